Context: an optimization exercise on an open-source flow, tuned for small area. The choices shown serve that exercise and are no tape-out recipe.
The RTL was checked by simulation tests, not by an equivalence proof against the original design.
Runs are listed by start time; runs that overlapped did not see each other's results, and the first one shown may already differ from the original design.
Not every run is shown, and edits may drop behaviour that the tests do not exercise.
Power figures rest on the tool's default switching activity, not on a simulated workload.

File: config.mk
export PLATFORM = sky130hd
export DESIGN_NAME = uart_fifo
export DESIGN_NICKNAME = uart_fifo
export VERILOG_FILES = /design/flow/design.v
export SDC_FILE = /design/flow/constraint.sdc
export NUM_CORES = 4
export LEC_CHECK = 0
export CAP_MARGIN = 20
export CORE_MARGIN = 2
export CORE_UTILIZATION = 40
export SLEW_MARGIN = 20
File: run.sh
#!/bin/bash
# synth_recipe.tcl (not shown) runs the flow's synth.tcl, then flattens the netlist and writes it again
# the make line also repeats each setting of config.mk as NAME=value (left out here)
make -C /OpenROAD-flow-scripts/flow DESIGN_CONFIG=/design/flow/config.mk WORK_HOME=/design/flow/orfs CLKGATE_MAP_FILE= SYNTH_SCRIPT=/design/flow/synth_recipe.tcl finish
File: constraint.sdc
create_clock -name core_clock -period 5.0 [get_ports {clk_i}]
set_input_delay 1.0000 -clock core_clock [delete_from_list [all_inputs] [get_ports {clk_i}]]
set_output_delay 1.0000 -clock core_clock [all_outputs]
set_load 0.01 [all_outputs]
File: design.v
module gen_baudrate (
    input  wire        clk_i,            
    input  wire        rst_n_i,          
    input  wire        gen_en_i,         
    input  wire [11:0] cfg_div_i,        
    output wire        bit_done_o,       
    output wire        bit_half_done_o   
);
    reg [11:0] baud_counter;
    assign bit_done_o      = baud_counter == cfg_div_i;
    assign bit_half_done_o = baud_counter == cfg_div_i[11:1];
    always @(posedge clk_i or negedge rst_n_i) begin
        if (!rst_n_i) begin
            baud_counter <= 12'h0;
        end else begin
            if (!gen_en_i || bit_done_o) begin
                baud_counter <= 12'h0;
            end else begin
                baud_counter <= baud_counter + 1;
            end
        end
    end
endmodule
module uart_tx (
    input  wire        clk_i,
    input  wire        rst_n_i,
    input  wire        cfg_en_i,          
    input  wire [11:0] cfg_div_i,         
    input  wire [ 1:0] cfg_bits_i,        
    input  wire        cfg_parity_en_i,   
    input  wire        cfg_stop_bits_i,   
    output reg         tx_o,
    output reg         tx_busy_o,
    input  wire [ 7:0] tx_data_i,
    input  wire        tx_vld_i,
    output reg         tx_rdy_o
);
    localparam [2:0] IDLE = 3'd0, START = 3'd1, DATA = 3'd2, PARITY = 3'd3, STOP = 3'd4;
    reg  [2:0] state;
    reg  [2:0] state_next;
    reg  [2:0] tx_data_cnt;
    reg  [7:0] tx_data;
    reg        parity;
    reg  [1:0] stop;
    wire [3:0] tx_data_cnt_next;
    wire [3:0] tx_data_bits;
    wire       tx_data_done;
    wire       bit_done;
    wire       stop_done;
    wire       state_next_is_IDLE;
    assign state_next_is_IDLE = state_next == IDLE;
    assign tx_data_cnt_next = tx_data_cnt + 1;
    assign tx_data_bits = cfg_bits_i + 4'd5;
    assign tx_data_done = (tx_data_cnt_next == tx_data_bits) && bit_done;
    assign stop_done = (!cfg_stop_bits_i || (cfg_stop_bits_i && stop[1])) && stop[0];
    gen_baudrate gen_baud (
        .clk_i(clk_i),
        .rst_n_i(rst_n_i),
        .gen_en_i(tx_busy_o),
        .cfg_div_i(cfg_div_i),
        .bit_done_o(bit_done),
        .bit_half_done_o()
    );
    always @(posedge clk_i or negedge rst_n_i) begin
        if (!rst_n_i) begin
            state <= IDLE;
        end else begin
            if (cfg_en_i) begin
                state <= state_next;
            end else begin
                state <= IDLE;
            end
        end
    end
    always @(*) begin
        case (state)
            IDLE: begin
                if (tx_vld_i) begin
                    state_next = START;
                end else begin
                    state_next = state;
                end
            end
            START: begin
                if (bit_done) begin
                    state_next = DATA;
                end else begin
                    state_next = state;
                end
            end
            DATA: begin
                if (tx_data_done) begin
                    if (cfg_parity_en_i) begin
                        state_next = PARITY;
                    end else begin
                        state_next = STOP;
                    end
                end else begin
                    state_next = state;
                end
            end
            PARITY: begin
                if (bit_done) begin
                    state_next = STOP;
                end else begin
                    state_next = state;
                end
            end
            STOP: begin
                if (stop_done) begin
                    state_next = IDLE;
                end else begin
                    state_next = state;
                end
            end
            default: begin
                state_next = IDLE;
            end
        endcase
    end
    always @(posedge clk_i or negedge rst_n_i) begin
        if (!rst_n_i) begin
            tx_o <= 1'b0;
        end else begin
            case (state)
                IDLE: begin
                    tx_o <= 1'b1;
                end
                START: begin
                    tx_o <= 1'b0;
                end
                DATA: begin
                    tx_o <= tx_data[0];
                end
                PARITY: begin
                    tx_o <= parity;
                end
                STOP: begin
                    tx_o <= 1'b1;
                end
                default: begin
                    tx_o <= 1'b1;
                end
            endcase
        end
    end
    always @(posedge clk_i or negedge rst_n_i) begin
        if (!rst_n_i) begin
            parity <= 1'b0;
            tx_data_cnt <= 3'd0;
        end else begin
            if (state == DATA) begin
                if (bit_done) begin
                    parity <= parity ^ tx_data[0];
                    tx_data_cnt <= tx_data_cnt_next;
                end
            end else if (state == START) begin
                parity <= 1'b0;
                tx_data_cnt <= 3'd0;
            end
        end
    end
    always @(posedge clk_i or negedge rst_n_i) begin
        if (!rst_n_i) begin
            tx_busy_o <= 1'b0;
        end else begin
            tx_busy_o <= !state_next_is_IDLE;
        end
    end
    always @(posedge clk_i or negedge rst_n_i) begin
        if (!rst_n_i) begin
            tx_rdy_o <= 1'b0;
        end else begin
            tx_rdy_o <= state == START && bit_done;
        end
    end
    always @(posedge clk_i or negedge rst_n_i) begin
        if (!rst_n_i) begin
            tx_data <= 8'h0;
        end else begin
            if (bit_done) begin
                if (state == START) begin
                    tx_data <= tx_data_i;
                end else begin
                    tx_data <= {1'b0, tx_data[7:1]};
                end
            end
        end
    end
    always @(posedge clk_i or negedge rst_n_i) begin
        if (!rst_n_i) begin
            stop <= 2'b0;
        end else begin
            if (bit_done) begin
                stop[0] <= state == STOP;
                stop[1] <= stop[0];
            end
        end
    end
endmodule
module uart_rx (
    input  wire        clk_i,
    input  wire        rst_n_i,
    input  wire        cfg_en_i,          
    input  wire [11:0] cfg_div_i,         
    input  wire        cfg_parity_en_i,   
    input  wire [ 1:0] cfg_bits_i,        
    input  wire        rx_i,
    input  wire        rx_rdy_i,
    output reg         rx_vld_o,
    output reg  [ 7:0] rx_data_o
);
    localparam [2:0] IDLE = 3'd0, START = 3'd1, DATA = 3'd2, PARITY = 3'd3, STOP = 3'd4;
    reg  [2:0] state;
    reg  [2:0] state_next;
    reg  [2:0] rx_data_cnt;
    reg        parity;
    reg        rx_busy;
    wire       bit_half_done;
    wire       cfg_bit_5;
    wire       cfg_bit_6;
    wire       cfg_bit_7;
    wire       cfg_bit_8;
    wire [3:0] rx_data_cnt_next;
    wire [3:0] rx_data_bits;
    wire [3:0] rx_data_bit_next_7_4;
    wire       state_is_START;
    wire       state_is_DATA;
    assign state_is_START = state == START;
    assign rx_data_bits = cfg_bits_i + 4'd5;
    assign rx_data_cnt_next = rx_data_cnt + 4'd1;
    assign rx_data_done = (rx_data_cnt_next == rx_data_bits) && bit_half_done;
    assign cfg_bit_5 = cfg_bits_i == 0;
    assign cfg_bit_6 = cfg_bits_i == 1;
    assign cfg_bit_7 = cfg_bits_i == 2;
    assign cfg_bit_8 = cfg_bits_i == 3;
    assign rx_data_bit_next_7_4 = {
        cfg_bit_8 ? rx_i : 1'b0,
        cfg_bit_7 ? rx_i : rx_data_o[7],
        cfg_bit_6 ? rx_i : rx_data_o[6],
        cfg_bit_5 ? rx_i : rx_data_o[5]
    };
    gen_baudrate gen_baud (
        .clk_i(clk_i),
        .rst_n_i(rst_n_i),
        .gen_en_i(rx_busy),
        .cfg_div_i(cfg_div_i),
        .bit_done_o(),
        .bit_half_done_o(bit_half_done)
    );
    always @(posedge clk_i or negedge rst_n_i) begin
        if (!rst_n_i) begin
            state <= IDLE;
        end else begin
            if (cfg_en_i) begin
                state <= state_next;
            end else begin
                state <= IDLE;
            end
        end
    end
    always @(*) begin
        case (state)
            IDLE: begin
                if (!rx_i) begin
                    state_next = START;
                end else begin
                    state_next = state;
                end
            end
            START: begin
                if (bit_half_done) begin
                    if (rx_i) begin
                        state_next = IDLE;
                    end else begin
                        state_next = DATA;
                    end
                end else begin
                    state_next = state;
                end
            end
            DATA: begin
                if (rx_data_done) begin
                    if (cfg_parity_en_i) begin
                        state_next = PARITY;
                    end else begin
                        state_next = STOP;
                    end
                end else begin
                    state_next = state;
                end
            end
            PARITY: begin
                if (bit_half_done) begin
                    state_next = STOP;
                end else begin
                    state_next = state;
                end
            end
            STOP: begin
                if (bit_half_done) begin
                    state_next = IDLE;
                end else begin
                    state_next = state;
                end
            end
            default: begin
                state_next = IDLE;
            end
        endcase
    end
    always @(posedge clk_i or negedge rst_n_i) begin
        if (!rst_n_i) begin
            rx_data_cnt <= 3'd0;
            rx_data_o   <= 8'h0;
        end else begin
            if (state == DATA) begin
                if (bit_half_done) begin
                    rx_data_o   <= {rx_data_bit_next_7_4, rx_data_o[4:1]};
                    rx_data_cnt <= rx_data_cnt_next;
                end
            end else if (state_is_START) begin
                rx_data_o   <= 8'h0;
                rx_data_cnt <= 8'h0;
            end
        end
    end
    always @(posedge clk_i or negedge rst_n_i) begin
        if (!rst_n_i) begin
            rx_vld_o <= 1'b0;
        end else begin
            if (state == STOP && bit_half_done) begin
                rx_vld_o <= cfg_parity_en_i ? (!parity) : 1'b1;
            end else if (rx_rdy_i || state_is_START) begin
                rx_vld_o <= 1'b0;
            end
        end
    end
    always @(posedge clk_i or negedge rst_n_i) begin
        if (!rst_n_i) begin
            parity <= 8'h0;
        end else begin
            if (state == IDLE) begin
                parity <= 8'h0;
            end else if (bit_half_done) begin
                if (state == DATA || state == PARITY) begin
                    parity <= parity ^ rx_i;
                end
            end
        end
    end
    always @(posedge clk_i or negedge rst_n_i) begin
        if (!rst_n_i) begin
            rx_busy <= 1'b0;
        end else begin
            rx_busy <= (state_next != IDLE);
        end
    end
endmodule
module uart (
    input  wire        clk_i,
    input  wire        rst_n_i,
    input  wire        cfg_en_i,          
    input  wire [11:0] cfg_div_i,         
    input  wire        cfg_parity_en_i,   
    input  wire [ 1:0] cfg_bits_i,        
    input  wire        cfg_stop_bits_i,   
    input  wire        rx_i,
    output wire        tx_o,
    output wire        tx_busy_o,
    input  wire [ 7:0] tx_data_i,
    input  wire        tx_vld_i,
    output wire        tx_rdy_o,
    output wire [ 7:0] rx_data_o,
    output wire        rx_vld_o,
    input  wire        rx_rdy_i
);
    uart_tx tx_u0 (
        .clk_i          (clk_i),
        .rst_n_i        (rst_n_i),
        .cfg_en_i       (cfg_en_i),
        .cfg_div_i      (cfg_div_i),
        .cfg_bits_i     (cfg_bits_i),
        .cfg_parity_en_i(cfg_parity_en_i),
        .cfg_stop_bits_i(cfg_stop_bits_i),
        .tx_o           (tx_o),
        .tx_busy_o      (tx_busy_o),
        .tx_data_i      (tx_data_i),
        .tx_vld_i       (tx_vld_i),
        .tx_rdy_o       (tx_rdy_o)
    );
    uart_rx rx_u1 (
        .clk_i          (clk_i),
        .rst_n_i        (rst_n_i),
        .cfg_en_i       (cfg_en_i),
        .cfg_div_i      (cfg_div_i),
        .cfg_bits_i     (cfg_bits_i),
        .cfg_parity_en_i(cfg_parity_en_i),
        .rx_i           (rx_i),
        .rx_data_o      (rx_data_o),
        .rx_vld_o       (rx_vld_o),
        .rx_rdy_i       (rx_rdy_i)
    );
endmodule
module sync_fifo #(
    parameter DATA_WIDTH = 32,
    parameter DATA_DEPTH = 8,
    parameter CNT_WIDTH  = $clog2(DATA_DEPTH)
) (
    input  wire                  clk_i,
    input  wire                  rstn_i,
    output wire                  wr_rdy_o,
    input  wire                  wr_vld_i,
    input  wire [DATA_WIDTH-1:0] wr_data_i,
    input  wire                  rd_rdy_i,
    output reg                   rd_vld_o,
    output reg  [DATA_WIDTH-1:0] rd_data_o,
    output wire                  full_o,
    output wire                  empty_o,
    output wire [   CNT_WIDTH:0] elem_cnt_o
);
    reg  [ CNT_WIDTH-1:0] wr_ptr;
    reg  [ CNT_WIDTH-1:0] rd_ptr;
    reg  [   CNT_WIDTH:0] elem_cnt;
    reg  [DATA_WIDTH-1:0] ram        [0:DATA_DEPTH-1];
    wire                  wr_valid;
    wire                  rd_valid;
    wire                  rd_preread;
    wire                  empty;
    wire                  full;
    assign elem_cnt_o = elem_cnt;
    assign full       = elem_cnt == DATA_DEPTH;
    assign empty      = elem_cnt == 0;
    assign full_o     = full;
    assign empty_o    = !rd_vld_o && empty;
    assign wr_rdy_o   = !full;
    assign wr_valid   = wr_vld_i && wr_rdy_o;
    assign rd_preread = !rd_vld_o || rd_rdy_i;
    assign rd_valid   = rd_preread && (!empty);
    always @(posedge clk_i or negedge rstn_i) begin
        if (!rstn_i) begin
            elem_cnt <= 'b0;
        end else begin
            if (rd_valid && wr_valid) begin
                elem_cnt <= elem_cnt;
            end else if (rd_valid) begin
                elem_cnt <= elem_cnt - 1;
            end else if (wr_valid) begin
                elem_cnt <= elem_cnt + 1;
            end else begin
                elem_cnt <= elem_cnt;
            end
        end
    end
    always @(posedge clk_i or negedge rstn_i) begin
        if (!rstn_i) begin
            rd_vld_o <= 1'b0;
        end else begin
            if (rd_preread) begin
                rd_vld_o <= !empty;
            end
        end
    end
    always @(posedge clk_i or negedge rstn_i) begin
        if (!rstn_i) begin
            rd_data_o <= 'b0;
        end else begin
            if (rd_preread) begin
                rd_data_o <= ram[rd_ptr];
            end
        end
    end
    always @(posedge clk_i or negedge rstn_i) begin
        if (!rstn_i) begin
            rd_ptr <= 'd0;
        end else begin
            if (rd_valid) begin
                rd_ptr <= rd_ptr + 1;
            end else begin
                rd_ptr <= rd_ptr;
            end
        end
    end
    integer i;
    always @(posedge clk_i or negedge rstn_i) begin
        if (!rstn_i) begin
            for (i = 0; i < DATA_DEPTH; i = i + 1) begin
                ram[i] <= 'd0;
            end
        end else begin
            if (wr_valid) begin
                ram[wr_ptr] <= wr_data_i;
            end
        end
    end
    always @(posedge clk_i or negedge rstn_i) begin
        if (!rstn_i) begin
            wr_ptr <= 'd0;
        end else begin
            if (wr_valid) begin
                wr_ptr <= wr_ptr + 1;
            end else begin
                wr_ptr <= wr_ptr;
            end
        end
    end
endmodule
module uart_fifo (
    input  wire        clk_i,
    input  wire        rst_n_i,
    input  wire        cfg_en_i,
    input  wire [11:0] cfg_div_i,
    input  wire        cfg_parity_en_i,
    input  wire [ 1:0] cfg_bits_i,
    input  wire        cfg_stop_bits_i,
    input  wire        rx_i,
    output wire        tx_o,
    output wire        tx_busy_o,
    input  wire        wr_vld_i,
    input  wire [ 7:0] wr_data_i,
    output wire        wr_rdy_o,
    output wire [ 3:0] tx_cnt_o,
    output wire        rd_vld_o,
    output wire [ 7:0] rd_data_o,
    input  wire        rd_rdy_i,
    output wire [ 3:0] rx_cnt_o
);
    wire       tx_rdy;
    wire       tx_vld;
    wire [7:0] tx_data;
    wire       rx_rdy;
    wire       rx_vld;
    wire [7:0] rx_data;
    sync_fifo #(
        .DATA_WIDTH(8),
        .DATA_DEPTH(8)
    ) fifo_tx (
        .clk_i     (clk_i),
        .rstn_i    (rst_n_i),
        .wr_rdy_o  (wr_rdy_o),
        .wr_vld_i  (wr_vld_i),
        .wr_data_i (wr_data_i),
        .rd_rdy_i  (tx_rdy),
        .rd_vld_o  (tx_vld),
        .rd_data_o (tx_data),
        .full_o    (),
        .empty_o   (),
        .elem_cnt_o(tx_cnt_o)
    );
    uart uart_u (
        .clk_i          (clk_i),
        .rst_n_i        (rst_n_i),
        .cfg_en_i       (cfg_en_i),
        .cfg_div_i      (cfg_div_i),
        .cfg_parity_en_i(cfg_parity_en_i),
        .cfg_bits_i     (cfg_bits_i),
        .cfg_stop_bits_i(cfg_stop_bits_i),
        .rx_i           (rx_i),
        .tx_o           (tx_o),
        .tx_busy_o      (tx_busy_o),
        .tx_data_i      (tx_data),
        .tx_vld_i       (tx_vld),
        .tx_rdy_o       (tx_rdy),
        .rx_data_o      (rx_data),
        .rx_vld_o       (rx_vld),
        .rx_rdy_i       (rx_rdy)
    );
    sync_fifo #(
        .DATA_WIDTH(8),
        .DATA_DEPTH(8)
    ) fifo_rx (
        .clk_i     (clk_i),
        .rstn_i    (rst_n_i),
        .wr_rdy_o  (rx_rdy),
        .wr_vld_i  (rx_vld),
        .wr_data_i (rx_data),
        .rd_rdy_i  (rd_rdy_i),
        .rd_vld_o  (rd_vld_o),
        .rd_data_o (rd_data_o),
        .full_o    (),
        .empty_o   (),
        .elem_cnt_o(rx_cnt_o)
    );
endmodule
==> summary.md, run 1 <==
| Metric | Value |
|---|---|
| Vias in the first global route | `7529` |
| Post-Syn Instances | `985` |
| Largest net degree at the start of global routing | `120` |
| Post-CTS setup repair buffer count | `0` |
| Final setup fails | `0` |
| Final hold viol count | `0` |
| Clock Pin Slew Worst Setup and Hold Paths | `0.06 ns` |
| Critical-path cell list | `clkdlybuf4s50_1 -> nand2b_1 -> inv_1 -> or2_2 -> clkinv_1 -> ha_1 -> a21o_1 -> a21oi_1 -> nor2_1 -> a22oi_1 -> xnor2_1` |
| Port bufs | `a little under 50` |
| Residual DRC | `0` |
| Placeable Area | `about 27000 um2` |
| Fmax | `~330 MHz` |
| Final Non-Filler Cells | `1380` |
| Number of synthesized register bits | `roughly 230` |
| Number of max-cap violations | `0` |
| Register area share after synthesis | `52.2%` |
| Die area | `~29000 um2` |
| Post-DP HPWL | `approximately 15000 um` |
| PnR worst setup slack | `1.99 ns` |
| Clock skew | `~0.010 ns` |
| Area of the multi-input gates | `roughly 4900 um2` |
| Syn Std Cell Area | `10900 um2` |
| Synth Net Count | `between 1000 and 1500` |
| Initial antenna violation count | `0` |
| YS warnings | `6` |
| # hold bufs at CTS | `0` |
| DR vias | `7320` |
| Vias per cell | `~5.3` |
| WL final | `between 20000 and 25000 um` |
| Row count | `60` |
| First-pass GRT wire length | `39200 um` |
| Fill count | `~2500` |
| Status | `no timing/DRC/antenna violations` |
| Clock Tree Root | `clkbuf_16` |
| Worst Tran Pin Value | `0.966 ns` |
| Ports | `50` |
| Die H | `about 170 um` |
| Final nets | `around 1100` |
| CTS H-tree depth | `1` |
| Total global routing overflow | `0` |
| CTS tree | `done` |
| Antenna Cells | `0` |
| DP Worst Slack | `1.45 ns` |
| Post-Place Cells | `1333` |
| RSZ-0062 raised after global routing | `no` |
| Main synth FF type | `dfrtp_1` |
| Max VDD drop | `0.279 mV` |
| FF-to-FF setup slack | `2.27 ns` |
| Hold Path Class | `reg2reg` |
| CTS resizes | `0` |
| Worst setup path category | `in2reg` |
| Slowest cell on crit path | `nand2b_1` |
| Crit share post-route | `about 60%` |
| Clock Latency Late Sink | `0.53 ns` |
| Initial detailed-routing violation count | `421` |
| Clock sinks | `227` |
| Worst path bufs/invs | `3` |
| FF/Latch Area | `between 5000 and 6000 um2` |
| Share of layout cells above drive strength 1 | `16.7%` |
| Die width | `169 um` |
| Setup TNS | `0 ns` |
| CP endpoint kind | `flop` |
| EDFF count, synth | `0` |
| Final RePlAce weighted congestion | `~0.77` |
| Slew Limit Fails | `0` |
| Worst Path Max Fanout | `18` |
| DR pass1 iterations | `8` |
| Layout overhead on the synthesized area | `15.2%` |
| Worst EP arrival | `3.45 ns` |
| CTS buffer count | `26` |
| Initial Utilization | `between 40% and 50%` |
| Pwr dens | `477 nW/um2` |
| Post-DRT Antenna Nets | `0` |
| Slew Limit Headroom | `around 35%` |
| Yosys cell types | `57` |
| Top delay family on crit path | `simple AND/OR/NAND/NOR gates` |
| Minimum clock period | `3.01 ns` |
| Ys async rst share | `100%` |
| Clock tree buffer depth | `3` |
| Crit-path max cell delay | `roughly 0.47 ns` |
| Mapped Avg Cell Area | `11.0 um2` |
| P_leak | `5.59 nW` |
| Total GRT Usage | `16.7%` |
| Critical Path Source Type | `input port` |
| Critical Path RT | `5.45 ns` |
| Wire length per cell | `16.7 um` |
## registers in the layout, indices dropped and copies added, names as in the netlist, 4 cells and up
name / cells
fifo_rx.elem_cnt: 4
fifo_rx.ram: 64
fifo_rx.rd_data_o: 8
fifo_tx.elem_cnt: 4
fifo_tx.ram: 64
fifo_tx.rd_data_o: 8
uart_u.rx_u1.gen_baud.baud_counter: 12
uart_u.rx_u1.rx_data_o: 8
uart_u.tx_u0.gen_baud.baud_counter: 12
uart_u.tx_u0.tx_data: 8
## stage by stage
stage	hold slack (ns)	area [um2]	total power, mW	util [%]
after floorplan	0.444	10900	3.57	-
after global placement	0.458	11700	4.09	43.5
after detailed placement	0.466	11700	4.13	43.5
after CTS	0.480	12500	6.06	46.8
after global routing	0.503	12500	6.34	46.8
final	0.476	12500	5.98	46.8
## layer usage
metal	wire [um]	up-vias	GRT usage [%]
met5	0	-	0
li1	-	3552	-
met3	698	35	2.13
met1	10900	3626	23.2
met4	583	0	4.84
met2	11000	107	27.5
## worst register-to-register path, stage by stage, from the launching register on
cell and delay (ns):
dfrtp_1 0.74, clkinv_1 0.43, ha_1 0.44, nor2_1 0.13, nand2_1 0.33, o21ai_0 0.40, a21oi_1 0.11
## power breakdown
group	switching, mW	total [mW]	leakage, nW	internal, mW
Sequential	0.315	2.56	2.91	2.25
Combinational	0.755	1.52	2.25	0.761
Clock	0.757	1.90	0.427	1.14
Total	1.83	5.98	5.59	4.15
## synthesized netlist by cell type, types with 4 or more instances
| cell type | n | area (um2) |
|---|---|---|
| xor2_1 | 22 | 193 |
| a221oi_1 | 8 | 70.1 |
| and2_1 | 7 | 43.8 |
| dfrtp_1 | 227 | 5680 |
| a21oi_1 | 39 | 195 |
| nor3_1 | 7 | 35.0 |
| inv_1 | 33 | 124 |
| clkbuf_1 | 33 | 124 |
| a222oi_1 | 20 | 200 |
| and3_1 | 7 | 43.8 |
| nand4_1 | 18 | 113 |
| nand2_1 | 95 | 357 |
| mux2i_1 | 14 | 140 |
| nor4_1 | 5 | 31.3 |
| xnor2_1 | 48 | 420 |
| nand3_1 | 26 | 130 |
| a22oi_1 | 4 | 30.0 |
| ha_1 | 36 | 450 |
| nand2b_1 | 9 | 56.3 |
| or3_1 | 4 | 25.0 |
| o21ai_0 | 66 | 330 |
| nor2_1 | 71 | 267 |
| nand3b_1 | 4 | 30.0 |
| mux2_2 | 113 | 1270 |
| a31oi_1 | 5 | 31.3 |
| buf_1 | 9 | 33.8 |
| a21o_1 | 6 | 45.0 |
## area by class of cell
class / count / share of cell area, %
timing repair buffer: 54 / 4.35
inverter: 36 / 1.08
clock buffer: 39 / 6.31
tap: 341 / 3.40
sequential: 227 / 45.3
clock inverter: 8 / 0.569
multi-input combinational: 675 / 39.0
## cells in the final DEF (no fill, tap or decap), types with 18 or more instances in the layout
cell type	netlist	final
dfrtp_1	227	227
mux2_2	113	113
nand2_1	95	95
nor2_1	71	71
o21ai_0	66	66
xnor2_1	48	48
clkdlybuf4s50_1	0	48
a21oi_1	39	39
ha_1	36	36
inv_1	33	33
clkbuf_16	0	27
nand3_1	26	26
xor2_1	22	22
a222oi_1	20	20
nand4_1	18	18
## path summary, 6_finish.rpt
path,from,endpoint,depth (start not counted)
min in group asynchronous,rst_n_i,fifo_rx.ram[0][7],1
worst max register to register,fifo_tx.rd_ptr[2],fifo_tx.rd_data_o[5],6
worst min-delay path,fifo_rx.ram[0][3],fifo_rx.ram[0][3],2
max in group asynchronous,rst_n_i,fifo_rx.ram[5][3],2
worst min register to register,fifo_rx.ram[0][3],fifo_rx.ram[0][3],2
worst max-delay path,rd_rdy_i,fifo_rx.elem_cnt[3],11
## kinds of logic (layout without fill, tap and decap cells)
logic type,count (synthesis),in the layout,synth area share [%]
compound gates,169,169,9.83
xor+xnor,70,70,5.63
fa+ha+maj,38,38,4.51
buf+inv,83,137,3.03
flops,227,227,52.2
mux,128,128,13.1
simple gates,270,270,11.7
==> run 2, diff against run 1 <==
==> design.v (replaced) <==
module uart_tx (
    input  wire        clk_i,
    input  wire        rst_n_i,
    input  wire        cfg_en_i,
    input  wire [11:0] cfg_div_i,
    input  wire [ 1:0] cfg_bits_i,
    input  wire        cfg_parity_en_i,
    input  wire        cfg_stop_bits_i,
    output reg         tx_o,
    output reg         tx_busy_o,
    input  wire [ 7:0] tx_data_i,
    input  wire        tx_vld_i,
    output reg         tx_rdy_o
);
    localparam [2:0] IDLE = 3'd0, START = 3'd1, DATA = 3'd2, PARITY = 3'd3, STOP = 3'd4;
    reg  [ 2:0] state;
    reg  [ 2:0] state_next;
    reg  [ 2:0] cnt;
    reg  [ 7:0] data;
    reg         parity;
    reg  [ 1:0] stop;
    reg  [11:0] baud;
    wire        bit_done  = baud == cfg_div_i;
    wire        data_done = ({1'b0, cnt} + 4'd1 == {2'b0, cfg_bits_i} + 4'd5) && bit_done;
    wire        stop_done = (!cfg_stop_bits_i || stop[1]) && stop[0];
    always @(posedge clk_i) begin
        if (!tx_busy_o || bit_done) baud <= 12'h0;
        else baud <= baud + 12'd1;
    end
    always @(*) begin
        case (state)
            IDLE:    state_next = tx_vld_i ? START : IDLE;
            START:   state_next = bit_done ? DATA : START;
            DATA:    state_next = data_done ? (cfg_parity_en_i ? PARITY : STOP) : DATA;
            PARITY:  state_next = bit_done ? STOP : PARITY;
            STOP:    state_next = stop_done ? IDLE : STOP;
            default: state_next = IDLE;
        endcase
    end
    always @(posedge clk_i or negedge rst_n_i) begin
        if (!rst_n_i) begin
            state     <= IDLE;
            tx_o      <= 1'b0;
            tx_busy_o <= 1'b0;
        end else begin
            state     <= cfg_en_i ? state_next : IDLE;
            tx_busy_o <= state_next != IDLE;
            case (state)
                START:   tx_o <= 1'b0;
                DATA:    tx_o <= data[0];
                PARITY:  tx_o <= parity;
                default: tx_o <= 1'b1;
            endcase
        end
    end
    always @(posedge clk_i) begin
        tx_rdy_o <= state == START && bit_done;
        if (state == DATA) begin
            if (bit_done) begin
                parity <= parity ^ data[0];
                cnt    <= cnt + 3'd1;
            end
        end else if (state == START) begin
            parity <= 1'b0;
            cnt    <= 3'd0;
        end
        if (bit_done) begin
            data    <= (state == START) ? tx_data_i : {1'b0, data[7:1]};
            stop[0] <= state == STOP;
            stop[1] <= stop[0];
        end
    end
endmodule
module uart_rx (
    input  wire        clk_i,
    input  wire        rst_n_i,
    input  wire        cfg_en_i,
    input  wire [11:0] cfg_div_i,
    input  wire        cfg_parity_en_i,
    input  wire [ 1:0] cfg_bits_i,
    input  wire        rx_i,
    input  wire        rx_rdy_i,
    output reg         rx_vld_o,
    output reg  [ 7:0] rx_data_o
);
    localparam [2:0] IDLE = 3'd0, START = 3'd1, DATA = 3'd2, PARITY = 3'd3, STOP = 3'd4;
    reg  [ 2:0] state;
    reg  [ 2:0] state_next;
    reg  [ 2:0] cnt;
    reg         parity;
    reg         busy;
    reg  [11:0] baud;
    wire        bit_done  = baud == cfg_div_i;
    wire        half_done = baud == {1'b0, cfg_div_i[11:1]};
    wire        data_done = ({1'b0, cnt} + 4'd1 == {2'b0, cfg_bits_i} + 4'd5) && half_done;
    wire [ 3:0] next_7_4  = {
        cfg_bits_i == 2'd3 ? rx_i : 1'b0,
        cfg_bits_i == 2'd2 ? rx_i : rx_data_o[7],
        cfg_bits_i == 2'd1 ? rx_i : rx_data_o[6],
        cfg_bits_i == 2'd0 ? rx_i : rx_data_o[5]
    };
    always @(posedge clk_i) begin
        if (!busy || bit_done) baud <= 12'h0;
        else baud <= baud + 12'd1;
    end
    always @(*) begin
        case (state)
            IDLE:    state_next = !rx_i ? START : IDLE;
            START:   state_next = half_done ? (rx_i ? IDLE : DATA) : START;
            DATA:    state_next = data_done ? (cfg_parity_en_i ? PARITY : STOP) : DATA;
            PARITY:  state_next = half_done ? STOP : PARITY;
            STOP:    state_next = half_done ? IDLE : STOP;
            default: state_next = IDLE;
        endcase
    end
    always @(posedge clk_i or negedge rst_n_i) begin
        if (!rst_n_i) begin
            state    <= IDLE;
            busy     <= 1'b0;
            rx_vld_o <= 1'b0;
        end else begin
            state <= cfg_en_i ? state_next : IDLE;
            busy  <= state_next != IDLE;
            if (state == STOP && half_done) rx_vld_o <= cfg_parity_en_i ? !parity : 1'b1;
            else if (rx_rdy_i || state == START) rx_vld_o <= 1'b0;
        end
    end
    always @(posedge clk_i) begin
        if (state == DATA) begin
            if (half_done) begin
                rx_data_o <= {next_7_4, rx_data_o[4:1]};
                cnt       <= cnt + 3'd1;
            end
        end else if (state == START) begin
            rx_data_o <= 8'h0;
            cnt       <= 3'd0;
        end
        if (state == IDLE) parity <= 1'b0;
        else if (half_done && (state == DATA || state == PARITY)) parity <= parity ^ rx_i;
    end
endmodule
module sync_fifo #(
    parameter RST_DATA = 1
) (
    input  wire       clk_i,
    input  wire       rstn_i,
    output wire       wr_rdy_o,
    input  wire       wr_vld_i,
    input  wire [7:0] wr_data_i,
    input  wire       rd_rdy_i,
    output reg        rd_vld_o,
    output reg  [7:0] rd_data_o,
    output wire [3:0] elem_cnt_o
);
    reg  [3:0] cnt;
    reg  [7:0] line [0:7];
    wire       full  = cnt[3];
    wire       empty = ~|cnt;
    wire       wr    = wr_vld_i & ~full;
    wire       pre   = ~rd_vld_o | rd_rdy_i;
    wire       rd    = pre & ~empty;
    assign wr_rdy_o   = ~full;
    assign elem_cnt_o = cnt;
    always @(posedge clk_i or negedge rstn_i) begin
        if (!rstn_i) begin
            cnt      <= 4'd0;
            rd_vld_o <= 1'b0;
        end else begin
            if (wr & ~rd) cnt <= cnt + 4'd1;
            else if (rd & ~wr) cnt <= cnt - 4'd1;
            if (pre) rd_vld_o <= ~empty;
        end
    end
    always @(posedge clk_i) begin
        if (pre) rd_data_o <= line[cnt[2:0]];
    end
    integer i;
    generate
        if (RST_DATA) begin : g_rst
            always @(posedge clk_i or negedge rstn_i) begin
                if (!rstn_i) begin
                    for (i = 0; i < 8; i = i + 1) line[i] <= 8'd0;
                end else if (wr) begin
                    line[1] <= wr_data_i;
                    for (i = 2; i < 8; i = i + 1) line[i] <= line[i-1];
                    line[0] <= line[7];
                end
            end
        end else begin : g_norst
            always @(posedge clk_i) begin
                if (wr) begin
                    line[1] <= wr_data_i;
                    for (i = 2; i < 8; i = i + 1) line[i] <= line[i-1];
                    line[0] <= line[7];
                end
            end
        end
    endgenerate
endmodule
module uart_fifo (
    input  wire        clk_i,
    input  wire        rst_n_i,
    input  wire        cfg_en_i,
    input  wire [11:0] cfg_div_i,
    input  wire        cfg_parity_en_i,
    input  wire [ 1:0] cfg_bits_i,
    input  wire        cfg_stop_bits_i,
    input  wire        rx_i,
    output wire        tx_o,
    output wire        tx_busy_o,
    input  wire        wr_vld_i,
    input  wire [ 7:0] wr_data_i,
    output wire        wr_rdy_o,
    output wire [ 3:0] tx_cnt_o,
    output wire        rd_vld_o,
    output wire [ 7:0] rd_data_o,
    input  wire        rd_rdy_i,
    output wire [ 3:0] rx_cnt_o
);
    wire       tx_rdy;
    wire       tx_vld;
    wire [7:0] tx_data;
    wire       rx_rdy;
    wire       rx_vld;
    wire [7:0] rx_data;
    sync_fifo #(
        .RST_DATA(1)
    ) fifo_tx (
        .clk_i     (clk_i),
        .rstn_i    (rst_n_i),
        .wr_rdy_o  (wr_rdy_o),
        .wr_vld_i  (wr_vld_i),
        .wr_data_i (wr_data_i),
        .rd_rdy_i  (tx_rdy),
        .rd_vld_o  (tx_vld),
        .rd_data_o (tx_data),
        .elem_cnt_o(tx_cnt_o)
    );
    uart_tx tx_u (
        .clk_i          (clk_i),
        .rst_n_i        (rst_n_i),
        .cfg_en_i       (cfg_en_i),
        .cfg_div_i      (cfg_div_i),
        .cfg_bits_i     (cfg_bits_i),
        .cfg_parity_en_i(cfg_parity_en_i),
        .cfg_stop_bits_i(cfg_stop_bits_i),
        .tx_o           (tx_o),
        .tx_busy_o      (tx_busy_o),
        .tx_data_i      (tx_data),
        .tx_vld_i       (tx_vld),
        .tx_rdy_o       (tx_rdy)
    );
    uart_rx rx_u (
        .clk_i          (clk_i),
        .rst_n_i        (rst_n_i),
        .cfg_en_i       (cfg_en_i),
        .cfg_div_i      (cfg_div_i),
        .cfg_parity_en_i(cfg_parity_en_i),
        .cfg_bits_i     (cfg_bits_i),
        .rx_i           (rx_i),
        .rx_rdy_i       (rx_rdy),
        .rx_vld_o       (rx_vld),
        .rx_data_o      (rx_data)
    );
    sync_fifo #(
        .RST_DATA(0)
    ) fifo_rx (
        .clk_i     (clk_i),
        .rstn_i    (rst_n_i),
        .wr_rdy_o  (rx_rdy),
        .wr_vld_i  (rx_vld),
        .wr_data_i (rx_data),
        .rd_rdy_i  (rd_rdy_i),
        .rd_vld_o  (rd_vld_o),
        .rd_data_o (rd_data_o),
        .elem_cnt_o(rx_cnt_o)
    );
endmodule
--- a/config.mk
+++ b/config.mk
@@ -6,4 +6,5 @@
 export NUM_CORES = 4
 export LEC_CHECK = 0
+export ABC_AREA = 1
 export CAP_MARGIN = 20
 export CORE_MARGIN = 2
==> summary.md, run 2 <==
| Metric | Value |
|---|---|
| Worst Path Max Fanout | `10 (was 18)` |
| Mapped Avg Cell Area | `9.44 um2 (was 11.0 um2)` |
| Max VDD drop | `0.317 mV (was 0.279 mV)` |
| Hold Path Class | `in2async (was reg2reg)` |
| Ys async rst share | `39.1% (was 100%)` |
| PnR worst setup slack | `1.98 ns (was 1.99 ns)` |
| Largest net degree at the start of global routing | `113 (was 120)` |
| Final setup fails | `0 (unchanged)` |
| Yosys cell types | `43 (was 57)` |
| Residual DRC | `0 (unchanged)` |
| Initial antenna violation count | `0 (unchanged)` |
| Layout overhead on the synthesized area | `15.6% (was 15.2%)` |
| Most frequent cell after synthesis | `nand2_1 (was dfrtp_1)` |
| Setup TNS | `0 ns (unchanged)` |
| Clock skew | `0.0215 ns (was 0.00998 ns)` |
| Slew Limit Fails | `0 (unchanged)` |
| Worst Tran Pin Value | `0.889 ns (was 0.966 ns)` |
| Status | `no timing/DRC/antenna violations (unchanged)` |
| DP Worst Slack | `1.44 ns (was 1.45 ns)` |
| RSZ-0062 raised after global routing | `no (unchanged)` |
| Final core utilization | `46.9% (was 46.8%)` |
| Vias per cell | `4.73 (was 5.30)` |
| Total GRT Usage | `15.3% (was 16.7%)` |
| Slew Limit Headroom | `40.7% (was 35.3%)` |
| Initial detailed-routing violation count | `338 (was 421)` |
| Clock tree buffer depth | `3 (unchanged)` |
| Total global routing overflow | `0 (unchanged)` |
| Post-DP HPWL | `13100 um (was 15500 um)` |
| Worst setup path category | `in2reg (unchanged)` |
| Area leader, netlist | `edfxtp_1 (was dfrtp_1)` |
| Synth area leaders | `edfxtp_1, dfrtp_1, nand2_1, inv_1, dfxtp_1 (was dfrtp_1, mux2_2, ha_1, xnor2_1, nand2_1)` |
| Die area | `25800 um2 (was 28500 um2)` |
| Register area share after synthesis | `58.8% (was 52.2%)` |
| Minimum clock period | `3.02 ns (was 3.01 ns)` |
| Design Power | `5.52 mW (was 5.98 mW)` |
| EDFF count, synth | `105 (was 0)` |
| Port bufs | `49 (unchanged)` |
| CTS tree | `done (unchanged)` |
| Post-Syn Instances | `1040 (was 985)` |
| Crit share post-route | `60.4% (was 60.1%)` |
| Share of layout cells above drive strength 1 | `6.04% (was 16.7%)` |
| Fmax | `331 MHz (was 333 MHz)` |
| Main synth FF type | `edfxtp_1 (was dfrtp_1)` |
| Synth cell count leaders | `nand2_1, inv_1, edfxtp_1, nor2_1, dfrtp_1 (was dfrtp_1, mux2_2, nand2_1, nor2_1, o21ai_0)` |
| Final nets | `1139 (was 1088)` |
| Critical Path Source Type | `input port (unchanged)` |
| Die H | `161 um (was 169 um)` |
| First-pass GRT wire length | `32600 um (was 39200 um)` |
| Final RePlAce weighted congestion | `0.820 (was 0.771)` |
| Largest regs | `fifo_rx.line (64), fifo_tx.line (64) (was fifo_rx.ram (64), fifo_tx.ram (64))` |
| Design area | `11300 um2 (was 12500 um2)` |
| Critical Path RT | `5.40 ns (was 5.45 ns)` |
| Number of synthesized register bits | `215 (was 227)` |
| Final hold viol count | `0 (unchanged)` |
| # hold bufs at CTS | `0 (unchanged)` |
| Antenna Cells | `0 (unchanged)` |
| Clock Latency Late Sink | `0.52 ns (was 0.53 ns)` |
| Placeable Area | `24200 um2 (was 26800 um2)` |
| Die width | `161 um (was 169 um)` |
| Share of the synthesized area in the top cell type | `32.1% (was 52.2%)` |
| CTS H-tree depth | `1 (unchanged)` |
| Worst EP arrival | `3.42 ns (was 3.45 ns)` |
| Syn Std Cell Area | `9820 um2 (was 10900 um2)` |
| Post-CTS setup repair buffer count | `0 (unchanged)` |
| Synth Net Count | `1086 (was 1053)` |
| DR vias | `6784 (was 7320)` |
| Number of max-cap violations | `0 (unchanged)` |
| Clock sinks | `215 (was 227)` |
| Post-DRT Antenna Nets | `0 (unchanged)` |
| CTS resizes | `0 (unchanged)` |
| CTS buffer count | `24 (was 26)` |
| Row count | `57 (was 60)` |
| Clock Pin Slew Worst Setup and Hold Paths | `0.06 ns (about the same)` |
| Post-Place Cells | `1391 (was 1333)` |
| Pwr dens | `486 nW/um2 (was 477 nW/um2)` |
| Initial Utilization | `40.6% (about the same)` |
| Vias in the first global route | `6617 (was 7529)` |
| Ports | `50 (unchanged)` |
| Commonest non-fill, non-tap cell in the layout | `nand2_1 (was dfrtp_1)` |
| Final Non-Filler Cells | `1434 (was 1380)` |
| CP endpoint kind | `flop (unchanged)` |
| Post-DP Area | `10600 um2 (was 11700 um2)` |
| Clock Tree Root | `clkbuf_16 (unchanged)` |
| WL final | `19300 um (was 23100 um)` |
| DR pass1 iterations | `4 (was 8)` |
| YS warnings | `6 (unchanged)` |
| Wire length per cell | `13.4 um (was 16.7 um)` |
| P_leak | `4.77 nW (was 5.59 nW)` |
| Most frequent cells in the layout | `nand2_1, inv_1, edfxtp_1, nor2_1, dfrtp_1 (was dfrtp_1, mux2_2, nand2_1, nor2_1, o21ai_0)` |
| Final hold slack | `0.419 ns (was 0.476 ns)` |
## run 2: worst paths after layout
path | start | to | cells past startpoint | slack (ns)
max | rd_rdy_i | fifo_rx.cnt[3] | 14 | 1.98
min | rst_n_i | fifo_tx.line[7][2] | 1 | 0.42
max reg2reg | fifo_rx.cnt[0] | fifo_rx.cnt[3] | 13 | 2.06
min reg2reg | rx_u.rx_data_o[0] | fifo_rx.line[1][0] | 0 | 0.42
max in group asynchronous | rst_n_i | fifo_tx.line[1][6] | 2 | 3.52
min in group core_clock | rx_u.rx_data_o[0] | fifo_rx.line[1][0] | 0 | 0.42
## run 2: per-layer routing
metal	routed length [um]	GRT usage [%]
met4	379	3.93
met2	8860	25.2
met5	0	0
met3	680	2.30
met1	9340	21.3
## run 2: worst max-delay path, stage by stage
cell             delay (ns)
clkdlybuf4s50_1        0.46
inv_1                  0.04
nand2_1                0.32
o21ai_0                0.23
ha_1                   0.26
inv_1                  0.12
ha_1                   0.28
nand2_1                0.08
nor2_1                 0.04
a211oi_1               0.25
nor2_1                 0.07
nor2_1                 0.08
nand2_1                0.07
xnor2_1                0.12
## run 2: cells by family (layout without fill, tap and decap cells)
family	count (synthesis)	after routing	synth area share, %
AO/OA/AOI/OAI	151	151	9.00
XOR/XNOR	42	42	3.75
buffers and inverters	208	278	8.27
flip-flops	215	215	58.8
adder cells (fa/ha/maj)	16	16	2.19
multiplexers	3	3	0.306
AND/OR/NAND/NOR	405	405	17.6
## run 2: where the power goes
part | switching, mW | total (mW) | internal, mW
sequential | 0.266 | 2.50 | 2.23
clock | 0.663 | 1.62 | 0.955
combinational | 0.847 | 1.40 | 0.558
total | 1.78 | 5.52 | 3.74
## run 2: final cells by class
cell class                      instances  area [um2]
Fill cell                            2325       12800
Sequential cell                       215        5780
Multi-Input combinational cell        617        3240
Clock buffer                           41         706
Inverter                              183         688
Timing Repair Buffer                   52         510
Tap cell                              324         405
Clock inverter                          2        20.0
==> run 3, diff against run 2 <==
--- a/design.v
+++ b/design.v
@@ -22,5 +22,5 @@
     reg  [11:0] baud;
     wire        bit_done  = baud == cfg_div_i;
-    wire        data_done = ({1'b0, cnt} + 4'd1 == {2'b0, cfg_bits_i} + 4'd5) && bit_done;
+    wire        data_done = cnt[2] && (cnt[1:0] == cfg_bits_i) && bit_done;
     wire        stop_done = (!cfg_stop_bits_i || stop[1]) && stop[0];
     always @(posedge clk_i) begin
@@ -93,5 +93,5 @@
     wire        bit_done  = baud == cfg_div_i;
     wire        half_done = baud == {1'b0, cfg_div_i[11:1]};
-    wire        data_done = ({1'b0, cnt} + 4'd1 == {2'b0, cfg_bits_i} + 4'd5) && half_done;
+    wire        data_done = cnt[2] && (cnt[1:0] == cfg_bits_i) && half_done;
     wire [ 3:0] next_7_4  = {
         cfg_bits_i == 2'd3 ? rx_i : 1'b0,
@@ -173,28 +173,33 @@
     end
     always @(posedge clk_i) begin
-        if (pre) rd_data_o <= line[cnt[2:0]];
-    end
-    integer i;
+        if (pre) rd_data_o <= (cnt[2:0] == 3'd0) ? line0 : line[cnt[2:0]];
+    end
+    wire [7:0] line0;
     generate
-        if (RST_DATA) begin : g_rst
+        if (RST_DATA) begin : g_seen
+            reg [2:0] wcnt;
+            reg       seen;
             always @(posedge clk_i or negedge rstn_i) begin
                 if (!rstn_i) begin
-                    for (i = 0; i < 8; i = i + 1) line[i] <= 8'd0;
+                    wcnt <= 3'd0;
+                    seen <= 1'b0;
                 end else if (wr) begin
-                    line[1] <= wr_data_i;
-                    for (i = 2; i < 8; i = i + 1) line[i] <= line[i-1];
-                    line[0] <= line[7];
+                    wcnt <= wcnt + 3'd1;
+                    if (&wcnt) seen <= 1'b1;
                 end
             end
-        end else begin : g_norst
-            always @(posedge clk_i) begin
-                if (wr) begin
-                    line[1] <= wr_data_i;
-                    for (i = 2; i < 8; i = i + 1) line[i] <= line[i-1];
-                    line[0] <= line[7];
-                end
-            end
+            assign line0 = line[0] & {8{seen}};
+        end else begin : g_noseen
+            assign line0 = line[0];
         end
     endgenerate
+    integer i;
+    always @(posedge clk_i) begin
+        if (wr) begin
+            line[1] <= wr_data_i;
+            for (i = 2; i < 8; i = i + 1) line[i] <= line[i-1];
+            line[0] <= line[7];
+        end
+    end
 endmodule
 module uart_fifo (
==> flow/run.sh (new file) <==
#!/bin/bash
# Own layout flow: the standard flow (standard.sh, with the standard
# synthesis unchanged), except that
#  - the port buffers are sky130_fd_sc_hd__buf_1 (every port still gets one),
#  - the clock tree is built from clkbuf_4 with larger sink clusters and
#    without the dummy loads CTS adds for balancing.
# make's full output goes to flow_make.log; ORFS's per-step logs stay in orfs/logs.
set -euo pipefail
cd "$(dirname "${BASH_SOURCE[0]}")/.."
bash standard.sh \
  "BUFFER_PORTS_ARGS=-buffer_cell sky130_fd_sc_hd__buf_1" \
  "CTS_ARGS=-sink_clustering_enable -repair_clock_nets -dont_use_dummy_load -buf_list sky130_fd_sc_hd__clkbuf_16 -sink_clustering_size 30 -sink_clustering_max_diameter 100" \
  finish > flow_make.log 2>&1
==> standard.sh (new file) <==
#!/bin/bash
# synth_recipe.tcl (not shown) runs the flow's synth.tcl, then flattens the netlist and writes it again
# the make line also repeats each setting of config.mk as NAME=value (left out here)
make -C /OpenROAD-flow-scripts/flow DESIGN_CONFIG=/design/flow/config.mk WORK_HOME=/design/flow/orfs CLKGATE_MAP_FILE= SYNTH_SCRIPT=/design/flow/synth_recipe.tcl "${@:-finish}"
--- a/config.mk
+++ b/config.mk
@@ -6,5 +6,4 @@
 export NUM_CORES = 4
 export LEC_CHECK = 0
-export ABC_AREA = 1
 export CAP_MARGIN = 20
 export CORE_MARGIN = 2
removed: run.sh
==> summary.md, run 3 <==
| Metric | Value |
|---|---|
| Status | `no timing/DRC/antenna violations (unchanged)` |
| Die width | `156 um (was 161 um)` |
| Register area share after synthesis | `66.7% (was 58.8%)` |
| Worst Tran Pin Value | `1.01 ns (was 0.889 ns)` |
| Largest net degree at the start of global routing | `69 (was 113)` |
| Syn Std Cell Area | `9290 um2 (was 9820 um2)` |
| DR pass1 iterations | `5 (was 4)` |
| Most frequent cells in the layout | `edfxtp_1, nor2_1, buf_1, nand2_1, xor2_1 (was nand2_1, inv_1, edfxtp_1, nor2_1, dfrtp_1)` |
| # hold bufs at CTS | `0 (unchanged)` |
| Hold Path Class | `reg2reg (was in2async)` |
| Clock skew | `0.0233 ns (was 0.0215 ns)` |
| Final RePlAce weighted congestion | `0.903 (was 0.820)` |
| CP endpoint kind | `flop (unchanged)` |
| Final hold slack | `0.446 ns (was 0.419 ns)` |
| Max VDD drop | `0.206 mV (was 0.317 mV)` |
| Number of max-cap violations | `0 (unchanged)` |
| Critical Path RT | `5.07 ns (was 5.40 ns)` |
| CTS tree | `done (unchanged)` |
| YS warnings | `6 (unchanged)` |
| Clock tree buffer depth | `3 (unchanged)` |
| EDFF count, synth | `169 (was 105)` |
| Vias per cell | `5.27 (was 4.73)` |
| Share of the synthesized area in the top cell type | `54.7% (was 32.1%)` |
| Worst Path Max Fanout | `12 (was 10)` |
| Slowest cell on crit path | `a21oi_1 (was clkdlybuf4s50_1)` |
| Area leader, netlist | `edfxtp_1 (unchanged)` |
| Largest regs | `fifo_rx.line (64), fifo_tx.line (64) (unchanged)` |
| Crit share post-route | `63.2% (was 60.4%)` |
| Yosys cell types | `54 (was 43)` |
| Row count | `55 (was 57)` |
| Total global routing overflow | `0 (unchanged)` |
| Final nets | `758 (was 1139)` |
| CTS H-tree depth | `1 (unchanged)` |
| Critical-path cell list | `buf_1 -> xor2_1 -> nor4_1 -> nand3_1 -> or3b_1 -> a21oi_1 (was clkdlybuf4s50_1 -> inv_1 -> nand2_1 -> o21ai_0 -> ha_1 -> inv_1 -> ha_1 -> nand2_1 -> nor2_1 -> a211oi_1 -> nor2_1 -> nor2_1 -> nand2_1 -> xnor2_1)` |
| Initial antenna violation count | `0 (unchanged)` |
| First-pass GRT wire length | `27400 um (was 32600 um)` |
| CTS buffer count | `11 (was 24)` |
| Post-CTS setup repair buffer count | `0 (unchanged)` |
| Post-Syn Instances | `678 (was 1040)` |
| P_leak | `3.47 nW (was 4.77 nW)` |
| Initial detailed-routing violation count | `359 (was 338)` |
| Mapped Avg Cell Area | `13.7 um2 (was 9.44 um2)` |
| Pwr dens | `467 nW/um2 (was 486 nW/um2)` |
| Ys async rst share | `11.0% (was 39.1%)` |
| Number of synthesized register bits | `219 (was 215)` |
| Crit-path max cell delay | `0.80 ns (was 0.46 ns)` |
| Slew Limit Fails | `0 (unchanged)` |
| CTS resizes | `0 (unchanged)` |
| Synth Net Count | `721 (was 1086)` |
| Main synth FF type | `edfxtp_1 (unchanged)` |
| Clock Latency Late Sink | `0.46 ns (was 0.52 ns)` |
| Design area | `10000 um2 (was 11300 um2)` |
| Slew Limit Headroom | `32.8% (was 40.7%)` |
| Post-DRT Antenna Nets | `0 (unchanged)` |
| RSZ-0062 raised after global routing | `no (unchanged)` |
| Post-Place Cells | `987 (was 1391)` |
| Residual DRC | `0 (unchanged)` |
| Fmax | `316 MHz (was 331 MHz)` |
| Vias in the first global route | `5451 (was 6617)` |
| Ports | `50 (unchanged)` |
| Top delay family on crit path | `simple AND/OR/NAND/NOR gates (unchanged)` |
| Wire length per cell | `16.4 um (was 13.4 um)` |
| Synth area leaders | `edfxtp_1, dfrtp_1, dfxtp_1, xor2_1, xnor2_1 (was edfxtp_1, dfrtp_1, nand2_1, inv_1, dfxtp_1)` |
| Antenna Cells | `0 (unchanged)` |
| Layout overhead on the synthesized area | `7.82% (was 15.6%)` |
| Minimum clock period | `3.16 ns (was 3.02 ns)` |
| WL final | `16400 um (was 19300 um)` |
| Initial Utilization | `40.9% (was 40.6%)` |
| Worst path bufs/invs | `1 (was 3)` |
| Clock Pin Slew Worst Setup and Hold Paths | `0.10 ns (was 0.06 ns)` |
| Synth cell count leaders | `edfxtp_1, nor2_1, nand2_1, xor2_1, xnor2_1 (was nand2_1, inv_1, edfxtp_1, nor2_1, dfrtp_1)` |
| Clock sinks | `219 (was 215)` |
| Worst EP arrival | `3.23 ns (was 3.42 ns)` |
| Final setup fails | `0 (unchanged)` |
| Port bufs | `49 (unchanged)` |
| Setup TNS | `0 ns (unchanged)` |
| Share of layout cells above drive strength 1 | `7.57% (was 6.04%)` |
| Commonest non-fill, non-tap cell in the layout | `edfxtp_1 (was nand2_1)` |
| Total GRT Usage | `13.8% (was 15.3%)` |
| Final Non-Filler Cells | `998 (was 1434)` |
| Post-DP HPWL | `11100 um (was 13100 um)` |
| DR vias | `5257 (was 6784)` |
| Final hold viol count | `0 (unchanged)` |
| Die area | `24400 um2 (was 25800 um2)` |
| Clock Tree Root | `clkbuf_16 (unchanged)` |
| Post-DP Area | `9740 um2 (was 10600 um2)` |
| Fill count | `2056 (was 2325)` |
| Critical Path Source Type | `input port (unchanged)` |
| Most frequent cell after synthesis | `edfxtp_1 (was nand2_1)` |
| Worst setup path category | `in2reg (unchanged)` |
| Die H | `156 um (was 161 um)` |
| Placeable Area | `22700 um2 (was 24200 um2)` |
run 3: cell count changes after synthesis, sizes merged, moves of 18 or more:
cell / before / now
o22ai: 38 / 6
dfrtp: 84 / 24
edfxtp: 105 / 169
nand2: 215 / 48
inv: 179 / 16
nor2: 107 / 58
xnor2: 16 / 34
nand3: 43 / 20
mux2: 0 / 18
o21ai: 81 / 21
run 3: final timing paths:
| check | startpoint | end | slack (ns) | cells past startpoint |
|---|---|---|---|---|
| setup / recovery | cfg_div_i[1] | rx_u.cnt[0] | 1.84 | 6 |
| setup reg to reg | rx_u.baud[2] | rx_u.cnt[0] | 2.10 | 5 |
| max in group asynchronous | rst_n_i | fifo_rx.cnt[0] | 4.21 | 2 |
| min in group asynchronous | rst_n_i | fifo_tx.cnt[2] | 0.51 | 2 |
| hold reg to reg | rx_u.rx_data_o[0] | fifo_rx.line[1][0] | 0.45 | 0 |
| hold / removal | rx_u.rx_data_o[0] | fifo_rx.line[1][0] | 0.45 | 0 |
run 3: layout make-up:
cell class | instances | area [um2] | share of cell area [%]
repair buffers | 57 | 244 | 2.44
well taps | 285 | 357 | 3.56
inverters | 17 | 63.8 | 0.637
clock buffers | 11 | 275 | 2.75
multi-input cells | 409 | 2880 | 28.7
flip-flops and latches | 219 | 6200 | 61.9
run 3: kinds of logic after synthesis:
family / synth area share (%)
DFF: 66.7
and+or+nand+nor: 10.1
AOI/OAI and AO/OA: 6.19
xor gates and xnor gates: 6.79
buffers and inverters: 2.47
muxes: 5.77
adders and majority gates: 1.91
run 3: per-layer routing:
layer	wire length, um	vias up	track usage (%)
met5	0	-	0
met4	297	0	3.54
met3	438	17	1.88
met2	8030	86	23.9
met1	7630	2608	18.3
li1	-	2546	-
run 3: per-stage QoR:
stage / util [%] / setup WS (ns) / power (mW)
after detailed placement: 42.9 / 1.37 / 3.82
after global routing: 44.1 / 1.57 / 4.98
final: 44.1 / 1.84 / 4.67
after CTS: 44.1 / 1.85 / 4.74
after floorplan: - / 0.0211 / 3.47
after global placement: 42.9 / 1.46 / 3.77
run 3: worst reg2reg max path, stage by stage, from the launching register on:
cell and delay (ns):
dfxtp_1 0.51, xor2_1 0.12, nor4_1 0.29, nand3_1 0.36, or3b_1 0.46, a21oi_1 0.80
run 3: power breakdown:
part | internal [mW] | switching (mW) | total (mW)
registers | 2.28 | 0.214 | 2.49
logic | 0.550 | 0.717 | 1.27
clock network | 0.398 | 0.519 | 0.917
total | 3.22 | 1.45 | 4.67
==> run 4, diff against run 3 <==
--- a/flow/run.sh
+++ b/flow/run.sh
@@ -10,4 +10,4 @@
 bash standard.sh \
   "BUFFER_PORTS_ARGS=-buffer_cell sky130_fd_sc_hd__buf_1" \
-  "CTS_ARGS=-sink_clustering_enable -repair_clock_nets -dont_use_dummy_load -buf_list sky130_fd_sc_hd__clkbuf_16 -sink_clustering_size 30 -sink_clustering_max_diameter 100" \
+  "CTS_ARGS=-sink_clustering_enable -repair_clock_nets -dont_use_dummy_load -buf_list sky130_fd_sc_hd__clkbuf_8 -sink_clustering_size 16 -sink_clustering_max_diameter 60" \
   finish > flow_make.log 2>&1
==> summary.md, run 4 <==
| Metric | Value |
|---|---|
| Status | `no timing/DRC/antenna violations (unchanged)` |
| Final RePlAce weighted congestion | `0.903 (unchanged)` |
| Most frequent cells in the layout | `edfxtp_1, nor2_1, buf_1, nand2_1, xor2_1 (unchanged)` |
| Die area | `24400 um2 (unchanged)` |
| Pwr dens | `465 nW/um2 (was 467 nW/um2)` |
| Clk pwr share | `19.2% (was 19.6%)` |
| Post-DP Area | `9740 um2 (unchanged)` |
| Int Pwr | `3.18 mW (was 3.22 mW)` |
| Syn Std Cell Area | `9290 um2 (unchanged)` |
| Critical Path Source Type | `input port (unchanged)` |
| DR vias | `5297 (was 5257)` |
| Share of layout cells above drive strength 1 | `8.73% (was 7.57%)` |
| Main synth FF type | `edfxtp_1 (unchanged)` |
| Row count | `55 (unchanged)` |
| Final nets | `767 (was 758)` |
| EDFF count, synth | `169 (unchanged)` |
| YS warnings | `6 (unchanged)` |
| P_leak | `3.48 nW (was 3.47 nW)` |
| Final hold slack | `0.435 ns (was 0.446 ns)` |
| Sw Share | `31.6% (was 31.0%)` |
| Most frequent cell after synthesis | `edfxtp_1 (unchanged)` |
| Slew Limit Headroom | `33.4% (was 32.8%)` |
| Port bufs | `49 (unchanged)` |
| Minimum clock period | `3.15 ns (was 3.16 ns)` |
| Largest regs | `fifo_rx.line (64), fifo_tx.line (64) (unchanged)` |
| Setup TNS | `0 ns (unchanged)` |
| Worst Tran Pin Value | `1.00 ns (was 1.01 ns)` |
| Slew Limit Fails | `0 (unchanged)` |
| Clock Latency Late Sink | `0.50 ns (was 0.46 ns)` |
| Synth area leaders | `edfxtp_1, dfrtp_1, dfxtp_1, xor2_1, xnor2_1 (unchanged)` |
| CP endpoint kind | `flop (unchanged)` |
| Ports | `50 (unchanged)` |
| Placeable Area | `22700 um2 (unchanged)` |
| Design area | `10000 um2 (unchanged)` |
| Post-DP HPWL | `11100 um (unchanged)` |
| Area leader, netlist | `edfxtp_1 (unchanged)` |
| First-pass GRT wire length | `28000 um (was 27400 um)` |
| Sw Pwr | `1.47 mW (was 1.45 mW)` |
| Initial detailed-routing violation count | `353 (was 359)` |
| Clock Tree Root | `clkbuf_8 (was clkbuf_16)` |
| Reg power frac | `53.5% (was 53.3%)` |
| Clock tree buffer depth | `3 (unchanged)` |
| Crit share post-route | `63.0% (was 63.2%)` |
| Hold Path Class | `reg2reg (unchanged)` |
| Final Non-Filler Cells | `1007 (was 998)` |
| Commonest non-fill, non-tap cell in the layout | `edfxtp_1 (unchanged)` |
| Share of the synthesized area in the top cell type | `54.7% (unchanged)` |
| Max VDD drop | `0.241 mV (was 0.206 mV)` |
| CTS tree | `done (unchanged)` |
| CTS buffer count | `20 (was 11)` |
| RSZ-0062 raised after global routing | `no (unchanged)` |
| Register area share after synthesis | `66.7% (unchanged)` |
| Mapped Avg Cell Area | `13.7 um2 (unchanged)` |
| Largest net degree at the start of global routing | `69 (unchanged)` |
| WL final | `16700 um (was 16400 um)` |
| Final hold viol count | `0 (unchanged)` |
| Residual DRC | `0 (unchanged)` |
| Synth Net Count | `721 (unchanged)` |
| # hold bufs at CTS | `0 (unchanged)` |
| Wire length per cell | `16.6 um (was 16.4 um)` |
| Total global routing overflow | `0 (unchanged)` |
| Final core utilization | `44.1% (unchanged)` |
| Final setup fails | `0 (unchanged)` |
| CTS resizes | `0 (unchanged)` |
| Vias in the first global route | `5533 (was 5451)` |
| Worst setup path category | `in2reg (unchanged)` |
| Antenna Cells | `0 (unchanged)` |
| Layout overhead on the synthesized area | `7.82% (unchanged)` |
| Worst EP arrival | `3.24 ns (was 3.23 ns)` |
| Post-Syn Instances | `678 (unchanged)` |
| Design Power | `4.65 mW (was 4.67 mW)` |
| Post-CTS setup repair buffer count | `0 (unchanged)` |
| Fmax | `318 MHz (was 316 MHz)` |
| CTS H-tree depth | `1 (unchanged)` |
| Number of max-cap violations | `0 (unchanged)` |
| Clock Pin Slew Worst Setup and Hold Paths | `0.09 ns (was 0.10 ns)` |
| Total GRT Usage | `14.0% (was 13.8%)` |
| Initial antenna violation count | `0 (unchanged)` |
| Ys async rst share | `11.0% (unchanged)` |
| Yosys cell types | `54 (unchanged)` |
| Post-Place Cells | `987 (unchanged)` |
| Combinational share of power | `27.3% (was 27.1%)` |
| Synth cell count leaders | `edfxtp_1, nor2_1, nand2_1, xor2_1, xnor2_1 (unchanged)` |
| Clock sinks | `219 (unchanged)` |
| Worst Path Max Fanout | `12 (unchanged)` |
| Initial Utilization | `40.9% (unchanged)` |
| PnR worst setup slack | `1.85 ns (was 1.84 ns)` |
| Number of synthesized register bits | `219 (unchanged)` |
| DP Worst Slack | `1.37 ns (unchanged)` |
| Vias per cell | `5.26 (was 5.27)` |
| Clock skew | `0.0303 ns (was 0.0233 ns)` |
| Die H | `156 um (unchanged)` |
| Die width | `156 um (unchanged)` |
| DR pass1 iterations | `5 (unchanged)` |
| Critical Path RT | `5.09 ns (was 5.07 ns)` |
| Post-DRT Antenna Nets | `0 (unchanged)` |
[run 4: cell count changes in the layout (fill, tap and decap cells not counted)]
| cell | change |
|---|---|
| clkbuf_16 | -11 |
| clkbuf_8 | +20 |
[run 4: logic make-up (layout without fill, tap and decap cells)]
logic type	after synthesis	count (layout)	share of synthesized area (%)
AO/OA/AOI/OAI	89	89	6.19
AND/OR/NAND/NOR	195	195	10.1
adder cells (fa/ha/maj)	13	13	1.91
multiplexers	40	40	5.77
flip-flops	219	219	66.7
buffers and inverters	50	94	2.47
XOR/XNOR	72	72	6.79
[run 4: area by class of cell]
class | count | area [um2]
multi-input combinational | 409 | 2880
inverter | 17 | 63.8
fill | 2070 | 12700
sequential | 219 | 6200
tap | 285 | 357
timing repair buffer | 57 | 244
clock buffer | 20 | 275
[run 4: layer usage]
layer | GRT usage [%] | share of wire [%] | vias up
li1 | - | - | 2559
met1 | 18.5 | 46 | 2598
met2 | 23.8 | 48 | 108
met3 | 2.08 | 3.3 | 32
met4 | 4.33 | 2.5 | 0
met5 | 0 | 0 | -
[run 4: worst paths after layout]
path | from | slack (ns) | depth (start not counted) | endpoint
setup reg to reg | rx_u.baud[2] | 2.08 | 5 | rx_u.cnt[0]
hold reg to reg | fifo_tx.line[3][2] | 0.43 | 0 | fifo_tx.line[4][2]
min in group asynchronous | rst_n_i | 0.46 | 2 | fifo_tx.cnt[2]
hold / removal | fifo_tx.line[3][2] | 0.43 | 0 | fifo_tx.line[4][2]
max in group asynchronous | rst_n_i | 4.23 | 2 | rx_u.rx_vld_o
setup / recovery | cfg_div_i[1] | 1.85 | 6 | rx_u.cnt[0]
[run 4: power by group through the flow]
stage | Combinational [mW] | Sequential [mW] | Clock, mW
2_1_floorplan | 0.991 | 2.48 | 0
3_3_place_gp | 1.25 | 2.52 | 0
3_5_place_dp | 1.28 | 2.53 | 0
4_1_cts | 1.29 | 2.49 | 0.946
5_1_grt | 1.45 | 2.53 | 1.00
6_report | 1.27 | 2.49 | 0.895
[run 4: critical path: stages]
cell	delay, ns
buf_1	0.19
xor2_1	0.12
nor4_1	0.31
nand3_1	0.36
or3b_1	0.46
a21oi_1	0.80
==> run 5, diff against run 4 <==
==> flow/run.sh (replaced) <==
#!/bin/bash
# Own layout flow, built on the standard flow (standard.sh):
#  1. Synthesis is the standard synthesis script (synth_recipe.tcl, via
#     standard.sh) with one change: ABC maps the combinational logic with an
#     area-oriented script (flow/abc_area_map.script: repeated dch + map -a)
#     instead of ORFS's abc_speed.script. Flip-flops are mapped by dfflibmap
#     before ABC runs, so the registers, their names and cells are the
#     standard synthesis's. ORFS's scripts are copied into this work folder
#     and only abc_speed.script is replaced in the copy.
#  2. Floorplan to finish is standard.sh with ORFS's own scripts, except that
#     the port buffers are sky130_fd_sc_hd__buf_1 (every port still gets one)
#     and the clock tree uses clkbuf_8 with larger sink clusters and no dummy
#     loads.
# Each make call's full output goes to its own log in this folder; ORFS's
# per-step logs are in orfs/logs.
set -euo pipefail
cd "$(dirname "${BASH_SOURCE[0]}")/.."
rm -rf synth_scripts
cp -r "$FLOW_HOME/scripts" synth_scripts
cp flow/abc_area_map.script synth_scripts/abc_speed.script
bash standard.sh "SCRIPTS_DIR=$PWD/synth_scripts" ABC_AREA=0 synth > flow_synth.log 2>&1
bash standard.sh \
  "BUFFER_PORTS_ARGS=-buffer_cell sky130_fd_sc_hd__buf_1" \
  "CTS_ARGS=-sink_clustering_enable -repair_clock_nets -dont_use_dummy_load -buf_list sky130_fd_sc_hd__clkbuf_8 -sink_clustering_size 16 -sink_clustering_max_diameter 60" \
  finish > flow_layout.log 2>&1
==> flow/abc_area_map.script (new file) <==
strash
dch
map -a
strash
dch -f
map -a
strash
dch -f
map -a
strash
dch -f
map -a
topo
stime -c
==> summary.md, run 5 <==
| Metric | Value |
|---|---|
| Slew Limit Fails | `0 (unchanged)` |
| Clock Tree Root | `clkbuf_8 (unchanged)` |
| Placeable Area | `21800 um2 (was 22700 um2)` |
| Final setup fails | `0 (unchanged)` |
| CTS buffer count | `19 (was 20)` |
| Worst Tran Pin Value | `0.816 ns (was 1.00 ns)` |
| Pwr dens | `454 nW/um2 (was 465 nW/um2)` |
| YS warnings | `6 (unchanged)` |
| Clock Pin Slew Worst Setup and Hold Paths | `0.10 ns (was 0.09 ns)` |
| CP startpoint | `fifo_rx.cnt[3] (was cfg_div_i[1])` |
| Die width | `152 um (was 156 um)` |
| Synth area leaders | `edfxtp_1, dfrtp_1, dfxtp_1, a22oi_1, clkinv_1 (was edfxtp_1, dfrtp_1, dfxtp_1, xor2_1, xnor2_1)` |
| Post-Syn Instances | `677 (was 678)` |
| Minimum clock period | `2.88 ns (was 3.15 ns)` |
| Fill count | `1984 (was 2070)` |
| Hold Path Class | `reg2reg (unchanged)` |
| Vias per cell | `5.46 (was 5.26)` |
| Sw Pwr | `1.38 mW (was 1.47 mW)` |
| Final Non-Filler Cells | `1032 (was 1007)` |
| Main synth FF type | `edfxtp_1 (unchanged)` |
| Largest regs | `fifo_rx.line (64), fifo_tx.line (64) (unchanged)` |
| CTS H-tree depth | `1 (unchanged)` |
| Total global routing overflow | `0 (unchanged)` |
| FF-to-FF setup slack | `2.12 ns (was 2.08 ns)` |
| Share of layout cells above drive strength 1 | `6.52% (was 8.73%)` |
| Worst r2r path cells | `10 (was 5)` |
| EDFF count, synth | `169 (unchanged)` |
| First-pass GRT wire length | `29100 um (was 28000 um)` |
| Residual DRC | `0 (unchanged)` |
| Final RePlAce weighted congestion | `0.896 (was 0.903)` |
| Ports | `50 (unchanged)` |
| Total GRT Usage | `15.0% (was 14.0%)` |
| Post-DRT Antenna Nets | `0 (unchanged)` |
| Initial detailed-routing violation count | `305 (was 353)` |
| Int Pwr | `3.03 mW (was 3.18 mW)` |
| Clock sinks | `219 (unchanged)` |
| RSZ-0062 raised after global routing | `no (unchanged)` |
| Share of the synthesized area in the top cell type | `57.6% (was 54.7%)` |
| Vias in the first global route | `5643 (was 5533)` |
| Sw Share | `31.3% (was 31.6%)` |
| Mapped Avg Cell Area | `13.0 um2 (was 13.7 um2)` |
| Fmax | `347 MHz (was 318 MHz)` |
| Clock skew | `0.0506 ns (was 0.0303 ns)` |
| Post-DP HPWL | `12000 um (was 11100 um)` |
| Crit share post-route | `57.6% (was 63.0%)` |
| Wire length per cell | `17.0 um (was 16.6 um)` |
| Clock Latency Late Sink | `0.52 ns (was 0.50 ns)` |
| Post-Place Cells | `1013 (was 987)` |
| CP endpoint kind | `flop (unchanged)` |
| Final hold viol count | `0 (unchanged)` |
| Slowest cell on crit path | `buf_4 (was a21oi_1)` |
| Hold path cells | `0 (unchanged)` |
| Worst EP arrival | `3.30 ns (was 3.24 ns)` |
| Synth cell count leaders | `edfxtp_1, clkinv_1, nand2_1, a22oi_1, nor2_1 (was edfxtp_1, nor2_1, nand2_1, xor2_1, xnor2_1)` |
| Area of the multi-input gates | `2370 um2 (was 2880 um2)` |
| Die H | `152 um (was 156 um)` |
| Setup TNS | `0 ns (unchanged)` |
| Die area | `23200 um2 (was 24400 um2)` |
| Number of max-cap violations | `0 (unchanged)` |
| Status | `no timing/DRC/antenna violations (unchanged)` |
| Combinational share of power | `24.2% (was 27.3%)` |
| Most frequent cell after synthesis | `edfxtp_1 (unchanged)` |
| Worst Path Max Fanout | `65 (was 12)` |
| Worst r2r dst | `fifo_rx.cnt[3] (was rx_u.cnt[0])` |
| Crit-path max cell delay | `0.62 ns (was 0.80 ns)` |
| Post-DP Area | `9450 um2 (was 9740 um2)` |
| Row count | `54 (was 55)` |
| Slew Limit Headroom | `45.6% (was 33.4%)` |
| Critical Path Source Type | `flop (was input port)` |
| Antenna Cells | `0 (unchanged)` |
| Critical Path RT | `5.42 ns (was 5.09 ns)` |
| FF/Latch Area | `6200 um2 (unchanged)` |
| Critical-path cell list | `nor2_4 -> buf_4 -> ha_1 -> clkinv_1 -> ha_1 -> clkinv_1 -> o21bai_1 -> nor2_1 -> nor3b_1 -> xor2_1 (was buf_1 -> xor2_1 -> nor4_1 -> nand3_1 -> or3b_1 -> a21oi_1)` |
| Final nets | `797 (was 767)` |
| Area leader, netlist | `edfxtp_1 (unchanged)` |
| Design area | `9720 um2 (was 10000 um2)` |
| Layout overhead on the synthesized area | `10.2% (was 7.82%)` |
| Yosys cell types | `36 (was 54)` |
| Syn Std Cell Area | `8820 um2 (was 9290 um2)` |
| WL final | `17600 um (was 16700 um)` |
| DR vias | `5635 (was 5297)` |
| Initial Utilization | `40.5% (was 40.9%)` |
| DP Worst Slack | `1.84 ns (was 1.37 ns)` |
| CTS resizes | `0 (unchanged)` |
| Port bufs | `49 (unchanged)` |
| Post-CTS setup repair buffer count | `0 (unchanged)` |
| Number of synthesized register bits | `219 (unchanged)` |
| Largest net degree at the start of global routing | `68 (was 69)` |
| Ys async rst share | `11.0% (unchanged)` |
| CP endpoint | `fifo_rx.cnt[3] (was rx_u.cnt[0])` |
| Max VDD drop | `0.303 mV (was 0.241 mV)` |
| Register area share after synthesis | `70.3% (was 66.7%)` |
| Clk pwr share | `19.8% (was 19.2%)` |
| Most frequent cells in the layout | `edfxtp_1, clkinv_1, nand2_1, a22oi_1, nor2_1 (was edfxtp_1, nor2_1, buf_1, nand2_1, xor2_1)` |
| P_leak | `3.18 nW (was 3.48 nW)` |
| DR pass1 iterations | `5 (unchanged)` |
| Worst R2R Start | `fifo_rx.cnt[3] (was rx_u.baud[2])` |
| Initial antenna violation count | `0 (unchanged)` |
| Commonest non-fill, non-tap cell in the layout | `edfxtp_1 (unchanged)` |
| Worst setup path category | `reg2reg (was in2reg)` |
| Synth Net Count | `720 (was 721)` |
| PnR worst setup slack | `2.12 ns (was 1.85 ns)` |
| Reg power frac | `55.9% (was 53.5%)` |
| Clock tree buffer depth | `3 (unchanged)` |
| # hold bufs at CTS | `0 (unchanged)` |
| CTS tree | `done (unchanged)` |
[run 5: cell types whose count changed in the layout (fill, tap and decap cells not counted), sizes merged, moves of 14 or more]
cell    change
clkinv     +74
a22oi      +53
nor3       +33
xnor2      -29
mux2       -17
inv        -16
nand2      +14
[run 5: final cells by class]
| cell class | count | area share (%) |
|---|---|---|
| sequential | 219 | 63.8 |
| multi-input combinational | 381 | 24.4 |
| tap | 280 | 3.61 |
| inverter | 75 | 2.90 |
| clock buffer | 19 | 2.69 |
| timing repair buffer | 58 | 2.59 |
[run 5: routing by layer]
metal	global-route usage (%)	part of all wire, %
met3	2.53	5.2
met5	0	0
met1	20.0	43
met2	26.1	50
met4	3.40	1.7
[run 5: how the worst min path moves through the flow]
stage,from,to,slack [ns]
detailed placement,rx_u.rx_data_o[0],fifo_rx.line[1][0],0.41
global placement,rx_u.rx_data_o[0],fifo_rx.line[1][0],0.41
global route,fifo_tx.line[7][3],fifo_tx.line[0][3],0.39
floorplan,rx_u.rx_data_o[0],fifo_rx.line[1][0],0.40
finish,fifo_tx.line[4][3],fifo_tx.line[5][3],0.39
CTS,fifo_tx.line[4][3],fifo_tx.line[5][3],0.39
[run 5: power groups by stage]
stage / registers, mW / logic (mW) / clock network [mW]
2_1_floorplan: 2.48 / 0.708 / 0
3_3_place_gp: 2.49 / 1.04 / 0
3_5_place_dp: 2.51 / 1.08 / 0
4_1_cts: 2.47 / 1.09 / 0.921
5_1_grt: 2.50 / 1.21 / 0.979
6_report: 2.47 / 1.07 / 0.875
[run 5: through the flow]
step | hold WS (ns) | total power [mW] | utilization [%]
5_1_grt | 0.390 | 4.69 | 44.7
6_report | 0.394 | 4.41 | 44.7
3_5_place_dp | 0.406 | 3.59 | 43.5
2_1_floorplan | 0.400 | 3.18 | -
3_3_place_gp | 0.409 | 3.52 | 43.3
4_1_cts | 0.392 | 4.48 | 44.7
[run 5: worst max-delay path: cells and delay by family, from the launching register on]
family	cells	cell delay [ns]
buffers and inverters	3	0.86
adder cells (fa/ha/maj)	2	0.63
flip-flops	1	0.48
AND/OR/NAND/NOR	3	0.46
AO/OA/AOI/OAI	1	0.19
XOR/XNOR	1	0.18
[run 5: kinds of logic (layout without fill, tap and decap cells)]
| kind of cell | count (synthesis) | count (layout) | synth area share [%] |
|---|---|---|---|
| DFF | 219 | 219 | 70.3 |
| AOI/OAI and AO/OA | 136 | 136 | 10.9 |
| muxes | 1 | 1 | 0.128 |
| buffers and inverters | 77 | 152 | 3.36 |
| xor gates and xnor gates | 31 | 31 | 3.08 |
| adders and majority gates | 13 | 13 | 2.02 |
| and+or+nand+nor | 200 | 200 | 10.2 |
==> run 6, diff against run 5 <==
--- a/flow/run.sh
+++ b/flow/run.sh
@@ -10,5 +10,5 @@
 #  2. Floorplan to finish is standard.sh with ORFS's own scripts, except that
 #     the port buffers are sky130_fd_sc_hd__buf_1 (every port still gets one)
-#     and the clock tree uses clkbuf_8 with larger sink clusters and no dummy
+#     and the clock tree uses clkbuf_16 with larger sink clusters and no dummy
 #     loads.
 # Each make call's full output goes to its own log in this folder; ORFS's
@@ -22,4 +22,4 @@
 bash standard.sh \
   "BUFFER_PORTS_ARGS=-buffer_cell sky130_fd_sc_hd__buf_1" \
-  "CTS_ARGS=-sink_clustering_enable -repair_clock_nets -dont_use_dummy_load -buf_list sky130_fd_sc_hd__clkbuf_8 -sink_clustering_size 16 -sink_clustering_max_diameter 60" \
+  "CTS_ARGS=-sink_clustering_enable -repair_clock_nets -dont_use_dummy_load -buf_list sky130_fd_sc_hd__clkbuf_16 -sink_clustering_size 24 -sink_clustering_max_diameter 70" \
   finish > flow_layout.log 2>&1
--- a/config.mk
+++ b/config.mk
@@ -6,6 +6,6 @@
 export NUM_CORES = 4
 export LEC_CHECK = 0
-export CAP_MARGIN = 20
+export CAP_MARGIN = 0
 export CORE_MARGIN = 2
-export CORE_UTILIZATION = 40
-export SLEW_MARGIN = 20
+export CORE_UTILIZATION = 65
+export SLEW_MARGIN = 0
==> summary.md, run 6 <==
| Metric | Value |
|---|---|
| Slew Limit Fails | `0 (unchanged)` |
| Mapped Avg Cell Area | `13.0 um2 (unchanged)` |
| Pwr dens | `467 nW/um2 (was 454 nW/um2)` |
| Ys async rst share | `11.0% (unchanged)` |
| Share of the synthesized area in the top cell type | `57.6% (unchanged)` |
| Worst r2r path cells | `10 (unchanged)` |
| # hold bufs at CTS | `0 (unchanged)` |
| Largest net degree at the start of global routing | `68 (unchanged)` |
| Share of layout cells above drive strength 1 | `4.70% (was 6.52%)` |
| Max VDD drop | `0.311 mV (was 0.303 mV)` |
| Initial detailed-routing violation count | `441 (was 305)` |
| YS warnings | `6 (unchanged)` |
| Slew Limit Headroom | `16.3% (was 45.6%)` |
| Reg power frac | `54.8% (was 55.9%)` |
| CTS resizes | `0 (unchanged)` |
| EDFF count, synth | `169 (unchanged)` |
| Final RePlAce weighted congestion | `0.967 (was 0.896)` |
| Hold path cells | `0 (unchanged)` |
| Sw Share | `29.9% (was 31.3%)` |
| Synth Net Count | `720 (unchanged)` |
| Clock skew | `0.0290 ns (was 0.0506 ns)` |
| Crit share post-route | `57.9% (was 57.6%)` |
| Placeable Area | `13200 um2 (was 21800 um2)` |
| Setup TNS | `0 ns (unchanged)` |
| Area leader, netlist | `edfxtp_1 (unchanged)` |
| Post-DRT Antenna Nets | `0 (unchanged)` |
| Port bufs | `49 (unchanged)` |
| DR vias | `5643 (was 5635)` |
| Final hold viol count | `0 (unchanged)` |
| Synth area leaders | `edfxtp_1, dfrtp_1, dfxtp_1, a22oi_1, clkinv_1 (unchanged)` |
| Most frequent cell after synthesis | `edfxtp_1 (unchanged)` |
| Clk pwr share | `22.0% (was 19.8%)` |
| Row count | `42 (was 54)` |
| Final nets | `790 (was 797)` |
| Die area | `14500 um2 (was 23200 um2)` |
| Total GRT Usage | `23.0% (was 15.0%)` |
| Clock tree buffer depth | `3 (unchanged)` |
| Worst Hold End | `fifo_rx.line[1][0] (was fifo_tx.line[5][3])` |
| Worst Path Max Fanout | `65 (unchanged)` |
| Clock sinks | `219 (unchanged)` |
| Fmax | `345 MHz (was 347 MHz)` |
| Most frequent cells in the layout | `edfxtp_1, clkinv_1, nand2_1, a22oi_1, nor2_1 (unchanged)` |
| Yosys cell types | `36 (unchanged)` |
| Commonest non-fill, non-tap cell in the layout | `edfxtp_1 (unchanged)` |
| Critical Path RT | `5.38 ns (was 5.42 ns)` |
| Post-Syn Instances | `677 (unchanged)` |
| Worst Tran Pin Value | `1.25 ns (was 0.816 ns)` |
| Number of max-cap violations | `0 (unchanged)` |
| Ports | `50 (unchanged)` |
| Main synth FF type | `edfxtp_1 (unchanged)` |
| Clock Tree Root | `clkbuf_16 (was clkbuf_8)` |
| WL final | `16200 um (was 17600 um)` |
| Initial Utilization | `66.6% (was 40.5%)` |
| Worst R2R Start | `fifo_rx.cnt[3] (unchanged)` |
| Die width | `120 um (was 152 um)` |
| Total global routing overflow | `0 (unchanged)` |
| FF-to-FF setup slack | `2.10 ns (was 2.12 ns)` |
| Vias per cell | `6.13 (was 5.46)` |
| Die H | `120 um (was 152 um)` |
| Hold path startpoint | `rx_u.rx_data_o[0] (was fifo_tx.line[4][3])` |
| CP endpoint kind | `flop (unchanged)` |
| CTS tree | `done (unchanged)` |
| Worst EP arrival | `3.28 ns (was 3.30 ns)` |
| PnR worst setup slack | `2.10 ns (was 2.12 ns)` |
| Worst r2r dst | `fifo_rx.cnt[3] (unchanged)` |
| Residual DRC | `0 (unchanged)` |
| DR pass1 iterations | `5 (unchanged)` |
| Final hold slack | `0.429 ns (was 0.394 ns)` |
| Minimum clock period | `2.90 ns (was 2.88 ns)` |
| Largest regs | `fifo_rx.line (64), fifo_tx.line (64) (unchanged)` |
| Post-CTS setup repair buffer count | `0 (unchanged)` |
| RSZ-0062 raised after global routing | `no (unchanged)` |
| CTS H-tree depth | `1 (unchanged)` |
| Register area share after synthesis | `70.3% (unchanged)` |
| CTS buffer count | `13 (was 19)` |
| Clock Latency Late Sink | `0.46 ns (was 0.52 ns)` |
| Clock Pin Slew Worst Setup and Hold Paths | `0.09 ns (was 0.10 ns)` |
| Design area | `9610 um2 (was 9720 um2)` |
| Hold Path Class | `reg2reg (unchanged)` |
| Sw Pwr | `1.34 mW (was 1.38 mW)` |
| First-pass GRT wire length | `26600 um (was 29100 um)` |
| Worst setup path category | `reg2reg (unchanged)` |
| Number of synthesized register bits | `219 (unchanged)` |
| Status | `no timing/DRC/antenna violations (unchanged)` |
| DP Worst Slack | `1.86 ns (was 1.84 ns)` |
| Layout overhead on the synthesized area | `8.95% (was 10.2%)` |
| Critical Path Source Type | `flop (unchanged)` |
| Final setup fails | `0 (unchanged)` |
| P_leak | `3.19 nW (was 3.18 nW)` |
| Int Pwr | `3.15 mW (was 3.03 mW)` |
| Vias in the first global route | `5590 (was 5643)` |
| Synth cell count leaders | `edfxtp_1, clkinv_1, nand2_1, a22oi_1, nor2_1 (unchanged)` |
| Initial antenna violation count | `0 (unchanged)` |
| Wire length per cell | `17.6 um (was 17.0 um)` |
| Post-DP HPWL | `11400 um (was 12000 um)` |
| Combinational share of power | `23.1% (was 24.2%)` |
| Post-DP Area | `9280 um2 (was 9450 um2)` |
| Antenna Cells | `0 (unchanged)` |
| Syn Std Cell Area | `8820 um2 (unchanged)` |
-- run 6: cell counts after synthesis --
No cell type changed its count.
-- run 6: layout make-up --
class | count | area [um2]
flip-flops and latches | 219 | 6200
well taps | 176 | 220
multi-input cells | 381 | 2340
clock buffers | 13 | 325
inverters | 75 | 282
fillers | 925 | 3640
repair buffers | 57 | 244
-- run 6: routing by layer --
layer	track usage, %	routed length [um]
met5	0	0
met2	39.2	8090
met3	3.58	903
met4	7.63	410
met1	30.6	6830
-- run 6: worst max path at each step --
stage                         startpoint        endpoint  slack [ns]  cells past startpoint
final                     fifo_rx.cnt[3]  fifo_rx.cnt[3]        2.10                     10
after floorplan           fifo_rx.cnt[3]  fifo_rx.cnt[3]        0.20                      9
after CTS                 fifo_rx.cnt[3]  fifo_rx.cnt[3]        2.11                     10
after detailed placement        rd_rdy_i  fifo_rx.cnt[3]        1.86                     12
after global placement          rd_rdy_i  fifo_rx.cnt[3]        2.10                     12
after global routing      fifo_rx.cnt[3]  fifo_rx.cnt[3]        1.90                     10
-- run 6: stage by stage --
step	power, mW	std cells	utilization (%)
6_report	4.49	921	72.5
5_1_grt	4.73	921	72.5
4_1_cts	4.51	921	72.5
3_5_place_dp	3.54	908	70.1
3_3_place_gp	3.49	908	70.1
2_1_floorplan	3.18	677	-
-- run 6: power by group through the flow --
stage | clock [mW] | combinational [mW] | sequential [mW]
floorplan | 0 | 0.708 | 2.48
global placement | 0 | 1.01 | 2.48
detailed placement | 0 | 1.03 | 2.50
CTS | 1.01 | 1.04 | 2.46
global route | 1.07 | 1.17 | 2.49
finish | 0.989 | 1.04 | 2.46
-- run 6: kinds of logic after synthesis --
logic type	synth area share, %
AND/OR/NAND/NOR	10.2
multiplexers	0.128
XOR/XNOR	3.08
flip-flops	70.3
buffers and inverters	3.36
adder cells (fa/ha/maj)	2.02
AO/OA/AOI/OAI	10.9
-- run 6: worst max-delay path, cell delays in order (launching register included) --
cell      delay [ns]
dfrtp_1         0.48
nor2_4          0.13
buf_4           0.62
ha_1            0.27
clkinv_1        0.17
ha_1            0.37
clkinv_1        0.07
o21bai_1        0.19
nor2_1          0.06
nor3b_1         0.24
xor2_1          0.19
==> run 7, diff against run 6 <==
--- a/flow/run.sh
+++ b/flow/run.sh
@@ -10,5 +10,5 @@
 #  2. Floorplan to finish is standard.sh with ORFS's own scripts, except that
 #     the port buffers are sky130_fd_sc_hd__buf_1 (every port still gets one)
-#     and the clock tree uses clkbuf_16 with larger sink clusters and no dummy
+#     and the clock tree uses clkbuf_8 with larger sink clusters and no dummy
 #     loads.
 # Each make call's full output goes to its own log in this folder; ORFS's
@@ -22,4 +22,4 @@
 bash standard.sh \
   "BUFFER_PORTS_ARGS=-buffer_cell sky130_fd_sc_hd__buf_1" \
-  "CTS_ARGS=-sink_clustering_enable -repair_clock_nets -dont_use_dummy_load -buf_list sky130_fd_sc_hd__clkbuf_16 -sink_clustering_size 24 -sink_clustering_max_diameter 70" \
+  "CTS_ARGS=-sink_clustering_enable -repair_clock_nets -dont_use_dummy_load -buf_list sky130_fd_sc_hd__clkbuf_8 -sink_clustering_size 16 -sink_clustering_max_diameter 60" \
   finish > flow_layout.log 2>&1
==> summary.md, run 7 <==
| Metric | Value |
|---|---|
| Share of the synthesized area in the top cell type | `57.6% (unchanged)` |
| Yosys cell types | `36 (unchanged)` |
| Antenna Cells | `0 (unchanged)` |
| Final hold slack | `0.434 ns (was 0.429 ns)` |
| Number of max-cap violations | `0 (unchanged)` |
| Syn Std Cell Area | `8820 um2 (unchanged)` |
| Final hold viol count | `0 (unchanged)` |
| Post-DRT Antenna Nets | `0 (unchanged)` |
| Final setup fails | `0 (unchanged)` |
| DR pass1 iterations | `6 (was 5)` |
| Pwr dens | `455 nW/um2 (was 467 nW/um2)` |
| Share of layout cells above drive strength 1 | `5.33% (was 4.70%)` |
| Commonest non-fill, non-tap cell in the layout | `edfxtp_1 (unchanged)` |
| Initial Utilization | `66.6% (unchanged)` |
| Ys async rst share | `11.0% (unchanged)` |
| Layout overhead on the synthesized area | `8.07% (was 8.95%)` |
| Register area share after synthesis | `70.3% (unchanged)` |
| Clock sinks | `219 (unchanged)` |
| # hold bufs at CTS | `0 (unchanged)` |
| Wire length per cell | `17.6 um (about the same)` |
| Synth Net Count | `720 (unchanged)` |
| Fmax | `345 MHz (about the same)` |
| Residual DRC | `0 (unchanged)` |
| Clock Tree Root | `clkbuf_8 (was clkbuf_16)` |
| Final core utilization | `72.0% (was 72.5%)` |
| Row count | `42 (unchanged)` |
| CTS resizes | `0 (unchanged)` |
| Slew Limit Fails | `0 (unchanged)` |
| Design Power | `4.34 mW (was 4.49 mW)` |
| Ports | `50 (unchanged)` |
| Slew Limit Headroom | `17.2% (was 16.3%)` |
| P_leak | `3.16 nW (was 3.19 nW)` |
| Total GRT Usage | `23.1% (was 23.0%)` |
| Die area | `14500 um2 (unchanged)` |
| Minimum clock period | `2.90 ns (about the same)` |
| Final nets | `795 (was 790)` |
| Synth cell count leaders | `edfxtp_1, clkinv_1, nand2_1, a22oi_1, nor2_1 (unchanged)` |
| Most frequent cells in the layout | `edfxtp_1, clkinv_1, nand2_1, a22oi_1, nor2_1 (unchanged)` |
| Worst Tran Pin Value | `1.23 ns (was 1.25 ns)` |
| CTS H-tree depth | `1 (unchanged)` |
| Post-CTS setup repair buffer count | `0 (unchanged)` |
| Clock Pin Slew Worst Setup and Hold Paths | `0.09 ns (about the same)` |
| WL final | `16300 um (was 16200 um)` |
| Placeable Area | `13200 um2 (unchanged)` |
| Clock skew | `0.0442 ns (was 0.0290 ns)` |
| CP endpoint kind | `flop (unchanged)` |
| Clock Latency Late Sink | `0.51 ns (was 0.46 ns)` |
| Synth area leaders | `edfxtp_1, dfrtp_1, dfxtp_1, a22oi_1, clkinv_1 (unchanged)` |
| Mapped Avg Cell Area | `13.0 um2 (unchanged)` |
| Critical Path RT | `5.41 ns (was 5.38 ns)` |
| Status | `no timing/DRC/antenna violations (unchanged)` |
| Vias per cell | `6.06 (was 6.13)` |
| Most frequent cell after synthesis | `edfxtp_1 (unchanged)` |
| Critical Path Source Type | `flop (unchanged)` |
| Area leader, netlist | `edfxtp_1 (unchanged)` |
| Largest regs | `fifo_rx.line (64), fifo_tx.line (64) (unchanged)` |
| Post-DP HPWL | `11400 um (unchanged)` |
| Largest net degree at the start of global routing | `68 (unchanged)` |
| Initial antenna violation count | `0 (unchanged)` |
| CTS tree | `done (unchanged)` |
| CTS buffer count | `18 (was 13)` |
| Clock tree buffer depth | `3 (unchanged)` |
| Setup TNS | `0 ns (unchanged)` |
| Post-Syn Instances | `677 (unchanged)` |
| EDFF count, synth | `169 (unchanged)` |
| Hold Path Class | `reg2reg (unchanged)` |
| Worst EP arrival | `3.30 ns (was 3.28 ns)` |
| Initial detailed-routing violation count | `397 (was 441)` |
| Die width | `120 um (unchanged)` |
| Vias in the first global route | `5665 (was 5590)` |
| Worst Path Max Fanout | `65 (unchanged)` |
| RSZ-0062 raised after global routing | `no (unchanged)` |
| First-pass GRT wire length | `26800 um (was 26600 um)` |
| Crit share post-route | `57.9% (about the same)` |
| Port bufs | `49 (unchanged)` |
| Main synth FF type | `edfxtp_1 (unchanged)` |
| Max VDD drop | `0.343 mV (was 0.311 mV)` |
| Final RePlAce weighted congestion | `0.967 (unchanged)` |
| Worst setup path category | `reg2reg (unchanged)` |
| YS warnings | `6 (unchanged)` |
| Total global routing overflow | `0 (unchanged)` |
| DR vias | `5616 (was 5643)` |
| Number of synthesized register bits | `219 (unchanged)` |
| Die H | `120 um (unchanged)` |
-- run 7: cell counts after synthesis --
Identical to the previous run, type by type.
-- run 7: area by class of cell --
class                      instances  area, um2
inverter                          75        282
tap                              176        220
timing repair buffer              57        244
multi-input combinational        381       2340
fill                             926       3710
clock buffer                      18        248
sequential                       219       6200
-- run 7: power by group --
group | internal [mW] | switching, mW | total, mW
Clock | 0.324 | 0.516 | 0.840
Sequential | 2.27 | 0.190 | 2.46
Combinational | 0.413 | 0.627 | 1.04
Total | 3.01 | 1.33 | 4.34
-- run 7: critical path, stage by stage (launching register included) --
cell,delay [ns]
dfrtp_1,0.49
nor2_4,0.13
buf_4,0.62
ha_1,0.27
clkinv_1,0.17
ha_1,0.37
clkinv_1,0.07
o21bai_1,0.19
nor2_1,0.06
nor3b_1,0.24
xor2_1,0.19
-- run 7: routing by layer --
layer / vias to the layer above / track usage [%] / share of wire (%)
li1: 2677 / - / -
met1: 2723 / 30.4 / 43
met2: 176 / 39.4 / 50
met3: 40 / 3.73 / 4.9
met4: 0 / 8.14 / 2.7
met5: - / 0 / 0
-- run 7: path summary, 6_finish.rpt --
kind                                    start            endpoint  slack, ns  cells after the start
max reg2reg                    fifo_rx.cnt[3]      fifo_rx.cnt[3]       2.10                     10
max                            fifo_rx.cnt[3]      fifo_rx.cnt[3]       2.10                     10
min in group asynchronous             rst_n_i    fifo_tx.rd_vld_o       0.46                      2
max in group asynchronous             rst_n_i           rx_u.busy       4.25                      2
min reg2reg                fifo_tx.line[1][2]  fifo_tx.line[2][2]       0.43                      0
min                        fifo_tx.line[1][2]  fifo_tx.line[2][2]       0.43                      0
-- run 7: cells by family (layout without fill, tap and decap cells) --
group | after synthesis | after routing | share of synthesized area [%]
compound gates | 136 | 136 | 10.9
flops | 219 | 219 | 70.3
xor+xnor | 31 | 31 | 3.08
buf+inv | 77 | 150 | 3.36
fa+ha+maj | 13 | 13 | 2.02
simple gates | 200 | 200 | 10.2
mux | 1 | 1 | 0.128
-- run 7: stage by stage --
| stage | cells | instance area, um2 | worst slack [ns] |
|---|---|---|---|
| finish | 926 | 9530 | 2.10 |
| global route | 926 | 9530 | 1.89 |
| CTS | 926 | 9530 | 2.11 |
| detailed placement | 908 | 9280 | 1.86 |
| global placement | 908 | 9280 | 2.10 |
| floorplan | 677 | 8820 | 0.202 |
==> run 8, diff against run 7 <==
--- a/flow/run.sh
+++ b/flow/run.sh
@@ -22,4 +22,4 @@
 bash standard.sh \
   "BUFFER_PORTS_ARGS=-buffer_cell sky130_fd_sc_hd__buf_1" \
-  "CTS_ARGS=-sink_clustering_enable -repair_clock_nets -dont_use_dummy_load -buf_list sky130_fd_sc_hd__clkbuf_8 -sink_clustering_size 16 -sink_clustering_max_diameter 60" \
+  "CTS_ARGS=-sink_clustering_enable -repair_clock_nets -dont_use_dummy_load -buf_list sky130_fd_sc_hd__clkbuf_8 -sink_clustering_size 20 -sink_clustering_max_diameter 50" \
   finish > flow_layout.log 2>&1
==> summary.md, run 8 <==
| Metric | Value |
|---|---|
| Total GRT Usage | `23.2% (was 23.1%)` |
| Synth area leaders | `edfxtp_1, dfrtp_1, dfxtp_1, a22oi_1, clkinv_1 (unchanged)` |
| Area leader, netlist | `edfxtp_1 (unchanged)` |
| DR pass1 iterations | `5 (was 6)` |
| Initial detailed-routing violation count | `350 (was 397)` |
| Total global routing overflow | `0 (unchanged)` |
| Layout overhead on the synthesized area | `8.39% (was 8.07%)` |
| PnR worst setup slack | `2.10 ns (about the same)` |
| Residual DRC | `0 (unchanged)` |
| RSZ-0062 raised after global routing | `no (unchanged)` |
| WL met1 | `6880 um (was 6920 um)` |
| Share of the synthesized area in the top cell type | `57.6% (unchanged)` |
| Design Power | `4.38 mW (was 4.34 mW)` |
| Number of synthesized register bits | `219 (unchanged)` |
| Final hold slack | `0.407 ns (was 0.434 ns)` |
| Final hold viol count | `0 (unchanged)` |
| Worst EP arrival | `3.30 ns (about the same)` |
| Setup TNS | `0 ns (unchanged)` |
| Adder-cell share of the synthesized area | `2.02% (unchanged)` |
| Die H | `120 um (unchanged)` |
| Yosys cell types | `36 (unchanged)` |
| CP endpoint kind | `flop (unchanged)` |
| Die width | `120 um (unchanged)` |
| Antenna Cells | `0 (unchanged)` |
| Slew Limit Fails | `0 (unchanged)` |
| Largest family of logic cells by synthesized area | `compound AO/OA/AOI/OAI gates (unchanged)` |
| Commonest non-fill, non-tap cell in the layout | `edfxtp_1 (unchanged)` |
| Clock sinks | `219 (unchanged)` |
| Initial Utilization | `66.6% (unchanged)` |
| Fmax | `345 MHz (about the same)` |
| YS warnings | `6 (unchanged)` |
| Placeable Area | `13200 um2 (unchanged)` |
| Number of max-cap violations | `0 (unchanged)` |
| Critical Path RT | `5.40 ns (was 5.41 ns)` |
| Clock skew | `0.0454 ns (was 0.0442 ns)` |
| Final setup fails | `0 (unchanged)` |
| WL final | `16300 um (about the same)` |
| Minimum clock period | `2.90 ns (about the same)` |
| DR top layer | `met4 (unchanged)` |
| EDFF count, synth | `169 (unchanged)` |
| Crit share post-route | `58.0% (was 57.9%)` |
| Simple-gate share of the synthesized area | `10.2% (unchanged)` |
| P_leak | `3.17 nW (was 3.16 nW)` |
| Post-DP HPWL | `11400 um (unchanged)` |
| Row count | `42 (unchanged)` |
| Post-Synth XOR/XNOR Area | `3.08% (unchanged)` |
| Design area | `9560 um2 (was 9530 um2)` |
| Die area | `14500 um2 (unchanged)` |
| Clock Pin Slew Worst Setup and Hold Paths | `0.09 ns (about the same)` |
| Post-DP Area | `9280 um2 (unchanged)` |
| Mux share of post-synthesis cell area | `0.128% (unchanged)` |
| Max VDD drop | `0.367 mV (was 0.343 mV)` |
| Mapped Avg Cell Area | `13.0 um2 (unchanged)` |
| Final Non-Filler Cells | `928 (was 926)` |
| Post-synthesis compound-gate area fraction | `10.9% (unchanged)` |
| Final RePlAce weighted congestion | `0.967 (unchanged)` |
| Largest regs | `fifo_rx.line (64), fifo_tx.line (64) (unchanged)` |
| Largest net degree at the start of global routing | `68 (unchanged)` |
| CTS H-tree depth | `1 (unchanged)` |
| Top delay family on crit path | `buffers and inverters (unchanged)` |
| Detailed route wirelength on metal2 | `8140 um (was 8100 um)` |
| Post-CTS setup repair buffer count | `0 (unchanged)` |
| First-pass GRT wire length | `26800 um (about the same)` |
| Register area share after synthesis | `70.3% (unchanged)` |
| Post-Syn Instances | `677 (unchanged)` |
| DP Worst Slack | `1.86 ns (unchanged)` |
| # hold bufs at CTS | `0 (unchanged)` |
| Syn Std Cell Area | `8820 um2 (unchanged)` |
| Ports | `50 (unchanged)` |
| Worst Tran Pin Value | `1.24 ns (was 1.23 ns)` |
| Vias in the first global route | `5708 (was 5665)` |
| Post-Place Cells | `908 (unchanged)` |
| Vias per cell | `6.04 (was 6.06)` |
| DR vias | `5605 (was 5616)` |
| Clock Latency Late Sink | `0.52 ns (was 0.51 ns)` |
| Initial antenna violation count | `0 (unchanged)` |
| Share of layout cells above drive strength 1 | `5.59% (was 5.33%)` |
| Wire length per cell | `17.6 um (about the same)` |
| Worst path bufs/invs | `3 (unchanged)` |
| Worst setup path category | `reg2reg (unchanged)` |
| Slew Limit Headroom | `16.6% (was 17.2%)` |
| Critical-path cell list | `nor2_4 -> buf_4 -> ha_1 -> clkinv_1 -> ha_1 -> clkinv_1 -> o21bai_1 -> nor2_1 -> nor3b_1 -> xor2_1 (unchanged)` |
| Synth Net Count | `720 (unchanged)` |
| Ys async rst share | `11.0% (unchanged)` |
| Slowest cell on crit path | `buf_4 (unchanged)` |
| Worst Path Max Fanout | `65 (unchanged)` |
| Crit-path max cell delay | `0.62 ns (about the same)` |
| CTS buffer count | `20 (was 18)` |
| Main synth FF type | `edfxtp_1 (unchanged)` |
| Met3 wire len | `846 um (was 792 um)` |
| Synth cell count leaders | `edfxtp_1, clkinv_1, nand2_1, a22oi_1, nor2_1 (unchanged)` |
| Post-DRT Antenna Nets | `0 (unchanged)` |
| Most frequent cell after synthesis | `edfxtp_1 (unchanged)` |
| CTS tree | `done (unchanged)` |
| Most frequent cells in the layout | `edfxtp_1, clkinv_1, nand2_1, a22oi_1, nor2_1 (unchanged)` |
| Clock tree buffer depth | `3 (unchanged)` |
| Final core utilization | `72.2% (was 72.0%)` |
| CTS resizes | `0 (unchanged)` |
| Port bufs | `49 (unchanged)` |
| Clock Tree Root | `clkbuf_8 (unchanged)` |
| Critical Path Source Type | `flop (unchanged)` |
| Status | `no timing/DRC/antenna violations (unchanged)` |
| Hold Path Class | `reg2reg (unchanged)` |
| Pwr dens | `458 nW/um2 (was 455 nW/um2)` |
| Final nets | `797 (was 795)` |
## run 8: cell types whose count changed in the layout (fill, tap and decap cells not counted)
cell / delta
clkbuf_8: +2
## run 8: worst paths after layout
| path | start | endpoint | slack [ns] | depth (start not counted) |
|---|---|---|---|---|
| hold reg to reg | fifo_tx.line[4][7] | fifo_tx.line[5][7] | 0.41 | 0 |
| setup / recovery | fifo_rx.cnt[3] | fifo_rx.cnt[3] | 2.10 | 10 |
| max in group asynchronous | rst_n_i | fifo_rx.rd_vld_o | 4.25 | 2 |
| min in group asynchronous | rst_n_i | fifo_tx.cnt[0] | 0.45 | 2 |
| setup reg to reg | fifo_rx.cnt[3] | fifo_rx.cnt[3] | 2.10 | 10 |
| hold / removal | fifo_tx.line[4][7] | fifo_tx.line[5][7] | 0.41 | 0 |
## run 8: kinds of logic (layout without fill, tap and decap cells)
group           after synthesis  after routing
compound gates              136            136
xor+xnor                     31             31
fa+ha+maj                    13             13
buf+inv                      77            152
flops                       219            219
mux                           1              1
simple gates                200            200
## run 8: power breakdown
part / leakage (nW) / internal [mW] / total, mW / switching [mW]
sequential: 2.07 / 2.27 / 2.46 / 0.192
combinational: 0.962 / 0.413 / 1.04 / 0.624
clock: 0.144 / 0.358 / 0.881 / 0.523
total: 3.17 / 3.04 / 4.38 / 1.34
## run 8: area by class of cell
class,count,area [um2]
sequential,219,6200
fill,930,3690
multi-input combinational,381,2340
inverter,75,282
clock buffer,20,275
timing repair buffer,57,244
tap,176,220
## run 8: metal layers
metal | GRT usage (%) | up-vias
met5 | 0 | -
met4 | 8.87 | 0
met3 | 3.68 | 47
met2 | 39.7 | 173
met1 | 30.0 | 2703
li1 | - | 2682
## run 8: worst reg2reg max path: stages, from the launching register on
cell      delay [ns]
dfrtp_1         0.48
nor2_4          0.13
buf_4           0.62
ha_1            0.31
clkinv_1        0.16
ha_1            0.36
clkinv_1        0.07
o21bai_1        0.19
nor2_1          0.06
nor3b_1         0.24
xor2_1          0.19
==> run 9, diff against run 8 <==
--- a/flow/run.sh
+++ b/flow/run.sh
@@ -10,5 +10,5 @@
 #  2. Floorplan to finish is standard.sh with ORFS's own scripts, except that
 #     the port buffers are sky130_fd_sc_hd__buf_1 (every port still gets one)
-#     and the clock tree uses clkbuf_8 with larger sink clusters and no dummy
+#     and the clock tree uses clkbuf_4 with larger sink clusters and no dummy
 #     loads.
 # Each make call's full output goes to its own log in this folder; ORFS's
@@ -22,4 +22,4 @@
 bash standard.sh \
   "BUFFER_PORTS_ARGS=-buffer_cell sky130_fd_sc_hd__buf_1" \
-  "CTS_ARGS=-sink_clustering_enable -repair_clock_nets -dont_use_dummy_load -buf_list sky130_fd_sc_hd__clkbuf_8 -sink_clustering_size 20 -sink_clustering_max_diameter 50" \
+  "CTS_ARGS=-sink_clustering_enable -repair_clock_nets -dont_use_dummy_load -buf_list sky130_fd_sc_hd__clkbuf_4 -sink_clustering_size 8 -sink_clustering_max_diameter 35" \
   finish > flow_layout.log 2>&1
==> summary.md, run 9 <==
| Metric | Value |
|---|---|
| Status | `no timing/DRC/antenna violations (unchanged)` |
| Crit share post-route | `58.5% (was 58.0%)` |
| Critical Path RT | `5.50 ns (was 5.40 ns)` |
| Total global routing overflow | `0 (unchanged)` |
| Max VDD drop | `0.323 mV (was 0.367 mV)` |
| Combinational share of power | `23.7% (about the same)` |
| Ys async rst share | `11.0% (unchanged)` |
| CP endpoint kind | `flop (unchanged)` |
| Pwr dens | `458 nW/um2 (about the same)` |
| Die width | `120 um (unchanged)` |
| Critical Path Source Type | `flop (unchanged)` |
| CTS tree | `done (unchanged)` |
| Met1 usage | `30.8% (was 30.0%)` |
| Fmax | `342 MHz (was 345 MHz)` |
| Initial detailed-routing violation count | `438 (was 350)` |
| Register area share after synthesis | `70.3% (unchanged)` |
| Critical-path cell list | `nor2_4 -> buf_4 -> ha_1 -> clkinv_1 -> ha_1 -> clkinv_1 -> o21bai_1 -> nor2_1 -> nor3b_1 -> xor2_1 (unchanged)` |
| CTS resizes | `0 (unchanged)` |
| PnR worst setup slack | `2.08 ns (was 2.10 ns)` |
| Design Power | `4.38 mW (about the same)` |
| WL final | `16500 um (was 16300 um)` |
| Post-DRT Antenna Nets | `0 (unchanged)` |
| Largest net degree at the start of global routing | `68 (unchanged)` |
| Final nets | `813 (was 797)` |
| Worst EP arrival | `3.42 ns (was 3.30 ns)` |
| Vias per cell | `6.03 (was 6.04)` |
| RSZ-0062 raised after global routing | `no (unchanged)` |
| Clock Tree Root | `clkbuf_4 (was clkbuf_8)` |
| Worst Tran Pin Value | `1.24 ns (about the same)` |
| Layout overhead on the synthesized area | `8.33% (was 8.39%)` |
| Slew Limit Fails | `0 (unchanged)` |
| Slew Limit Headroom | `16.6% (about the same)` |
| Reg power frac | `56.2% (about the same)` |
| Most frequent cells in the layout | `edfxtp_1, clkinv_1, nand2_1, a22oi_1, nor2_1 (unchanged)` |
| First-pass GRT wire length | `27100 um (was 26800 um)` |
| Share of the synthesized area in the top cell type | `57.6% (unchanged)` |
| Wire length per cell | `17.5 um (was 17.6 um)` |
| Clock sinks | `219 (unchanged)` |
| Port bufs | `49 (unchanged)` |
| Final hold viol count | `0 (unchanged)` |
| Worst path bufs/invs | `3 (unchanged)` |
| Worst Path Max Fanout | `65 (unchanged)` |
| Slowest cell on crit path | `buf_4 (unchanged)` |
| Clock skew | `0.0763 ns (was 0.0454 ns)` |
| Residual DRC | `0 (unchanged)` |
| Initial antenna violation count | `0 (unchanged)` |
| Share of layout cells above drive strength 1 | `7.55% (was 5.59%)` |
| Synth area leaders | `edfxtp_1, dfrtp_1, dfxtp_1, a22oi_1, clkinv_1 (unchanged)` |
| YS warnings | `6 (unchanged)` |
| Placeable Area | `13200 um2 (unchanged)` |
| Sw Share | `31.1% (was 30.6%)` |
| Antenna Cells | `0 (unchanged)` |
| Commonest non-fill, non-tap cell in the layout | `edfxtp_1 (unchanged)` |
| Setup TNS | `0 ns (unchanged)` |
| Minimum clock period | `2.92 ns (was 2.90 ns)` |
| Final setup fails | `0 (unchanged)` |
| DP Worst Slack | `1.86 ns (unchanged)` |
| Worst setup path category | `reg2reg (unchanged)` |
| Row count | `42 (unchanged)` |
| Design area | `9550 um2 (was 9560 um2)` |
| # hold bufs at CTS | `0 (unchanged)` |
| Mapped Avg Cell Area | `13.0 um2 (unchanged)` |
| Clk pwr share | `20.1% (about the same)` |
| Final RePlAce weighted congestion | `0.967 (unchanged)` |
| GR Layer Usage met2 | `39.0% (was 39.7%)` |
| Clock tree buffer depth | `3 (unchanged)` |
| Clock Latency Late Sink | `0.61 ns (was 0.52 ns)` |
| Hold Path Class | `in2async (was reg2reg)` |
| EDFF count, synth | `169 (unchanged)` |
| Synth cell count leaders | `edfxtp_1, clkinv_1, nand2_1, a22oi_1, nor2_1 (unchanged)` |
| Area leader, netlist | `edfxtp_1 (unchanged)` |
| Post-DP Area | `9280 um2 (unchanged)` |
| Sw Pwr | `1.36 mW (was 1.34 mW)` |
| Crit-path max cell delay | `0.63 ns (was 0.62 ns)` |
| Largest regs | `fifo_rx.line (64), fifo_tx.line (64) (unchanged)` |
| Die H | `120 um (unchanged)` |
| DR vias | `5690 (was 5605)` |
| Number of synthesized register bits | `219 (unchanged)` |
| Total GRT Usage | `23.8% (was 23.2%)` |
| Yosys cell types | `36 (unchanged)` |
| Clock Pin Slew Worst Setup and Hold Paths | `0.08 ns (was 0.09 ns)` |
| Syn Std Cell Area | `8820 um2 (unchanged)` |
| Int Pwr | `3.02 mW (was 3.04 mW)` |
| Post-Syn Instances | `677 (unchanged)` |
| Top Usage Layer GRT | `met2 (unchanged)` |
| Main synth FF type | `edfxtp_1 (unchanged)` |
| Ports | `50 (unchanged)` |
| Top delay family on crit path | `buffers and inverters (unchanged)` |
| Vias in the first global route | `5782 (was 5708)` |
| Die area | `14500 um2 (unchanged)` |
| Post-CTS setup repair buffer count | `0 (unchanged)` |
| CTS H-tree depth | `2 (was 1)` |
| CTS buffer count | `36 (was 20)` |
| Initial Utilization | `66.6% (unchanged)` |
| GR Util met3 | `6.13% (was 3.68%)` |
| P_leak | `3.19 nW (was 3.17 nW)` |
| Post-DP HPWL | `11400 um (unchanged)` |
| DR pass1 iterations | `4 (was 5)` |
| Number of max-cap violations | `0 (unchanged)` |
| Most frequent cell after synthesis | `edfxtp_1 (unchanged)` |
| Synth Net Count | `720 (unchanged)` |
run 9: cell types whose count changed in the layout (fill, tap and decap cells not counted):
cell / change
clkbuf_8: -20
clkbuf_4: +36
run 9: path summary, 6_finish.rpt:
path | cells after the start | startpoint | slack [ns] | endpoint
worst max-delay path | 10 | fifo_rx.cnt[3] | 2.08 | fifo_rx.cnt[3]
worst min-delay path | 2 | rst_n_i | 0.38 | fifo_tx.cnt[0]
worst max register to register | 10 | fifo_rx.cnt[3] | 2.08 | fifo_rx.cnt[3]
worst min register to register | 0 | fifo_rx.line[2][7] | 0.43 | fifo_rx.line[3][7]
max in group asynchronous | 2 | rst_n_i | 4.35 | rx_u.state[0]
min in group core_clock | 0 | fifo_rx.line[2][7] | 0.43 | fifo_rx.line[3][7]
run 9: final cells by class:
class                           instances  area, um2
Multi-Input combinational cell        381       2340
Fill cell                             937       3690
Clock buffer                           36        270
Timing Repair Buffer                   57        244
Inverter                               75        282
Sequential cell                       219       6200
Tap cell                              176        220
run 9: cells by family (layout without fill, tap and decap cells):
logic type               count (synthesis)  after routing  synth area share, %
buffers and inverters                   77            168                 3.36
multiplexers                             1              1                0.128
XOR/XNOR                                31             31                 3.08
AO/OA/AOI/OAI                          136            136                 10.9
flip-flops                             219            219                 70.3
adder cells (fa/ha/maj)                 13             13                 2.02
AND/OR/NAND/NOR                        200            200                 10.2
run 9: power groups by stage:
stage | logic [mW] | registers (mW) | clock network [mW]
final | 1.04 | 2.46 | 0.878
after global placement | 1.01 | 2.48 | 0
after detailed placement | 1.03 | 2.50 | 0
after floorplan | 0.708 | 2.48 | 0
after CTS | 1.04 | 2.46 | 0.908
after global routing | 1.17 | 2.49 | 0.981
run 9: metrics by stage:
step                util [%]  hold WS [ns]  std cells
global route            72.1         0.347        944
detailed placement      70.1         0.410        908
finish                  72.1         0.380        944
floorplan                  -         0.400        677
CTS                     72.1         0.344        944
global placement        70.1         0.404        908
run 9: layer usage:
| layer | up-vias | share of wire (%) |
|---|---|---|
| li1 | 2729 | - |
| met1 | 2730 | 43 |
| met2 | 188 | 49 |
| met3 | 43 | 5.2 |
| met4 | 0 | 2.7 |
| met5 | - | 0 |
==> run 10, diff against run 9 <==
--- a/flow/run.sh
+++ b/flow/run.sh
@@ -3,5 +3,5 @@
 #  1. Synthesis is the standard synthesis script (synth_recipe.tcl, via
 #     standard.sh) with one change: ABC maps the combinational logic with an
-#     area-oriented script (flow/abc_area_map.script: repeated dch + map -a)
+#     area-oriented script (flow/abc_area_map.script: repeated dch + amap)
 #     instead of ORFS's abc_speed.script. Flip-flops are mapped by dfflibmap
 #     before ABC runs, so the registers, their names and cells are the
@@ -10,5 +10,5 @@
 #  2. Floorplan to finish is standard.sh with ORFS's own scripts, except that
 #     the port buffers are sky130_fd_sc_hd__buf_1 (every port still gets one)
-#     and the clock tree uses clkbuf_4 with larger sink clusters and no dummy
+#     and the clock tree uses clkbuf_8 with larger sink clusters and no dummy
 #     loads.
 # Each make call's full output goes to its own log in this folder; ORFS's
@@ -22,4 +22,4 @@
 bash standard.sh \
   "BUFFER_PORTS_ARGS=-buffer_cell sky130_fd_sc_hd__buf_1" \
-  "CTS_ARGS=-sink_clustering_enable -repair_clock_nets -dont_use_dummy_load -buf_list sky130_fd_sc_hd__clkbuf_4 -sink_clustering_size 8 -sink_clustering_max_diameter 35" \
+  "CTS_ARGS=-sink_clustering_enable -repair_clock_nets -dont_use_dummy_load -buf_list sky130_fd_sc_hd__clkbuf_8 -sink_clustering_size 16 -sink_clustering_max_diameter 60" \
   finish > flow_layout.log 2>&1
==> flow/abc_area_map.script (replaced) <==
strash
dch
amap
strash
dch -f
amap
strash
dch -f
amap
strash
dch -f
amap
topo
stime -c
==> summary.md, run 10 <==
| Metric | Value |
|---|---|
| Worst EP arrival | `4.46 ns (was 3.42 ns)` |
| Final setup fails | `0 (unchanged)` |
| Hold Path Class | `in2async (unchanged)` |
| Slowest cell on crit path | `nor2_1 (was buf_4)` |
| Final hold viol count | `0 (unchanged)` |
| PnR worst setup slack | `0.954 ns (was 2.08 ns)` |
| CP endpoint kind | `flop (unchanged)` |
| Max VDD drop | `0.407 mV (was 0.323 mV)` |
| Critical Path Source Type | `flop (unchanged)` |
| Total global routing overflow | `0 (unchanged)` |
| Pwr dens | `465 nW/um2 (was 458 nW/um2)` |
| DR top layer | `met4 (unchanged)` |
| RSZ-0062 raised after global routing | `no (unchanged)` |
| Row count | `42 (unchanged)` |
| Post-Place Cells | `884 (was 908)` |
| Initial antenna violation count | `0 (unchanged)` |
| Clock Tree Root | `clkbuf_8 (was clkbuf_4)` |
| Share of the synthesized area in the top cell type | `58.5% (was 57.6%)` |
| Worst Tran Pin Value | `1.34 ns (was 1.24 ns)` |
| WL met1 | `6950 um (was 7060 um)` |
| Clock sinks | `219 (unchanged)` |
| Final Non-Filler Cells | `902 (was 944)` |
| Main synth FF type | `edfxtp_1 (unchanged)` |
| Synth cell count leaders | `edfxtp_1, nor2_1, clkinv_1, nand2_1, a21oi_1 (was edfxtp_1, clkinv_1, nand2_1, a22oi_1, nor2_1)` |
| DP Worst Slack | `1.03 ns (was 1.86 ns)` |
| Share of layout cells above drive strength 1 | `4.55% (was 7.55%)` |
| CTS resizes | `0 (unchanged)` |
| Syn Std Cell Area | `8670 um2 (was 8820 um2)` |
| Largest net degree at the start of global routing | `67 (was 68)` |
| Most frequent cell after synthesis | `edfxtp_1 (unchanged)` |
| Die area | `14300 um2 (was 14500 um2)` |
| Antenna Cells | `0 (unchanged)` |
| Post-DP Area | `9170 um2 (was 9280 um2)` |
| WL final | `16700 um (was 16500 um)` |
| YS warnings | `6 (unchanged)` |
| Clock skew | `0.0602 ns (was 0.0763 ns)` |
| Worst path bufs/invs | `3 (unchanged)` |
| Layout overhead on the synthesized area | `8.56% (was 8.33%)` |
| Most frequent cell on the critical path | `nor2_1` |
| CTS buffer count | `18 (was 36)` |
| Largest regs | `fifo_rx.line (64), fifo_tx.line (64) (unchanged)` |
| Final RePlAce weighted congestion | `0.886 (was 0.967)` |
| Slew Limit Fails | `0 (unchanged)` |
| EDFF count, synth | `169 (unchanged)` |
| Crit-path max cell delay | `0.54 ns (was 0.63 ns)` |
| Design area | `9410 um2 (was 9550 um2)` |
| Top delay family on crit path | `simple AND/OR/NAND/NOR gates (was buffers and inverters)` |
| Number of max-cap violations | `0 (unchanged)` |
| Synth area leaders | `edfxtp_1, dfrtp_1, dfxtp_1, a222oi_1, nor2_1 (was edfxtp_1, dfrtp_1, dfxtp_1, a22oi_1, clkinv_1)` |
| Initial Utilization | `66.0% (was 66.6%)` |
| Initial detailed-routing violation count | `581 (was 438)` |
| Area leader, netlist | `edfxtp_1 (unchanged)` |
| Die width | `120 um (about the same)` |
| DR vias | `5686 (was 5690)` |
| P_leak | `3.08 nW (was 3.19 nW)` |
| Ports | `50 (unchanged)` |
| Post-Syn Instances | `648 (was 677)` |
| Detailed route wirelength on metal2 | `8300 um (was 8160 um)` |
| Wire length per cell | `18.5 um (was 17.5 um)` |
| Clock Latency Late Sink | `0.53 ns (was 0.61 ns)` |
| Minimum clock period | `4.05 ns (was 2.92 ns)` |
| Die H | `120 um (about the same)` |
| Vias per cell | `6.30 (was 6.03)` |
| Setup TNS | `0 ns (unchanged)` |
| Critical-path cell list | `nor2_1 -> clkinv_1 -> nor2_1 -> clkinv_1 -> o21ai_0 -> ha_1 -> clkinv_1 -> ha_1 -> a21oi_1 -> nor2_1 -> nor2_1 -> nor2_1 -> a211oi_1 -> nor2_1 -> a21oi_1 (was nor2_4 -> buf_4 -> ha_1 -> clkinv_1 -> ha_1 -> clkinv_1 -> o21bai_1 -> nor2_1 -> nor3b_1 -> xor2_1)` |
| Synth Net Count | `691 (was 720)` |
| Post-CTS setup repair buffer count | `0 (unchanged)` |
| CTS H-tree depth | `1 (was 2)` |
| Most frequent cells in the layout | `edfxtp_1, nor2_1, clkinv_1, buf_1, nand2_1 (was edfxtp_1, clkinv_1, nand2_1, a22oi_1, nor2_1)` |
| Final nets | `771 (was 813)` |
| Mapped Avg Cell Area | `13.4 um2 (was 13.0 um2)` |
| Commonest non-fill, non-tap cell in the layout | `edfxtp_1 (unchanged)` |
| Slew Limit Headroom | `9.16% (was 16.6%)` |
| Port bufs | `49 (unchanged)` |
| Post-DP HPWL | `11600 um (was 11400 um)` |
| Number of synthesized register bits | `219 (unchanged)` |
| Placeable Area | `13100 um2 (was 13200 um2)` |
| Fmax | `247 MHz (was 342 MHz)` |
| Crit share post-route | `80.9% (was 58.5%)` |
| Critical Path RT | `5.42 ns (was 5.50 ns)` |
| Residual DRC | `0 (unchanged)` |
| Vias in the first global route | `5483 (was 5782)` |
| DR pass1 iterations | `5 (was 4)` |
| Clock tree buffer depth | `3 (unchanged)` |
| # hold bufs at CTS | `0 (unchanged)` |
| Register area share after synthesis | `71.4% (was 70.3%)` |
| Worst setup path category | `reg2reg (unchanged)` |
| Ys async rst share | `11.0% (unchanged)` |
| First-pass GRT wire length | `26900 um (was 27100 um)` |
| Total GRT Usage | `23.6% (was 23.8%)` |
| CP startpoint | `fifo_rx.cnt[1] (was fifo_rx.cnt[3])` |
| Worst Path Max Fanout | `8 (was 65)` |
| Yosys cell types | `40 (was 36)` |
| Worst R2R Start | `fifo_rx.cnt[1] (was fifo_rx.cnt[3])` |
| Post-DRT Antenna Nets | `0 (unchanged)` |
| Met3 wire len | `1040 um (was 858 um)` |
| Status | `no timing/DRC/antenna violations (unchanged)` |
| Clock Pin Slew Worst Setup and Hold Paths | `0.10 ns (was 0.08 ns)` |
| CTS tree | `done (unchanged)` |
==> run 10: power breakdown <==
group	leakage (nW)	internal, mW	switching, mW
Combinational	0.882	0.398	0.683
Clock	0.129	0.324	0.517
Sequential	2.07	2.28	0.182
==> run 10: area by class of cell <==
cell class,count,area (um2)
Inverter,59,221
Sequential cell,219,6200
Timing Repair Buffer,62,282
Multi-Input combinational cell,368,2250
Clock buffer,18,248
Tap cell,176,220
Fill cell,921,3720
==> run 10: worst paths after layout <==
check	end	slack [ns]	cells after the start
max	fifo_rx.cnt[3]	0.95	15
min in group core_clock	fifo_rx.line[3][5]	0.45	0
max reg2reg	fifo_rx.cnt[3]	0.95	15
min	fifo_tx.g_seen.wcnt[0]	0.44	2
max in group asynchronous	fifo_rx.rd_vld_o	4.25	2
min reg2reg	fifo_rx.line[3][5]	0.45	0
==> run 10: cell families after synthesis <==
family,count (synthesis),synth area share [%]
buf+inv,61,2.73
flops,219,71.4
simple gates,178,9.32
compound gates,177,14.5
fa+ha+maj,13,2.05
==> run 10: worst reg2reg max path: stages (launching register included) <==
cell and delay [ns]:
dfrtp_1 0.48, nor2_1 0.54, clkinv_1 0.31, nor2_1 0.43, clkinv_1 0.36, o21ai_0 0.31
ha_1 0.24, clkinv_1 0.14, ha_1 0.29, a21oi_1 0.16, nor2_1 0.06, nor2_1 0.13
nor2_1 0.06, a211oi_1 0.28, nor2_1 0.07, a21oi_1 0.12
==> run 10: routing by layer <==
metal	vias to the layer above	track usage [%]
met5	-	0
met4	0	7.35
met3	34	4.18
met2	234	39.2
met1	2721	32.2
li1	2697	-
==> run 10: through the flow <==
step                      power, mW  hold slack [ns]  util, %
final                          4.38            0.435     71.7
after global placement         3.53            0.419     69.8
after global routing           4.63            0.457     71.7
after CTS                      4.40            0.421     71.7
after floorplan                3.18            0.400        -
after detailed placement       3.57            0.421     69.8
==> run 11, diff against run 10 <==
--- a/flow/run.sh
+++ b/flow/run.sh
@@ -7,5 +7,7 @@
 #     before ABC runs, so the registers, their names and cells are the
 #     standard synthesis's. ORFS's scripts are copied into this work folder
-#     and only abc_speed.script is replaced in the copy.
+#     and only abc_speed.script is replaced in the copy. The adders are left
+#     to ABC as well (ADDER_MAP_FILE empty) instead of being mapped to
+#     ha/fa cells beforehand.
 #  2. Floorplan to finish is standard.sh with ORFS's own scripts, except that
 #     the port buffers are sky130_fd_sc_hd__buf_1 (every port still gets one)
@@ -19,5 +21,5 @@
 cp -r "$FLOW_HOME/scripts" synth_scripts
 cp flow/abc_area_map.script synth_scripts/abc_speed.script
-bash standard.sh "SCRIPTS_DIR=$PWD/synth_scripts" ABC_AREA=0 synth > flow_synth.log 2>&1
+bash standard.sh "SCRIPTS_DIR=$PWD/synth_scripts" ABC_AREA=0 ADDER_MAP_FILE= synth > flow_synth.log 2>&1
 bash standard.sh \
   "BUFFER_PORTS_ARGS=-buffer_cell sky130_fd_sc_hd__buf_1" \
--- a/config.mk
+++ b/config.mk
@@ -9,3 +9,4 @@
 export CORE_MARGIN = 2
 export CORE_UTILIZATION = 65
+export GPL_TIMING_DRIVEN = 0
 export SLEW_MARGIN = 0
==> summary.md, run 11 <==
| Metric | Value |
|---|---|
| Clock Pin Slew Worst Setup and Hold Paths | `0.09 ns (was 0.10 ns)` |
| Clock skew | `0.0463 ns (was 0.0602 ns)` |
| Post-CTS setup repair buffer count | `0 (unchanged)` |
| Top delay family on crit path | `compound AO/OA/AOI/OAI gates (was simple AND/OR/NAND/NOR gates)` |
| Clock Latency Late Sink | `0.50 ns (was 0.53 ns)` |
| Post-DRT Antenna Nets | `0 (unchanged)` |
| Residual DRC | `0 (unchanged)` |
| Crit-path max cell delay | `0.98 ns (was 0.54 ns)` |
| Final hold viol count | `0 (unchanged)` |
| Worst r2r path cells | `10 (was 15)` |
| FF-to-FF setup slack | `1.39 ns (was 0.95 ns)` |
| Die H | `118 um (was 120 um)` |
| P_leak | `2.91 nW (was 3.08 nW)` |
| Hold path startpoint | `fifo_tx.line[6][0]` |
| YS warnings | `6 (unchanged)` |
| DP Worst Slack | `1.41 ns (was 1.03 ns)` |
| Critical Path RT | `5.37 ns (was 5.42 ns)` |
| Worst Path Max Fanout | `11 (was 8)` |
| Pwr dens | `402 nW/um2 (was 465 nW/um2)` |
| Post-DP HPWL | `11000 um (was 11600 um)` |
| Most frequent cell after synthesis | `edfxtp_1 (unchanged)` |
| Sw Share | `28.4% (was 31.6%)` |
| Die width | `118 um (was 120 um)` |
| Port bufs | `49 (unchanged)` |
| EDFF count, synth | `169 (unchanged)` |
| Largest regs | `fifo_rx.line (64), fifo_tx.line (64) (unchanged)` |
| Commonest non-fill, non-tap cell in the layout | `edfxtp_1 (unchanged)` |
| CTS resizes | `0 (unchanged)` |
| Worst path bufs/invs | `2 (was 3)` |
| Synth cell count leaders | `edfxtp_1, nor2_1, clkinv_1, nand2_1, o22ai_1 (was edfxtp_1, nor2_1, clkinv_1, nand2_1, a21oi_1)` |
| Layout overhead on the synthesized area | `8.78% (was 8.56%)` |
| CP endpoint kind | `flop (unchanged)` |
| Initial Utilization | `67.0% (was 66.0%)` |
| Clock tree buffer depth | `3 (unchanged)` |
| Main synth FF type | `edfxtp_1 (unchanged)` |
| Met3 wire len | `1020 um (was 1040 um)` |
| First-pass GRT wire length | `26200 um (was 26900 um)` |
| Final RePlAce weighted congestion | `0.908 (was 0.886)` |
| RSZ-0062 raised after global routing | `no (unchanged)` |
| Initial detailed-routing violation count | `672 (was 581)` |
| Mapped Avg Cell Area | `13.5 um2 (was 13.4 um2)` |
| Slowest cell on crit path | `nor3_1 (was nor2_1)` |
| DR vias | `5526 (was 5686)` |
| Number of max-cap violations | `0 (unchanged)` |
| Final core utilization | `72.9% (was 71.7%)` |
| Most frequent cells in the layout | `edfxtp_1, nor2_1, clkinv_1, buf_1, nand2_1 (unchanged)` |
| Slew Limit Fails | `0 (unchanged)` |
| Syn Std Cell Area | `8490 um2 (was 8670 um2)` |
| Post-DP Area | `8990 um2 (was 9170 um2)` |
| Wire length per cell | `18.4 um (was 18.5 um)` |
| Yosys cell types | `39 (was 40)` |
| WL met1 | `6650 um (was 6950 um)` |
| Number of synthesized register bits | `219 (unchanged)` |
| Crit share post-route | `72.2% (was 80.9%)` |
| DR pass1 iterations | `6 (was 5)` |
| # hold bufs at CTS | `0 (unchanged)` |
| Area leader, netlist | `edfxtp_1 (unchanged)` |
| Largest net degree at the start of global routing | `61 (was 67)` |
| Hold Path Class | `reg2reg (was in2async)` |
| Share of layout cells above drive strength 1 | `3.99% (was 4.55%)` |
| Total GRT Usage | `23.2% (was 23.6%)` |
| Worst Tran Pin Value | `1.37 ns (was 1.34 ns)` |
| Final hold slack | `0.404 ns (was 0.435 ns)` |
| Antenna Cells | `0 (unchanged)` |
| Final nets | `733 (was 771)` |
| PnR worst setup slack | `1.39 ns (was 0.954 ns)` |
| Die area | `14000 um2 (was 14300 um2)` |
| Minimum clock period | `3.61 ns (was 4.05 ns)` |
| Critical Path Source Type | `flop (unchanged)` |
| Clock sinks | `219 (unchanged)` |
| Worst R2R Start | `fifo_tx.cnt[0] (was fifo_rx.cnt[1])` |
| CTS H-tree depth | `1 (unchanged)` |
| WL final | `16100 um (was 16700 um)` |
| Detailed route wirelength on metal2 | `7920 um (was 8300 um)` |
| CTS tree | `done (unchanged)` |
| Clock Tree Root | `clkbuf_8 (unchanged)` |
| Row count | `41 (was 42)` |
| Worst r2r dst | `fifo_tx.cnt[2] (was fifo_rx.cnt[3])` |
| Most frequent cell on the critical path | `o22ai_1 (was nor2_1)` |
| Placeable Area | `12700 um2 (was 13100 um2)` |
| Reg power frac | `57.5% (was 56.1%)` |
| Worst EP arrival | `3.98 ns (was 4.46 ns)` |
| Synth Net Count | `659 (was 691)` |
| DR top layer | `met4 (unchanged)` |
| Status | `no timing/DRC/antenna violations (unchanged)` |
| Share of the synthesized area in the top cell type | `59.8% (was 58.5%)` |
| Design area | `9240 um2 (was 9410 um2)` |
| Critical-path cell list | `nor3_1 -> clkinv_1 -> o21ai_0 -> nand2_1 -> clkinv_1 -> o22ai_1 -> o22ai_1 -> o21ai_0 -> o22ai_1 -> o22ai_1 (was nor2_1 -> clkinv_1 -> nor2_1 -> clkinv_1 -> o21ai_0 -> ha_1 -> clkinv_1 -> ha_1 -> a21oi_1 -> nor2_1 -> nor2_1 -> nor2_1 -> a211oi_1 -> nor2_1 -> a21oi_1)` |
| Total global routing overflow | `0 (unchanged)` |
| Ys async rst share | `11.0% (unchanged)` |
| Clk pwr share | `22.7% (was 19.2%)` |
| Ports | `50 (unchanged)` |
| Register area share after synthesis | `73.0% (was 71.4%)` |
| Fmax | `277 MHz (was 247 MHz)` |
| Int Pwr | `2.66 mW (was 3.00 mW)` |
| Sw Pwr | `1.05 mW (was 1.38 mW)` |
| Design Power | `3.71 mW (was 4.38 mW)` |
| Synth area leaders | `edfxtp_1, dfrtp_1, dfxtp_1, a222oi_1, nor2_1 (unchanged)` |
| Worst Hold End | `fifo_tx.line[7][0]` |
| Vias per cell | `6.33 (was 6.30)` |
| Initial antenna violation count | `0 (unchanged)` |
| Vias in the first global route | `5366 (was 5483)` |
| Post-Syn Instances | `629 (was 648)` |
| Combinational share of power | `19.8% (was 24.7%)` |
| Final setup fails | `0 (unchanged)` |
| Slew Limit Headroom | `8.04% (was 9.16%)` |
| CTS buffer count | `18 (unchanged)` |
| Worst setup path category | `reg2reg (unchanged)` |
| Max VDD drop | `0.277 mV (was 0.407 mV)` |
| Hold path cells | `0` |
run 11: cell count changes in the layout (fill, tap and decap cells not counted), moves of 5 or more:
| cell | previous run | this run |
|---|---|---|
| a21oi_1 | 33 | 21 |
| and3_1 | 7 | 1 |
| buf_4 | 13 | 3 |
| nor3_1 | 24 | 18 |
| clkinv_1 | 58 | 63 |
| ha_1 | 11 | 0 |
run 11: cell type report:
type | instances | area [um2]
repair buffers | 54 | 273
well taps | 172 | 215
inverters | 64 | 241
flip-flops and latches | 219 | 6200
plain buffers | 2 | 15.0
clock buffers | 18 | 248
fillers | 894 | 3430
multi-input cells | 344 | 2050
run 11: cell families (layout without fill, tap and decap cells):
logic type | count (synthesis) | after routing | share of synthesized area, %
and+or+nand+nor | 171 | 171 | 9.06
AOI/OAI and AO/OA | 173 | 173 | 15.0
DFF | 219 | 219 | 73.0
buffers and inverters | 66 | 138 | 3.01
run 11: worst max path at each step:
stage | startpoint | to | slack [ns] | cells after the start
final | fifo_tx.cnt[0] | fifo_tx.cnt[2] | 1.39 | 10
after global routing | fifo_tx.cnt[0] | fifo_tx.cnt[2] | 0.94 | 10
after CTS | fifo_tx.cnt[0] | fifo_tx.cnt[2] | 1.40 | 10
after detailed placement | cfg_div_i[5] | rx_u.busy | 1.41 | 10
after global placement | cfg_div_i[4] | rx_u.rx_data_o[0] | -0.39 | 7
after floorplan | fifo_rx.cnt[3] | fifo_rx.cnt[3] | 0.75 | 5
run 11: worst register-to-register path, stage by stage (launching register included):
cell,delay [ns]
dfrtp_1,0.46
nor3_1,0.98
clkinv_1,0.53
o21ai_0,0.42
nand2_1,0.18
clkinv_1,0.12
o22ai_1,0.12
o22ai_1,0.19
o21ai_0,0.15
o22ai_1,0.23
o22ai_1,0.10
run 11: metal layers:
layer,track usage [%],vias to the layer above
met2,38.9,247
li1,-,2614
met5,0,-
met1,31.4,2616
met4,8.36,0
met3,3.28,49
run 11: per-stage QoR:
step / TNS [ns] / cells
after CTS: 0 / 873
final: 0 / 873
after detailed placement: 0 / 855
after global placement: -4.96 / 850
after floorplan: 0 / 629
after global routing: 0 / 873
run 11: power groups by stage:
stage	registers [mW]	logic [mW]	clock network, mW
2_1_floorplan	2.19	0.468	0
5_1_grt	2.15	0.817	0.928
4_1_cts	2.13	0.735	0.866
6_report	2.13	0.736	0.842
3_5_place_dp	2.17	0.728	0
3_3_place_gp	2.17	0.706	0
==> run 12, diff against run 11 <==
--- a/config.mk
+++ b/config.mk
@@ -9,4 +9,3 @@
 export CORE_MARGIN = 2
 export CORE_UTILIZATION = 65
-export GPL_TIMING_DRIVEN = 0
 export SLEW_MARGIN = 0
==> summary.md, run 12 <==
| Metric | Value |
|---|---|
| Status | `no timing/DRC/antenna violations (unchanged)` |
| Vias in the first global route | `5499 (was 5366)` |
| Crit share post-route | `60.1% (was 72.2%)` |
| Slew Limit Headroom | `11.9% (was 8.04%)` |
| Residual DRC | `0 (unchanged)` |
| Largest regs | `fifo_rx.line (64), fifo_tx.line (64) (unchanged)` |
| CTS buffer count | `17 (was 18)` |
| Initial Utilization | `67.0% (unchanged)` |
| Sw Pwr | `1.06 mW (was 1.05 mW)` |
| PnR worst setup slack | `2.00 ns (was 1.39 ns)` |
| Clock Latency Late Sink | `0.51 ns (was 0.50 ns)` |
| Synth Net Count | `659 (unchanged)` |
| Post-CTS setup repair buffer count | `0 (unchanged)` |
| Commonest non-fill, non-tap cell in the layout | `edfxtp_1 (unchanged)` |
| CP endpoint kind | `flop (unchanged)` |
| Total global routing overflow | `0 (unchanged)` |
| FF-to-FF setup slack | `2.00 ns (was 1.39 ns)` |
| Most frequent cell on the critical path | `clkinv_1 (was o22ai_1)` |
| Clock sinks | `219 (unchanged)` |
| CTS H-tree depth | `1 (unchanged)` |
| Fmax | `333 MHz (was 277 MHz)` |
| Slew Limit Fails | `0 (unchanged)` |
| Top delay family on crit path | `simple AND/OR/NAND/NOR gates (was compound AO/OA/AOI/OAI gates)` |
| Critical-path cell list | `clkinv_1 -> nand2_1 -> nor2_1 -> clkinv_1 -> o21ai_0 -> nand2_1 -> clkinv_1 -> nor2_1 -> o32a_1 (was nor3_1 -> clkinv_1 -> o21ai_0 -> nand2_1 -> clkinv_1 -> o22ai_1 -> o22ai_1 -> o21ai_0 -> o22ai_1 -> o22ai_1)` |
| Final hold viol count | `0 (unchanged)` |
| Syn Std Cell Area | `8490 um2 (unchanged)` |
| Fill count | `883 (was 894)` |
| Final setup fails | `0 (unchanged)` |
| Most frequent cells in the layout | `edfxtp_1, nor2_1, clkinv_1, buf_1, nand2_1 (unchanged)` |
| YS warnings | `6 (unchanged)` |
| Wire length per cell | `18.3 um (was 18.4 um)` |
| Minimum clock period | `3.00 ns (was 3.61 ns)` |
| Critical Path RT | `5.37 ns (about the same)` |
| DP Worst Slack | `1.54 ns (was 1.41 ns)` |
| CTS resizes | `0 (unchanged)` |
| Synth area leaders | `edfxtp_1, dfrtp_1, dfxtp_1, a222oi_1, nor2_1 (unchanged)` |
| Largest net degree at the start of global routing | `67 (was 61)` |
| Int Pwr | `2.67 mW (was 2.66 mW)` |
| First-pass GRT wire length | `26400 um (was 26200 um)` |
| Reg power frac | `57.2% (was 57.5%)` |
| Clock Pin Slew Worst Setup and Hold Paths | `0.09 ns (about the same)` |
| # hold bufs at CTS | `0 (unchanged)` |
| Area leader, netlist | `edfxtp_1 (unchanged)` |
| Pwr dens | `404 nW/um2 (was 402 nW/um2)` |
| Worst path bufs/invs | `3 (was 2)` |
| Layout overhead on the synthesized area | `8.71% (was 8.78%)` |
| Most frequent cell after synthesis | `edfxtp_1 (unchanged)` |
| Clock tree buffer depth | `3 (unchanged)` |
| Antenna Cells | `0 (unchanged)` |
| Post-Syn Instances | `629 (unchanged)` |
| Worst setup path category | `reg2reg (unchanged)` |
| Die H | `118 um (unchanged)` |
| Worst Path Max Fanout | `11 (unchanged)` |
| Critical Path Source Type | `flop (unchanged)` |
| Row count | `41 (unchanged)` |
| Total GRT Usage | `23.3% (was 23.2%)` |
| Worst Tran Pin Value | `1.31 ns (was 1.37 ns)` |
| Share of layout cells above drive strength 1 | `4.80% (was 3.99%)` |
| Main synth FF type | `edfxtp_1 (unchanged)` |
| Post-DRT Antenna Nets | `0 (unchanged)` |
| Final RePlAce weighted congestion | `0.891 (was 0.908)` |
| Synth cell count leaders | `edfxtp_1, nor2_1, clkinv_1, nand2_1, o22ai_1 (unchanged)` |
| Setup TNS | `0 ns (unchanged)` |
| CTS tree | `done (unchanged)` |
| Vias per cell | `6.27 (was 6.33)` |
| Die width | `118 um (unchanged)` |
| P_leak | `2.93 nW (was 2.91 nW)` |
| DR pass1 iterations | `6 (unchanged)` |
| Port bufs | `49 (unchanged)` |
| Number of synthesized register bits | `219 (unchanged)` |
| Final nets | `740 (was 733)` |
| Hold Path Class | `reg2reg (unchanged)` |
| Clk pwr share | `22.0% (was 22.7%)` |
| WL final | `16100 um (about the same)` |
| EDFF count, synth | `169 (unchanged)` |
| Clock Tree Root | `clkbuf_8 (unchanged)` |
| Crit-path max cell delay | `0.55 ns (was 0.98 ns)` |
| Share of the synthesized area in the top cell type | `59.8% (unchanged)` |
| Yosys cell types | `39 (unchanged)` |
| Sw Share | `28.3% (was 28.4%)` |
| Mapped Avg Cell Area | `13.5 um2 (unchanged)` |
| Post-DP HPWL | `11000 um (about the same)` |
| Ys async rst share | `11.0% (unchanged)` |
| Clock skew | `0.0411 ns (was 0.0463 ns)` |
| Die area | `14000 um2 (unchanged)` |
| Slowest cell on crit path | `clkinv_1 (was nor3_1)` |
| Initial antenna violation count | `0 (unchanged)` |
| Combinational share of power | `20.7% (was 19.8%)` |
| Register area share after synthesis | `73.0% (unchanged)` |
| Number of max-cap violations | `0 (unchanged)` |
| Worst EP arrival | `3.37 ns (was 3.98 ns)` |
| Placeable Area | `12700 um2 (unchanged)` |
| Max VDD drop | `0.311 mV (was 0.277 mV)` |
| Ports | `50 (unchanged)` |
| DR vias | `5515 (was 5526)` |
| Initial detailed-routing violation count | `393 (was 672)` |
| RSZ-0062 raised after global routing | `no (unchanged)` |
-- run 12: cell counts after synthesis --
No cell type changed its count.
-- run 12: path summary, 6_finish.rpt --
path                                         from            endpoint  cells past startpoint
worst min register to register  rx_u.rx_data_o[0]  fifo_rx.line[1][0]                      0
max in group asynchronous                 rst_n_i      fifo_rx.cnt[2]                      2
min in group asynchronous                 rst_n_i      tx_u.tx_busy_o                      2
worst min-delay path            rx_u.rx_data_o[0]  fifo_rx.line[1][0]                      0
worst max register to register     fifo_rx.cnt[0]      fifo_rx.cnt[3]                      9
worst max-delay path               fifo_rx.cnt[0]      fifo_rx.cnt[3]                      9
-- run 12: worst reg2reg max path: cells and delay by family (launching register included) --
| kind | cells | cell delay (ns) |
|---|---|---|
| flip-flops | 1 | 0.47 |
| AO/OA/AOI/OAI | 2 | 0.81 |
| AND/OR/NAND/NOR | 4 | 0.84 |
| buffers and inverters | 3 | 0.79 |
-- run 12: per-stage QoR --
stage	util [%]	hold WS (ns)	power (mW)	area [um2]	std cells
6_report	72.8	0.443	3.73	9230	880
5_1_grt	72.8	0.451	3.91	9230	880
4_1_cts	72.8	0.441	3.75	9230	880
3_5_place_dp	71.0	0.419	2.95	9000	863
3_3_place_gp	71.0	0.427	2.93	9000	863
2_1_floorplan	-	0.400	2.66	8490	629
-- run 12: power by group through the flow --
stage / Clock [mW] / Combinational, mW / Sequential (mW)
global route: 0.906 / 0.859 / 2.15
finish: 0.822 / 0.772 / 2.14
floorplan: 0 / 0.468 / 2.19
detailed placement: 0 / 0.768 / 2.18
CTS: 0.842 / 0.772 / 2.14
global placement: 0 / 0.755 / 2.17
-- run 12: cell families after synthesis --
family                 synth area share (%)
AOI/OAI and AO/OA                      15.0
buffers and inverters                  3.01
DFF                                    73.0
and+or+nand+nor                        9.06
-- run 12: final cells by class --
type | count | area, um2 | area share (%)
multi-input combinational | 344 | 2050 | 22.2
sequential | 219 | 6200 | 67.1
clock buffer | 17 | 234 | 2.53
timing repair buffer | 64 | 297 | 3.21
tap | 172 | 215 | 2.33
inverter | 64 | 240 | 2.60
-- run 12: metal layers --
metal  GRT usage (%)  share of wire, %
met3            3.72               6.0
met4            7.53               2.0
met2            39.7                50
met5               0                 0
met1            31.0                42
==> run 13, diff against run 12 <==
--- a/design.v
+++ b/design.v
@@ -28,13 +28,13 @@
         else baud <= baud + 12'd1;
     end
+    wire s_idle   = ~|state;
+    wire s_start  = state[0] & ~state[1];
+    wire s_data   = state[1] & ~state[0];
+    wire s_parity = state[1] & state[0];
+    wire s_stop   = state[2];
     always @(*) begin
-        case (state)
-            IDLE:    state_next = tx_vld_i ? START : IDLE;
-            START:   state_next = bit_done ? DATA : START;
-            DATA:    state_next = data_done ? (cfg_parity_en_i ? PARITY : STOP) : DATA;
-            PARITY:  state_next = bit_done ? STOP : PARITY;
-            STOP:    state_next = stop_done ? IDLE : STOP;
-            default: state_next = IDLE;
-        endcase
+        state_next[0] = (s_idle & tx_vld_i) | (s_start & ~bit_done) | (s_data & data_done & cfg_parity_en_i) | (s_parity & ~bit_done);
+        state_next[1] = (s_start & bit_done) | (s_data & (~data_done | cfg_parity_en_i)) | (s_parity & ~bit_done);
+        state_next[2] = (s_data & data_done & ~cfg_parity_en_i) | (s_parity & bit_done) | (s_stop & ~stop_done);
     end
     always @(posedge clk_i or negedge rst_n_i) begin
@@ -45,27 +45,22 @@
         end else begin
             state     <= cfg_en_i ? state_next : IDLE;
-            tx_busy_o <= state_next != IDLE;
-            case (state)
-                START:   tx_o <= 1'b0;
-                DATA:    tx_o <= data[0];
-                PARITY:  tx_o <= parity;
-                default: tx_o <= 1'b1;
-            endcase
-        end
-    end
-    always @(posedge clk_i) begin
-        tx_rdy_o <= state == START && bit_done;
-        if (state == DATA) begin
+            tx_busy_o <= |state_next;
+            tx_o <= s_start ? 1'b0 : s_data ? data[0] : s_parity ? parity : 1'b1;
+        end
+    end
+    always @(posedge clk_i) begin
+        tx_rdy_o <= s_start && bit_done;
+        if (s_data) begin
             if (bit_done) begin
                 parity <= parity ^ data[0];
                 cnt    <= cnt + 3'd1;
             end
-        end else if (state == START) begin
+        end else if (s_start) begin
             parity <= 1'b0;
             cnt    <= 3'd0;
         end
         if (bit_done) begin
-            data    <= (state == START) ? tx_data_i : {1'b0, data[7:1]};
-            stop[0] <= state == STOP;
+            data    <= s_start ? tx_data_i : {1'b0, data[7:1]};
+            stop[0] <= s_stop;
             stop[1] <= stop[0];
         end
@@ -104,13 +99,13 @@
         else baud <= baud + 12'd1;
     end
+    wire s_idle   = ~|state;
+    wire s_start  = state[0] & ~state[1];
+    wire s_data   = state[1] & ~state[0];
+    wire s_parity = state[1] & state[0];
+    wire s_stop   = state[2];
     always @(*) begin
-        case (state)
-            IDLE:    state_next = !rx_i ? START : IDLE;
-            START:   state_next = half_done ? (rx_i ? IDLE : DATA) : START;
-            DATA:    state_next = data_done ? (cfg_parity_en_i ? PARITY : STOP) : DATA;
-            PARITY:  state_next = half_done ? STOP : PARITY;
-            STOP:    state_next = half_done ? IDLE : STOP;
-            default: state_next = IDLE;
-        endcase
+        state_next[0] = (s_idle & ~rx_i) | (s_start & ~half_done) | (s_data & data_done & cfg_parity_en_i) | (s_parity & ~half_done);
+        state_next[1] = (s_start & half_done & ~rx_i) | (s_data & (~data_done | cfg_parity_en_i)) | (s_parity & ~half_done);
+        state_next[2] = (s_data & data_done & ~cfg_parity_en_i) | (s_parity & half_done) | (s_stop & ~half_done);
     end
     always @(posedge clk_i or negedge rst_n_i) begin
@@ -121,21 +116,21 @@
         end else begin
             state <= cfg_en_i ? state_next : IDLE;
-            busy  <= state_next != IDLE;
-            if (state == STOP && half_done) rx_vld_o <= cfg_parity_en_i ? !parity : 1'b1;
-            else if (rx_rdy_i || state == START) rx_vld_o <= 1'b0;
-        end
-    end
-    always @(posedge clk_i) begin
-        if (state == DATA) begin
+            busy  <= |state_next;
+            if (s_stop && half_done) rx_vld_o <= cfg_parity_en_i ? !parity : 1'b1;
+            else if (rx_rdy_i || s_start) rx_vld_o <= 1'b0;
+        end
+    end
+    always @(posedge clk_i) begin
+        if (s_data) begin
             if (half_done) begin
                 rx_data_o <= {next_7_4, rx_data_o[4:1]};
                 cnt       <= cnt + 3'd1;
             end
-        end else if (state == START) begin
+        end else if (s_start) begin
             rx_data_o <= 8'h0;
             cnt       <= 3'd0;
         end
-        if (state == IDLE) parity <= 1'b0;
-        else if (half_done && (state == DATA || state == PARITY)) parity <= parity ^ rx_i;
+        if (s_idle) parity <= 1'b0;
+        else if (half_done && state[1]) parity <= parity ^ rx_i;
     end
 endmodule
==> summary.md, run 13 <==
| Metric | Value |
|---|---|
| Status | `no timing/DRC/antenna violations (unchanged)` |
| # hold bufs at CTS | `0 (unchanged)` |
| Die area | `13900 um2 (was 14000 um2)` |
| Residual DRC | `0 (unchanged)` |
| Hold Path Class | `reg2reg (unchanged)` |
| Share of the synthesized area in the top cell type | `60.1% (was 59.8%)` |
| Final hold viol count | `0 (unchanged)` |
| Vias per cell | `6.36 (was 6.27)` |
| Clock Tree Root | `clkbuf_8 (unchanged)` |
| Clock Pin Slew Worst Setup and Hold Paths | `0.09 ns (about the same)` |
| Row count | `41 (unchanged)` |
| Yosys cell types | `33 (was 39)` |
| Minimum clock period | `2.87 ns (was 3.00 ns)` |
| Wire length per cell | `19.2 um (was 18.3 um)` |
| YS warnings | `6 (unchanged)` |
| Share of layout cells above drive strength 1 | `4.59% (was 4.80%)` |
| Most frequent cells in the layout | `edfxtp_1, nor2_1, clkinv_1, buf_1, nand2_1 (unchanged)` |
| Design Power | `4.17 mW (was 3.73 mW)` |
| Vias in the first global route | `5430 (was 5499)` |
| CTS tree | `done (unchanged)` |
| Post-Place Cells | `851 (was 863)` |
| Port bufs | `49 (unchanged)` |
| Final setup fails | `0 (unchanged)` |
| Post-DP Area | `8940 um2 (was 9000 um2)` |
| Detailed route wirelength on metal2 | `8080 um (was 8060 um)` |
| RSZ-0062 raised after global routing | `no (unchanged)` |
| CTS buffer count | `18 (was 17)` |
| Ports | `50 (unchanged)` |
| Commonest non-fill, non-tap cell in the layout | `edfxtp_1 (unchanged)` |
| Post-Syn Instances | `620 (was 629)` |
| WL final | `16700 um (was 16100 um)` |
| CTS H-tree depth | `1 (unchanged)` |
| EDFF count, synth | `169 (unchanged)` |
| DR pass1 iterations | `6 (unchanged)` |
| Main synth FF type | `edfxtp_1 (unchanged)` |
| Die width | `118 um (about the same)` |
| Synth area leaders | `edfxtp_1, dfrtp_1, dfxtp_1, a222oi_1, nor2_1 (unchanged)` |
| Setup TNS | `0 ns (unchanged)` |
| Syn Std Cell Area | `8450 um2 (was 8490 um2)` |
| Post-DP HPWL | `11500 um (was 11000 um)` |
| Number of max-cap violations | `0 (unchanged)` |
| Max VDD drop | `0.353 mV (was 0.311 mV)` |
| Clock tree buffer depth | `3 (unchanged)` |
| Final hold slack | `0.444 ns (was 0.443 ns)` |
| Critical Path RT | `5.33 ns (was 5.37 ns)` |
| Clock sinks | `219 (unchanged)` |
| Register area share after synthesis | `73.3% (was 73.0%)` |
| Final RePlAce weighted congestion | `0.899 (was 0.891)` |
| DR top layer | `met4 (unchanged)` |
| Design area | `9190 um2 (was 9230 um2)` |
| Mapped Avg Cell Area | `13.6 um2 (was 13.5 um2)` |
| Total global routing overflow | `0 (unchanged)` |
| Largest regs | `fifo_rx.line (64), fifo_tx.line (64) (unchanged)` |
| Worst EP arrival | `3.20 ns (was 3.37 ns)` |
| Ys async rst share | `11.0% (unchanged)` |
| Initial detailed-routing violation count | `697 (was 393)` |
| Layout overhead on the synthesized area | `8.72% (was 8.71%)` |
| Initial Utilization | `66.7% (was 67.0%)` |
| Crit share post-route | `57.4% (was 60.1%)` |
| Largest net degree at the start of global routing | `67 (unchanged)` |
| Total GRT Usage | `24.2% (was 23.3%)` |
| Antenna Cells | `0 (unchanged)` |
| Worst Tran Pin Value | `1.23 ns (was 1.31 ns)` |
| First-pass GRT wire length | `27000 um (was 26400 um)` |
| Number of synthesized register bits | `219 (unchanged)` |
| DR vias | `5525 (was 5515)` |
| Initial antenna violation count | `0 (unchanged)` |
| P_leak | `2.95 nW (was 2.93 nW)` |
| Die H | `118 um (about the same)` |
| Post-CTS setup repair buffer count | `0 (unchanged)` |
| Slew Limit Fails | `0 (unchanged)` |
| Critical Path Source Type | `flop (unchanged)` |
| Worst Path Max Fanout | `11 (unchanged)` |
| Final Non-Filler Cells | `869 (was 880)` |
| PnR worst setup slack | `2.13 ns (was 2.00 ns)` |
| CTS resizes | `0 (unchanged)` |
| Final nets | `729 (was 740)` |
| Clock skew | `0.0579 ns (was 0.0411 ns)` |
| Fmax | `348 MHz (was 333 MHz)` |
| WL met1 | `6990 um (was 6780 um)` |
| Synth Net Count | `650 (was 659)` |
| Met3 wire len | `1300 um (was 960 um)` |
| Area leader, netlist | `edfxtp_1 (unchanged)` |
| Placeable Area | `12700 um2 (unchanged)` |
| DP Worst Slack | `1.76 ns (was 1.54 ns)` |
| Most frequent cell after synthesis | `edfxtp_1 (unchanged)` |
| Post-DRT Antenna Nets | `0 (unchanged)` |
| Pwr dens | `454 nW/um2 (was 404 nW/um2)` |
| Worst setup path category | `reg2reg (unchanged)` |
| Clock Latency Late Sink | `0.49 ns (was 0.51 ns)` |
| Final core utilization | `72.5% (was 72.8%)` |
| Synth cell count leaders | `edfxtp_1, nor2_1, clkinv_1, nand2_1, a222oi_1 (was edfxtp_1, nor2_1, clkinv_1, nand2_1, o22ai_1)` |
| Slew Limit Headroom | `17.3% (was 11.9%)` |
| CP endpoint kind | `flop (unchanged)` |
run 13: final cells by class:
class / instances / area (um2)
Clock buffer: 18 / 248
Tap cell: 172 / 215
Sequential cell: 219 / 6200
Timing Repair Buffer: 61 / 274
Inverter: 66 / 248
Multi-Input combinational cell: 333 / 2000
Fill cell: 850 / 3490
run 13: cell families after synthesis:
family | after synthesis | synth area share, %
compound gates | 165 | 14.8
simple gates | 168 | 8.80
flops | 219 | 73.3
buf+inv | 68 | 3.11
run 13: worst paths after layout:
| check | startpoint | to | slack, ns | cells after the start |
|---|---|---|---|---|
| setup / recovery | fifo_rx.cnt[0] | fifo_rx.cnt[3] | 2.13 | 9 |
| hold / removal | fifo_tx.line[1][1] | fifo_tx.line[2][1] | 0.44 | 0 |
| setup reg to reg | fifo_rx.cnt[0] | fifo_rx.cnt[3] | 2.13 | 9 |
| hold reg to reg | fifo_tx.line[1][1] | fifo_tx.line[2][1] | 0.44 | 0 |
| max in group asynchronous | rst_n_i | fifo_tx.cnt[3] | 4.17 | 2 |
| min in group asynchronous | rst_n_i | fifo_rx.cnt[1] | 0.51 | 2 |
run 13: metal layers:
layer,vias to the layer above,global-route usage [%]
li1,2577,-
met1,2677,33.3
met2,242,39.8
met3,29,4.36
met4,0,8.06
met5,-,0
run 13: power breakdown:
| part | leakage [nW] | total [mW] | switching, mW | internal, mW |
|---|---|---|---|---|
| registers | 2.04 | 2.31 | 0.122 | 2.18 |
| logic | 0.776 | 1.04 | 0.649 | 0.389 |
| clock network | 0.129 | 0.825 | 0.501 | 0.324 |
run 13: critical path, stage by stage (launching register included):
cell	delay, ns
dfrtp_1	0.45
clkinv_1	0.13
nand2_1	0.10
nor2_1	0.51
clkinv_1	0.51
o21ai_0	0.42
nand2_1	0.16
clkinv_1	0.11
nor2_1	0.07
o32a_1	0.29
==> run 14, diff against run 13 <==
--- a/flow/run.sh
+++ b/flow/run.sh
@@ -12,5 +12,5 @@
 #  2. Floorplan to finish is standard.sh with ORFS's own scripts, except that
 #     the port buffers are sky130_fd_sc_hd__buf_1 (every port still gets one)
-#     and the clock tree uses clkbuf_8 with larger sink clusters and no dummy
+#     and the clock tree uses clkbuf_16 with larger sink clusters and no dummy
 #     loads.
 # Each make call's full output goes to its own log in this folder; ORFS's
@@ -24,4 +24,4 @@
 bash standard.sh \
   "BUFFER_PORTS_ARGS=-buffer_cell sky130_fd_sc_hd__buf_1" \
-  "CTS_ARGS=-sink_clustering_enable -repair_clock_nets -dont_use_dummy_load -buf_list sky130_fd_sc_hd__clkbuf_8 -sink_clustering_size 16 -sink_clustering_max_diameter 60" \
+  "CTS_ARGS=-sink_clustering_enable -repair_clock_nets -dont_use_dummy_load -buf_list sky130_fd_sc_hd__clkbuf_16 -sink_clustering_size 28 -sink_clustering_max_diameter 60" \
   finish > flow_layout.log 2>&1
==> summary.md, run 14 <==
| Metric | Value |
|---|---|
| Largest regs | `fifo_rx.line (64), fifo_tx.line (64) (unchanged)` |
| Final Non-Filler Cells | `866 (was 869)` |
| Most frequent cells in the layout | `edfxtp_1, nor2_1, clkinv_1, buf_1, nand2_1 (unchanged)` |
| Syn Std Cell Area | `8450 um2 (unchanged)` |
| Die H | `118 um (unchanged)` |
| YS warnings | `6 (unchanged)` |
| Initial detailed-routing violation count | `711 (was 697)` |
| Wire length per cell | `19.5 um (was 19.2 um)` |
| Slew Limit Fails | `0 (unchanged)` |
| DR pass1 iterations | `6 (unchanged)` |
| Initial Utilization | `66.7% (unchanged)` |
| Clock skew | `0.0525 ns (was 0.0579 ns)` |
| Design Power | `4.41 mW (was 4.17 mW)` |
| CTS tree | `done (unchanged)` |
| Post-DP Area | `8940 um2 (unchanged)` |
| Slew Limit Headroom | `14.9% (was 17.3%)` |
| Design area | `9310 um2 (was 9190 um2)` |
| DR vias | `5507 (was 5525)` |
| CTS buffer count | `15 (was 18)` |
| Worst Path Max Fanout | `11 (unchanged)` |
| Number of max-cap violations | `0 (unchanged)` |
| DP Worst Slack | `1.76 ns (unchanged)` |
| Max VDD drop | `0.374 mV (was 0.353 mV)` |
| CP endpoint kind | `flop (unchanged)` |
| Largest net degree at the start of global routing | `67 (unchanged)` |
| Final RePlAce weighted congestion | `0.899 (unchanged)` |
| Most frequent cell after synthesis | `edfxtp_1 (unchanged)` |
| Mapped Avg Cell Area | `13.6 um2 (unchanged)` |
| CTS resizes | `0 (unchanged)` |
| Clock Tree Root | `clkbuf_16 (was clkbuf_8)` |
| Number of synthesized register bits | `219 (unchanged)` |
| Share of the synthesized area in the top cell type | `60.1% (unchanged)` |
| Clock Latency Late Sink | `0.47 ns (was 0.49 ns)` |
| Clock Pin Slew Worst Setup and Hold Paths | `0.10 ns (was 0.09 ns)` |
| Post-DP HPWL | `11500 um (unchanged)` |
| Status | `no timing/DRC/antenna violations (unchanged)` |
| Vias per cell | `6.36 (about the same)` |
| Die area | `13900 um2 (unchanged)` |
| Post-Syn Instances | `620 (unchanged)` |
| Commonest non-fill, non-tap cell in the layout | `edfxtp_1 (unchanged)` |
| Final setup fails | `0 (unchanged)` |
| Total global routing overflow | `0 (unchanged)` |
| Synth cell count leaders | `edfxtp_1, nor2_1, clkinv_1, nand2_1, a222oi_1 (unchanged)` |
| First-pass GRT wire length | `27200 um (was 27000 um)` |
| Port bufs | `49 (unchanged)` |
| Synth Net Count | `650 (unchanged)` |
| Fill count | `851 (was 850)` |
| Register area share after synthesis | `73.3% (unchanged)` |
| Pwr dens | `474 nW/um2 (was 454 nW/um2)` |
| Worst Tran Pin Value | `1.27 ns (was 1.23 ns)` |
| Residual DRC | `0 (unchanged)` |
| Die width | `118 um (unchanged)` |
| Post-CTS setup repair buffer count | `0 (unchanged)` |
| Minimum clock period | `2.98 ns (was 2.87 ns)` |
| Share of layout cells above drive strength 1 | `4.18% (was 4.59%)` |
| Final hold viol count | `0 (unchanged)` |
| Ys async rst share | `11.0% (unchanged)` |
| Final core utilization | `73.5% (was 72.5%)` |
| Setup TNS | `0 ns (unchanged)` |
| Fmax | `336 MHz (was 348 MHz)` |
| Critical Path Source Type | `flop (unchanged)` |
| Antenna Cells | `0 (unchanged)` |
| Final nets | `726 (was 729)` |
| Synth area leaders | `edfxtp_1, dfrtp_1, dfxtp_1, a222oi_1, nor2_1 (unchanged)` |
| EDFF count, synth | `169 (unchanged)` |
| FF/Latch Area | `6200 um2 (unchanged)` |
| Yosys cell types | `33 (unchanged)` |
| PnR worst setup slack | `2.02 ns (was 2.13 ns)` |
| Row count | `41 (unchanged)` |
| Post-Place Cells | `851 (unchanged)` |
| Post-DRT Antenna Nets | `0 (unchanged)` |
| Crit share post-route | `59.6% (was 57.4%)` |
| CTS H-tree depth | `1 (unchanged)` |
| WL final | `16900 um (was 16700 um)` |
| Worst setup path category | `reg2reg (unchanged)` |
| P_leak | `3.00 nW (was 2.95 nW)` |
| # hold bufs at CTS | `0 (unchanged)` |
| Area of the multi-input gates | `2000 um2 (unchanged)` |
| Critical Path RT | `5.36 ns (was 5.33 ns)` |
| Hold Path Class | `reg2reg (unchanged)` |
| Final hold slack | `0.429 ns (was 0.444 ns)` |
| RSZ-0062 raised after global routing | `no (unchanged)` |
| Area leader, netlist | `edfxtp_1 (unchanged)` |
| Clock sinks | `219 (unchanged)` |
| Clock tree buffer depth | `3 (unchanged)` |
| Layout overhead on the synthesized area | `10.2% (was 8.72%)` |
| Placeable Area | `12700 um2 (unchanged)` |
| Worst EP arrival | `3.34 ns (was 3.20 ns)` |
| Vias in the first global route | `5416 (was 5430)` |
| Main synth FF type | `edfxtp_1 (unchanged)` |
| Ports | `50 (unchanged)` |
| Total GRT Usage | `24.4% (was 24.2%)` |
| Initial antenna violation count | `0 (unchanged)` |
==> run 14: layer usage <==
| metal | vias up | routed length [um] | global-route usage, % |
|---|---|---|---|
| met5 | - | 0 | 0 |
| met4 | 0 | 402 | 7.76 |
| met3 | 32 | 1280 | 4.46 |
| met2 | 243 | 8150 | 40.4 |
| met1 | 2653 | 7070 | 33.4 |
| li1 | 2579 | - | - |
==> run 14: area by class of cell <==
type	instances	area share, %
clock buffer	15	4.03
inverter	66	2.66
multi-input combinational	333	21.5
sequential	219	66.5
tap	172	2.31
timing repair buffer	61	2.94
==> run 14: final timing paths <==
path	startpoint	end	slack, ns	cells after the start
max in group asynchronous	rst_n_i	rx_u.rx_vld_o	4.17	2
min in group asynchronous	rst_n_i	fifo_tx.g_seen.wcnt[2]	0.52	2
setup reg to reg	fifo_rx.cnt[0]	fifo_rx.cnt[3]	2.02	9
hold / removal	rx_u.rx_data_o[0]	fifo_rx.line[1][0]	0.43	0
setup / recovery	fifo_rx.cnt[0]	fifo_rx.cnt[3]	2.02	9
hold reg to reg	rx_u.rx_data_o[0]	fifo_rx.line[1][0]	0.43	0
==> run 14: cells by family after synthesis <==
| group | synth area share [%] |
|---|---|
| buffers and inverters | 3.11 |
| DFF | 73.3 |
| and+or+nand+nor | 8.80 |
| AOI/OAI and AO/OA | 14.8 |
==> run 14: critical path: stages, from the launching register on <==
cell	delay (ns)
dfrtp_1	0.46
clkinv_1	0.13
nand2_1	0.10
nor2_1	0.55
clkinv_1	0.55
o21ai_0	0.44
nand2_1	0.16
clkinv_1	0.11
nor2_1	0.07
o32a_1	0.29
==> run 14: power by group <==
part,internal (mW),total [mW],switching (mW),leakage (nW)
registers,2.18,2.31,0.121,2.04
clock network,0.534,1.06,0.530,0.185
logic,0.389,1.04,0.656,0.776
==> run 15, diff against run 14 <==
--- a/flow/run.sh
+++ b/flow/run.sh
@@ -12,5 +12,5 @@
 #  2. Floorplan to finish is standard.sh with ORFS's own scripts, except that
 #     the port buffers are sky130_fd_sc_hd__buf_1 (every port still gets one)
-#     and the clock tree uses clkbuf_16 with larger sink clusters and no dummy
+#     and the clock tree uses clkbuf_8 with larger sink clusters and no dummy
 #     loads.
 # Each make call's full output goes to its own log in this folder; ORFS's
@@ -24,4 +24,4 @@
 bash standard.sh \
   "BUFFER_PORTS_ARGS=-buffer_cell sky130_fd_sc_hd__buf_1" \
-  "CTS_ARGS=-sink_clustering_enable -repair_clock_nets -dont_use_dummy_load -buf_list sky130_fd_sc_hd__clkbuf_16 -sink_clustering_size 28 -sink_clustering_max_diameter 60" \
+  "CTS_ARGS=-sink_clustering_enable -repair_clock_nets -dont_use_dummy_load -buf_list sky130_fd_sc_hd__clkbuf_8 -sink_clustering_size 18 -sink_clustering_max_diameter 55" \
   finish > flow_layout.log 2>&1
==> summary.md, run 15 <==
| Metric | Value |
|---|---|
| Status | `no timing/DRC/antenna violations (unchanged)` |
| Die width | `118 um (unchanged)` |
| Initial antenna violation count | `0 (unchanged)` |
| Crit-path max cell delay | `0.51 ns (was 0.55 ns)` |
| YS warnings | `6 (unchanged)` |
| Mapped Avg Cell Area | `13.6 um2 (unchanged)` |
| Ports | `50 (unchanged)` |
| Post-Syn Instances | `620 (unchanged)` |
| Critical Path Source Type | `flop (unchanged)` |
| Most frequent cell on the critical path | `clkinv_1 (unchanged)` |
| Total global routing overflow | `0 (unchanged)` |
| Post-Place Cells | `851 (unchanged)` |
| Clock Tree Root | `clkbuf_8 (was clkbuf_16)` |
| Worst setup path category | `reg2reg (unchanged)` |
| Worst path bufs/invs | `3 (unchanged)` |
| CTS H-tree depth | `1 (unchanged)` |
| Syn Std Cell Area | `8450 um2 (unchanged)` |
| Area leader, netlist | `edfxtp_1 (unchanged)` |
| Slew Limit Fails | `0 (unchanged)` |
| Number of synthesized register bits | `219 (unchanged)` |
| Most frequent cells in the layout | `edfxtp_1, nor2_1, clkinv_1, buf_1, nand2_1 (unchanged)` |
| Slowest cell on crit path | `nor2_1 (unchanged)` |
| Final Non-Filler Cells | `868 (was 866)` |
| Layout overhead on the synthesized area | `8.56% (was 10.2%)` |
| Wire length per cell | `19.5 um (about the same)` |
| # hold bufs at CTS | `0 (unchanged)` |
| Critical Path RT | `5.38 ns (was 5.36 ns)` |
| DR vias | `5513 (was 5507)` |
| Pwr dens | `454 nW/um2 (was 474 nW/um2)` |
| CTS buffer count | `17 (was 15)` |
| Vias per cell | `6.35 (was 6.36)` |
| Post-CTS setup repair buffer count | `0 (unchanged)` |
| Port bufs | `49 (unchanged)` |
| EDFF count, synth | `169 (unchanged)` |
| Placeable Area | `12700 um2 (unchanged)` |
| Main synth FF type | `edfxtp_1 (unchanged)` |
| Synth cell count leaders | `edfxtp_1, nor2_1, clkinv_1, nand2_1, a222oi_1 (unchanged)` |
| Minimum clock period | `2.80 ns (was 2.98 ns)` |
| Die area | `13900 um2 (unchanged)` |
| Worst Path Max Fanout | `11 (unchanged)` |
| Register area share after synthesis | `73.3% (unchanged)` |
| Commonest non-fill, non-tap cell in the layout | `edfxtp_1 (unchanged)` |
| Number of max-cap violations | `0 (unchanged)` |
| WL final | `16900 um (about the same)` |
| Max VDD drop | `0.404 mV (was 0.374 mV)` |
| Post-DP HPWL | `11500 um (unchanged)` |
| Row count | `41 (unchanged)` |
| Synth area leaders | `edfxtp_1, dfrtp_1, dfxtp_1, a222oi_1, nor2_1 (unchanged)` |
| Die H | `118 um (unchanged)` |
| Worst Tran Pin Value | `1.32 ns (was 1.27 ns)` |
| CTS resizes | `0 (unchanged)` |
| Critical-path cell list | `clkinv_1 -> nand2_1 -> nor2_1 -> clkinv_1 -> o21ai_0 -> nand2_1 -> clkinv_1 -> nor2_1 -> o32a_1 (unchanged)` |
| Clock Latency Late Sink | `0.52 ns (was 0.47 ns)` |
| Final RePlAce weighted congestion | `0.899 (unchanged)` |
| Setup TNS | `0 ns (unchanged)` |
| Ys async rst share | `11.0% (unchanged)` |
| Clock sinks | `219 (unchanged)` |
| Largest regs | `fifo_rx.line (64), fifo_tx.line (64) (unchanged)` |
| Largest net degree at the start of global routing | `67 (unchanged)` |
| Slew Limit Headroom | `11.6% (was 14.9%)` |
| Final hold viol count | `0 (unchanged)` |
| Share of the synthesized area in the top cell type | `60.1% (unchanged)` |
| Yosys cell types | `33 (unchanged)` |
| Initial Utilization | `66.7% (unchanged)` |
| Total GRT Usage | `24.5% (was 24.4%)` |
| Vias in the first global route | `5404 (was 5416)` |
| Final setup fails | `0 (unchanged)` |
| Synth Net Count | `650 (unchanged)` |
| Antenna Cells | `0 (unchanged)` |
| Initial detailed-routing violation count | `767 (was 711)` |
| Residual DRC | `0 (unchanged)` |
| CTS tree | `done (unchanged)` |
| Crit share post-route | `56.1% (was 59.6%)` |
| RSZ-0062 raised after global routing | `no (unchanged)` |
| Top delay family on crit path | `simple AND/OR/NAND/NOR gates (unchanged)` |
| Clock skew | `0.0821 ns (was 0.0525 ns)` |
| Worst EP arrival | `3.18 ns (was 3.34 ns)` |
| Share of layout cells above drive strength 1 | `4.45% (was 4.18%)` |
| Most frequent cell after synthesis | `edfxtp_1 (unchanged)` |
| CP endpoint kind | `flop (unchanged)` |
| Post-DRT Antenna Nets | `0 (unchanged)` |
| Fmax | `357 MHz (was 336 MHz)` |
| First-pass GRT wire length | `27200 um (about the same)` |
| Hold Path Class | `reg2reg (unchanged)` |
| DR pass1 iterations | `6 (unchanged)` |
| Final nets | `728 (was 726)` |
| Clock tree buffer depth | `3 (unchanged)` |
| P_leak | `2.94 nW (was 3.00 nW)` |
| Clock Pin Slew Worst Setup and Hold Paths | `0.10 ns (about the same)` |
run 15: cell counts after synthesis:
Identical to the previous run, type by type.
run 15: worst reg2reg max path: cells and delay by family, from the launching register on:
family / cells / cell delay [ns]
compound gates: 2 / 0.72
flops: 1 / 0.44
buf+inv: 3 / 0.75
simple gates: 4 / 0.84
run 15: path summary, 6_finish.rpt:
check	to	depth (start not counted)	from	slack [ns]
min in group asynchronous	fifo_tx.g_seen.wcnt[2]	2	rst_n_i	0.47
max in group asynchronous	fifo_rx.cnt[0]	2	rst_n_i	4.17
hold / removal	fifo_rx.line[4][4]	0	fifo_rx.line[3][4]	0.44
setup / recovery	fifo_rx.cnt[3]	9	fifo_rx.cnt[0]	2.20
hold reg to reg	fifo_rx.line[4][4]	0	fifo_rx.line[3][4]	0.44
setup reg to reg	fifo_rx.cnt[3]	9	fifo_rx.cnt[0]	2.20
run 15: logic make-up (layout without fill, tap and decap cells):
kind of cell           count (synthesis)  after routing  share of synthesized area, %
flip-flops                           219            219                          73.3
AND/OR/NAND/NOR                      168            168                          8.80
AO/OA/AOI/OAI                        165            165                          14.8
buffers and inverters                 68            144                          3.11
run 15: per-layer routing:
metal | vias to the layer above | track usage (%) | share of wire [%]
met3 | 30 | 4.89 | 7.5
met1 | 2670 | 33.4 | 42
met5 | - | 0 | 0
met4 | 0 | 6.93 | 2.3
li1 | 2578 | - | -
met2 | 235 | 40.5 | 48
run 15: metrics by stage:
step           hold WS, ns  util [%]  total power, mW  worst slack, ns  instance area, um2
6_report             0.439      72.4             4.16             2.20                9170
5_1_grt              0.444      72.4             4.35             1.96                9170
4_1_cts              0.445      72.4             4.17             2.21                9170
3_5_place_dp         0.422      70.5             3.37             1.76                8940
3_3_place_gp         0.411      70.5             3.34             1.92                8940
2_1_floorplan        0.400         -             3.00            0.709                8450
run 15: final cells by class:
class	instances	area [um2]
Inverter	66	248
Clock buffer	17	234
Tap cell	172	215
Fill cell	847	3500
Sequential cell	219	6200
Timing Repair Buffer	61	274
Multi-Input combinational cell	333	2000
run 15: power breakdown:
group / switching, mW / internal [mW] / leakage [nW]
Clock: 0.508 / 0.307 / 0.122
Sequential: 0.122 / 2.18 / 2.04
Combinational: 0.650 / 0.389 / 0.776
Total: 1.28 / 2.88 / 2.94

## afterwards: timing with drivers on the ports
The flow's constraints put no driver on any port. The routed layouts listed below were extracted and timed again, unchanged, in two steps.
Step 1 sets driving cells, clkbuf_16 on the clock port and buf_2 on the other inputs (assumed; they add their load-dependent delay and slew).
Step 2 moves the port delays by t, midway between the first and last clock arrival at a register: inputs arrive t later, outputs are due t later. That takes back most of the time a late clock gives input paths.
Three values: ideal, step 1, step 2; two values: the first two.
| run | t, ns | setup WS [ns] | slew at the worst register clock pin (ns) |
|---|---|---|---|
| run 1 | 0.568 | 1.994 / 2.013 / 1.445 | 0.06 / 0.06 |
| run 2 | 0.557 | 1.978 / 1.997 / 1.440 | 0.06 / 0.06 |
| run 3 | 0.497 | 1.840 / 1.864 / 1.367 | 0.11 / 0.11 |
| run 4 | 0.533 | 1.851 / 1.868 / 1.335 | 0.10 / 0.10 |
| run 5 | 0.537 | 2.120 / 2.120 / 1.813 | 0.10 / 0.10 |
| run 6 | 0.490 | 2.103 / 2.103 / 1.863 | 0.09 / 0.09 |
| run 7 | 0.522 | 2.105 / 2.105 / 1.868 | 0.10 / 0.10 |
| run 8 | 0.530 | 2.098 / 2.098 / 1.859 | 0.11 / 0.11 |
| run 9 | 0.609 | 2.077 / 2.077 / 1.845 | 0.09 / 0.09 |
| run 10 | 0.532 | 0.954 / 0.954 / 0.954 | 0.10 / 0.10 |
| run 11 | 0.518 | 1.392 / 1.392 / 1.340 | 0.10 / 0.10 |
| run 12 | 0.524 | 1.997 / 1.997 / 1.531 | 0.10 / 0.10 |
| run 13 | 0.496 | 2.130 / 2.130 / 1.719 | 0.10 / 0.10 |
| run 14 | 0.490 | 2.020 / 2.020 / 1.712 | 0.10 / 0.10 |
| run 15 | 0.512 | 2.196 / 2.196 / 1.740 | 0.10 / 0.10 |
After both steps every run listed still meets setup and hold. For run 1, which loses most, drivers alone change the setup slack by +0.019 ns; drivers and shift together by -0.549 ns.
